What follows belongs to an exercise in optimizing a design on an open flow for a short achievable clock period and few clock cycles; a production flow would make more cautious choices. Function was checked by simulation only, so behaviour that the tests miss may differ from the original. The runs stand in the order in which they began. Some may have run side by side, so a run need not build on the results above it, and the first need not be the original design. Not every run is shown, and edits may drop behaviour that the tests do not exercise. Power and IR drop assume default switching activity.

### design.v
module minirv_pipe(
input         clk,
input         rst_n,
output [31:0] imem_addr,
input  [31:0] imem_rdata,
output [31:0] dmem_addr,
output        dmem_we,
output [31:0] dmem_wdata,
input  [31:0] dmem_rdata,
output        debug_wb_have_inst,
output [31:0] debug_wb_pc,
output        debug_wb_ena,
output [4:0]  debug_wb_reg,
output [31:0] debug_wb_value
);
reg  [31:0] pc;
reg         id_valid;
reg  [31:0] id_inst;
reg  [31:0] id_pc;
reg         ex_valid;
reg  [31:0] ex_pc;
reg  [31:0] ex_rs1v, ex_rs2v;
reg  [31:0] ex_imm;
reg  [31:0] ex_pres;       
reg  [31:0] ex_btarget;    
reg  [4:0]  ex_rd;
reg         ex_wen, ex_fwen;
reg         ex_is_load, ex_is_store, ex_is_sbsh, ex_is_br, ex_is_jalr, ex_pred;
reg  [2:0]  ex_f3;
reg         ex_bsel_imm;
reg         ex_sel_add, ex_sub, ex_sel_sll, ex_sel_slt, ex_sel_sltu, ex_sel_xor,
            ex_sel_sr, ex_sra, ex_sel_or, ex_sel_and, ex_sel_pres;
reg         ex_f1_mem, ex_f1_wb, ex_f2_mem, ex_f2_wb;
reg         mem_valid;
reg  [31:0] mem_pc;
reg  [31:0] mem_result;    
reg  [31:0] mem_sdata;
reg  [4:0]  mem_rd;
reg         mem_wen, mem_fwen;
reg         mem_is_load, mem_is_sw, mem_is_sbsh;
reg  [2:0]  mem_f3;
reg         wb_valid;
reg  [31:0] wb_pc;
reg  [31:0] wb_result;     
reg  [31:0] wb_addr;
reg  [4:0]  wb_rd;
reg         wb_wen, wb_fwen, wb_is_sbsh;
reg  [32*32-1:32] rf;
wire [32*32-1:0] rf_all = {rf, 32'b0};
genvar gi;
generate
    for (gi = 1; gi < 32; gi = gi + 1) begin : g_rf
        always @(posedge clk or negedge rst_n) begin
            if (~rst_n)
                rf[gi*32 +: 32] <= 32'b0;
            else if (wb_valid && wb_fwen && wb_rd == gi)
                rf[gi*32 +: 32] <= wb_result;
        end
    end
endgenerate
wire [6:0] id_op   = id_inst[6:0];
wire [4:0] id_rd   = id_inst[11:7];
wire [2:0] id_f3   = id_inst[14:12];
wire [4:0] id_rs1  = id_inst[19:15];
wire [4:0] id_rs2  = id_inst[24:20];
wire id_lui   = id_op == 7'b0110111;
wire id_auipc = id_op == 7'b0010111;
wire id_jal   = id_op == 7'b1101111;
wire id_jalr  = id_op == 7'b1100111;
wire id_br    = id_op == 7'b1100011;
wire id_load  = id_op == 7'b0000011;
wire id_store = id_op == 7'b0100011;
wire id_opimm = id_op == 7'b0010011;
wire id_opr   = id_op == 7'b0110011;
wire id_wen   = id_lui | id_auipc | id_jal | id_jalr | id_load | id_opimm | id_opr;
wire id_fwen  = id_wen & (|id_rd);
wire id_use1  = id_jalr | id_br | id_load | id_store | id_opimm | id_opr;
wire id_use2  = id_br | id_store | id_opr;
wire [31:0] imm_i = {{20{id_inst[31]}}, id_inst[31:20]};
wire [31:0] imm_s = {{20{id_inst[31]}}, id_inst[31:25], id_inst[11:7]};
wire [31:0] imm_b = {{19{id_inst[31]}}, id_inst[31], id_inst[7], id_inst[30:25], id_inst[11:8], 1'b0};
wire [31:0] imm_u = {id_inst[31:12], 12'b0};
wire [31:0] imm_j = {{11{id_inst[31]}}, id_inst[31], id_inst[19:12], id_inst[20], id_inst[30:21], 1'b0};
wire [31:0] id_imm   = id_store ? imm_s : (id_lui | id_auipc) ? imm_u : imm_i;
wire [31:0] id_pcimm_off = id_jal ? imm_j : id_br ? imm_b : imm_u;
wire [31:0] id_pcimm = id_pc + id_pcimm_off;
wire [31:0] id_pc4   = id_pc + 32'd4;
wire [31:0] id_pres  = id_lui ? imm_u : id_auipc ? id_pcimm : id_pc4;
wire        id_pred  = id_br & id_inst[31];
wire [31:0] rf_r1 = rf_all[id_rs1*32 +: 32];
wire [31:0] rf_r2 = rf_all[id_rs2*32 +: 32];
wire        byp1  = wb_valid & wb_fwen & (wb_rd == id_rs1);
wire        byp2  = wb_valid & wb_fwen & (wb_rd == id_rs2);
wire [31:0] id_r1 = byp1 ? wb_result : rf_r1;
wire [31:0] id_r2 = byp2 ? wb_result : rf_r2;
wire f1_mem = ex_valid & ex_fwen & (ex_rd == id_rs1);
wire f2_mem = ex_valid & ex_fwen & (ex_rd == id_rs2);
wire f1_wb  = mem_valid & mem_fwen & (mem_rd == id_rs1) & ~f1_mem;
wire f2_wb  = mem_valid & mem_fwen & (mem_rd == id_rs2) & ~f2_mem;
wire load_use = id_valid & ex_valid & ex_is_load & (|ex_rd) &
                ((id_use1 & (ex_rd == id_rs1)) | (id_use2 & (ex_rd == id_rs2)));
wire stall_ex = mem_valid & mem_is_sbsh & ex_valid & (ex_is_load | ex_is_store);
wire stall_id = stall_ex | load_use;
wire id_redirect = id_valid & (id_jal | id_pred);
wire [31:0] a  = ex_f1_mem ? mem_result : ex_f1_wb ? wb_result : ex_rs1v;
wire [31:0] r2 = ex_f2_mem ? mem_result : ex_f2_wb ? wb_result : ex_rs2v;
wire [31:0] b  = ex_bsel_imm ? ex_imm : r2;
wire [31:0] sum   = a + (ex_sub ? ~b : b) + {31'b0, ex_sub};
wire        slt   = (a[31] ^ b[31]) ? a[31] : (a[30:0] < b[30:0]);
wire        sltu  = a < b;
wire [31:0] sll_r = a << b[4:0];
wire [63:0] sr_x  = {{32{ex_sra & a[31]}}, a} >> b[4:0];
wire [31:0] sr_r  = sr_x[31:0];
wire [31:0] ex_res =
      ({32{ex_sel_add }} & sum)
    | ({32{ex_sel_sll }} & sll_r)
    | ({32{ex_sel_slt }} & {31'b0, slt})
    | ({32{ex_sel_sltu}} & {31'b0, sltu})
    | ({32{ex_sel_xor }} & (a ^ b))
    | ({32{ex_sel_sr  }} & sr_r)
    | ({32{ex_sel_or  }} & (a | b))
    | ({32{ex_sel_and }} & (a & b))
    | ({32{ex_sel_pres}} & ex_pres);
wire br_eq  = a == r2;
wire br_lt  = (a[31] ^ r2[31]) ? a[31] : (a[30:0] < r2[30:0]);
wire br_ltu = a < r2;
reg  br_taken;
always @(*) begin
    case (ex_f3)
        3'b000:  br_taken = br_eq;
        3'b001:  br_taken = ~br_eq;
        3'b100:  br_taken = br_lt;
        3'b101:  br_taken = ~br_lt;
        3'b110:  br_taken = br_ltu;
        default: br_taken = ~br_ltu;
    endcase
end
wire [31:0] jalr_sum    = a + ex_imm;
wire        ex_redirect = ex_valid & (ex_is_jalr | (ex_is_br & (br_taken ^ ex_pred)));
wire [31:0] ex_target   = ex_is_jalr ? {jalr_sum[31:1], 1'b0} : (ex_pred ? ex_pres : ex_btarget);
wire [1:0]  ma = mem_result[1:0];
wire [31:0] rdata = dmem_rdata;
wire [7:0]  ld_b = ma[1] ? (ma[0] ? rdata[31:24] : rdata[23:16]) : (ma[0] ? rdata[15:8] : rdata[7:0]);
wire [15:0] ld_h = ma[1] ? rdata[31:16] : rdata[15:0];
reg  [31:0] ld_val;
always @(*) begin
    case (mem_f3)
        3'b000:  ld_val = {{24{ld_b[7]}}, ld_b};
        3'b100:  ld_val = {24'b0, ld_b};
        3'b001:  ld_val = {{16{ld_h[15]}}, ld_h};
        3'b101:  ld_val = {16'b0, ld_h};
        default: ld_val = rdata;
    endcase
end
wire [31:0] st_merged;
assign st_merged[7:0]   = (mem_f3[0] ? ~ma[1] : ma == 2'd0) ? mem_sdata[7:0]  : rdata[7:0];
assign st_merged[15:8]  = (mem_f3[0] ? ~ma[1] : ma == 2'd1) ? (mem_f3[0] ? mem_sdata[15:8] : mem_sdata[7:0]) : rdata[15:8];
assign st_merged[23:16] = (mem_f3[0] ?  ma[1] : ma == 2'd2) ? mem_sdata[7:0]  : rdata[23:16];
assign st_merged[31:24] = (mem_f3[0] ?  ma[1] : ma == 2'd3) ? (mem_f3[0] ? mem_sdata[15:8] : mem_sdata[7:0]) : rdata[31:24];
wire wb_pend = wb_valid & wb_is_sbsh;
assign dmem_addr  = wb_pend ? wb_addr : mem_result;
assign dmem_we    = wb_pend | (mem_valid & mem_is_sw);
assign dmem_wdata = wb_pend ? wb_result : mem_sdata;
assign imem_addr = pc;
assign debug_wb_have_inst = wb_valid;
assign debug_wb_pc        = wb_pc;
assign debug_wb_ena       = wb_wen;
assign debug_wb_reg       = wb_rd;
assign debug_wb_value     = wb_result;
always @(posedge clk or negedge rst_n) begin
    if (~rst_n) begin
        pc        <= 32'b0;
        id_valid  <= 1'b0;
        ex_valid  <= 1'b0;
        mem_valid <= 1'b0;
        wb_valid  <= 1'b0;
    end else begin
        if (ex_redirect)      pc <= ex_target;
        else if (stall_id)    pc <= pc;
        else if (id_redirect) pc <= id_pcimm;
        else                  pc <= pc + 32'd4;
        if (ex_redirect)      id_valid <= 1'b0;
        else if (stall_id)    id_valid <= id_valid;
        else                  id_valid <= ~id_redirect;
        if (stall_ex)         ex_valid <= ex_valid;
        else                  ex_valid <= id_valid & ~ex_redirect & ~load_use;
        mem_valid <= ex_valid & ~stall_ex;
        wb_valid  <= mem_valid;
    end
end
always @(posedge clk) begin
    if (~stall_id) begin
        id_inst <= imem_rdata;
        id_pc   <= pc;
    end
end
always @(posedge clk) begin
    if (stall_ex) begin
        ex_rs1v   <= a;
        ex_rs2v   <= r2;
        ex_f1_mem <= 1'b0;
        ex_f1_wb  <= 1'b0;
        ex_f2_mem <= 1'b0;
        ex_f2_wb  <= 1'b0;
    end else begin
        ex_pc       <= id_pc;
        ex_rs1v     <= id_r1;
        ex_rs2v     <= id_r2;
        ex_imm      <= id_imm;
        ex_pres     <= id_pres;
        ex_btarget  <= id_pcimm;
        ex_rd       <= id_rd;
        ex_wen      <= id_wen;
        ex_fwen     <= id_fwen;
        ex_is_load  <= id_load;
        ex_is_store <= id_store;
        ex_is_sbsh  <= id_store & ~id_f3[1];
        ex_is_br    <= id_br;
        ex_is_jalr  <= id_jalr;
        ex_pred     <= id_pred;
        ex_f3       <= id_f3;
        ex_bsel_imm <= ~(id_opr | id_br);
        ex_sel_add  <= id_load | id_store | ((id_opr | id_opimm) & id_f3 == 3'b000);
        ex_sub      <= id_opr & id_inst[30];
        ex_sel_sll  <= (id_opr | id_opimm) & id_f3 == 3'b001;
        ex_sel_slt  <= (id_opr | id_opimm) & id_f3 == 3'b010;
        ex_sel_sltu <= (id_opr | id_opimm) & id_f3 == 3'b011;
        ex_sel_xor  <= (id_opr | id_opimm) & id_f3 == 3'b100;
        ex_sel_sr   <= (id_opr | id_opimm) & id_f3 == 3'b101;
        ex_sra      <= id_inst[30];
        ex_sel_or   <= (id_opr | id_opimm) & id_f3 == 3'b110;
        ex_sel_and  <= (id_opr | id_opimm) & id_f3 == 3'b111;
        ex_sel_pres <= id_lui | id_auipc | id_jal | id_jalr;
        ex_f1_mem   <= f1_mem;
        ex_f1_wb    <= f1_wb;
        ex_f2_mem   <= f2_mem;
        ex_f2_wb    <= f2_wb;
    end
end
always @(posedge clk) begin
    mem_pc      <= ex_pc;
    mem_result  <= ex_res;
    mem_sdata   <= r2;
    mem_rd      <= ex_rd;
    mem_wen     <= ex_wen;
    mem_fwen    <= ex_fwen;
    mem_is_load <= ex_is_load;
    mem_is_sw   <= ex_is_store & ~ex_is_sbsh;
    mem_is_sbsh <= ex_is_sbsh;
    mem_f3      <= ex_f3;
end
always @(posedge clk) begin
    wb_pc      <= mem_pc;
    wb_result  <= mem_is_load ? ld_val : mem_is_sbsh ? st_merged : mem_result;
    wb_addr    <= mem_result;
    wb_rd      <= mem_rd;
    wb_wen     <= mem_wen;
    wb_fwen    <= mem_fwen;
    wb_is_sbsh <= mem_is_sbsh;
end
endmodule
### run.sh
#!/bin/bash
# synth_recipe.tcl (not shown) runs the flow's synth.tcl, then flattens the netlist and writes it again
# the make line also repeats each setting of config.mk as NAME=value (left out here)
make -C /OpenROAD-flow-scripts/flow DESIGN_CONFIG=/design/flow/config.mk WORK_HOME=/design/flow/orfs CLKGATE_MAP_FILE= SYNTH_SCRIPT=/design/flow/synth_recipe.tcl finish
### config.mk
export PLATFORM = sky130hd
export DESIGN_NAME = minirv_pipe
export DESIGN_NICKNAME = minirv_pipe
export VERILOG_FILES = /design/flow/design.v
export SDC_FILE = /design/flow/constraint.sdc
export NUM_CORES = 4
export LEC_CHECK = 0
export CAP_MARGIN = 20
export CORE_MARGIN = 2
export CORE_UTILIZATION = 40
export SLEW_MARGIN = 20
### constraint.sdc
create_clock -name core_clock -period 11.0 [get_ports {clk}]
set_input_delay 2.2000 -clock core_clock [delete_from_list [all_inputs] [get_ports {clk}]]
set_output_delay 2.2000 -clock core_clock [all_outputs]
set_load 0.01 [all_outputs]
==> impl_metrics.env, run 1 <==
export IMPL_yosysTopAreaCellShare=0.293
export IMPL_post_cts_buffers=0
export IMPL_r2r_start="ex_f2_wb"
export IMPL_cts_buffers=172
export IMPL_cp_data_required_time_ps=11750
export IMPL_dieWidth_um=472
export IMPL_antenna_found_initial=13
export IMPL_synth_ff_type="dfrtp_1"
export IMPL_hp_start="ex_pc[5]"
export IMPL_dp_hpwl_um=218000
export IMPL_fp_dieH_um=472
export IMPL_power_density_nw_per_um2=150
export IMPL_initial_core_util=0.403
export IMPL_max_freq_ghz=0.167
export IMPL_rsz0062_at_grt="false"
export IMPL_ys_seq_area_frac=0.432
export IMPL_drtPass1Iterations=7
export IMPL_synth_largest_area_cell="dfrtp_1"
export IMPL_power_frac_clock=0.392
export IMPL_cts_tree="built"
export IMPL_cts_resized=0
export IMPL_crit_fanout=33
export IMPL_num_io_pins=234
export IMPL_outcome="finished clean"
export IMPL_synth_edf_count=219
export IMPL_cp_top_family="compound AO/OA/AOI/OAI gates"
export IMPL_area_delta_synth_final_pct=12.5
export IMPL_path_class="flop to flop"
export IMPL_final_cell_mix="1103 x mux2_2, 1028 x dfrtp_1, 590 x mux4_2"
export IMPL_setup_slack_ps=5030
export IMPL_slowest_stage="and2_2"
export IMPL_drt_wl_total_um=329000
export IMPL_synth_xor_area_frac=0.0153
export IMPL_postRouteAntennaNets=0
export IMPL_clock_latency_ps=890
export IMPL_cts_hold_buf=0
export IMPL_fin_crit_ps=5970
export IMPL_fin_crit_sh=0.543
export IMPL_tns_ps=0
export IMPL_irDropWorstVdd_uv=171
export IMPL_reg2reg_to="mem_result[28]"
export IMPL_crit_arrival_ps=6730
export IMPL_worst_hold_path_endpoint="mem_pc[5]"
export IMPL_final_common_cell="mux2_2"
export IMPL_routed_via_density=6.37
export IMPL_ff2ff_setup_slack_ps=5030
export IMPL_grt_pass1_vias=63600
export IMPL_grt_pass1_wl_um=470000
export IMPL_cts_buffer_depth=3
export IMPL_syn_area_um2=87700
export IMPL_synth_top_family_by_area="multiplexers"
export IMPL_synth_cells=7146
export IMPL_crit_chain="buf_4, mux2_2, o211ai_1, and2_2, inv_2, buf_4, nand2_1, nand2_1, fa_1, a21o_1, a21oi_1, o31a_1, a21oi_1, nand4_1, nand4_1, a311oi_1, xnor2_1, a221o_1"
export IMPL_synth_cell_types=86
export IMPL_via_count=64300
export IMPL_path_clk_slew_ps=60
export IMPL_path_buf_inv=3
export IMPL_largest_reg_flops=992
export IMPL_die_area_um2=223000
export IMPL_seqPwrFrac=0.454
export IMPL_drive_above_1_share=0.307
export IMPL_hold_viol=0
export IMPL_p_int_w=0.0105
export IMPL_numPortBuffers=233
export IMPL_gp_congestion=1.02
export IMPL_critPathCaptureType="flop"
export IMPL_overflow=0
export IMPL_yosys_warnings=1
export IMPL_utilization=0.454
export IMPL_nets=7408
export IMPL_synth_compound_area_frac=0.0956
export IMPL_multi_input_comb_area_um2=46900
export IMPL_clock_sinks=1528
export IMPL_synthArstFlopShare=0.673
export IMPL_synth_avg_cell_area_um2=12.3
export IMPL_wl_per_cell_um=32.6
export IMPL_start_kind="flop"
export IMPL_seqCellArea_um2=37900
export IMPL_synth_seq_cells=1528
export IMPL_worst_pin_slew_ps=1120
export IMPL_synth_area_mux_share=0.331
export IMPL_drt_initial_drc_count=7142
export IMPL_cts_root_buffer="clkbuf_16"
export IMPL_p_leak_nw=43.1
export IMPL_row_count=171
export IMPL_yosys_area_share_simple=0.0574
export IMPL_remaining_drc_errors=0
export IMPL_core_area_um2=218000
export IMPL_clock_skew_ps=62.6
export IMPL_max_stage_delay_ps=710
export IMPL_holdPathStages=0
export IMPL_sw_frac_of_total=0.289
export IMPL_grt_use_total=0.291
export IMPL_setup_viol=0
export IMPL_synth_area_leaders="dfrtp_1 29%, mux4_2 15%, mux2_2 14%, edfxtp_1 7.5%, dfxtp_1 6.4%"
export IMPL_slew_headroom=0.253
export IMPL_regMostFlops="rf"
export IMPL_grt_max_degree=183
export IMPL_maxSlewViolCount=0
export IMPL_r2r_cells=18
export IMPL_syn_nets=7440
export IMPL_fill_cells=19600
export IMPL_pre_cts_ws_ps=5210
export IMPL_switchingPower_w=0.00429
export IMPL_maxCapViolations=0
export IMPL_synthAdderAreaFrac=0.0328
export IMPL_holdCritPathClass="flop to flop"
export IMPL_cts_max_level=4
export IMPL_combPwrFrac=0.154
[power by group through the flow]
stage	Sequential (W)	Clock [W]	Combinational (W)
after detailed placement	0.00683	0	0.00225
after CTS	0.00673	0.00592	0.00226
after global routing	0.00677	0.00613	0.00245
after global placement	0.00683	0	0.00224
final	0.00673	0.00582	0.00228
after floorplan	0.00662	0	0.00133
[cells by family (layout without fill, tap and decap cells)]
kind of cell	after synthesis	count (layout)
mux	2027	2027
simple gates	1077	1077
flops	1528	1528
other cells	0	6
buf+inv	805	904
compound gates	1328	1328
fa+ha+maj	228	228
xor+xnor	153	153
[area by class of cell]
class,instances,share of cell area
clock buffer,248,0.0506
tap,2854,0.0362
antenna,6,0.000152
clock inverter,57,0.00664
inverter,171,0.00657
timing repair buffer,428,0.0398
multi-input combinational,4813,0.476
sequential,1528,0.384
[Yosys cell counts, drive strengths merged (31+ instances only)]
| master | count |
|---|---|
| buf | 157 |
| dfxtp | 281 |
| mux2 | 1103 |
| nand2b | 40 |
| o21ai | 197 |
| a31oi | 32 |
| edfxtp | 219 |
| nand3 | 108 |
| xor2 | 43 |
| nand4 | 37 |
| ha | 225 |
| a211oi | 130 |
| o211ai | 36 |
| inv | 167 |
| clkbuf | 477 |
| nor2 | 347 |
| mux4 | 590 |
| o21a | 44 |
| xnor2 | 110 |
| dfrtp | 1028 |
| a21oi | 531 |
| and3 | 31 |
| a21o | 79 |
| nor3 | 62 |
| nor2b | 60 |
| nand2 | 284 |
| mux2i | 334 |
[stage by stage]
step | area [µm²] | total power (W) | std cells | hold slack (ps)
floorplan | 87700 | 0.00795 | 7146 | 310
global placement | 93000 | 0.00907 | 9794 | 312
detailed placement | 93000 | 0.00908 | 9794 | 312
CTS | 98700 | 0.0149 | 10100 | 312
global route | 98700 | 0.0153 | 10100 | 326
finish | 98700 | 0.0148 | 10100 | 315
[per-layer routing]
metal  global-route usage  vias up  share of wire
met5                    0        -        0.00023
met4                0.136       12          0.052
met3               0.0601      704          0.084
met2                0.448     3055           0.45
met1                0.392    33700           0.41
li1                     -    26900              -
[worst max-delay path by stage]
stage,startpoint,endpoint,slack [ps],depth (start not counted)
2_1_floorplan,id_inst[4],pc[29],6380,18
3_3_place_gp,ex_f2_wb,mem_result[28],5160,18
6_report,ex_f2_wb,mem_result[28],5030,18
5_1_grt,id_inst[5],pc[29],4720,18
4_1_cts,id_inst[5],pc[29],5170,18
3_5_place_dp,ex_f2_wb,mem_result[28],5210,18
Testbench counts, summed over its fixed seeds: cycles 216,643.
==> inputs of run 2 (changes only) <==
==> flow/run.sh (new file) <==
#!/bin/bash
# Standard synthesis and layout; only the setup margin that repair_timing aims for is raised.
set -euo pipefail
bash standard.sh synth > synth.log 2>&1
bash standard.sh SETUP_SLACK_MARGIN=7 finish > layout.log 2>&1
==> standard.sh (new file) <==
#!/bin/bash
# synth_recipe.tcl (not shown) runs the flow's synth.tcl, then flattens the netlist and writes it again
# the make line also repeats each setting of config.mk as NAME=value (left out here)
make -C /OpenROAD-flow-scripts/flow DESIGN_CONFIG=/design/flow/config.mk WORK_HOME=/design/flow/orfs CLKGATE_MAP_FILE= SYNTH_SCRIPT=/design/flow/synth_recipe.tcl "${@:-finish}"
removed: run.sh
==> run 2 against run 1 <==
  * Clock skew grew 3.6 ps
  * Utilization grew 3.5 points
  * Synthesized area is the same
  * Design area grew 7.8%
  * Die area is the same
  * Via count grew 4.9%
  * Critical path depth shrank 12
  * Non-clock buffer count grew 321
  * Clock power grew 5.0%
  * Wire length grew 11%
==> impl_metrics.env, run 2 <==
export IMPL_outcome="finished clean"
export IMPL_clock_sinks=1528
export IMPL_tns_ps=0
export IMPL_rsz0062_at_grt="true"
export IMPL_area_delta_synth_final_pct=21.3
export IMPL_regMostFlops="rf"
export IMPL_combPwrFrac=0.177
export IMPL_setup_viol=0
export IMPL_num_io_pins=234
export IMPL_grt_use_met3=0.0721
export IMPL_crit_arrival_ps=2410
export IMPL_cts_hold_buf=0
export IMPL_grt_use_total=0.318
export IMPL_initial_core_util=0.403
export IMPL_setup_slack_ps=6390
export IMPL_met1_usage=0.417
export IMPL_path_class="flop to primary output"
export IMPL_drt_wl_total_um=364000
export IMPL_yosysTopAreaCellShare=0.293
export IMPL_pre_cts_ws_ps=5520
export IMPL_die_area_um2=223000
export IMPL_maxSlewViolCount=0
export IMPL_syn_area_um2=87700
export IMPL_cts_buffers=170
export IMPL_synth_avg_cell_area_um2=12.3
export IMPL_synth_top_family_by_area="multiplexers"
export IMPL_cts_root_buffer="clkbuf_16"
export IMPL_utilization=0.489
export IMPL_slew_headroom=0.227
export IMPL_yosys_area_share_simple=0.0574
export IMPL_synth_area_mux_share=0.331
export IMPL_dp_hpwl_um=225000
export IMPL_hold_viol=0
export IMPL_synthArstFlopShare=0.673
export IMPL_remaining_drc_errors=0
export IMPL_postRouteAntennaNets=0
export IMPL_nets=7732
export IMPL_clock_skew_ps=66.2
export IMPL_drive_above_1_share=0.403
export IMPL_max_freq_ghz=0.217
export IMPL_p_leak_nw=46.6
export IMPL_synth_xor_area_frac=0.0153
export IMPL_routed_via_density=6.45
export IMPL_p_int_w=0.0110
export IMPL_final_common_cell="mux2_2"
export IMPL_core_area_um2=218000
export IMPL_clock_latency_ps=870
export IMPL_final_cell_mix="1044 x mux2_2, 999 x dfrtp_1, 590 x mux4_2"
export IMPL_crit_fanout=6
export IMPL_syn_nets=7440
export IMPL_grt_pass1_wl_um=507000
export IMPL_finalPower_w=0.0156
export IMPL_synth_edf_count=219
export IMPL_drt_initial_drc_count=7772
export IMPL_wl_per_cell_um=34.8
export IMPL_overflow=0
export IMPL_maxCapViolations=0
export IMPL_cp_data_required_time_ps=8800
export IMPL_worst_pin_slew_ps=1150
export IMPL_yosys_warnings=1
export IMPL_use_met2=0.483
export IMPL_synthAdderAreaFrac=0.0328
export IMPL_cts_tree="built"
export IMPL_synth_seq_cells=1528
export IMPL_synth_ff_type="dfrtp_1"
export IMPL_holdCritPathClass="flop to flop"
export IMPL_synth_largest_area_cell="dfrtp_1"
export IMPL_start_kind="flop"
export IMPL_synth_cells=7146
export IMPL_irDropWorstVdd_uv=167
export IMPL_seqPwrFrac=0.432
export IMPL_synth_compound_area_frac=0.0956
export IMPL_cts_buffer_depth=3
export IMPL_grt_max_degree=169
export IMPL_gp_congestion=1.04
export IMPL_row_count=171
export IMPL_fin_crit_ps=4610
export IMPL_power_density_nw_per_um2=147
export IMPL_synth_cell_types=86
export IMPL_fp_dieH_um=472
export IMPL_largest_reg_flops=992
export IMPL_synth_area_leaders="dfrtp_1 29%, mux4_2 15%, mux2_2 14%, edfxtp_1 7.5%, dfxtp_1 6.4%"
export IMPL_yosysMostFrequentCell="mux2_2"
export IMPL_dieWidth_um=472
export IMPL_switchingPower_w=0.00461
export IMPL_fill_cells=18900
export IMPL_antenna_found_initial=23
export IMPL_path_clk_slew_ps=60
export IMPL_grt_pass1_vias=65800
export IMPL_critPathCaptureType="primary output"
export IMPL_ys_seq_area_frac=0.432
export IMPL_drtPass1Iterations=6
export IMPL_synth_common_cells="1103 x mux2_2, 1028 x dfrtp_1, 590 x mux4_2"
export IMPL_sw_frac_of_total=0.295
export IMPL_power_frac_clock=0.391
export IMPL_fin_crit_sh=0.419
export IMPL_via_count=67500
export IMPL_numPortBuffers=233
export IMPL_top_usage_layer="met2"
export IMPL_cts_max_level=4
-- run 2: cell count changes in the layout (fill, tap and decap cells not counted), sizes merged, moves of 14 or more --
| cell | before | now |
|---|---|---|
| dlygate4sd2 | 0 | 53 |
| clkinv | 43 | 60 |
| clkinvlp | 3 | 17 |
| bufbuf | 0 | 32 |
| clkdlybuf4s50 | 232 | 95 |
| buf | 196 | 551 |
-- run 2: routing by layer --
layer / part of all wire / wire, µm
met1: 0.40 / 144000
met2: 0.45 / 163000
met3: 0.091 / 33000
met4: 0.066 / 23900
met5: 0.00028 / 103
-- run 2: kinds of logic after synthesis --
| group | Yosys count |
|---|---|
| AO/OA/AOI/OAI | 1328 |
| AND/OR/NAND/NOR | 1077 |
| flip-flops | 1528 |
| multiplexers | 2027 |
| XOR/XNOR | 153 |
| adder cells (fa/ha/maj) | 228 |
| buffers and inverters | 805 |
-- run 2: per-stage QoR --
| stage | instance area (µm²) | hold WS (ps) | std cells |
|---|---|---|---|
| floorplan | 87900 | 310 | 7146 |
| finish | 106000 | 325 | 10500 |
| detailed placement | 93000 | 312 | 9771 |
| global route | 106000 | 329 | 10400 |
| global placement | 93000 | 310 | 9771 |
| CTS | 105000 | 325 | 10400 |
-- run 2: final timing paths --
path	startpoint	end	slack, ps	cells after the start
worst min register to register	mem_pc[12]	wb_pc[12]	320	0
worst max register to register	id_inst[5]	pc[29]	6610	18
worst max-delay path	wb_valid	dmem_wdata[0]	6390	6
max in group asynchronous	rst_n	pc[2]	7430	3
worst min-delay path	mem_pc[12]	wb_pc[12]	320	0
min in group asynchronous	rst_n	rf[961]	1450	1
-- run 2: critical path, cell delays in order, from the launching register on --
cell and delay, ps:
dfrtp_2 450, nand2_8 100, buf_12 150, buf_12 140
buf_16 140, mux2_4 390, buf_6 150
-- run 2: area by class of cell --
type / instances / area (µm²) / area share
diodes: 13 / 32.5 / 0.000306
clock buffers: 240 / 4960 / 0.0467
clock inverters: 82 / 1030 / 0.00973
inverters: 171 / 721 / 0.00677
multi-input cells: 4817 / 49400 / 0.464
flip-flops and latches: 1528 / 38100 / 0.358
well taps: 2854 / 3570 / 0.0336
repair buffers: 749 / 8570 / 0.0806
repair inverters: 1 / 8.76 / 0.0000823
-- run 2: power by group through the flow --
stage	clock network (W)	logic [W]	registers [W]
4_1_cts	0.00619	0.00255	0.00672
2_1_floorplan	0	0.00133	0.00662
6_report	0.00611	0.00276	0.00674
3_3_place_gp	0	0.00226	0.00684
3_5_place_dp	0	0.00226	0.00684
5_1_grt	0.00641	0.00292	0.00677
-- run 2: timing repair --
| action | 4_1_cts | 5_1_grt |
|---|---|---|
| resized for setup | 1071 | 247 |
| gates cloned | 49 | 7 |
| pin swaps | 82 | 89 |
| buffers inserted | 223 | 69 |
| endpoints found under the setup margin | 355 | 479 |
==> inputs of run 3 (changes only) <==
--- a/design.v
+++ b/design.v
@@ -19,2 +19,4 @@
 reg  [31:0] id_pc;
+reg  [31:0] id_relimm;     
+reg         id_is_jal, id_is_br, id_off4, id_off8;
 reg         ex_valid;
@@ -33,2 +35,4 @@
 reg         ex_f1_mem, ex_f1_wb, ex_f2_mem, ex_f2_wb;
+reg         ex_skip8;      
+reg  [31:0] ex_jexp;       
 reg         mem_valid;
@@ -84,7 +88,7 @@
 wire [31:0] id_imm   = id_store ? imm_s : (id_lui | id_auipc) ? imm_u : imm_i;
-wire [31:0] id_pcimm_off = id_jal ? imm_j : id_br ? imm_b : imm_u;
-wire [31:0] id_pcimm = id_pc + id_pcimm_off;
+wire [31:0] id_pcimm = id_pc + id_relimm;
 wire [31:0] id_pc4   = id_pc + 32'd4;
 wire [31:0] id_pres  = id_lui ? imm_u : id_auipc ? id_pcimm : id_pc4;
-wire        id_pred  = id_br & id_inst[31];
+wire        id_pred  = id_is_br & id_inst[31];
+wire [31:0] id_jexp  = id_pc + 32'd8 - imm_i;
 wire [31:0] rf_r1 = rf_all[id_rs1*32 +: 32];
@@ -103,3 +107,3 @@
 wire stall_id = stall_ex | load_use;
-wire id_redirect = id_valid & (id_jal | id_pred);
+wire id_redirect = id_valid & ((id_is_jal & ~id_off4) | id_pred);
 wire [31:0] a  = ex_f1_mem ? mem_result : ex_f1_wb ? wb_result : ex_rs1v;
@@ -138,3 +142,5 @@
 wire [31:0] jalr_sum    = a + ex_imm;
-wire        ex_redirect = ex_valid & (ex_is_jalr | (ex_is_br & (br_taken ^ ex_pred)));
+wire        jalr_skip   = a == ex_jexp;
+wire        ex_skip     = ex_valid & ((ex_is_jalr & jalr_skip) | (ex_is_br & ex_skip8 & br_taken));
+wire        ex_redirect = ex_valid & ((ex_is_jalr & ~jalr_skip) | (ex_is_br & ~ex_skip8 & (br_taken ^ ex_pred)));
 wire [31:0] ex_target   = ex_is_jalr ? {jalr_sum[31:1], 1'b0} : (ex_pred ? ex_pres : ex_btarget);
@@ -169,2 +175,8 @@
 assign debug_wb_value     = wb_result;
+wire [31:0] fi = imem_rdata;
+wire        if_jal = fi[6:0] == 7'b1101111;
+wire        if_br  = fi[6:0] == 7'b1100011;
+wire [31:0] if_relimm = if_jal ? {{11{fi[31]}}, fi[31], fi[19:12], fi[20], fi[30:21], 1'b0} :
+                        if_br  ? {{19{fi[31]}}, fi[31], fi[7], fi[30:25], fi[11:8], 1'b0} :
+                                 {fi[31:12], 12'b0};
 always @(posedge clk or negedge rst_n) begin
@@ -185,3 +197,3 @@
         if (stall_ex)         ex_valid <= ex_valid;
-        else                  ex_valid <= id_valid & ~ex_redirect & ~load_use;
+        else                  ex_valid <= id_valid & ~ex_redirect & ~ex_skip & ~load_use;
         mem_valid <= ex_valid & ~stall_ex;
@@ -192,4 +204,9 @@
     if (~stall_id) begin
-        id_inst <= imem_rdata;
-        id_pc   <= pc;
+        id_inst   <= imem_rdata;
+        id_pc     <= pc;
+        id_relimm <= if_relimm;
+        id_is_jal <= if_jal;
+        id_is_br  <= if_br;
+        id_off4   <= if_relimm == 32'd4;
+        id_off8   <= if_relimm == 32'd8;
     end
@@ -217,3 +234,5 @@
         ex_is_sbsh  <= id_store & ~id_f3[1];
-        ex_is_br    <= id_br;
+        ex_is_br    <= id_is_br & ~id_off4;
+        ex_skip8    <= id_off8;
+        ex_jexp     <= id_jexp;
         ex_is_jalr  <= id_jalr;
==> run 3 against run 2 <==
  * Register-to-register slack better by 90 ps
  * Flip-flop and latch count is 67 higher
  * Cell count rose by 5.2%
  * Combinational power up 14%
  * Sequential power up 7.4%
  * Wire length rose by 2.6%
  * Utilization fell by 0.54 points
  * Clock-buffer cell count grew 12
==> impl_metrics.env, run 3 <==
export IMPL_slew_headroom=0.184
export IMPL_start_kind="flop"
export IMPL_regMostFlops="rf"
export IMPL_critPathMostFrequentCell="buf_12"
export IMPL_maxSlewViolCount=0
export IMPL_die_area_um2=232000
export IMPL_drt_initial_drc_count=8776
export IMPL_combPwrFrac=0.189
export IMPL_synth_area_leaders="dfrtp_1 28%, mux4_2 14%, mux2_2 14%, edfxtp_1 9.4%, dfxtp_1 6.2%"
export IMPL_yosysTopAreaCellShare=0.282
export IMPL_finalPower_w=0.0167
export IMPL_switchingPower_w=0.00512
export IMPL_holdCritPathClass="flop to flop"
export IMPL_synth_edf_count=286
export IMPL_crit_chain="nand2_8, buf_12, buf_12, buf_12, buf_16, mux2_4, buf_6"
export IMPL_path_class="flop to primary output"
export IMPL_pre_cts_ws_ps=5380
export IMPL_syn_nets=7848
export IMPL_path_buf_inv=5
export IMPL_cts_buffer_depth=3
export IMPL_syn_area_um2=91300
export IMPL_ys_seq_area_frac=0.437
export IMPL_num_io_pins=234
export IMPL_postRouteAntennaNets=0
export IMPL_initial_core_util=0.402
export IMPL_largest_reg_flops=992
export IMPL_dieWidth_um=482
export IMPL_critPathCaptureType="primary output"
export IMPL_nets=8191
export IMPL_drive_above_1_share=0.374
export IMPL_yosys_warnings=1
export IMPL_drt_wl_total_um=374000
export IMPL_antenna_found_initial=27
export IMPL_synth_avg_cell_area_um2=12.2
export IMPL_clock_skew_ps=87.0
export IMPL_fp_dieH_um=482
export IMPL_remaining_drc_errors=0
export IMPL_cts_tree="built"
export IMPL_synth_seq_cells=1595
export IMPL_seqCellArea_um2=40100
export IMPL_area_delta_synth_final_pct=20.3
export IMPL_cp_top_family="buffers and inverters"
export IMPL_fin_crit_sh=0.426
export IMPL_rsz0062_at_grt="true"
export IMPL_startpoint="wb_valid"
export IMPL_power_density_nw_per_um2=152
export IMPL_fill_cells=19900
export IMPL_power_frac_clock=0.377
export IMPL_multi_input_comb_area_um2=50200
export IMPL_hp_start="mem_pc[28]"
export IMPL_grt_pass1_vias=67900
export IMPL_hold_viol=0
export IMPL_yosysMostFrequentCell="mux2_2"
export IMPL_worst_pin_slew_ps=1220
export IMPL_final_cell_mix="1045 x mux2_2, 1004 x dfrtp_1, 576 x mux4_2"
export IMPL_crit_arrival_ps=2490
export IMPL_maxCapViolations=0
export IMPL_core_area_um2=227000
export IMPL_final_common_cell="mux2_2"
export IMPL_seqPwrFrac=0.434
export IMPL_grt_max_degree=192
export IMPL_placedCellCount=10300
export IMPL_clock_sinks=1595
export IMPL_grt_pass1_wl_um=521000
export IMPL_r2r_start="ex_f2_wb"
export IMPL_irDropWorstVdd_uv=129
export IMPL_synth_largest_area_cell="dfrtp_1"
export IMPL_utilization=0.484
export IMPL_path_clk_slew_ps=60
export IMPL_gp_congestion=1.01
export IMPL_dp_hpwl_um=230000
export IMPL_slowest_stage="dfrtp_2"
export IMPL_drtPass1Iterations=8
export IMPL_fin_crit_ps=4690
export IMPL_p_leak_nw=48.7
export IMPL_wl_per_cell_um=34.0
export IMPL_tns_ps=0
export IMPL_cp_data_required_time_ps=8800
export IMPL_max_freq_ghz=0.213
export IMPL_clock_latency_ps=880
export IMPL_synthArstFlopShare=0.645
export IMPL_numPortBuffers=233
export IMPL_via_count=70100
export IMPL_crit_fanout=6
export IMPL_synth_cell_types=94
export IMPL_synth_common_cells="1106 x mux2_2, 1028 x dfrtp_1, 576 x mux4_2"
export IMPL_outcome="finished clean"
export IMPL_setup_viol=0
export IMPL_row_count=175
export IMPL_sw_frac_of_total=0.307
export IMPL_max_stage_delay_ps=490
export IMPL_synth_ff_type="dfrtp_1"
export IMPL_cts_root_buffer="clkbuf_16"
export IMPL_routed_via_density=6.37
export IMPL_final_cells=11000
export IMPL_grt_use_total=0.316
export IMPL_setup_slack_ps=6310
export IMPL_cts_max_level=4
export IMPL_overflow=0
export IMPL_p_int_w=0.0116
export IMPL_synth_cells=7492
export IMPL_cts_buffers=178
-- run 3: final timing paths --
path                       slack (ps)            end  depth (start not counted)
hold / removal                    280      wb_pc[28]                          0
min in group asynchronous        1410        rf[561]                          1
max in group asynchronous        7490        rf[297]                          4
setup reg to reg                 6700         pc[23]                         21
hold reg to reg                   280      wb_pc[28]                          0
setup / recovery                 6310  dmem_addr[28]                          7
-- run 3: layer usage --
| layer | part of all wire | global-route usage |
|---|---|---|
| met5 | 0.00057 | 0 |
| met4 | 0.058 | 0.162 |
| met3 | 0.11 | 0.0872 |
| met2 | 0.44 | 0.464 |
| met1 | 0.40 | 0.426 |
-- run 3: cell type report --
type                       instances  area share
clock buffer                     252      0.0466
inverter                         197     0.00762
sequential                      1595       0.365
clock inverter                    77     0.00950
antenna                           10    0.000228
tap                             3009      0.0343
multi-input combinational       5080       0.457
timing repair inverter             1   0.0000455
timing repair buffer             782      0.0804
-- run 3: per-stage QoR --
step | hold slack [ps] | instance area, µm²
5_1_grt | 287 | 110000
3_3_place_gp | 310 | 96900
4_1_cts | 284 | 108000
2_1_floorplan | 310 | 91400
3_5_place_dp | 312 | 96900
6_report | 278 | 110000
-- run 3: what timing repair did --
| item | 4_1_cts | 5_1_grt |
|---|---|---|
| hold buffers | 0 | 0 |
| resized for setup | 928 | 226 |
| endpoints found under the setup margin | 355 | 469 |
| pin swaps | 42 | 105 |
| gates cloned | 47 | 4 |
| setup buffers | 235 | 73 |
-- run 3: power groups by stage --
stage	sequential [W]	clock (W)	combinational (W)
after floorplan	0.00705	0	0.00174
after global placement	0.00735	0	0.00276
after detailed placement	0.00735	0	0.00279
after CTS	0.00722	0.00637	0.00299
after global routing	0.00726	0.00661	0.00338
final	0.00724	0.00630	0.00316
-- run 3: kinds of logic after synthesis --
kind of cell	Yosys count	synth area share
buffers and inverters	821	0.0346
adder cells (fa/ha/maj)	290	0.0401
flip-flops	1595	0.437
AND/OR/NAND/NOR	1214	0.0599
multiplexers	1982	0.312
XOR/XNOR	218	0.0209
AO/OA/AOI/OAI	1372	0.0952
-- run 3: worst reg2reg max path, delay by kind of cell, from the launching register on --
family	cells	cell delay, ps
AOI/OAI and AO/OA	10	1720
adders and majority gates	1	230
buffers and inverters	6	950
DFF	1	390
muxes	2	390
and+or+nand+nor	2	550
Testbench counts for the RTL of run 3, summed over its fixed seeds: cycles 207,790.
==> inputs of run 4 (changes only) <==
--- a/flow/run.sh
+++ b/flow/run.sh
@@ -4,2 +4,2 @@
 bash standard.sh synth > synth.log 2>&1
-bash standard.sh SETUP_SLACK_MARGIN=7 finish > layout.log 2>&1
+bash standard.sh SETUP_SLACK_MARGIN=8.5 finish > layout.log 2>&1
==> run 4 against run 3 <==
  * Utilization is 6.0 points higher
  * Largest cell class unchanged
  * Flip-flop and latch count unchanged
  * First-iteration DRC count up 25%
  * Still clean
  * Design area up 12%
  * Critical path depth fell by 1
  * Synthesized cell count stayed put
  * Non-clock buffer count is 612 higher
==> impl_metrics.env, run 4 <==
export IMPL_outcome="finished clean"
export IMPL_maxSlewViolCount=0
export IMPL_grt_pass1_wl_um=576000
export IMPL_drt_initial_drc_count=10900
export IMPL_routed_via_density=6.57
export IMPL_drt_wl_total_um=427000
export IMPL_synth_edf_count=286
export IMPL_fin_crit_sh=0.418
export IMPL_critPathCaptureType="primary output"
export IMPL_path_clk_slew_ps=60
export IMPL_synth_largest_area_cell="dfrtp_1"
export IMPL_gp_congestion=0.987
export IMPL_grt_pass1_vias=72500
export IMPL_cts_buffer_depth=3
export IMPL_synth_seq_cells=1595
export IMPL_row_count=175
export IMPL_antenna_found_initial=49
export IMPL_yosys_warnings=1
export IMPL_postRouteAntennaNets=0
export IMPL_rsz0062_at_grt="true"
export IMPL_via_count=76500
export IMPL_final_common_cell="mux2_2"
export IMPL_drtPass1Iterations=8
export IMPL_cts_max_level=4
export IMPL_syn_nets=7848
export IMPL_cts_buffers=178
export IMPL_regMostFlops="rf"
export IMPL_utilization=0.544
export IMPL_irDropWorstVdd_uv=182
export IMPL_largest_reg_flops=992
export IMPL_dieWidth_um=482
export IMPL_crit_fanout=6
export IMPL_wl_per_cell_um=36.7
export IMPL_remaining_drc_errors=0
export IMPL_fin_crit_ps=4600
export IMPL_numPortBuffers=233
export IMPL_synth_area_leaders="dfrtp_1 28%, mux4_2 14%, mux2_2 14%, edfxtp_1 9.4%, dfxtp_1 6.2%"
export IMPL_clock_sinks=1595
export IMPL_drive_above_1_share=0.496
export IMPL_power_density_nw_per_um2=150
export IMPL_maxCapViolations=0
export IMPL_dp_hpwl_um=231000
export IMPL_clock_skew_ps=73.8
export IMPL_die_area_um2=232000
export IMPL_grt_max_degree=91
export IMPL_synth_cells=7492
export IMPL_cp_data_required_time_ps=8800
export IMPL_slew_headroom=0.190
export IMPL_synth_avg_cell_area_um2=12.2
export IMPL_pre_cts_ws_ps=5730
export IMPL_cts_root_buffer="clkbuf_16"
export IMPL_nets=8807
export IMPL_initial_core_util=0.402
export IMPL_path_class="flop to primary output"
export IMPL_overflow=0
export IMPL_cts_hold_buf=0
export IMPL_synth_common_cells="1106 x mux2_2, 1028 x dfrtp_1, 576 x mux4_2"
export IMPL_fp_dieH_um=482
export IMPL_crit_arrival_ps=2400
export IMPL_cts_tree="built"
export IMPL_synthArstFlopShare=0.645
export IMPL_core_area_um2=227000
export IMPL_area_delta_synth_final_pct=35.3
export IMPL_worst_pin_slew_ps=1220
export IMPL_num_io_pins=234
export IMPL_finalPower_w=0.0185
export IMPL_final_cell_mix="1039 x mux2_2, 999 x dfrtp_1, 599 x buf_4"
export IMPL_syn_area_um2=91300
export IMPL_clock_latency_ps=890
export IMPL_p_leak_nw=54.3
export IMPL_start_kind="flop"
export IMPL_setup_viol=0
export IMPL_yosysMostFrequentCell="mux2_2"
export IMPL_synth_cell_types=94
export IMPL_holdCritPathClass="flop to flop"
export IMPL_yosysTopAreaCellShare=0.282
export IMPL_hold_viol=0
export IMPL_synth_ff_type="dfrtp_1"
export IMPL_ys_seq_area_frac=0.437
export IMPL_setup_slack_ps=6400
export IMPL_max_freq_ghz=0.218
export IMPL_tns_ps=0
export IMPL_grt_use_total=0.353
==> run 4: logic make-up (layout without fill, tap and decap cells) <==
kind of cell,after synthesis,count (layout),synth area share
XOR/XNOR,218,218,0.0209
other,0,17,0
adder cells (fa/ha/maj),290,290,0.0401
AND/OR/NAND/NOR,1214,1218,0.0599
AO/OA/AOI/OAI,1372,1372,0.0952
flip-flops,1595,1595,0.437
multiplexers,1982,1982,0.312
buffers and inverters,821,1930,0.0346
==> run 4: report_power, final <==
part           internal (W)  switching (W)
Combinational       0.00212        0.00256
Sequential          0.00666       0.000561
Clock               0.00386        0.00274
Total                0.0126        0.00585
==> run 4: metrics by stage <==
step | instance area, µm² | hold WS, ps | cells
2_1_floorplan | 93200 | 310 | 7492
3_3_place_gp | 97900 | 310 | 10300
3_5_place_dp | 97900 | 312 | 10300
4_1_cts | 119000 | 306 | 11300
5_1_grt | 124000 | 318 | 11600
6_report | 124000 | 304 | 11600
==> run 4: per-layer routing <==
layer | up-vias | share of wire | GRT usage
li1 | 30200 | - | -
met1 | 39300 | 0.38 | 0.471
met2 | 5510 | 0.41 | 0.495
met3 | 1380 | 0.13 | 0.113
met4 | 52 | 0.077 | 0.219
met5 | - | 0.00086 | 0
==> run 4: path summary, 6_finish.rpt <==
path	start	endpoint	slack, ps	cells after the start
worst max register to register	ex_f1_wb	pc[26]	6750	21
min in group asynchronous	rst_n	rf[873]	1200	1
worst min-delay path	mem_pc[17]	wb_pc[17]	300	0
worst max-delay path	wb_valid	dmem_wdata[16]	6400	6
max in group asynchronous	rst_n	rf[1010]	8650	3
worst min register to register	mem_pc[17]	wb_pc[17]	300	0
==> run 4: area by class of cell <==
type	instances	area, µm²
inverter	197	907
clock inverter	91	1270
timing repair buffer	1394	18100
fill	18100	104000
sequential	1595	40200
multi-input combinational	5080	54100
clock buffer	243	5190
antenna	17	42.5
tap	3009	3760
timing repair inverter	5	47.5
==> run 4: critical path, cell delays in order, from the launching register on <==
cell and delay [ps]:
dfrtp_2 440, nand2_8 130, buf_12 160, buf_16 150
buf_12 110, mux2_4 390, buf_6 150
==> run 4: repair_timing <==
item / in CTS / in global routing
buffers inserted: 609 / 234
pin swaps: 276 / 267
endpoints found under the hold margin: 0 / 0
gates cloned: 119 / 40
setup endpoints to repair: 2308 / 1752
gates resized for setup: 2075 / 480
==> inputs of run 5 (changes only) <==
--- a/design.v
+++ b/design.v
@@ -19,4 +19,6 @@
 reg  [31:0] id_pc;
-reg  [31:0] id_relimm;     
-reg         id_is_jal, id_is_br, id_off4, id_off8;
+reg  [31:0] id_target;     
+reg  [31:0] id_pc4;
+reg         id_is_br, id_off4, id_off8;
+reg         id_pred;       
 reg         ex_valid;
@@ -34,3 +36,2 @@
             ex_sel_sr, ex_sra, ex_sel_or, ex_sel_and, ex_sel_pres;
-reg         ex_f1_mem, ex_f1_wb, ex_f2_mem, ex_f2_wb;
 reg         ex_skip8;      
@@ -43,10 +44,12 @@
 reg         mem_wen, mem_fwen;
-reg         mem_is_load, mem_is_sw, mem_is_sbsh;
+reg         mem_is_load, mem_is_sbsh;
 reg  [2:0]  mem_f3;
-reg         wb_valid;
+reg         wb_we;         
 reg  [31:0] wb_pc;
 reg  [31:0] wb_result;     
-reg  [31:0] wb_addr;
 reg  [4:0]  wb_rd;
-reg         wb_wen, wb_fwen, wb_is_sbsh;
+reg         wb_wen;
+reg  [31:0] dm_addr;
+reg  [31:0] dm_wdata;
+reg         dm_we;
 reg  [32*32-1:32] rf;
@@ -59,3 +62,3 @@
                 rf[gi*32 +: 32] <= 32'b0;
-            else if (wb_valid && wb_fwen && wb_rd == gi)
+            else if (wb_we && wb_rd == gi)
                 rf[gi*32 +: 32] <= wb_result;
@@ -88,6 +91,3 @@
 wire [31:0] id_imm   = id_store ? imm_s : (id_lui | id_auipc) ? imm_u : imm_i;
-wire [31:0] id_pcimm = id_pc + id_relimm;
-wire [31:0] id_pc4   = id_pc + 32'd4;
-wire [31:0] id_pres  = id_lui ? imm_u : id_auipc ? id_pcimm : id_pc4;
-wire        id_pred  = id_is_br & id_inst[31];
+wire [31:0] id_pres  = id_lui ? imm_u : id_auipc ? id_target : id_pc4;
 wire [31:0] id_jexp  = id_pc + 32'd8 - imm_i;
@@ -95,4 +95,4 @@
 wire [31:0] rf_r2 = rf_all[id_rs2*32 +: 32];
-wire        byp1  = wb_valid & wb_fwen & (wb_rd == id_rs1);
-wire        byp2  = wb_valid & wb_fwen & (wb_rd == id_rs2);
+wire        byp1  = wb_we & (wb_rd == id_rs1);
+wire        byp2  = wb_we & (wb_rd == id_rs2);
 wire [31:0] id_r1 = byp1 ? wb_result : rf_r1;
@@ -107,5 +107,4 @@
 wire stall_id = stall_ex | load_use;
-wire id_redirect = id_valid & ((id_is_jal & ~id_off4) | id_pred);
-wire [31:0] a  = ex_f1_mem ? mem_result : ex_f1_wb ? wb_result : ex_rs1v;
-wire [31:0] r2 = ex_f2_mem ? mem_result : ex_f2_wb ? wb_result : ex_rs2v;
+wire [31:0] a  = ex_rs1v;
+wire [31:0] r2 = ex_rs2v;
 wire [31:0] b  = ex_bsel_imm ? ex_imm : r2;
@@ -141,6 +140,8 @@
 end
-wire [31:0] jalr_sum    = a + ex_imm;
+wire [31:0] agu         = a + ex_imm;    
+wire [31:0] jalr_sum    = agu;
 wire        jalr_skip   = a == ex_jexp;
-wire        ex_skip     = ex_valid & ((ex_is_jalr & jalr_skip) | (ex_is_br & ex_skip8 & br_taken));
-wire        ex_redirect = ex_valid & ((ex_is_jalr & ~jalr_skip) | (ex_is_br & ~ex_skip8 & (br_taken ^ ex_pred)));
+wire        if_seq      = ~id_pred;
+wire        ex_skip     = ex_valid & if_seq & ((ex_is_jalr & jalr_skip) | (ex_is_br & ex_skip8 & br_taken));
+wire        ex_redirect = ex_valid & ((ex_is_jalr & ~(jalr_skip & if_seq)) | (ex_is_br & ~(ex_skip8 & if_seq) & (br_taken ^ ex_pred)));
 wire [31:0] ex_target   = ex_is_jalr ? {jalr_sum[31:1], 1'b0} : (ex_pred ? ex_pres : ex_btarget);
@@ -165,12 +166,34 @@
 assign st_merged[31:24] = (mem_f3[0] ?  ma[1] : ma == 2'd3) ? (mem_f3[0] ? mem_sdata[15:8] : mem_sdata[7:0]) : rdata[31:24];
-wire wb_pend = wb_valid & wb_is_sbsh;
-assign dmem_addr  = wb_pend ? wb_addr : mem_result;
-assign dmem_we    = wb_pend | (mem_valid & mem_is_sw);
-assign dmem_wdata = wb_pend ? wb_result : mem_sdata;
+wire        pend_next = mem_valid & mem_is_sbsh;
+wire [31:0] mem_fwd   = mem_is_load ? ld_val : mem_result;
+always @(posedge clk) begin
+    dm_addr  <= pend_next ? mem_result : agu;
+    dm_wdata <= pend_next ? st_merged : r2;
+end
+always @(posedge clk or negedge rst_n) begin
+    if (~rst_n) dm_we <= 1'b0;
+    else        dm_we <= pend_next | (ex_valid & ~stall_ex & ex_is_store & ~ex_is_sbsh);
+end
+assign dmem_addr  = dm_addr;
+assign dmem_we    = dm_we;
+assign dmem_wdata = dm_wdata;
 assign imem_addr = pc;
-assign debug_wb_have_inst = wb_valid;
+reg         dbg_have;
+reg  [4:0]  dbg_reg;
+reg  [31:0] dbg_value;
+always @(posedge clk or negedge rst_n) begin
+    if (~rst_n) dbg_have <= 1'b0;
+    else        dbg_have <= mem_valid;
+end
+always @(posedge clk) begin
+    if (mem_valid) begin
+        dbg_reg   <= mem_rd;
+        dbg_value <= mem_fwd;
+    end
+end
+assign debug_wb_have_inst = dbg_have;
 assign debug_wb_pc        = wb_pc;
 assign debug_wb_ena       = wb_wen;
-assign debug_wb_reg       = wb_rd;
-assign debug_wb_value     = wb_result;
+assign debug_wb_reg       = dbg_reg;
+assign debug_wb_value     = dbg_value;
 wire [31:0] fi = imem_rdata;
@@ -181,2 +204,10 @@
                                  {fi[31:12], 12'b0};
+wire        if_off4   = if_relimm == 32'd4;
+wire        if_off8   = if_relimm == 32'd8;
+wire        if_same   = fi[19:15] == fi[24:20];
+wire        if_always = fi[14:12] == 3'b000 || fi[14:12] == 3'b101 || fi[14:12] == 3'b111;
+wire        if_bpred  = if_br & (if_same ? if_always : fi[31]);
+wire        if_taken  = (if_jal | if_bpred) & ~if_off4;
+wire [31:0] if_target = pc + if_relimm;
+wire [31:0] if_pc4    = pc + 32'd4;
 always @(posedge clk or negedge rst_n) begin
@@ -187,3 +218,3 @@
         mem_valid <= 1'b0;
-        wb_valid  <= 1'b0;
+        wb_we     <= 1'b0;
     end else begin
@@ -191,7 +222,7 @@
         else if (stall_id)    pc <= pc;
-        else if (id_redirect) pc <= id_pcimm;
-        else                  pc <= pc + 32'd4;
+        else if (if_taken)    pc <= if_target;
+        else                  pc <= if_pc4;
         if (ex_redirect)      id_valid <= 1'b0;
         else if (stall_id)    id_valid <= id_valid;
-        else                  id_valid <= ~id_redirect;
+        else                  id_valid <= 1'b1;
         if (stall_ex)         ex_valid <= ex_valid;
@@ -199,3 +230,3 @@
         mem_valid <= ex_valid & ~stall_ex;
-        wb_valid  <= mem_valid;
+        wb_we     <= mem_valid & mem_fwen;
     end
@@ -206,24 +237,18 @@
         id_pc     <= pc;
-        id_relimm <= if_relimm;
-        id_is_jal <= if_jal;
+        id_target <= if_target;
+        id_pc4    <= if_pc4;
         id_is_br  <= if_br;
-        id_off4   <= if_relimm == 32'd4;
-        id_off8   <= if_relimm == 32'd8;
-    end
-end
-always @(posedge clk) begin
-    if (stall_ex) begin
-        ex_rs1v   <= a;
-        ex_rs2v   <= r2;
-        ex_f1_mem <= 1'b0;
-        ex_f1_wb  <= 1'b0;
-        ex_f2_mem <= 1'b0;
-        ex_f2_wb  <= 1'b0;
-    end else begin
+        id_off4   <= if_off4;
+        id_off8   <= if_off8;
+        id_pred   <= if_taken;
+    end
+end
+always @(posedge clk) begin
+    if (~stall_ex) begin
         ex_pc       <= id_pc;
-        ex_rs1v     <= id_r1;
-        ex_rs2v     <= id_r2;
+        ex_rs1v     <= f1_mem ? ex_res : f1_wb ? mem_fwd : id_r1;
+        ex_rs2v     <= f2_mem ? ex_res : f2_wb ? mem_fwd : id_r2;
         ex_imm      <= id_imm;
         ex_pres     <= id_pres;
-        ex_btarget  <= id_pcimm;
+        ex_btarget  <= id_target;
         ex_rd       <= id_rd;
@@ -235,6 +260,6 @@
         ex_is_br    <= id_is_br & ~id_off4;
-        ex_skip8    <= id_off8;
+        ex_skip8    <= id_off8 & ~id_pred;
         ex_jexp     <= id_jexp;
         ex_is_jalr  <= id_jalr;
-        ex_pred     <= id_pred;
+        ex_pred     <= id_pred & id_is_br;
         ex_f3       <= id_f3;
@@ -252,6 +277,2 @@
         ex_sel_pres <= id_lui | id_auipc | id_jal | id_jalr;
-        ex_f1_mem   <= f1_mem;
-        ex_f1_wb    <= f1_wb;
-        ex_f2_mem   <= f2_mem;
-        ex_f2_wb    <= f2_wb;
     end
@@ -266,3 +287,2 @@
     mem_is_load <= ex_is_load;
-    mem_is_sw   <= ex_is_store & ~ex_is_sbsh;
     mem_is_sbsh <= ex_is_sbsh;
@@ -272,8 +292,5 @@
     wb_pc      <= mem_pc;
-    wb_result  <= mem_is_load ? ld_val : mem_is_sbsh ? st_merged : mem_result;
-    wb_addr    <= mem_result;
+    wb_result  <= mem_fwd;
     wb_rd      <= mem_rd;
     wb_wen     <= mem_wen;
-    wb_fwen    <= mem_fwen;
-    wb_is_sbsh <= mem_is_sbsh;
 end
--- a/flow/run.sh
+++ b/flow/run.sh
@@ -4,2 +4,2 @@
 bash standard.sh synth > synth.log 2>&1
-bash standard.sh SETUP_SLACK_MARGIN=8.5 finish > layout.log 2>&1
+bash standard.sh SETUP_SLACK_MARGIN=8 finish > layout.log 2>&1
==> run 5 against run 4 <==
  * Clock skew fell by 9.8 ps
  * Synthesized cell count fell by 0.60%
  * Utilization fell by 4.1 points
  * Clock-buffer cell count rose by 17
  * Synthesized area rose by 2.2%
  * Still clean on timing, DRC and antenna
  * Cell count fell by 3.7%
  * Combinational power fell by 5.3%
  * Via count fell by 7.7%
  * Global-route usage fell by 4.0 points
==> impl_metrics.env, run 5 <==
export IMPL_grt_pass1_wl_um=529000
export IMPL_whs_ps=325
export IMPL_start_kind="input port"
export IMPL_yosys_warnings=1
export IMPL_rsz0062_at_grt="true"
export IMPL_path_clk_slew_ps=60
export IMPL_p_leak_nw=51.6
export IMPL_gp_congestion=0.986
export IMPL_num_io_pins=234
export IMPL_cts_root_buffer="clkbuf_16"
export IMPL_ys_seq_area_frac=0.459
export IMPL_power_density_nw_per_um2=161
export IMPL_routed_via_density=6.30
export IMPL_cts_hold_buf=0
export IMPL_startpoint="imem_rdata[2]"
export IMPL_die_area_um2=237000
export IMPL_fill_cells=20000
export IMPL_outcome="finished clean"
export IMPL_finalPower_w=0.0188
export IMPL_worst_pin_slew_ps=1200
export IMPL_nets=8380
export IMPL_yosysTopAreaCellShare=0.276
export IMPL_drive_above_1_share=0.447
export IMPL_r2r_cells=20
export IMPL_final_common_cell="mux2_2"
export IMPL_max_freq_ghz=0.212
export IMPL_cts_max_level=4
export IMPL_antenna_found_initial=20
export IMPL_yosysMostFrequentCell="mux2_2"
export IMPL_fin_crit_sh=0.429
export IMPL_synth_edf_count=418
export IMPL_r2r_start="ex_bsel_imm"
export IMPL_row_count=177
export IMPL_drtPass1Iterations=6
export IMPL_clock_skew_ps=64.0
export IMPL_synth_common_cells="1057 x mux2_2, 1030 x dfrtp_1, 590 x mux4_2"
export IMPL_reg2reg_to="ex_rs1v[31]"
export IMPL_drt_wl_total_um=379000
export IMPL_ff2ff_setup_slack_ps=6620
export IMPL_multi_input_comb_area_um2=52200
export IMPL_tns_ps=0
export IMPL_max_stage_delay_ps=270
export IMPL_crit_fanout=5
export IMPL_dieWidth_um=487
export IMPL_cp_top_family="compound AO/OA/AOI/OAI gates"
export IMPL_maxCapViolations=0
export IMPL_cts_tree="built"
export IMPL_syn_nets=7830
export IMPL_regMostFlops="rf"
export IMPL_numPortBuffers=233
export IMPL_syn_area_um2=93400
export IMPL_grt_max_degree=123
export IMPL_synth_avg_cell_area_um2=12.5
export IMPL_synth_ff_type="dfrtp_1"
export IMPL_crit_arrival_ps=5430
export IMPL_clock_latency_ps=870
export IMPL_clock_sinks=1674
export IMPL_holdCritPathClass="flop to flop"
export IMPL_synth_area_leaders="dfrtp_1 28%, mux4_2 14%, edfxtp_1 13%, mux2_2 13%, dfxtp_1 4.8%"
export IMPL_cp_depth=20
export IMPL_largest_reg_flops=992
export IMPL_endpoint="pc[19]"
export IMPL_critPathCaptureType="flop"
export IMPL_cts_buffer_depth=3
export IMPL_hold_viol=0
export IMPL_irDropWorstVdd_uv=184
export IMPL_dp_hpwl_um=233000
export IMPL_overflow=0
export IMPL_fin_crit_ps=4720
export IMPL_cts_buffers=184
export IMPL_grt_pass1_vias=69200
export IMPL_crit_chain="buf_8, or2_4, nor3_4, nor3b_4, buf_12, buf_12, nor2_4, ha_4, and3_4, buf_4, buf_4, a31oi_1, o21ai_4, buf_6, a21o_1, a21oi_2, xnor2_2, o211a_1, a21oi_2, mux2i_1"
export IMPL_synthArstFlopShare=0.615
export IMPL_drt_initial_drc_count=8232
export IMPL_core_area_um2=232000
export IMPL_cp_data_required_time_ps=11710
export IMPL_synth_largest_area_cell="dfrtp_1"
export IMPL_wl_per_cell_um=33.9
export IMPL_synth_cells=7447
export IMPL_area_delta_synth_final_pct=25.2
export IMPL_setup_viol=0
export IMPL_final_cell_mix="1043 x mux2_2, 999 x dfrtp_1, 591 x mux4_2"
export IMPL_slew_headroom=0.198
export IMPL_grt_use_total=0.313
export IMPL_synth_seq_cells=1674
export IMPL_utilization=0.503
export IMPL_via_count=70600
export IMPL_maxSlewViolCount=0
export IMPL_path_class="input port to flop"
export IMPL_path_buf_inv=6
export IMPL_postRouteAntennaNets=0
export IMPL_slowest_stage="nor3b_4"
export IMPL_initial_core_util=0.402
export IMPL_synth_cell_types=92
export IMPL_fp_dieH_um=487
export IMPL_remaining_drc_errors=0
export IMPL_seqCellArea_um2=43000
-- run 5: cell types whose count changed in the layout (fill, tap and decap cells not counted), moves of 69 or more --
cell,delta
buf_4,-221
buf_16,-79
a21oi_1,-101
nand2_1,+127
buf_12,-69
edfxtp_1,+132
buf_2,+81
-- run 5: kinds of logic (layout without fill, tap and decap cells) --
kind of cell / count (synthesis) / count (layout) / synth area share
mux: 1944 / 1944 / 0.302
xor+xnor: 237 / 237 / 0.0222
fa+ha+maj: 317 / 317 / 0.0428
simple gates: 1284 / 1285 / 0.0604
other cells: 0 / 8 / 0
compound gates: 1195 / 1196 / 0.0809
flops: 1674 / 1674 / 0.459
buf+inv: 796 / 1496 / 0.0327
-- run 5: through the flow --
step           setup WS (ps)  cell area [µm²]  instances
2_1_floorplan           5620            94400       7447
3_3_place_gp            4070            99700      10300
3_5_place_dp            4090            99700      10300
4_1_cts                 6320           114000      11100
5_1_grt                 6170           117000      11200
6_report                6280           117000      11200
-- run 5: final cells by class --
cell class | instances | area share
multi-input combinational | 4979 | 0.447
sequential | 1674 | 0.368
timing repair buffer | 932 | 0.0883
clock buffer | 260 | 0.0459
tap | 3043 | 0.0326
clock inverter | 78 | 0.00906
inverter | 216 | 0.00846
timing repair inverter | 10 | 0.000781
antenna | 8 | 0.000171
-- run 5: timing repair --
item / 4_1_cts / 5_1_grt
resized for setup: 1795 / 357
setup endpoints to repair: 1611 / 969
endpoints found under the hold margin: 0 / 0
pin swaps: 216 / 186
setup buffers: 369 / 121
gates cloned: 51 / 2
-- run 5: where the power goes --
group | leakage, nW | internal [W] | switching (W) | total, W
Clock | 3.16 | 0.00382 | 0.00276 | 0.00658
Combinational | 27.7 | 0.00196 | 0.00248 | 0.00443
Sequential | 20.7 | 0.00720 | 0.000620 | 0.00783
Total | 51.6 | 0.0130 | 0.00585 | 0.0188
-- run 5: worst min-delay path by stage --
stage                     from         to  slack [ps]  cells after the start
finish              mem_pc[14]  wb_pc[14]         330                      0
global route        mem_pc[28]  wb_pc[28]         330                      0
CTS                   ex_pc[5]  mem_pc[5]         320                      0
detailed placement  mem_pc[14]  wb_pc[14]         310                      0
global placement    mem_pc[17]  wb_pc[17]         310                      0
floorplan            mem_pc[0]   wb_pc[0]         310                      0
-- run 5: per-layer routing --
metal  track usage  share of wire  routed length [µm]
met1         0.402           0.39              146000
met2         0.486           0.45              172000
met3        0.0598          0.082               31200
met4         0.199          0.078               29700
met5             0        0.00024                  92
Testbench counts for the RTL of run 5, summed over its fixed seeds: cycles 195,676.
==> inputs of run 6 (changes only) <==
--- a/design.v
+++ b/design.v
@@ -15,3 +15,5 @@
 );
-reg  [31:0] pc;
+reg  [31:0] pc;            
+reg  [31:0] pc_n;          
+wire [31:0] pci = ~pc_n;
 reg         id_valid;
@@ -21,4 +23,9 @@
 reg  [31:0] id_pc4;
+reg  [31:0] id_pc8;
 reg         id_is_br, id_off4, id_off8;
 reg         id_pred;       
+reg  [31:0] id_recv;       
+reg         rec_valid;     
+reg  [4:0]  rec_rd;
+reg  [31:0] rec_val;
 reg         ex_valid;
@@ -33,3 +40,4 @@
 reg  [2:0]  ex_f3;
-reg         ex_bsel_imm;
+reg  [31:0] ex_opb;        
+reg  [31:0] ex_opbx;       
 reg         ex_sel_add, ex_sub, ex_sel_sll, ex_sel_slt, ex_sel_sltu, ex_sel_xor,
@@ -37,3 +45,6 @@
 reg         ex_skip8;      
+reg         ex_is_addi;
+reg  [31:0] ex_nimm;       
 reg  [31:0] ex_jexp;       
+reg         ex_jpred;      
 reg         mem_valid;
@@ -54,2 +65,6 @@
 reg         dm_we;
+reg         dm_drain;      
+reg         sb_valid;
+reg  [29:0] sb_addr;       
+reg  [31:0] sb_data;
 reg  [32*32-1:32] rf;
@@ -91,4 +106,4 @@
 wire [31:0] id_imm   = id_store ? imm_s : (id_lui | id_auipc) ? imm_u : imm_i;
-wire [31:0] id_pres  = id_lui ? imm_u : id_auipc ? id_target : id_pc4;
-wire [31:0] id_jexp  = id_pc + 32'd8 - imm_i;
+wire [31:0] id_pres  = id_lui ? imm_u : id_auipc ? id_pc + imm_u : id_pc4;
+wire [31:0] id_jexp  = id_pc8 - imm_i;
 wire [31:0] rf_r1 = rf_all[id_rs1*32 +: 32];
@@ -105,8 +120,16 @@
                 ((id_use1 & (ex_rd == id_rs1)) | (id_use2 & (ex_rd == id_rs2)));
-wire stall_ex = mem_valid & mem_is_sbsh & ex_valid & (ex_is_load | ex_is_store);
+wire sb_ins   = mem_valid & mem_is_sbsh;             
+wire sb_vnext = sb_ins | (sb_valid & ~dm_drain);     
+wire stall_ex = ex_valid & ex_is_store & sb_vnext;
 wire stall_id = stall_ex | load_use;
+wire id_zdep = ex_valid & ex_is_addi & ex_fwen & id_is_br & ~id_off4 & (id_f3[2:1] == 2'b00) &
+               (((ex_rd == id_rs1) & (id_rs2 == 5'd0)) | ((ex_rd == id_rs2) & (id_rs1 == 5'd0)));
+wire id_zero = ex_rs1v == ex_nimm;
+wire id_ztaken = id_zero ^ id_f3[0];
+wire id_redirect = id_valid & id_zdep & (id_ztaken ^ id_pred);
+wire [31:0] id_rtarget = id_ztaken ? id_target : id_pc4;
 wire [31:0] a  = ex_rs1v;
 wire [31:0] r2 = ex_rs2v;
-wire [31:0] b  = ex_bsel_imm ? ex_imm : r2;
-wire [31:0] sum   = a + (ex_sub ? ~b : b) + {31'b0, ex_sub};
+wire [31:0] b  = ex_opb;
+wire [31:0] sum   = a + ex_opbx + {31'b0, ex_sub};
 wire        slt   = (a[31] ^ b[31]) ? a[31] : (a[30:0] < b[30:0]);
@@ -142,9 +165,10 @@
 wire [31:0] jalr_sum    = agu;
-wire        jalr_skip   = a == ex_jexp;
+wire        jalr_ok     = a == ex_jexp;
 wire        if_seq      = ~id_pred;
-wire        ex_skip     = ex_valid & if_seq & ((ex_is_jalr & jalr_skip) | (ex_is_br & ex_skip8 & br_taken));
-wire        ex_redirect = ex_valid & ((ex_is_jalr & ~(jalr_skip & if_seq)) | (ex_is_br & ~(ex_skip8 & if_seq) & (br_taken ^ ex_pred)));
+wire        ex_skip     = ex_valid & if_seq & ((ex_is_jalr & ~ex_jpred & jalr_ok) | (ex_is_br & ex_skip8 & br_taken));
+wire        ex_redirect = ex_valid & ((ex_is_jalr & ~(jalr_ok & (ex_jpred | if_seq))) | (ex_is_br & ~(ex_skip8 & if_seq) & (br_taken ^ ex_pred)));
 wire [31:0] ex_target   = ex_is_jalr ? {jalr_sum[31:1], 1'b0} : (ex_pred ? ex_pres : ex_btarget);
 wire [1:0]  ma = mem_result[1:0];
-wire [31:0] rdata = dmem_rdata;
+wire        sb_hit = sb_valid & (sb_addr == mem_result[31:2]);
+wire [31:0] rdata = sb_hit ? sb_data : dmem_rdata;
 wire [7:0]  ld_b = ma[1] ? (ma[0] ? rdata[31:24] : rdata[23:16]) : (ma[0] ? rdata[15:8] : rdata[7:0]);
@@ -166,11 +190,23 @@
 assign st_merged[31:24] = (mem_f3[0] ?  ma[1] : ma == 2'd3) ? (mem_f3[0] ? mem_sdata[15:8] : mem_sdata[7:0]) : rdata[31:24];
-wire        pend_next = mem_valid & mem_is_sbsh;
+wire        ex_adv_mem = ex_valid & (ex_is_load | ex_is_store) & ~stall_ex;
+wire        drain_next = sb_vnext & ~ex_adv_mem;
 wire [31:0] mem_fwd   = mem_is_load ? ld_val : mem_result;
 always @(posedge clk) begin
-    dm_addr  <= pend_next ? mem_result : agu;
-    dm_wdata <= pend_next ? st_merged : r2;
+    dm_addr  <= ex_adv_mem ? agu : sb_ins ? mem_result : {sb_addr, 2'b00};
+    dm_wdata <= ex_adv_mem ? r2  : sb_ins ? st_merged  : sb_data;
+    if (sb_ins) begin
+        sb_addr <= mem_result[31:2];
+        sb_data <= st_merged;
+    end
 end
 always @(posedge clk or negedge rst_n) begin
-    if (~rst_n) dm_we <= 1'b0;
-    else        dm_we <= pend_next | (ex_valid & ~stall_ex & ex_is_store & ~ex_is_sbsh);
+    if (~rst_n) begin
+        dm_we    <= 1'b0;
+        dm_drain <= 1'b0;
+        sb_valid <= 1'b0;
+    end else begin
+        dm_we    <= ex_adv_mem ? (ex_is_store & ~ex_is_sbsh) : drain_next;
+        dm_drain <= drain_next;
+        sb_valid <= sb_vnext;
+    end
 end
@@ -201,13 +237,46 @@
 wire        if_br  = fi[6:0] == 7'b1100011;
-wire [31:0] if_relimm = if_jal ? {{11{fi[31]}}, fi[31], fi[19:12], fi[20], fi[30:21], 1'b0} :
-                        if_br  ? {{19{fi[31]}}, fi[31], fi[7], fi[30:25], fi[11:8], 1'b0} :
-                                 {fi[31:12], 12'b0};
-wire        if_off4   = if_relimm == 32'd4;
-wire        if_off8   = if_relimm == 32'd8;
+wire [31:0] if_imm_j  = {{11{fi[31]}}, fi[31], fi[19:12], fi[20], fi[30:21], 1'b0};
+wire [31:0] if_imm_b  = {{19{fi[31]}}, fi[31], fi[7], fi[30:25], fi[11:8], 1'b0};
+wire        if_off4   = if_jal ? if_imm_j == 32'd4 : if_imm_b == 32'd4;
+wire        if_off8   = if_jal ? if_imm_j == 32'd8 : if_imm_b == 32'd8;
 wire        if_same   = fi[19:15] == fi[24:20];
 wire        if_always = fi[14:12] == 3'b000 || fi[14:12] == 3'b101 || fi[14:12] == 3'b111;
-wire        if_bpred  = if_br & (if_same ? if_always : fi[31]);
-wire        if_taken  = (if_jal | if_bpred) & ~if_off4;
-wire [31:0] if_target = pc + if_relimm;
-wire [31:0] if_pc4    = pc + 32'd4;
+wire        if_z2     = fi[24:20] == 5'd0;
+wire        if_z1     = fi[19:15] == 5'd0;
+wire        if_zpred  = (fi[14:12] == 3'b001) | (fi[14:12] == (if_z2 ? 3'b111 : 3'b110));
+wire        if_zknown = fi[14:12] != 3'b100 && fi[14:12] != 3'b101;
+wire        if_bpred  = if_br & (if_same ? if_always :
+                                 ((if_z1 | if_z2) & if_zknown) ? if_zpred : fi[31]);
+wire        if_jalr   = fi[6:0] == 7'b1100111;
+wire        if_jpred  = if_jalr & rec_valid & (fi[19:15] == rec_rd);
+wire        if_taken  = ((if_jal | if_bpred) & ~if_off4) | if_jpred;
+wire [31:0] if_tgt_j  = pci + if_imm_j;
+wire [31:0] if_tgt_b  = pci + if_imm_b;
+wire [31:0] if_tgt_r  = rec_val + {{20{fi[31]}}, fi[31:20]};
+wire [31:0] if_target = if_jal ? if_tgt_j : if_jalr ? {if_tgt_r[31:1], 1'b0} : if_tgt_b;
+wire        if_auipc  = fi[6:0] == 7'b0010111;
+wire        if_writes = if_auipc | if_jal | if_jalr | (fi[6:0] == 7'b0110111) | (fi[6:0] == 7'b0000011) |
+                        (fi[6:0] == 7'b0010011) | (fi[6:0] == 7'b0110011);
+always @(posedge clk or negedge rst_n) begin
+    if (~rst_n)
+        rec_valid <= 1'b0;
+    else if (~stall_id) begin
+        if (if_auipc & (|fi[11:7]))                 rec_valid <= 1'b1;
+        else if (if_writes & (fi[11:7] == rec_rd))  rec_valid <= 1'b0;
+    end
+end
+always @(posedge clk) begin
+    if (~stall_id & if_auipc) begin
+        rec_rd  <= fi[11:7];
+        rec_val <= pci + {fi[31:12], 12'b0};
+    end
+end
+wire [31:0] if_pc4    = pci + 32'd4;
+wire        pc_take_if = if_taken & ~ex_redirect & ~id_redirect & ~stall_id;
+wire [31:0] pc_other   = ex_redirect ? ex_target : id_redirect ? id_rtarget : stall_id ? pci : if_pc4;
+wire [31:0] pc_next    = pc_take_if ? if_target : pc_other;
+wire        id_bsel_imm = ~(id_opr | id_br);
+wire        id_sub   = id_opr & id_inst[30];
+wire [31:0] id_b_fwd = f2_mem ? ex_res : f2_wb ? mem_fwd : id_r2;
+wire [31:0] id_opb   = id_bsel_imm ? id_imm : id_b_fwd;
 always @(posedge clk or negedge rst_n) begin
@@ -215,2 +284,3 @@
         pc        <= 32'b0;
+        pc_n      <= 32'hffffffff;
         id_valid  <= 1'b0;
@@ -220,7 +290,6 @@
     end else begin
-        if (ex_redirect)      pc <= ex_target;
-        else if (stall_id)    pc <= pc;
-        else if (if_taken)    pc <= if_target;
-        else                  pc <= if_pc4;
+        pc   <= pc_next;
+        pc_n <= ~pc_next;
         if (ex_redirect)      id_valid <= 1'b0;
+        else if (id_redirect) id_valid <= 1'b0;
         else if (stall_id)    id_valid <= id_valid;
@@ -236,5 +305,6 @@
         id_inst   <= imem_rdata;
-        id_pc     <= pc;
+        id_pc     <= pci;
         id_target <= if_target;
         id_pc4    <= if_pc4;
+        id_pc8    <= pci + 32'd8;
         id_is_br  <= if_br;
@@ -243,2 +313,3 @@
         id_pred   <= if_taken;
+        id_recv   <= rec_val;
     end
@@ -249,3 +320,5 @@
         ex_rs1v     <= f1_mem ? ex_res : f1_wb ? mem_fwd : id_r1;
-        ex_rs2v     <= f2_mem ? ex_res : f2_wb ? mem_fwd : id_r2;
+        ex_rs2v     <= id_b_fwd;
+        ex_opb      <= id_opb;
+        ex_opbx     <= id_sub ? ~id_b_fwd : id_opb;
         ex_imm      <= id_imm;
@@ -259,5 +332,8 @@
         ex_is_sbsh  <= id_store & ~id_f3[1];
-        ex_is_br    <= id_is_br & ~id_off4;
+        ex_is_br    <= id_is_br & ~id_off4 & ~id_zdep;
+        ex_is_addi  <= id_opimm & (id_f3 == 3'b000);
+        ex_nimm     <= 32'd0 - imm_i;
         ex_skip8    <= id_off8 & ~id_pred;
-        ex_jexp     <= id_jexp;
+        ex_jexp     <= id_pred ? id_recv : id_jexp;
+        ex_jpred    <= id_pred & id_jalr;
         ex_is_jalr  <= id_jalr;
@@ -265,5 +341,4 @@
         ex_f3       <= id_f3;
-        ex_bsel_imm <= ~(id_opr | id_br);
         ex_sel_add  <= id_load | id_store | ((id_opr | id_opimm) & id_f3 == 3'b000);
-        ex_sub      <= id_opr & id_inst[30];
+        ex_sub      <= id_sub;
         ex_sel_sll  <= (id_opr | id_opimm) & id_f3 == 3'b001;
==> run 6 against run 5 <==
  * Global-route usage increased by 1.7 points
  * Cell count rose by 20%
  * Non-clock buffer count is 269 higher
  * Power is 26% higher
  * Utilization is 1.3 points higher
  * Largest cell class unchanged
  * Worst setup slack better by 440 ps
  * Synthesized cell count grew 20%
  * Die area rose by 17%
  * Register-to-register slack improved by 100 ps
==> impl_metrics.env, run 6 <==
export IMPL_critPathMostFrequentCell="buf_6"
export IMPL_synth_avg_cell_area_um2=12.3
export IMPL_syn_nets=9332
export IMPL_synth_common_cells="1093 x mux2_2, 1033 x dfrtp_1, 638 x mux4_2"
export IMPL_clock_sinks=1949
export IMPL_grt_use_total=0.329
export IMPL_synthAdderAreaFrac=0.0392
export IMPL_gp_congestion=0.980
export IMPL_fp_dieH_um=527
export IMPL_die_area_um2=278000
export IMPL_initial_core_util=0.401
export IMPL_postRouteAntennaNets=0
export IMPL_drt_initial_drc_count=10800
export IMPL_cts_buffer_depth=4
export IMPL_holdPathStages=0
export IMPL_synth_ff_type="dfrtp_1"
export IMPL_power_density_nw_per_um2=169
export IMPL_sw_frac_of_total=0.329
export IMPL_seqPwrFrac=0.396
export IMPL_setup_viol=0
export IMPL_via_count=86200
export IMPL_maxCapViolations=0
export IMPL_cts_tree="built"
export IMPL_synth_seq_cells=1949
export IMPL_drt_wl_total_um=472000
export IMPL_path_buf_inv=5
export IMPL_cts_max_level=4
export IMPL_irDropWorstVdd_uv=159
export IMPL_wl_per_cell_um=35.0
export IMPL_grt_pass1_vias=84600
export IMPL_ys_seq_area_frac=0.463
export IMPL_start_kind="flop"
export IMPL_final_cell_mix="1061 x mux2_2, 1016 x dfrtp_1, 638 x mux4_2"
export IMPL_fin_crit_sh=0.389
export IMPL_crit_arrival_ps=5080
export IMPL_dp_hpwl_um=294000
export IMPL_rsz0062_at_grt="true"
export IMPL_synth_cells=8929
export IMPL_setup_slack_ps=6720
export IMPL_slowest_stage="edfxtp_1"
export IMPL_p_int_w=0.0159
export IMPL_synth_cell_types=94
export IMPL_tns_ps=0
export IMPL_p_leak_nw=59.7
export IMPL_holdCritPathClass="flop to flop"
export IMPL_worst_pin_slew_ps=1180
export IMPL_yosysTopAreaCellShare=0.236
export IMPL_clock_latency_ps=980
export IMPL_overflow=0
export IMPL_area_delta_synth_final_pct=28.8
export IMPL_cts_root_buffer="clkbuf_16"
export IMPL_antenna_found_initial=27
export IMPL_hold_viol=0
export IMPL_grt_pass1_wl_um=653000
export IMPL_reg2reg_to="pc[31]"
export IMPL_r2r_cells=16
export IMPL_max_freq_ghz=0.234
export IMPL_cp_top_family="simple AND/OR/NAND/NOR gates"
export IMPL_yosys_area_share_simple=0.0685
export IMPL_remaining_drc_errors=0
export IMPL_slew_headroom=0.210
export IMPL_synth_edf_count=626
export IMPL_hp_start="mem_pc[25]"
export IMPL_largest_reg_flops=992
export IMPL_yosysMostFrequentCell="mux2_2"
export IMPL_syn_area_um2=109000
export IMPL_drtPass1Iterations=8
export IMPL_pre_cts_ws_ps=4540
export IMPL_crit_chain="inv_2, ha_4, nand4_1, buf_6, or4_4, a31oi_1, o211ai_1, mux2_4, or3_4, a2111oi_4, buf_4, nand3_4, buf_6, buf_12, a31o_1, a21o_1"
export IMPL_fin_crit_ps=4280
export IMPL_synth_area_leaders="dfrtp_1 24%, edfxtp_1 17%, mux4_2 13%, mux2_2 11%, dfxtp_1 4.7%"
export IMPL_synth_largest_area_cell="dfrtp_1"
export IMPL_num_io_pins=234
export IMPL_synth_compound_area_frac=0.0946
export IMPL_power_frac_clock=0.327
export IMPL_ff2ff_setup_slack_ps=6720
export IMPL_yosys_warnings=1
export IMPL_cts_buffers=221
export IMPL_crit_fanout=5
export IMPL_regMostFlops="rf"
export IMPL_final_common_cell="mux2_2"
export IMPL_r2r_start="ex_rs2v[29]"
export IMPL_placedCellCount=12300
export IMPL_combPwrFrac=0.276
export IMPL_outcome="finished clean"
export IMPL_synth_xor_area_frac=0.0300
export IMPL_routed_via_density=6.39
export IMPL_row_count=192
export IMPL_clock_skew_ps=116
export IMPL_dieWidth_um=527
export IMPL_numPortBuffers=233
export IMPL_maxSlewViolCount=0
export IMPL_synth_top_family_by_area="multiplexers"
export IMPL_core_area_um2=273000
export IMPL_final_cells=13500
export IMPL_worst_hold_path_endpoint="wb_pc[25]"
export IMPL_grt_max_degree=170
export IMPL_finalPower_w=0.0238
export IMPL_max_stage_delay_ps=580
export IMPL_switchingPower_w=0.00782
export IMPL_synthArstFlopShare=0.546
export IMPL_whs_ps=290
export IMPL_path_class="flop to flop"
export IMPL_drive_above_1_share=0.454
export IMPL_critPathCaptureType="flop"
export IMPL_cp_data_required_time_ps=11800
export IMPL_path_clk_slew_ps=60
export IMPL_synth_area_mux_share=0.271
export IMPL_nets=10100
run 6: changes by cell type after synthesis, moves of 35 or more:
cell / change
edfxtp_1: +208
nand2_1: +147
xnor2_1: +127
o21ai_0: +117
clkbuf_1: +83
inv_1: +72
a21oi_1: +56
mux4_2: +48
mux2_2: +36
o211ai_1: +35
run 6: through the flow:
stage	utilization	cell area, µm²
after floorplan	-	111000
after global routing	0.516	141000
after CTS	0.501	137000
final	0.516	141000
after detailed placement	0.429	117000
after global placement	0.429	117000
run 6: cell type report:
cell class	count	area (µm²)
antenna	20	50.0
clock buffer	335	6780
clock inverter	79	858
fill	23000	132000
inverter	290	1210
multi-input combinational	6019	62900
sequential	1949	50900
tap	3589	4490
timing repair buffer	1201	13700
timing repair inverter	3	21.3
run 6: worst max-delay path by stage:
stage | startpoint | end | slack, ps | cells past startpoint
finish | ex_rs2v[29] | pc[31] | 6720 | 16
global route | ex_rs1v[0] | ex_opbx[20] | 6730 | 17
CTS | imem_rdata[14] | rec_val[31] | 6790 | 14
detailed placement | imem_rdata[21] | pc[31] | 4540 | 12
global placement | imem_rdata[21] | pc[31] | 4440 | 12
floorplan | mem_valid | dm_wdata[0] | 4130 | 8
run 6: metal layers:
metal  track usage  vias to the layer above  wire length (µm)  share of wire
met3        0.0719                     1360             46900          0.099
met1         0.423                    44500            177000           0.38
met5             0                        -                78        0.00017
li1              -                    35200                 -              -
met2         0.499                     5145            208000           0.44
met4         0.222                       12             39500          0.084
run 6: power by group through the flow:
stage / clock network, W / logic [W] / registers (W)
final: 0.00778 / 0.00656 / 0.00942
after detailed placement: 0 / 0.00494 / 0.00949
after global routing: 0.00814 / 0.00689 / 0.00946
after floorplan: 0 / 0.00316 / 0.00902
after CTS: 0.00784 / 0.00597 / 0.00940
after global placement: 0 / 0.00489 / 0.00949
run 6: cells by family (layout without fill, tap and decap cells):
family                     Yosys count  in the layout
AOI/OAI and AO/OA                 1621           1622
xor gates and xnor gates           375            375
adders and majority gates          337            337
buffers and inverters              966           1908
DFF                               1949           1949
muxes                             2029           2029
other                                0             20
and+or+nand+nor                   1652           1656
run 6: timing repair:
| action | in CTS | in global routing |
|---|---|---|
| resized for setup | 2382 | 537 |
| endpoints found under the setup margin | 1753 | 853 |
| hold buffers | 0 | 0 |
| pin swaps | 343 | 338 |
| setup buffers | 461 | 214 |
| cloned | 69 | 6 |
Testbench counts for the RTL of run 6, summed over its fixed seeds: cycles 188,256.
==> inputs of run 7 (changes only) <==
--- a/design.v
+++ b/design.v
@@ -29,3 +29,6 @@
 reg  [4:0]  rec_rd;
-reg  [31:0] rec_val;
+reg  [31:0] rec_any;       
+reg         rec_new;       
+reg  [31:0] rec_old;       
+wire [31:0] rec_val = rec_new ? rec_any : rec_old;
 reg         ex_valid;
@@ -57,6 +60,5 @@
 reg  [2:0]  mem_f3;
-reg         wb_we;         
 reg  [31:0] wb_pc;
 reg  [31:0] wb_result;     
-reg  [4:0]  wb_rd;
+reg  [4:0]  wb_rd;         
 reg         wb_wen;
@@ -77,3 +79,3 @@
                 rf[gi*32 +: 32] <= 32'b0;
-            else if (wb_we && wb_rd == gi)
+            else if (wb_rd == gi)
                 rf[gi*32 +: 32] <= wb_result;
@@ -110,4 +112,4 @@
 wire [31:0] rf_r2 = rf_all[id_rs2*32 +: 32];
-wire        byp1  = wb_we & (wb_rd == id_rs1);
-wire        byp2  = wb_we & (wb_rd == id_rs2);
+wire        byp1  = (|wb_rd) & (wb_rd == id_rs1);
+wire        byp2  = (|wb_rd) & (wb_rd == id_rs2);
 wire [31:0] id_r1 = byp1 ? wb_result : rf_r1;
@@ -122,4 +124,5 @@
 wire sb_vnext = sb_ins | (sb_valid & ~dm_drain);     
-wire stall_ex = ex_valid & ex_is_store & sb_vnext;
-wire stall_id = stall_ex | load_use;
+wire ex_mem_op = ex_valid & (ex_is_load | ex_is_store);
+wire st_wait  = id_valid & id_store & ((ex_valid & ex_is_sbsh) | (sb_vnext & ex_mem_op));
+wire stall_id = st_wait | load_use;
 wire id_zdep = ex_valid & ex_is_addi & ex_fwen & id_is_br & ~id_off4 & (id_f3[2:1] == 2'b00) &
@@ -128,4 +131,5 @@
 wire id_ztaken = id_zero ^ id_f3[0];
-wire id_redirect = id_valid & id_zdep & (id_ztaken ^ id_pred);
-wire [31:0] id_rtarget = id_ztaken ? id_target : id_pc4;
+wire id_jfar     = id_jal & ~id_pred & ~id_off4;    
+wire id_redirect = id_valid & ((id_zdep & (id_ztaken ^ id_pred)) | id_jfar) & ~ex_skip;
+wire [31:0] id_rtarget = id_jfar ? id_pc + imm_j : id_ztaken ? id_target : id_pc4;
 wire [31:0] a  = ex_rs1v;
@@ -190,3 +194,3 @@
 assign st_merged[31:24] = (mem_f3[0] ?  ma[1] : ma == 2'd3) ? (mem_f3[0] ? mem_sdata[15:8] : mem_sdata[7:0]) : rdata[31:24];
-wire        ex_adv_mem = ex_valid & (ex_is_load | ex_is_store) & ~stall_ex;
+wire        ex_adv_mem = ex_mem_op;
 wire        drain_next = sb_vnext & ~ex_adv_mem;
@@ -224,6 +228,4 @@
 always @(posedge clk) begin
-    if (mem_valid) begin
-        dbg_reg   <= mem_rd;
-        dbg_value <= mem_fwd;
-    end
+    dbg_reg   <= mem_rd;
+    dbg_value <= mem_fwd;
 end
@@ -251,7 +253,21 @@
 wire        if_jpred  = if_jalr & rec_valid & (fi[19:15] == rec_rd);
-wire        if_taken  = ((if_jal | if_bpred) & ~if_off4) | if_jpred;
-wire [31:0] if_tgt_j  = pci + if_imm_j;
-wire [31:0] if_tgt_b  = pci + if_imm_b;
-wire [31:0] if_tgt_r  = rec_val + {{20{fi[31]}}, fi[31:20]};
-wire [31:0] if_target = if_jal ? if_tgt_j : if_jalr ? {if_tgt_r[31:1], 1'b0} : if_tgt_b;
+wire        if_jnear  = if_jal & (fi[19:12] == {8{fi[31]}});
+wire        if_taken  = ((if_jnear | if_bpred) & ~if_off4) | if_jpred;
+wire [13:0] if_lo_b   = {1'b0, pci[12:0]} + {1'b0, if_imm_b[12:0]};
+wire [18:0] if_hb     = pci[31:13];
+wire [18:0] if_hb_p   = if_hb + 19'd1;
+wire [18:0] if_hb_m   = if_hb - 19'd1;
+wire [18:0] if_hi_b   = fi[31] ? (if_lo_b[13] ? if_hb : if_hb_m) : (if_lo_b[13] ? if_hb_p : if_hb);
+wire [31:0] if_tgt_b  = {if_hi_b, if_lo_b[12:0]};
+wire [13:0] if_lo_j   = {1'b0, pci[12:0]} + {1'b0, if_imm_j[12:0]};
+wire [18:0] if_hi_j   = fi[31] ? (if_lo_j[13] ? if_hb : if_hb_m) : (if_lo_j[13] ? if_hb_p : if_hb);
+wire [31:0] if_tgt_j  = {if_hi_j, if_lo_j[12:0]};    
+wire [12:0] if_lo_r   = {1'b0, rec_val[11:0]} + {1'b0, fi[31:20]};
+wire [19:0] if_hr     = rec_val[31:12];
+wire [19:0] if_hr_p   = if_hr + 20'd1;
+wire [19:0] if_hr_m   = if_hr - 20'd1;
+wire [19:0] if_hi_r   = fi[31] ? (if_lo_r[12] ? if_hr : if_hr_m) : (if_lo_r[12] ? if_hr_p : if_hr);
+wire [31:0] if_tgt_r  = {if_hi_r, if_lo_r[11:0]};
+wire [31:0] if_target = ({32{if_jal}} & if_tgt_j) | ({32{if_jalr}} & {if_tgt_r[31:1], 1'b0}) |
+                        ({32{~if_jal & ~if_jalr}} & if_tgt_b);
 wire        if_auipc  = fi[6:0] == 7'b0010111;
@@ -268,6 +284,7 @@
 always @(posedge clk) begin
-    if (~stall_id & if_auipc) begin
+    if (~stall_id & if_auipc & (|fi[11:7]))
         rec_rd  <= fi[11:7];
-        rec_val <= pci + {fi[31:12], 12'b0};
-    end
+    rec_any <= pci + {fi[31:12], 12'b0};
+    rec_new <= ~stall_id & if_auipc & (|fi[11:7]);
+    rec_old <= rec_val;
 end
@@ -288,3 +305,3 @@
         mem_valid <= 1'b0;
-        wb_we     <= 1'b0;
+        wb_rd     <= 5'd0;
     end else begin
@@ -296,6 +313,5 @@
         else                  id_valid <= 1'b1;
-        if (stall_ex)         ex_valid <= ex_valid;
-        else                  ex_valid <= id_valid & ~ex_redirect & ~ex_skip & ~load_use;
-        mem_valid <= ex_valid & ~stall_ex;
-        wb_we     <= mem_valid & mem_fwen;
+        ex_valid <= id_valid & ~ex_redirect & ~ex_skip & ~stall_id;
+        mem_valid <= ex_valid;
+        wb_rd     <= (mem_valid & mem_fwen) ? mem_rd : 5'd0;
     end
@@ -317,3 +333,3 @@
 always @(posedge clk) begin
-    if (~stall_ex) begin
+    begin
         ex_pc       <= id_pc;
@@ -367,4 +383,4 @@
     wb_pc      <= mem_pc;
-    wb_result  <= mem_fwd;
-    wb_rd      <= mem_rd;
+    if (mem_valid & mem_fwen)
+        wb_result <= mem_fwd;
     wb_wen     <= mem_wen;
==> run 7 against run 6 <==
  * Still clean on timing, DRC and antenna
  * Largest power group unchanged
  * Power grew 1.3%
  * Sequential share of layout area is 1.5 points lower
  * Worst setup slack worse by 78 ps
  * Via count fell by 0.11%
  * Non-clock buffer count rose by 36
==> impl_metrics.env, run 7 <==
export IMPL_dieWidth_um=521
export IMPL_cts_buffers=221
export IMPL_grt_use_total=0.331
export IMPL_hold_viol=0
export IMPL_utilization=0.520
export IMPL_yosys_warnings=1
export IMPL_regMostFlops="rf"
export IMPL_fill_cells=22400
export IMPL_final_cell_area_um2=138000
export IMPL_antenna_found_initial=35
export IMPL_tns_ps=0
export IMPL_cts_buffer_depth=4
export IMPL_top_usage_layer="met2"
export IMPL_maxCapViolations=0
export IMPL_outcome="finished clean"
export IMPL_numPortBuffers=233
export IMPL_reg2reg_to="pc[28]"
export IMPL_synth_area_leaders="dfrtp_1 24%, mux4_2 14%, dfxtp_1 12%, mux2_2 11%, edfxtp_1 7.2%"
export IMPL_clock_latency_ps=970
export IMPL_max_stage_delay_ps=370
export IMPL_path_class="input port to flop"
export IMPL_synth_edf_count=258
export IMPL_nets=10200
export IMPL_fp_dieH_um=521
export IMPL_hp_start="mem_pc[29]"
export IMPL_startpoint="imem_rdata[20]"
export IMPL_multi_input_comb_area_um2=62800
export IMPL_synth_largest_area_cell="dfrtp_1"
export IMPL_cts_hold_buf=0
export IMPL_clock_skew_ps=127
export IMPL_synth_cell_types=105
export IMPL_irDropWorstVdd_uv=138
export IMPL_syn_nets=9430
export IMPL_whs_ps=318
export IMPL_synth_cells=9037
export IMPL_drtPass1Iterations=7
export IMPL_synth_common_cells="1085 x mux2_2, 1037 x dfrtp_1, 654 x dfxtp_1"
export IMPL_largest_reg_flops=992
export IMPL_seqPwrFrac=0.391
export IMPL_routed_via_density=6.34
export IMPL_synthArstFlopShare=0.540
export IMPL_grt_pass1_vias=83700
export IMPL_crit_chain="buf_6, buf_6, and2_4, fa_2, a211oi_4, o21ai_2, nand3_2, nand3_4, nand2_4, buf_4, and3_4, nand2_4, nor4_2, a31oi_1, xnor2_1, a221o_1, mux2_2"
export IMPL_r2r_cells=19
export IMPL_crit_arrival_ps=5120
export IMPL_worst_hold_path_endpoint="wb_pc[29]"
export IMPL_postRouteAntennaNets=0
export IMPL_seqCellArea_um2=47800
export IMPL_ff2ff_setup_slack_ps=6720
export IMPL_overflow=0
export IMPL_max_freq_ghz=0.230
export IMPL_rsz0062_at_grt="true"
export IMPL_power_frac_clock=0.321
export IMPL_clock_sinks=1981
export IMPL_setup_viol=0
export IMPL_synth_avg_cell_area_um2=11.8
export IMPL_fin_crit_sh=0.396
export IMPL_holdCritPathClass="flop to flop"
export IMPL_path_clk_slew_ps=60
export IMPL_power_density_nw_per_um2=174
export IMPL_via_count=86100
export IMPL_start_kind="input port"
export IMPL_placed_cell_area_um2=114000
export IMPL_ys_seq_area_frac=0.445
export IMPL_grt_use_met3=0.0770
export IMPL_cts_max_level=4
export IMPL_syn_area_um2=107000
export IMPL_drive_above_1_share=0.449
export IMPL_crit_fanout=6
export IMPL_synth_ff_type="dfrtp_1"
export IMPL_combPwrFrac=0.288
export IMPL_yosysTopAreaCellShare=0.243
export IMPL_cts_root_buffer="clkbuf_16"
export IMPL_area_delta_synth_final_pct=29.1
export IMPL_worst_pin_slew_ps=1250
export IMPL_r2r_start="ex_rs1v[0]"
export IMPL_dp_hpwl_um=295000
export IMPL_slew_headroom=0.169
export IMPL_core_area_um2=266000
export IMPL_final_cell_mix="1057 x mux2_2, 1021 x dfrtp_1, 652 x mux4_2"
export IMPL_drt_wl_total_um=465000
export IMPL_critPathCaptureType="flop"
export IMPL_drt_initial_drc_count=10500
export IMPL_cts_tree="built"
export IMPL_slowest_stage="fa_2"
export IMPL_fin_crit_ps=4360
export IMPL_final_common_cell="mux2_2"
export IMPL_met1_usage=0.429
export IMPL_synth_seq_cells=1981
export IMPL_switchingPower_w=0.00811
export IMPL_yosysMostFrequentCell="mux2_2"
export IMPL_grt_pass1_wl_um=642000
export IMPL_die_area_um2=272000
export IMPL_use_met2=0.494
export IMPL_gp_congestion=0.992
export IMPL_row_count=189
export IMPL_cp_data_required_time_ps=11760
export IMPL_sw_frac_of_total=0.337
export IMPL_p_int_w=0.0160
export IMPL_p_leak_nw=59.3
export IMPL_maxSlewViolCount=0
export IMPL_holdPathStages=0
export IMPL_num_io_pins=234
export IMPL_grt_max_degree=184
export IMPL_wl_per_cell_um=34.3
export IMPL_remaining_drc_errors=0
export IMPL_initial_core_util=0.403
-- run 7: cell types whose count changed in the layout (fill, tap and decap cells not counted), sizes merged, moves of 26 or more --
cell	change
dfxtp	+396
buf	+46
nor3	+28
and3	+26
edfxtp	-368
nor2	+84
nand2	-70
-- run 7: how the worst max path moves through the flow --
stage,to,slack [ps],cells past startpoint
after floorplan,pc[31],6110,15
after global placement,pc[28],3710,12
after detailed placement,pc[28],3600,12
after CTS,pc[28],6770,16
after global routing,pc[29],6590,17
final,pc[25],6640,17
-- run 7: cell type report --
cell class | instances | area share
Antenna cell | 17 | 0.000308
Clock inverter | 101 | 0.00840
Timing Repair Buffer | 1237 | 0.103
Timing Repair inverter | 2 | 0.000154
Tap cell | 3533 | 0.0320
Inverter | 289 | 0.00851
Clock buffer | 307 | 0.0459
Sequential cell | 1981 | 0.346
Multi-Input combinational cell | 6101 | 0.455
-- run 7: power by group through the flow --
stage          logic [W]  registers [W]  clock network, W
2_1_floorplan    0.00327        0.00897                 0
3_3_place_gp     0.00512        0.00950                 0
3_5_place_dp     0.00514        0.00951                 0
4_1_cts          0.00619        0.00937           0.00781
5_1_grt          0.00725        0.00944           0.00810
6_report         0.00694        0.00940           0.00774
-- run 7: kinds of logic (layout without fill, tap and decap cells) --
group                      after synthesis  in the layout  synth area share
AOI/OAI and AO/OA                     1623           1623            0.0963
xor gates and xnor gates               373            373            0.0308
adders and majority gates              328            328            0.0390
buffers and inverters                  963           1936            0.0350
DFF                                   1981           1981             0.445
muxes                                 2020           2020             0.278
other                                    0             17                 0
and+or+nand+nor                       1749           1757            0.0755
-- run 7: per-layer routing --
metal	vias up	wire length, µm
met1	44400	178000
met5	-	125
li1	35300	-
met4	18	36600
met2	4985	204000
met3	1320	46600
-- run 7: metrics by stage --
stage	cells	worst slack, ps	power (W)
after floorplan	9037	6110	0.0122
after global placement	12300	3710	0.0146
after detailed placement	12300	3600	0.0147
after CTS	13300	6770	0.0234
after global routing	13600	6590	0.0248
final	13600	6640	0.0241
-- run 7: worst max-delay path: cells and delay by family --
family | cells | cell delay (ps)
simple gates | 7 | 910
xor+xnor | 1 | 190
compound gates | 4 | 860
mux | 1 | 290
buf+inv | 3 | 300
fa+ha+maj | 1 | 370
-- run 7: what timing repair did --
action                                  in CTS  in global routing
endpoints found under the setup margin    1353                918
gates resized for setup                   2349                627
buffers inserted                           500                212
gates cloned                                64                 10
pin swaps                                  326                317
Testbench counts for the RTL of run 7, summed over its fixed seeds: cycles 188,256.
==> inputs of run 8 (changes only) <==
--- a/config.mk
+++ b/config.mk
@@ -9,3 +9,4 @@
 export CORE_MARGIN = 2
-export CORE_UTILIZATION = 40
+export CORE_UTILIZATION = 60
+export PLACE_DENSITY = 0.72
 export SLEW_MARGIN = 20
==> run 8 against run 7 <==
  * Via count is 5.5% higher
  * Clock-buffer cell count is 26 lower
  * Critical path depth is 1 lower
  * Wire length is 2.4% higher
  * Maximum frequency is 0.71% higher
  * Sequential share of layout area is 0.21 points lower
  * Die area is 33% lower
  * Power is 0.13% higher
  * Worst setup slack better by 31 ps
  * Design area is 0.62% higher
  * Critical endpoint is now pc[28]
  * Largest cell class unchanged
==> impl_metrics.env, run 8 <==
export IMPL_startpoint="imem_rdata[26]"
export IMPL_max_freq_ghz=0.231
export IMPL_synthArstFlopShare=0.540
export IMPL_placedCellCount=11100
export IMPL_postRouteAntennaNets=0
export IMPL_whs_ps=319
export IMPL_slowest_stage="or4_4"
export IMPL_irDropWorstVdd_uv=193
export IMPL_path_clk_slew_ps=70
export IMPL_area_delta_synth_final_pct=29.9
export IMPL_r2r_cells=16
export IMPL_power_frac_clock=0.311
export IMPL_fin_crit_ps=4330
export IMPL_grt_pass1_wl_um=649000
export IMPL_cts_buffer_depth=3
export IMPL_clock_sinks=1981
export IMPL_final_common_cell="mux2_2"
export IMPL_synth_ff_type="dfrtp_1"
export IMPL_power_density_nw_per_um2=174
export IMPL_cts_buffers=206
export IMPL_grt_pass1_vias=87800
export IMPL_holdPathStages=0
export IMPL_hp_start="mem_pc[24]"
export IMPL_max_stage_delay_ps=430
export IMPL_seqPwrFrac=0.392
export IMPL_remaining_drc_errors=0
export IMPL_gp_congestion=1.04
export IMPL_antenna_found_initial=33
export IMPL_synth_seq_cells=1981
export IMPL_slew_headroom=0.192
export IMPL_synth_largest_area_cell="dfrtp_1"
export IMPL_fin_crit_sh=0.393
export IMPL_cp_depth=16
export IMPL_tns_ps=0
export IMPL_synth_xor_area_frac=0.0308
export IMPL_synth_area_leaders="dfrtp_1 24%, mux4_2 14%, dfxtp_1 12%, mux2_2 11%, edfxtp_1 7.2%"
export IMPL_drtPass1Iterations=10
export IMPL_synth_compound_area_frac=0.0963
export IMPL_ys_seq_area_frac=0.445
export IMPL_cts_max_level=4
export IMPL_routed_via_density=7.28
export IMPL_num_io_pins=234
export IMPL_final_cells=12500
export IMPL_initial_core_util=0.605
export IMPL_maxCapViolations=0
export IMPL_synth_avg_cell_area_um2=11.8
export IMPL_crit_arrival_ps=5150
export IMPL_cp_data_required_time_ps=11820
export IMPL_yosysMostFrequentCell="mux2_2"
export IMPL_r2r_start="id_inst[21]"
export IMPL_crit_fanout=4
export IMPL_hold_viol=0
export IMPL_p_int_w=0.0159
export IMPL_p_leak_nw=60.1
export IMPL_combPwrFrac=0.297
export IMPL_path_buf_inv=3
export IMPL_setup_viol=0
export IMPL_overflow=0
export IMPL_switchingPower_w=0.00824
export IMPL_crit_chain="buf_12, buf_4, ha_4, o21ai_0, nand2b_1, nand3_2, nand3_4, nand2_4, buf_6, or4_4, a21oi_4, xnor2_2, o22ai_1, a211o_1, and2_4, or3_1"
export IMPL_synth_cells=9037
export IMPL_synth_top_family_by_area="multiplexers"
export IMPL_grt_max_degree=118
export IMPL_row_count=154
export IMPL_drt_initial_drc_count=13600
export IMPL_outcome="finished clean"
export IMPL_largest_reg_flops=992
export IMPL_yosysTopAreaCellShare=0.243
export IMPL_drt_wl_total_um=476000
export IMPL_rsz0062_at_grt="true"
export IMPL_synthAdderAreaFrac=0.0390
export IMPL_syn_nets=9430
export IMPL_synth_cell_types=105
export IMPL_cts_tree="built"
export IMPL_wl_per_cell_um=38.2
export IMPL_die_area_um2=182000
export IMPL_cp_top_family="simple AND/OR/NAND/NOR gates"
export IMPL_fp_dieH_um=426
export IMPL_yosys_warnings=1
export IMPL_synth_common_cells="1085 x mux2_2, 1037 x dfrtp_1, 654 x dfxtp_1"
export IMPL_path_class="input port to flop"
export IMPL_dp_hpwl_um=280000
export IMPL_clock_latency_ps=960
export IMPL_nets=10300
export IMPL_sw_frac_of_total=0.342
export IMPL_start_kind="input port"
export IMPL_via_count=90800
export IMPL_final_cell_mix="1062 x mux2_2, 1028 x dfrtp_1, 652 x mux4_2"
export IMPL_holdCritPathClass="flop to flop"
export IMPL_dieWidth_um=426
export IMPL_clock_skew_ps=66.4
export IMPL_critPathCaptureType="flop"
export IMPL_regMostFlops="rf"
export IMPL_synth_area_mux_share=0.278
export IMPL_cts_root_buffer="clkbuf_16"
export IMPL_worst_pin_slew_ps=1200
export IMPL_grt_use_total=0.507
export IMPL_syn_area_um2=107000
export IMPL_core_area_um2=177000
export IMPL_finalPower_w=0.0241
export IMPL_maxSlewViolCount=0
export IMPL_drive_above_1_share=0.462
export IMPL_numPortBuffers=233
export IMPL_yosys_area_share_simple=0.0755
export IMPL_synth_edf_count=258
## run 8: layout make-up
cell class	count	area, µm²
Sequential cell	1981	47800
Timing Repair Buffer	1353	16200
Tap cell	2340	2930
Antenna cell	19	47.5
Clock buffer	281	5990
Clock inverter	107	1210
Timing Repair inverter	3	40.0
Inverter	289	1210
Fill cell	10200	37800
Multi-Input combinational cell	6104	63400
## run 8: worst register-to-register path, stage by stage, from the launching register on
cell and delay, ps:
edfxtp_1 440, buf_12 180, buf_6 110, buf_8 130, buf_12 150, buf_16 150, buf_4 150, buf_8 130
buf_16 170, xor2_1 170, or4_4 600, buf_12 210, o21ai_0 390, o21ai_2 350, a211oi_2 620, a21oi_4 110
mux2i_1 150
## run 8: logic make-up (layout without fill, tap and decap cells)
family,Yosys count,count (layout)
simple gates,1749,1760
fa+ha+maj,328,328
flops,1981,1981
other cells,0,19
buf+inv,963,2033
mux,2020,2020
compound gates,1623,1623
xor+xnor,373,373
## run 8: metrics by stage
step           utilization  setup WS (ps)  cell area [µm²]
3_5_place_dp         0.637           3710           113000
6_report             0.786           6670           139000
5_1_grt              0.786           6630           139000
3_3_place_gp         0.637           3840           113000
4_1_cts              0.754           6800           133000
2_1_floorplan            -           6110           108000
## run 8: timing repair
| action | in CTS | in global routing |
|---|---|---|
| gates cloned | 86 | 25 |
| gates resized for setup | 2581 | 658 |
| buffers inserted | 565 | 238 |
| hold buffers | 0 | 0 |
| pin swaps | 387 | 332 |
| setup endpoints to repair | 1336 | 919 |
## run 8: layer usage
layer	wire length, µm	track usage	part of all wire
met3	66800	0.188	0.14
met2	199000	0.710	0.42
met4	51700	0.435	0.11
met1	159000	0.618	0.33
met5	318	0.00820	0.00067
## run 8: path summary, 6_finish.rpt
check	to	slack [ps]
min	wb_pc[24]	320
min in group asynchronous	rf[725]	1240
max reg2reg	ex_opbx[30]	6670
min reg2reg	wb_pc[24]	320
max in group asynchronous	rf[838]	8270
max	pc[28]	6670
## run 8: power by group through the flow
stage,combinational (W),sequential [W],clock [W]
after global placement,0.00499,0.00943,0
after global routing,0.00739,0.00946,0.00777
after floorplan,0.00327,0.00897,0
final,0.00716,0.00946,0.00749
after CTS,0.00619,0.00934,0.00744
after detailed placement,0.00505,0.00945,0
==> inputs of run 9 (changes only) <==
--- a/design.v
+++ b/design.v
@@ -1 +1,32 @@
+module fetch_target(
+input   wire    [31:0]  pc,
+input   wire    [31:0]  inst,
+input   wire    [31:0]  rec,
+input   wire            take,        
+input   wire    [31:0]  other,       
+output  wire    [31:0]  target,
+output  wire    [31:0]  next
+);
+wire        is_jal  = inst[6:0] == 7'b1101111;
+wire        is_jalr = inst[6:0] == 7'b1100111;
+wire        sign    = inst[31];
+wire [12:0] imm_b   = {inst[31], inst[7], inst[30:25], inst[11:8], 1'b0};
+wire [12:0] imm_j   = {inst[12], inst[20], inst[30:21], 1'b0};
+wire [18:0] hp   = pc[31:13];
+wire [18:0] hp_p = hp + 19'd1;
+wire [18:0] hp_m = hp - 19'd1;
+wire [13:0] lo_b = {1'b0, pc[12:0]} + {1'b0, imm_b};
+wire [18:0] hi_b = sign ? (lo_b[13] ? hp : hp_m) : (lo_b[13] ? hp_p : hp);
+wire [13:0] lo_j = {1'b0, pc[12:0]} + {1'b0, imm_j};
+wire [18:0] hi_j = sign ? (lo_j[13] ? hp : hp_m) : (lo_j[13] ? hp_p : hp);
+wire [19:0] hr   = rec[31:12];
+wire [19:0] hr_p = hr + 20'd1;
+wire [19:0] hr_m = hr - 20'd1;
+wire [12:0] lo_r = {1'b0, rec[11:0]} + {1'b0, inst[31:20]};
+wire [19:0] hi_r = sign ? (lo_r[12] ? hr : hr_m) : (lo_r[12] ? hr_p : hr);
+assign target = ({32{is_jal}} & {hi_j, lo_j[12:0]}) |
+                ({32{is_jalr}} & {hi_r, lo_r[11:1], 1'b0}) |
+                ({32{~is_jal & ~is_jalr}} & {hi_b, lo_b[12:0]});
+assign next = take ? target : other;
+endmodule
 module minirv_pipe(
@@ -254,20 +285,7 @@
 wire        if_jnear  = if_jal & (fi[19:12] == {8{fi[31]}});
-wire        if_taken  = ((if_jnear | if_bpred) & ~if_off4) | if_jpred;
-wire [13:0] if_lo_b   = {1'b0, pci[12:0]} + {1'b0, if_imm_b[12:0]};
-wire [18:0] if_hb     = pci[31:13];
-wire [18:0] if_hb_p   = if_hb + 19'd1;
-wire [18:0] if_hb_m   = if_hb - 19'd1;
-wire [18:0] if_hi_b   = fi[31] ? (if_lo_b[13] ? if_hb : if_hb_m) : (if_lo_b[13] ? if_hb_p : if_hb);
-wire [31:0] if_tgt_b  = {if_hi_b, if_lo_b[12:0]};
-wire [13:0] if_lo_j   = {1'b0, pci[12:0]} + {1'b0, if_imm_j[12:0]};
-wire [18:0] if_hi_j   = fi[31] ? (if_lo_j[13] ? if_hb : if_hb_m) : (if_lo_j[13] ? if_hb_p : if_hb);
-wire [31:0] if_tgt_j  = {if_hi_j, if_lo_j[12:0]};    
-wire [12:0] if_lo_r   = {1'b0, rec_val[11:0]} + {1'b0, fi[31:20]};
-wire [19:0] if_hr     = rec_val[31:12];
-wire [19:0] if_hr_p   = if_hr + 20'd1;
-wire [19:0] if_hr_m   = if_hr - 20'd1;
-wire [19:0] if_hi_r   = fi[31] ? (if_lo_r[12] ? if_hr : if_hr_m) : (if_lo_r[12] ? if_hr_p : if_hr);
-wire [31:0] if_tgt_r  = {if_hi_r, if_lo_r[11:0]};
-wire [31:0] if_target = ({32{if_jal}} & if_tgt_j) | ({32{if_jalr}} & {if_tgt_r[31:1], 1'b0}) |
-                        ({32{~if_jal & ~if_jalr}} & if_tgt_b);
+wire        if_taken  = if_jnear | if_bpred | if_jpred;
+wire [31:0] if_target;
+wire [31:0] pc_next;
+fetch_target u_fetch_target(.pc(pci), .inst(fi), .rec(rec_val), .take(pc_take_if), .other(pc_other),
+                            .target(if_target), .next(pc_next));
 wire        if_auipc  = fi[6:0] == 7'b0010111;
@@ -293,3 +311,2 @@
 wire [31:0] pc_other   = ex_redirect ? ex_target : id_redirect ? id_rtarget : stall_id ? pci : if_pc4;
-wire [31:0] pc_next    = pc_take_if ? if_target : pc_other;
 wire        id_bsel_imm = ~(id_opr | id_br);
@@ -328,3 +345,3 @@
         id_off8   <= if_off8;
-        id_pred   <= if_taken;
+        id_pred   <= if_taken & ~(if_off4 & ~if_jalr);
         id_recv   <= rec_val;
--- a/config.mk
+++ b/config.mk
@@ -9,4 +9,5 @@
 export CORE_MARGIN = 2
-export CORE_UTILIZATION = 60
-export PLACE_DENSITY = 0.72
+export CORE_UTILIZATION = 40
 export SLEW_MARGIN = 20
+export SYNTH_HIERARCHICAL = 1
+export SYNTH_MINIMUM_KEEP_SIZE = 0
==> run 9 against run 8 <==
  * Die area rose by 51%
  * Clock power up 2%
  * Worst hold slack better by 1.6 ps
  * Global-route usage down 16 points
  * Combinational power increased by 16%
  * Design area grew 0.60%
  * Critical path type is now flop to flop
  * Flip-flop and latch count unchanged
==> impl_metrics.env, run 9 <==
export IMPL_outcome="finished clean"
export IMPL_remaining_drc_errors=0
export IMPL_row_count=191
export IMPL_cts_tree="built"
export IMPL_crit_arrival_ps=5030
export IMPL_critPathCaptureType="flop"
export IMPL_routed_via_density=6.40
export IMPL_whs_ps=320
export IMPL_start_kind="flop"
export IMPL_crit_fanout=6
export IMPL_fin_crit_sh=0.384
export IMPL_dp_hpwl_um=304000
export IMPL_rsz0062_at_grt="true"
export IMPL_p_leak_nw=59.4
export IMPL_drtPass1Iterations=7
export IMPL_ys_seq_area_frac=0.440
export IMPL_clock_skew_ps=121
export IMPL_fp_dieH_um=524
export IMPL_final_common_cell="mux2_2"
export IMPL_fin_crit_ps=4220
export IMPL_cp_data_required_time_ps=11810
export IMPL_max_freq_ghz=0.237
export IMPL_drt_wl_total_um=487000
export IMPL_holdCritPathClass="flop to flop"
export IMPL_maxCapViolations=0
export IMPL_die_area_um2=275000
export IMPL_setup_viol=0
export IMPL_antenna_found_initial=37
export IMPL_gp_congestion=0.984
export IMPL_synth_common_cells="1121 x mux2_2, 1037 x dfrtp_1, 654 x dfxtp_1, 654 x mux4_2, 592 x nand2_1"
export IMPL_synth_largest_area_cell="dfrtp_1"
export IMPL_path_clk_slew_ps=60
export IMPL_synthArstFlopShare=0.540
export IMPL_synth_cell_types=114
export IMPL_yosysMostFrequentCell="mux2_2"
export IMPL_num_io_pins=234
export IMPL_cts_hold_buf=0
export IMPL_via_count=87700
export IMPL_synth_seq_cells=1981
export IMPL_synth_ff_type="dfrtp_1"
export IMPL_final_cell_mix="1071 x mux2_2, 1022 x dfrtp_1, 654 x mux4_2"
export IMPL_grt_max_degree=185
export IMPL_wl_per_cell_um=35.5
export IMPL_combPwrFrac=0.325
export IMPL_power_density_nw_per_um2=183
export IMPL_largest_reg_flops=992
export IMPL_initial_core_util=0.401
export IMPL_worst_pin_slew_ps=1240
export IMPL_drt_initial_drc_count=10900
export IMPL_grt_pass1_wl_um=669000
export IMPL_cts_root_buffer="clkbuf_16"
export IMPL_slew_headroom=0.147
export IMPL_syn_area_um2=108000
export IMPL_tns_ps=0
export IMPL_path_class="flop to flop"
export IMPL_synth_cells=9183
export IMPL_clock_sinks=1981
export IMPL_synth_avg_cell_area_um2=11.8
export IMPL_hold_viol=0
export IMPL_numPortBuffers=233
export IMPL_p_int_w=0.0166
export IMPL_dieWidth_um=524
export IMPL_overflow=0
export IMPL_cts_buffer_depth=4
export IMPL_grt_pass1_vias=85100
export IMPL_sw_frac_of_total=0.353
export IMPL_maxSlewViolCount=0
export IMPL_area_delta_synth_final_pct=29.1
export IMPL_power_frac_clock=0.299
export IMPL_cts_max_level=4
export IMPL_grt_use_total=0.344
export IMPL_core_area_um2=270000
export IMPL_seqCellArea_um2=47900
export IMPL_syn_nets=9577
export IMPL_multi_input_comb_area_um2=64500
export IMPL_cts_buffers=221
export IMPL_fill_cells=23000
export IMPL_nets=10300
export IMPL_yosysTopAreaCellShare=0.240
export IMPL_yosys_warnings=7
export IMPL_drive_above_1_share=0.451
export IMPL_clock_latency_ps=960
export IMPL_switchingPower_w=0.00904
export IMPL_synth_area_leaders="dfrtp_1 24%, mux4_2 14%, dfxtp_1 12%, mux2_2 12%, edfxtp_1 7.2%"
export IMPL_regMostFlops="rf"
export IMPL_irDropWorstVdd_uv=145
export IMPL_synth_edf_count=258
export IMPL_postRouteAntennaNets=0
export IMPL_seqPwrFrac=0.375
## run 9: cells by family (layout without fill, tap and decap cells)
| kind of cell | after synthesis | in the layout | share of synthesized area |
|---|---|---|---|
| compound gates | 1626 | 1628 | 0.0966 |
| other cells | 0 | 12 | 0 |
| simple gates | 1808 | 1810 | 0.0786 |
| flops | 1981 | 1981 | 0.440 |
| xor+xnor | 372 | 372 | 0.0301 |
| fa+ha+maj | 328 | 328 | 0.0386 |
| buf+inv | 995 | 1934 | 0.0358 |
| mux | 2073 | 2073 | 0.280 |
## run 9: final timing paths
path	from	endpoint	slack [ps]	depth (start not counted)
worst max-delay path	ex_rs1v[13]	pc_n[30]	6780	21
worst min-delay path	mem_pc[19]	wb_pc[19]	320	0
worst max register to register	ex_rs1v[13]	pc_n[30]	6780	21
worst min register to register	mem_pc[19]	wb_pc[19]	320	0
max in group asynchronous	rst_n	rf[728]	8150	2
min in group asynchronous	rst_n	rf[299]	1240	1
## run 9: per-layer routing
metal,part of all wire,global-route usage,vias up
li1,-,-,35800
met1,0.39,0.450,45300
met2,0.43,0.509,5156
met3,0.097,0.0761,1465
met4,0.085,0.241,18
met5,0.00021,0,-
## run 9: Yosys stat by module (local to each module, per instance)
| module | cells inside | flip-flops and latches | times used | cell area (µm²) |
|---|---|---|---|---|
| fetch_target | 660 | 0 | 1 | 4510 |
| minirv_pipe | 8523 | 1981 | 1 | 104000 |
## run 9: power groups by stage
stage	sequential [W]	clock (W)	combinational, W
floorplan	0.00914	0	0.00387
global placement	0.00966	0	0.00618
detailed placement	0.00968	0	0.00622
CTS	0.00957	0.00774	0.00756
global route	0.00966	0.00805	0.00867
finish	0.00962	0.00767	0.00834
## run 9: cell type report
| cell class | count | share of cell area |
|---|---|---|
| multi-input cells | 6211 | 0.462 |
| flip-flops and latches | 1981 | 0.343 |
| repair buffers | 1217 | 0.102 |
| clock buffers | 310 | 0.0449 |
| well taps | 3570 | 0.0320 |
| inverters | 306 | 0.00889 |
| clock inverters | 100 | 0.00802 |
| diodes | 12 | 0.000215 |
| repair inverters | 1 | 0.0000537 |
## run 9: repair_timing
item,CTS,global route
endpoints found under the setup margin,1306,866
setup buffers,493,188
cloned,65,9
gates resized for setup,2499,592
pin swaps,359,317
## run 9: per-stage QoR
step	instances	setup WS, ps	utilization	total power, W	cell area, µm²
global route	13700	6700	0.517	0.0264	140000
global placement	12500	4710	0.428	0.0158	116000
finish	13700	6780	0.518	0.0256	140000
detailed placement	12500	4650	0.428	0.0159	116000
floorplan	9183	6230	-	0.0130	110000
CTS	13500	6820	0.501	0.0249	135000
## run 9: worst max-delay path: stages, from the launching register on
cell      delay (ps)
dfxtp_2          330
buf_12           140
ha_4             280
nand4_1          160
o211ai_1         290
a21oi_1          110
or4_4            430
a211o_1          300
o211ai_1         130
buf_6            220
xor2_4           190
o32ai_4          100
nand2b_4         220
nor3b_4          230
buf_4            140
buf_6            100
buf_8            120
buf_16           140
buf_12           150
nor2_4            40
a41oi_2          180
inv_1             60
Testbench counts for the RTL of run 9, summed over its fixed seeds: cycles 188,256.
==> inputs of run 10 (changes only) <==
--- a/config.mk
+++ b/config.mk
@@ -9,3 +9,4 @@
 export CORE_MARGIN = 2
-export CORE_UTILIZATION = 40
+export CORE_UTILIZATION = 60
+export PLACE_DENSITY = 0.72
 export SLEW_MARGIN = 20
==> run 10 against run 9 <==
  * Critical path depth shrank 3
  * Synthesized area is the same
  * Synthesized cell count is the same
  * Flip-flop and latch count is the same
  * Design area shrank 2.2%
  * Cell count shrank 9.6%
  * Maximum frequency shrank 1.6%
  * First-iteration DRC count grew 16%
  * Clock power shrank 3.7%
  * Die area shrank 33%
  * Critical path type unchanged
  * Largest cell class unchanged
  * Largest power group unchanged
==> impl_metrics.env, run 10 <==
export IMPL_placedCellCount=11300
export IMPL_synth_edf_count=258
export IMPL_yosys_warnings=7
export IMPL_maxSlewViolCount=0
export IMPL_max_freq_ghz=0.233
export IMPL_antenna_found_initial=36
export IMPL_synth_cells=9183
export IMPL_tns_ps=0
export IMPL_synthArstFlopShare=0.540
export IMPL_nets=10200
export IMPL_synth_cell_types=114
export IMPL_grt_pass1_vias=87200
export IMPL_final_cell_area_um2=137000
export IMPL_synth_avg_cell_area_um2=11.8
export IMPL_outcome="finished clean"
export IMPL_crit_chain="buf_12, ha_4, nand4_1, nor2_2, nand2_2, or4_4, a211o_1, o211ai_1, buf_6, xor2_4, o32ai_4, buf_12, nand2b_4, nor3b_4, buf_4, buf_12, clkinv_8, o41a_1"
export IMPL_drt_initial_drc_count=12600
export IMPL_wl_per_cell_um=37.2
export IMPL_die_area_um2=184000
export IMPL_setup_viol=0
export IMPL_clock_skew_ps=45.5
export IMPL_fin_crit_sh=0.390
export IMPL_finalPower_w=0.0248
export IMPL_dp_hpwl_um=283000
export IMPL_cp_depth=18
export IMPL_synth_largest_area_cell="dfrtp_1"
export IMPL_power_density_nw_per_um2=181
export IMPL_crit_fanout=5
export IMPL_postRouteAntennaNets=0
export IMPL_cts_root_buffer="clkbuf_16"
export IMPL_endpoint="pc[28]"
export IMPL_holdCritPathClass="flop to flop"
export IMPL_clock_sinks=1981
export IMPL_r2r_cells=18
export IMPL_startpoint="ex_rs1v[24]"
export IMPL_ys_seq_area_frac=0.440
export IMPL_start_kind="flop"
export IMPL_r2r_start="ex_rs1v[24]"
export IMPL_hold_viol=0
export IMPL_largest_reg_flops=992
export IMPL_placed_cell_area_um2=114000
export IMPL_dieWidth_um=429
export IMPL_cp_top_family="simple AND/OR/NAND/NOR gates"
export IMPL_cts_hold_buf=0
export IMPL_final_cells=12400
export IMPL_routed_via_density=7.23
export IMPL_synth_common_cells="1121 x mux2_2, 1037 x dfrtp_1, 654 x dfxtp_1, 654 x mux4_2, 592 x nand2_1"
export IMPL_slowest_stage="or4_4"
export IMPL_drtPass1Iterations=9
export IMPL_utilization=0.765
export IMPL_path_buf_inv=6
export IMPL_cts_buffer_depth=3
export IMPL_final_common_cell="mux2_2"
export IMPL_fill_cells=11000
export IMPL_cts_tree="built"
export IMPL_synth_seq_cells=1981
export IMPL_remaining_drc_errors=0
export IMPL_maxCapViolations=0
export IMPL_clock_latency_ps=920
export IMPL_drive_above_1_share=0.439
export IMPL_cp_data_required_time_ps=11760
export IMPL_fin_crit_ps=4290
export IMPL_drt_wl_total_um=461000
export IMPL_rsz0062_at_grt="true"
export IMPL_critPathCaptureType="flop"
export IMPL_overflow=0
export IMPL_p_leak_nw=58.8
export IMPL_ff2ff_setup_slack_ps=6710
export IMPL_via_count=89500
export IMPL_path_clk_slew_ps=70
export IMPL_grt_max_degree=107
export IMPL_worst_pin_slew_ps=1310
export IMPL_fp_dieH_um=429
export IMPL_syn_nets=9577
export IMPL_yosysTopAreaCellShare=0.240
export IMPL_yosysMostFrequentCell="mux2_2"
export IMPL_synth_ff_type="dfrtp_1"
export IMPL_critPathMostFrequentCell="buf_12"
export IMPL_regMostFlops="rf"
export IMPL_final_cell_mix="1070 x mux2_2, 1025 x dfrtp_1, 654 x mux4_2"
export IMPL_irDropWorstVdd_uv=152
export IMPL_area_delta_synth_final_pct=26.3
export IMPL_num_io_pins=234
export IMPL_crit_arrival_ps=5050
export IMPL_max_stage_delay_ps=490
export IMPL_row_count=155
export IMPL_synth_area_leaders="dfrtp_1 24%, mux4_2 14%, dfxtp_1 12%, mux2_2 12%, edfxtp_1 7.2%"
export IMPL_grt_pass1_wl_um=639000
export IMPL_slew_headroom=0.119
export IMPL_core_area_um2=179000
export IMPL_grt_use_total=0.487
export IMPL_cts_max_level=4
export IMPL_syn_area_um2=108000
export IMPL_reg2reg_to="pc[28]"
export IMPL_cts_buffers=206
export IMPL_path_class="flop to flop"
export IMPL_initial_core_util=0.605
export IMPL_numPortBuffers=233
export IMPL_gp_congestion=1.06
[run 10: changes by cell type in the layout (fill, tap and decap cells not counted), moves of 13 or more]
cell,delta
o21ai_2,-18
nand2_1,+16
nand2_2,-14
buf_4,-104
o22ai_1,+24
mux2i_4,-18
o21ai_0,+18
mux2i_1,+25
dfxtp_4,-15
dfxtp_2,+15
o22ai_4,-13
buf_8,+14
buf_6,+26
[run 10: area by class of cell]
| cell class | instances | area [µm²] | share of cell area |
|---|---|---|---|
| repair buffers | 1124 | 13300 | 0.0974 |
| flip-flops and latches | 1981 | 47900 | 0.350 |
| clock buffers | 303 | 6170 | 0.0452 |
| well taps | 2355 | 2950 | 0.0216 |
| clock inverters | 86 | 913 | 0.00668 |
| multi-input cells | 6211 | 64100 | 0.469 |
| repair inverters | 3 | 32.5 | 0.000238 |
| diodes | 23 | 57.6 | 0.000421 |
| inverters | 306 | 1260 | 0.00923 |
[run 10: kinds of logic after synthesis]
family          synth area share
compound gates            0.0966
xor+xnor                  0.0301
fa+ha+maj                 0.0386
buf+inv                   0.0358
flops                      0.440
mux                        0.280
simple gates              0.0786
[run 10: worst min path at each step]
stage | cells after the start | startpoint | endpoint | slack [ps]
after floorplan | 0 | ex_pc[0] | mem_pc[0] | 310
after global placement | 0 | mem_pc[24] | wb_pc[24] | 310
after detailed placement | 0 | ex_pc[18] | mem_pc[18] | 310
after CTS | 0 | ex_pc[2] | mem_pc[2] | 300
after global routing | 0 | ex_pc[2] | mem_pc[2] | 300
final | 0 | ex_pc[2] | mem_pc[2] | 290
[run 10: worst reg2reg max path, stage by stage (launching register included)]
cell	delay, ps
dfxtp_1	320
buf_12	150
ha_4	270
nand4_1	250
nor2_2	250
nand2_2	110
or4_4	500
a211o_1	310
o211ai_1	120
buf_6	220
xor2_4	190
o32ai_4	110
buf_12	150
nand2b_4	150
nor3b_4	240
buf_4	160
buf_12	150
clkinv_8	80
o41a_1	430
[run 10: report_power, final]
group	switching, W	total [W]	internal, W
sequential	0.00100	0.00960	0.00860
clock	0.00318	0.00739	0.00421
combinational	0.00434	0.00779	0.00345
[run 10: stage by stage]
step / setup slack, ps / hold WS [ps]
floorplan: 6230 / 310
global placement: 4670 / 310
detailed placement: 4660 / 312
CTS: 6890 / 301
global route: 6690 / 304
finish: 6710 / 295
[run 10: per-layer routing]
metal | routed length, µm | part of all wire | vias to the layer above | global-route usage
li1 | - | - | 35600 | -
met1 | 157000 | 0.34 | 44700 | 0.597
met2 | 197000 | 0.43 | 7011 | 0.699
met3 | 58600 | 0.13 | 2182 | 0.160
met4 | 48100 | 0.10 | 24 | 0.405
met5 | 244 | 0.00053 | - | 0.00364
[run 10: per-module statistics from Yosys (local to each module, per instance)]
| module | cells inside | times used | cell area, µm² |
|---|---|---|---|
| fetch_target | 660 | 1 | 4510 |
| minirv_pipe | 8523 | 1 | 104000 |
[run 10: repair_timing]
action | 4_1_cts | 5_1_grt
resized for setup | 2371 | 635
setup buffers | 387 | 210
pin swaps | 341 | 302
endpoints found under the setup margin | 1598 | 1000
gates cloned | 57 | 14
endpoints found under the hold margin | 0 | 0
==> inputs of run 11 (changes only) <==
--- a/design.v
+++ b/design.v
@@ -52,3 +52,2 @@
 reg  [31:0] id_pc;
-reg  [31:0] id_target;     
 reg  [31:0] id_pc4;
@@ -164,2 +163,3 @@
 wire id_redirect = id_valid & ((id_zdep & (id_ztaken ^ id_pred)) | id_jfar) & ~ex_skip;
+wire [31:0] id_target  = id_pc + imm_b;             
 wire [31:0] id_rtarget = id_jfar ? id_pc + imm_j : id_ztaken ? id_target : id_pc4;
@@ -339,3 +339,2 @@
         id_pc     <= pci;
-        id_target <= if_target;
         id_pc4    <= if_pc4;
--- a/config.mk
+++ b/config.mk
@@ -9,4 +9,3 @@
 export CORE_MARGIN = 2
-export CORE_UTILIZATION = 60
-export PLACE_DENSITY = 0.72
+export CORE_UTILIZATION = 40
 export SLEW_MARGIN = 20
==> run 11 against run 10 <==
  * First-iteration DRC count down 15%
  * Clock power up 4.7%
  * Die area up 49%
  * Critical path depth down 1
  * Wire length up 2.4%
  * Synthesized cell count up 1.2%
==> impl_metrics.env, run 11 <==
export IMPL_switchingPower_w=0.00886
export IMPL_area_delta_synth_final_pct=29.1
export IMPL_clock_latency_ps=940
export IMPL_outcome="finished clean"
export IMPL_cts_max_level=4
export IMPL_via_count=87500
export IMPL_power_density_nw_per_um2=182
export IMPL_final_common_cell="mux2_2"
export IMPL_fin_crit_ps=4270
export IMPL_grt_pass1_vias=85900
export IMPL_syn_nets=9703
export IMPL_cts_hold_buf=0
export IMPL_grt_max_degree=147
export IMPL_drtPass1Iterations=8
export IMPL_dieWidth_um=523
export IMPL_maxSlewViolCount=0
export IMPL_initial_core_util=0.402
export IMPL_drt_initial_drc_count=10700
export IMPL_fill_cells=22900
export IMPL_placedCellCount=12600
export IMPL_rsz0062_at_grt="true"
export IMPL_maxCapViolations=0
export IMPL_final_cell_mix="1076 x mux2_2, 1029 x dfrtp_1, 642 x mux4_2"
export IMPL_crit_fanout=3
export IMPL_overflow=0
export IMPL_largest_reg_flops=992
export IMPL_placed_cell_area_um2=115000
export IMPL_antenna_found_initial=26
export IMPL_hold_viol=0
export IMPL_die_area_um2=274000
export IMPL_irDropWorstVdd_uv=186
export IMPL_routed_via_density=6.35
export IMPL_path_clk_slew_ps=60
export IMPL_clock_sinks=1948
export IMPL_worst_pin_slew_ps=1280
export IMPL_utilization=0.519
export IMPL_num_io_pins=234
export IMPL_crit_arrival_ps=5040
export IMPL_synth_avg_cell_area_um2=11.6
export IMPL_clock_skew_ps=85.0
export IMPL_p_int_w=0.0164
export IMPL_fp_dieH_um=523
export IMPL_cts_tree="built"
export IMPL_combPwrFrac=0.322
export IMPL_start_kind="flop"
export IMPL_dp_hpwl_um=294000
export IMPL_final_cell_area_um2=139000
export IMPL_max_freq_ghz=0.234
export IMPL_drive_above_1_share=0.441
export IMPL_cp_data_required_time_ps=11770
export IMPL_yosys_warnings=7
export IMPL_p_leak_nw=59.3
export IMPL_cts_buffer_depth=4
export IMPL_grt_use_total=0.333
export IMPL_slew_headroom=0.141
export IMPL_fin_crit_sh=0.388
export IMPL_critPathCaptureType="flop"
export IMPL_cts_buffers=217
export IMPL_core_area_um2=268000
export IMPL_drt_wl_total_um=472000
export IMPL_row_count=190
export IMPL_sw_frac_of_total=0.350
export IMPL_gp_congestion=0.976
export IMPL_regMostFlops="rf"
export IMPL_setup_viol=0
export IMPL_synth_cells=9295
export IMPL_tns_ps=0
export IMPL_grt_pass1_wl_um=652000
export IMPL_cts_root_buffer="clkbuf_16"
export IMPL_syn_area_um2=108000
export IMPL_nets=10400
export IMPL_path_class="flop to flop"
export IMPL_remaining_drc_errors=0
export IMPL_seqPwrFrac=0.372
export IMPL_postRouteAntennaNets=0
export IMPL_power_frac_clock=0.306
export IMPL_numPortBuffers=233
export IMPL_holdCritPathClass="flop to flop"
export IMPL_final_cells=13800
export IMPL_wl_per_cell_um=34.3
[run 11: path summary, 6_finish.rpt]
path,start,endpoint,slack (ps),cells past startpoint
max,ex_rs1v[0],pc[24],6730,17
min,mem_pc[4],wb_pc[4],300,0
max reg2reg,ex_rs1v[0],pc[24],6730,17
min reg2reg,mem_pc[4],wb_pc[4],300,0
max in group asynchronous,rst_n,rf[401],8180,3
min in group asynchronous,rst_n,rf[366],1240,1
[run 11: stage by stage]
step,hold WS [ps],setup WS [ps],power [W]
2_1_floorplan,310,6480,0.0130
3_3_place_gp,310,4900,0.0157
3_5_place_dp,312,4820,0.0157
4_1_cts,301,6890,0.0246
5_1_grt,312,6660,0.0261
6_report,297,6730,0.0253
[run 11: power groups by stage]
stage | Combinational, W | Clock, W | Sequential [W]
floorplan | 0.00408 | 0 | 0.00894
global placement | 0.00620 | 0 | 0.00947
detailed placement | 0.00623 | 0 | 0.00949
CTS | 0.00747 | 0.00781 | 0.00936
global route | 0.00853 | 0.00810 | 0.00945
finish | 0.00814 | 0.00774 | 0.00940
[run 11: routing by layer]
metal | routed length [µm] | up-vias | track usage | part of all wire
met1 | 176000 | 44900 | 0.420 | 0.37
met4 | 38700 | 16 | 0.223 | 0.082
met3 | 45500 | 1405 | 0.0735 | 0.096
li1 | - | 36100 | - | -
met5 | 172 | - | 0.00243 | 0.00036
met2 | 211000 | 5077 | 0.514 | 0.45
[run 11: area by class of cell]
type | count | area [µm²] | share of cell area
multi-input combinational | 6338 | 64900 | 0.466
clock inverter | 98 | 1200 | 0.00859
sequential | 1948 | 46900 | 0.337
clock buffer | 301 | 6320 | 0.0454
timing repair inverter | 3 | 25.0 | 0.000180
inverter | 316 | 1280 | 0.00916
tap | 3552 | 4440 | 0.0319
timing repair buffer | 1201 | 14200 | 0.102
antenna | 9 | 22.5 | 0.000162
[run 11: worst max-delay path, cell delays in order (launching register included)]
cell and delay [ps]:
dfxtp_4 360, buf_12 100, ha_4 150, inv_4 40, fa_2 370, nor2b_2 170, o31a_1 210, o41a_1 310
o211ai_1 110, buf_4 170, o31ai_4 230, a41oi_2 230, a2111oi_4 480, o311ai_2 140, mux2i_1 180, a31oi_2 360
mux2i_4 170, mux2_4 310
[run 11: what timing repair did]
action	CTS	global route
hold endpoints to repair	0	0
cloned	87	15
gates resized for setup	2388	580
setup endpoints to repair	1162	869
pin swaps	331	248
buffers inserted	486	157
Testbench counts for the RTL of run 11, summed over its fixed seeds: cycles 188,256.
==> inputs of run 12 (changes only) <==
--- a/design.v
+++ b/design.v
@@ -31,2 +31,9 @@
 endmodule
+module auipc_value(
+input   wire    [31:0]  pc,
+input   wire    [31:0]  inst,
+output  wire    [31:0]  value
+);
+assign value = {pc[31:12] + inst[31:12], pc[11:0]};
+endmodule
 module minirv_pipe(
@@ -287,5 +294,8 @@
 wire [31:0] if_target;
-wire [31:0] pc_next;
+wire [31:0] pc_fetch;
 fetch_target u_fetch_target(.pc(pci), .inst(fi), .rec(rec_val), .take(pc_take_if), .other(pc_other),
-                            .target(if_target), .next(pc_next));
+                            .target(if_target), .next(pc_fetch));
+wire [31:0] pc_next = ex_redirect ? ex_target : pc_fetch;
+wire [31:0] auipc_val;
+auipc_value u_auipc_value(.pc(pci), .inst(fi), .value(auipc_val));
 wire        if_auipc  = fi[6:0] == 7'b0010111;
@@ -304,3 +314,3 @@
         rec_rd  <= fi[11:7];
-    rec_any <= pci + {fi[31:12], 12'b0};
+    rec_any <= auipc_val;
     rec_new <= ~stall_id & if_auipc & (|fi[11:7]);
@@ -309,4 +319,4 @@
 wire [31:0] if_pc4    = pci + 32'd4;
-wire        pc_take_if = if_taken & ~ex_redirect & ~id_redirect & ~stall_id;
-wire [31:0] pc_other   = ex_redirect ? ex_target : id_redirect ? id_rtarget : stall_id ? pci : if_pc4;
+wire        pc_take_if = if_taken & ~id_redirect & ~stall_id;
+wire [31:0] pc_other   = id_redirect ? id_rtarget : stall_id ? pci : if_pc4;
 wire        id_bsel_imm = ~(id_opr | id_br);
==> run 12 against run 11 <==
  * Design area grew 3.2%
  * Non-clock buffer count increased by 179
  * First-iteration DRC count grew 0.40%
  * Highest routed layer unchanged
==> impl_metrics.env, run 12 <==
export IMPL_outcome="finished clean"
export IMPL_clock_skew_ps=123
export IMPL_start_kind="flop"
export IMPL_row_count=192
export IMPL_irDropWorstVdd_uv=140
export IMPL_pre_cts_ws_ps=4270
export IMPL_cts_root_buffer="clkbuf_16"
export IMPL_cp_data_required_time_ps=11840
export IMPL_wl_per_cell_um=35.3
export IMPL_cts_buffer_depth=4
export IMPL_grt_max_degree=186
export IMPL_final_cell_mix="1096 x mux2_2, 1021 x dfrtp_1, 656 x mux4_2"
export IMPL_num_io_pins=234
export IMPL_fill_cells=22900
export IMPL_via_count=89800
export IMPL_drt_wl_total_um=494000
export IMPL_holdCritPathClass="flop to flop"
export IMPL_antenna_found_initial=36
export IMPL_drt_initial_drc_count=10700
export IMPL_regMostFlops="rf"
export IMPL_path_clk_slew_ps=60
export IMPL_dp_hpwl_um=310000
export IMPL_clock_sinks=1948
export IMPL_numPortBuffers=233
export IMPL_synth_cells=9318
export IMPL_drtPass1Iterations=6
export IMPL_overflow=0
export IMPL_setup_slack_ps=6820
export IMPL_drive_above_1_share=0.469
export IMPL_critPathCaptureType="flop"
export IMPL_cts_buffers=213
export IMPL_initial_core_util=0.401
export IMPL_remaining_drc_errors=0
export IMPL_fin_crit_sh=0.380
export IMPL_dieWidth_um=527
export IMPL_slew_headroom=0.183
export IMPL_rsz0062_at_grt="true"
export IMPL_fp_dieH_um=527
export IMPL_p_leak_nw=60.9
export IMPL_crit_fanout=6
export IMPL_postRouteAntennaNets=0
export IMPL_max_freq_ghz=0.239
export IMPL_area_delta_synth_final_pct=31.3
export IMPL_routed_via_density=6.41
export IMPL_cts_hold_buf=0
export IMPL_syn_nets=9726
export IMPL_cts_tree="built"
export IMPL_fin_crit_ps=4180
export IMPL_crit_arrival_ps=5020
export IMPL_clock_latency_ps=1000
export IMPL_hold_viol=0
export IMPL_maxSlewViolCount=0
export IMPL_nets=10600
export IMPL_gp_congestion=1.02
export IMPL_grt_pass1_wl_um=673000
export IMPL_tns_ps=0
export IMPL_cts_max_level=4
export IMPL_core_area_um2=273000
export IMPL_yosys_warnings=7
export IMPL_syn_area_um2=109000
export IMPL_path_class="flop to flop"
export IMPL_grt_pass1_vias=87100
export IMPL_worst_pin_slew_ps=1210
export IMPL_maxCapViolations=0
export IMPL_largest_reg_flops=992
export IMPL_die_area_um2=278000
export IMPL_finalPower_w=0.0265
export IMPL_grt_use_total=0.341
export IMPL_setup_viol=0
export IMPL_final_common_cell="mux2_2"
export IMPL_power_density_nw_per_um2=184
export IMPL_synth_avg_cell_area_um2=11.7
## run 12: area by class of cell
class	count	area [µm²]	share of cell area
multi-input cells	6381	67400	0.469
flip-flops and latches	1948	46900	0.326
repair buffers	1380	16400	0.114
clock buffers	303	6300	0.0438
well taps	3589	4490	0.0312
inverters	285	1180	0.00823
clock inverters	89	981	0.00682
diodes	19	47.5	0.000331
repair inverters	2	16.3	0.000113
## run 12: report_power, final
part           switching [W]  internal (W)
sequential           0.00100       0.00844
combinational        0.00533       0.00412
clock                0.00323       0.00433
total                0.00956        0.0169
## run 12: repair_timing
item | 4_1_cts | 5_1_grt
cloned | 76 | 23
buffers inserted | 521 | 296
endpoints found under the setup margin | 1282 | 1039
resized for setup | 2589 | 740
pin swaps | 312 | 354
## run 12: stage by stage
step / hold WS (ps) / instances / util / instance area [µm²]
after floorplan: 310 / 9318 / - / 111000
after CTS: 284 / 13600 / 0.503 / 137000
after global placement: 313 / 12700 / 0.427 / 116000
after global routing: 294 / 14000 / 0.527 / 144000
final: 289 / 14000 / 0.527 / 144000
after detailed placement: 312 / 12700 / 0.427 / 116000
## run 12: worst max-delay path: stages (launching register included)
cell and delay, ps:
edfxtp_1 520, buf_4 230, ha_4 170, inv_2 50
fa_2 210, nand2b_4 150, a21oi_4 60, o31a_1 330
o41ai_4 390, o221ai_2 180, o41a_4 460, buf_6 170
a32oi_1 180, o221ai_1 140, o31ai_2 360, mux2_4 230
inv_2 30, mux2_4 250
## run 12: path summary, 6_finish.rpt
check	start	end	cells after the start	slack, ps
max	id_pc[1]	pc_n[29]	17	6820
min	ex_pc[19]	mem_pc[19]	0	290
max reg2reg	id_pc[1]	pc_n[29]	17	6820
min reg2reg	ex_pc[19]	mem_pc[19]	0	290
max in group asynchronous	rst_n	rf[464]	3	8240
min in group asynchronous	rst_n	rf[987]	1	1210
## run 12: layer usage
| metal | vias up | global-route usage | part of all wire |
|---|---|---|---|
| li1 | 36700 | - | - |
| met1 | 46200 | 0.428 | 0.37 |
| met2 | 5324 | 0.520 | 0.45 |
| met3 | 1522 | 0.0695 | 0.094 |
| met4 | 16 | 0.250 | 0.090 |
| met5 | - | 0.000519 | 0.00050 |
Testbench counts for the RTL of run 12, summed over its fixed seeds: cycles 188,256.

[afterwards: timing with drivers on the ports]
In the flow no input, the clock included, has a driving cell. The finished layouts below were timed again as built, in two steps.
Step 1, drivers: a clkbuf_16 drives clk and a buf_2 each remaining input, both assumed.
Step 2 also shifts input and output timing later by t, the mid clock arrival at the registers, as if the neighbouring blocks saw the same clock.
a / b / c = no drivers / after step 1 / after step 2; a / b = the first two.
run	t (ns)	setup WS [ns]	hold WS [ns]	latest minus earliest clock arrival (ns)	slew at the worst register clock pin (ns)
run 1	0.946	5.025 / 5.025 / 5.025	0.315 / 0.315 / 0.315	0.070 / 0.070	0.07 / 0.07
run 2	0.938	6.395 / 6.306 / 6.317	0.325 / 0.325 / 0.325	0.088 / 0.089	0.07 / 0.07
run 3	0.935	6.315 / 6.220 / 6.389	0.278 / 0.278 / 0.278	0.090 / 0.090	0.07 / 0.07
run 4	0.950	6.402 / 6.308 / 6.751	0.304 / 0.304 / 0.304	0.075 / 0.075	0.08 / 0.08
run 5	0.932	6.277 / 6.317 / 5.385	0.325 / 0.325 / 0.325	0.074 / 0.074	0.07 / 0.07
run 6	1.016	6.720 / 6.720 / 5.852	0.290 / 0.290 / 0.290	0.122 / 0.121	0.07 / 0.07
run 7	1.002	6.643 / 6.708 / 5.705	0.318 / 0.318 / 0.318	0.129 / 0.129	0.07 / 0.07
run 8	1.026	6.674 / 6.674 / 5.698	0.319 / 0.319 / 0.319	0.072 / 0.072	0.08 / 0.08
run 9	0.996	6.781 / 6.781 / 5.907	0.320 / 0.320 / 0.320	0.133 / 0.133	0.08 / 0.08
run 10	0.989	6.715 / 6.715 / 5.905	0.295 / 0.295 / 0.295	0.046 / 0.046	0.07 / 0.07
run 11	1.004	6.733 / 6.733 / 5.981	0.297 / 0.297 / 0.297	0.087 / 0.087	0.07 / 0.07
run 12	1.032	6.823 / 6.823 / 5.866	0.289 / 0.289 / 0.289	0.124 / 0.123	0.07 / 0.07
After both steps every run listed still meets setup and hold. The setup slack of run 8, which loses most, moves by 0.000 ns with the drivers and by -0.976 ns with both steps.
